Source: an optimization exercise on an open RTL-to-GDS flow (aim: small area). Production flows keep margins and buffers that such runs may drop.
RTL that was checked went through simulation tests only; none was proved equivalent to the original.
The runs stand in the order in which they began. Some may have run side by side, so a run need not build on the results above it, and the first need not be the original design.
The series may have gaps, and a smaller design here may also do less where the tests do not look.
No functional check of the RTL was part of runs 2 to 4, 8, 13, 14 and 17.
No activity file was given, so power comes from the tool's default toggle rates.

<file path="flow/run.sh">
#!/bin/bash
# synth_recipe.tcl (not shown) runs the flow's synth.tcl, then flattens the netlist and writes it again
# the make line also repeats each setting of config.mk as NAME=value (left out here)
make -C /OpenROAD-flow-scripts/flow DESIGN_CONFIG=/design/flow/config.mk WORK_HOME=/design/flow/orfs CLKGATE_MAP_FILE= SYNTH_SCRIPT=/design/flow/synth_recipe.tcl finish
</file>
<file path="flow/config.mk">
export PLATFORM = sky130hd
export DESIGN_NAME = gba_drawer_merge
export DESIGN_NICKNAME = gba_drawer_merge
export VERILOG_FILES = /design/flow/design.v
export SDC_FILE = /design/flow/constraint.sdc
export NUM_CORES = 4
export LEC_CHECK = 0
export CAP_MARGIN = 20
export CORE_MARGIN = 2
export CORE_UTILIZATION = 40
export SLEW_MARGIN = 20
</file>
<file path="flow/constraint.sdc">
create_clock -name core_clock -period 10.0 [get_ports {clk100}]
set_input_delay 2.0000 -clock core_clock [delete_from_list [all_inputs] [get_ports {clk100}]]
set_output_delay 2.0000 -clock core_clock [all_outputs]
set_load 0.01 [all_outputs]
</file>
<file path="flow/design.v">
module gba_drawer_merge
(
   input             clk100,
   input             enable,
   input             hblank,
   input      [7:0]  xpos,
   input      [7:0]  ypos,
   input             in_WND0_on,
   input             in_WND1_on,
   input             in_WNDOBJ_on,
   input      [7:0]  in_WND0_X1,
   input      [7:0]  in_WND0_X2,
   input      [7:0]  in_WND0_Y1,
   input      [7:0]  in_WND0_Y2,
   input      [7:0]  in_WND1_X1,
   input      [7:0]  in_WND1_X2,
   input      [7:0]  in_WND1_Y1,
   input      [7:0]  in_WND1_Y2,
   input      [5:0]  in_enables_wnd0,
   input      [5:0]  in_enables_wnd1,
   input      [5:0]  in_enables_wndobj,
   input      [5:0]  in_enables_wndout,
   input      [1:0]  in_special_effect_in,
   input             in_effect_1st_bg0,
   input             in_effect_1st_bg1,
   input             in_effect_1st_bg2,
   input             in_effect_1st_bg3,
   input             in_effect_1st_obj,
   input             in_effect_1st_BD,
   input             in_effect_2nd_bg0,
   input             in_effect_2nd_bg1,
   input             in_effect_2nd_bg2,
   input             in_effect_2nd_bg3,
   input             in_effect_2nd_obj,
   input             in_effect_2nd_BD,
   input      [1:0]  in_Prio_BG0,
   input      [1:0]  in_Prio_BG1,
   input      [1:0]  in_Prio_BG2,
   input      [1:0]  in_Prio_BG3,
   input      [4:0]  in_EVA,
   input      [4:0]  in_EVB,
   input      [4:0]  in_BLDY,
   input             in_ena_bg0,
   input             in_ena_bg1,
   input             in_ena_bg2,
   input             in_ena_bg3,
   input             in_ena_obj,
   input      [15:0] pixeldata_bg0,
   input      [15:0] pixeldata_bg1,
   input      [15:0] pixeldata_bg2,
   input      [15:0] pixeldata_bg3,
   input      [18:0] pixeldata_obj,
   input      [15:0] pixeldata_back,
   input             objwindow_in,
   output reg [14:0] pixeldata_out,
   output reg [7:0]  pixel_x,
   output reg [7:0]  pixel_y,
   output reg        pixel_we
);
   localparam BG0 = 0;
   localparam BG1 = 1;
   localparam BG2 = 2;
   localparam BG3 = 3;
   localparam OBJ = 4;
   localparam BD  = 5;
   localparam TRANSPARENT = 15;
   localparam OBJALPHA    = 16;
   reg        WND0_on, WND1_on, WNDOBJ_on;
   reg [7:0]  WND0_X1, WND0_X2, WND0_Y1, WND0_Y2;
   reg [7:0]  WND1_X1, WND1_X2, WND1_Y1, WND1_Y2;
   reg [5:0]  enables_wnd0, enables_wnd1, enables_wndobj, enables_wndout;
   reg [1:0]  special_effect_in;
   reg [5:0]  first_target;     
   reg [5:0]  second_target;
   reg [1:0]  Prio_BG0, Prio_BG1, Prio_BG2, Prio_BG3;
   reg [4:0]  EVA, EVB, BLDY;
   reg        ena_bg0, ena_bg1, ena_bg2, ena_bg3, ena_obj;
   reg [4:0]  EVA_MAXED, EVB_MAXED, BLDY_MAXED;
   reg        anywindow;
   reg        inwin_0y, inwin_1y;
   reg        enable_cycle1;
   reg [7:0]  xpos_cycle1, ypos_cycle1;
   reg [15:0] pixeldata_bg0_cycle1, pixeldata_bg1_cycle1, pixeldata_bg2_cycle1, pixeldata_bg3_cycle1;
   reg [18:0] pixeldata_obj_cycle1;
   reg [5:0]  enables_cycle1;
   reg        special_enable_cycle1;
   reg        enable_cycle2;
   reg [7:0]  xpos_cycle2, ypos_cycle2;
   reg [15:0] pixeldata_bg0_cycle2, pixeldata_bg1_cycle2, pixeldata_bg2_cycle2, pixeldata_bg3_cycle2;
   reg [18:0] pixeldata_obj_cycle2;
   reg [5:0]  enables_cycle2;
   reg        special_enable_cycle2;
   reg [5:0]  topprio_cycle2;
   reg        enable_cycle3;
   reg [7:0]  xpos_cycle3, ypos_cycle3;
   reg [15:0] pixeldata_bg0_cycle3, pixeldata_bg1_cycle3, pixeldata_bg2_cycle3, pixeldata_bg3_cycle3;
   reg [18:0] pixeldata_obj_cycle3;
   reg [5:0]  topprio_cycle3;
   reg        special_enable_cycle3;
   reg [5:0]  firstprio_cycle3;
   reg [5:0]  secondprio_cycle3;
   reg [14:0] firstpixel_cycle3;
   reg        enable_cycle4;
   reg [7:0]  xpos_cycle4, ypos_cycle4;
   reg [15:0] pixeldata_bg0_cycle4, pixeldata_bg1_cycle4, pixeldata_bg2_cycle4, pixeldata_bg3_cycle4;
   reg [18:0] pixeldata_obj_cycle4;
   reg [5:0]  topprio_cycle4;
   reg [1:0]  special_effect_cycle4;
   reg        special_out_cycle4;
   reg [8:0]  alpha_red, alpha_green, alpha_blue;
   reg [8:0]  whiter_red, whiter_green, whiter_blue;
   reg [8:0]  blacker_red, blacker_green, blacker_blue;
   function [5:0] resolve_prio;
      input [5:0] en;
      input [1:0] objprio;
      input [1:0] p0, p1, p2, p3;
      reg   [5:0] v;
      begin
         v = en;
         if (v[BG0] && v[OBJ] && objprio > p0) v[OBJ] = 1'b0;
         if (v[BG1] && v[OBJ] && objprio > p1) v[OBJ] = 1'b0;
         if (v[BG2] && v[OBJ] && objprio > p2) v[OBJ] = 1'b0;
         if (v[BG3] && v[OBJ] && objprio > p3) v[OBJ] = 1'b0;
         if (v[BG0] && v[BG1] && p0 > p1) v[BG0] = 1'b0;
         if (v[BG0] && v[BG2] && p0 > p2) v[BG0] = 1'b0;
         if (v[BG0] && v[BG3] && p0 > p3) v[BG0] = 1'b0;
         if (v[BG1] && v[BG2] && p1 > p2) v[BG1] = 1'b0;
         if (v[BG1] && v[BG3] && p1 > p3) v[BG1] = 1'b0;
         if (v[BG2] && v[BG3] && p2 > p3) v[BG2] = 1'b0;
         if      (v[OBJ]) resolve_prio = 6'b010000;
         else if (v[BG0]) resolve_prio = 6'b000001;
         else if (v[BG1]) resolve_prio = 6'b000010;
         else if (v[BG2]) resolve_prio = 6'b000100;
         else if (v[BG3]) resolve_prio = 6'b001000;
         else             resolve_prio = 6'b100000;
      end
   endfunction
   function in_range;
      input [7:0] pos, lo, hi;
      begin
         in_range = (lo <= hi && pos >= lo && pos < hi) ||
                    (lo >  hi && (pos >= lo || pos < hi));
      end
   endfunction
   function [8:0] blend_alpha;
      input [4:0] a, b, eva, evb;
      reg  [10:0] t;
      begin
         t = a * eva + b * evb;
         blend_alpha = {2'b00, t[10:4]};
      end
   endfunction
   function [8:0] blend_whiter;
      input [4:0] a, y;
      reg   [9:0] t;
      begin
         t = (5'd31 - a) * y;
         blend_whiter = {4'd0, a} + {3'd0, t[9:4]};
      end
   endfunction
   function [8:0] blend_blacker;
      input [4:0] a, y;
      reg   [9:0] t;
      begin
         t = a * y;
         blend_blacker = {4'd0, a} - {3'd0, t[9:4]};
      end
   endfunction
   always @(posedge clk100) begin
      if (hblank) begin
         WND0_on           <= in_WND0_on;
         WND1_on           <= in_WND1_on;
         WNDOBJ_on         <= in_WNDOBJ_on;
         WND0_X1           <= in_WND0_X1;
         WND0_X2           <= in_WND0_X2;
         WND0_Y1           <= in_WND0_Y1;
         WND0_Y2           <= in_WND0_Y2;
         WND1_X1           <= in_WND1_X1;
         WND1_X2           <= in_WND1_X2;
         WND1_Y1           <= in_WND1_Y1;
         WND1_Y2           <= in_WND1_Y2;
         enables_wnd0      <= in_enables_wnd0;
         enables_wnd1      <= in_enables_wnd1;
         enables_wndobj    <= in_enables_wndobj;
         enables_wndout    <= in_enables_wndout;
         special_effect_in <= in_special_effect_in;
         first_target      <= {in_effect_1st_BD, in_effect_1st_obj, in_effect_1st_bg3,
                               in_effect_1st_bg2, in_effect_1st_bg1, in_effect_1st_bg0};
         second_target     <= {in_effect_2nd_BD, in_effect_2nd_obj, in_effect_2nd_bg3,
                               in_effect_2nd_bg2, in_effect_2nd_bg1, in_effect_2nd_bg0};
         Prio_BG0          <= in_Prio_BG0;
         Prio_BG1          <= in_Prio_BG1;
         Prio_BG2          <= in_Prio_BG2;
         Prio_BG3          <= in_Prio_BG3;
         EVA               <= in_EVA;
         EVB               <= in_EVB;
         BLDY              <= in_BLDY;
         ena_bg0           <= in_ena_bg0;
         ena_bg1           <= in_ena_bg1;
         ena_bg2           <= in_ena_bg2;
         ena_bg3           <= in_ena_bg3;
         ena_obj           <= in_ena_obj;
      end
   end
   always @(posedge clk100) begin
      EVA_MAXED  <= (EVA  < 5'd16) ? EVA  : 5'd16;
      EVB_MAXED  <= (EVB  < 5'd16) ? EVB  : 5'd16;
      BLDY_MAXED <= (BLDY < 5'd16) ? BLDY : 5'd16;
      anywindow <= WND0_on | WND1_on | WNDOBJ_on;
      inwin_0y  <= WND0_on && in_range(ypos, WND0_Y1, WND0_Y2);
      inwin_1y  <= WND1_on && in_range(ypos, WND1_Y1, WND1_Y2);
   end
   reg [4:0] enables_var;
   always @(posedge clk100) begin
      enable_cycle1        <= enable;
      xpos_cycle1          <= xpos;
      ypos_cycle1          <= ypos;
      pixeldata_bg0_cycle1 <= pixeldata_bg0;
      pixeldata_bg1_cycle1 <= pixeldata_bg1;
      pixeldata_bg2_cycle1 <= pixeldata_bg2;
      pixeldata_bg3_cycle1 <= pixeldata_bg3;
      pixeldata_obj_cycle1 <= pixeldata_obj;
      enables_var = {~pixeldata_obj[TRANSPARENT],
                     ~pixeldata_bg3[TRANSPARENT], ~pixeldata_bg2[TRANSPARENT],
                     ~pixeldata_bg1[TRANSPARENT], ~pixeldata_bg0[TRANSPARENT]};
      special_enable_cycle1 <= 1'b1;
      if (anywindow) begin
         if (inwin_0y && in_range(xpos, WND0_X1, WND0_X2)) begin
            special_enable_cycle1 <= enables_wnd0[5];
            enables_var           = enables_var & enables_wnd0[4:0];
         end else if (inwin_1y && in_range(xpos, WND1_X1, WND1_X2)) begin
            special_enable_cycle1 <= enables_wnd1[5];
            enables_var           = enables_var & enables_wnd1[4:0];
         end else if (objwindow_in) begin
            special_enable_cycle1 <= enables_wndobj[5];
            enables_var           = enables_var & enables_wndobj[4:0];
         end else begin
            special_enable_cycle1 <= enables_wndout[5];
            enables_var           = enables_var & enables_wndout[4:0];
         end
      end
      enables_cycle1 <= {1'b1, enables_var & {ena_obj, ena_bg3, ena_bg2, ena_bg1, ena_bg0}};
   end
   always @(posedge clk100) begin
      enable_cycle2         <= enable_cycle1;
      xpos_cycle2           <= xpos_cycle1;
      ypos_cycle2           <= ypos_cycle1;
      pixeldata_bg0_cycle2  <= pixeldata_bg0_cycle1;
      pixeldata_bg1_cycle2  <= pixeldata_bg1_cycle1;
      pixeldata_bg2_cycle2  <= pixeldata_bg2_cycle1;
      pixeldata_bg3_cycle2  <= pixeldata_bg3_cycle1;
      pixeldata_obj_cycle2  <= pixeldata_obj_cycle1;
      enables_cycle2        <= enables_cycle1;
      special_enable_cycle2 <= special_enable_cycle1;
      topprio_cycle2 <= resolve_prio(enables_cycle1, pixeldata_obj_cycle1[18:17],
                                     Prio_BG0, Prio_BG1, Prio_BG2, Prio_BG3);
   end
   reg [5:0] firstprio_var;
   reg [5:0] secondprio_var;
   always @(posedge clk100) begin
      enable_cycle3         <= enable_cycle2;
      xpos_cycle3           <= xpos_cycle2;
      ypos_cycle3           <= ypos_cycle2;
      pixeldata_bg0_cycle3  <= pixeldata_bg0_cycle2;
      pixeldata_bg1_cycle3  <= pixeldata_bg1_cycle2;
      pixeldata_bg2_cycle3  <= pixeldata_bg2_cycle2;
      pixeldata_bg3_cycle3  <= pixeldata_bg3_cycle2;
      pixeldata_obj_cycle3  <= pixeldata_obj_cycle2;
      topprio_cycle3        <= topprio_cycle2;
      special_enable_cycle3 <= special_enable_cycle2;
      firstprio_var = enables_cycle2 & first_target;
      if (pixeldata_obj_cycle2[OBJALPHA]) firstprio_var[OBJ] = 1'b1;
      firstprio_var = firstprio_var & topprio_cycle2;
      firstprio_cycle3 <= firstprio_var;
      secondprio_var = resolve_prio(enables_cycle2 & ~firstprio_var, pixeldata_obj_cycle2[18:17],
                                    Prio_BG0, Prio_BG1, Prio_BG2, Prio_BG3);
      secondprio_cycle3 <= secondprio_var & second_target;
      if      (firstprio_var[OBJ]) firstpixel_cycle3 <= pixeldata_obj_cycle2[14:0];
      else if (firstprio_var[BG0]) firstpixel_cycle3 <= pixeldata_bg0_cycle2[14:0];
      else if (firstprio_var[BG1]) firstpixel_cycle3 <= pixeldata_bg1_cycle2[14:0];
      else if (firstprio_var[BG2]) firstpixel_cycle3 <= pixeldata_bg2_cycle2[14:0];
      else if (firstprio_var[BG3]) firstpixel_cycle3 <= pixeldata_bg3_cycle2[14:0];
      else                         firstpixel_cycle3 <= pixeldata_back[14:0];
   end
   reg [1:0]  special_effect_var;
   reg [14:0] secondpixel;
   always @(posedge clk100) begin
      enable_cycle4        <= enable_cycle3;
      xpos_cycle4          <= xpos_cycle3;
      ypos_cycle4          <= ypos_cycle3;
      pixeldata_bg0_cycle4 <= pixeldata_bg0_cycle3;
      pixeldata_bg1_cycle4 <= pixeldata_bg1_cycle3;
      pixeldata_bg2_cycle4 <= pixeldata_bg2_cycle3;
      pixeldata_bg3_cycle4 <= pixeldata_bg3_cycle3;
      pixeldata_obj_cycle4 <= pixeldata_obj_cycle3;
      topprio_cycle4       <= topprio_cycle3;
      special_effect_var = special_effect_in;
      special_out_cycle4 <= 1'b0;
      if (special_enable_cycle3 && special_effect_in != 2'd0) begin
         if (firstprio_cycle3 != 6'd0) begin
            if (special_effect_in == 2'd1) begin
               if (secondprio_cycle3 != 6'd0)
                  special_out_cycle4 <= 1'b1;
            end else begin
               special_out_cycle4 <= 1'b1;
            end
         end
      end
      if (pixeldata_obj_cycle3[OBJALPHA] && firstprio_cycle3[4:0] == 5'b10000 && secondprio_cycle3 != 6'd0) begin
         special_effect_var = 2'd1;
         special_out_cycle4 <= 1'b1;
      end
      special_effect_cycle4 <= special_effect_var;
      if      (secondprio_cycle3[OBJ]) secondpixel = pixeldata_obj_cycle3[14:0];
      else if (secondprio_cycle3[BG0]) secondpixel = pixeldata_bg0_cycle3[14:0];
      else if (secondprio_cycle3[BG1]) secondpixel = pixeldata_bg1_cycle3[14:0];
      else if (secondprio_cycle3[BG2]) secondpixel = pixeldata_bg2_cycle3[14:0];
      else if (secondprio_cycle3[BG3]) secondpixel = pixeldata_bg3_cycle3[14:0];
      else                             secondpixel = pixeldata_back[14:0];
      alpha_blue    <= blend_alpha(firstpixel_cycle3[14:10], secondpixel[14:10], EVA_MAXED, EVB_MAXED);
      alpha_green   <= blend_alpha(firstpixel_cycle3[ 9: 5], secondpixel[ 9: 5], EVA_MAXED, EVB_MAXED);
      alpha_red     <= blend_alpha(firstpixel_cycle3[ 4: 0], secondpixel[ 4: 0], EVA_MAXED, EVB_MAXED);
      whiter_blue   <= blend_whiter(firstpixel_cycle3[14:10], BLDY_MAXED);
      whiter_green  <= blend_whiter(firstpixel_cycle3[ 9: 5], BLDY_MAXED);
      whiter_red    <= blend_whiter(firstpixel_cycle3[ 4: 0], BLDY_MAXED);
      blacker_blue  <= blend_blacker(firstpixel_cycle3[14:10], BLDY_MAXED);
      blacker_green <= blend_blacker(firstpixel_cycle3[ 9: 5], BLDY_MAXED);
      blacker_red   <= blend_blacker(firstpixel_cycle3[ 4: 0], BLDY_MAXED);
   end
   always @(posedge clk100) begin
      pixel_we <= 1'b0;
      if (enable_cycle4) begin
         if (special_out_cycle4) begin
            case (special_effect_cycle4)
               2'd1: begin  
                  pixeldata_out[14:10] <= (alpha_blue  < 9'd31) ? alpha_blue[4:0]  : 5'd31;
                  pixeldata_out[ 9: 5] <= (alpha_green < 9'd31) ? alpha_green[4:0] : 5'd31;
                  pixeldata_out[ 4: 0] <= (alpha_red   < 9'd31) ? alpha_red[4:0]   : 5'd31;
               end
               2'd2: begin  
                  pixeldata_out[14:10] <= (whiter_blue  < 9'd31) ? whiter_blue[4:0]  : 5'd31;
                  pixeldata_out[ 9: 5] <= (whiter_green < 9'd31) ? whiter_green[4:0] : 5'd31;
                  pixeldata_out[ 4: 0] <= (whiter_red   < 9'd31) ? whiter_red[4:0]   : 5'd31;
               end
               2'd3: begin  
                  pixeldata_out[14:10] <= blacker_blue[4:0];
                  pixeldata_out[ 9: 5] <= blacker_green[4:0];
                  pixeldata_out[ 4: 0] <= blacker_red[4:0];
               end
               default: ;
            endcase
         end else if (topprio_cycle4[OBJ]) begin
            pixeldata_out <= pixeldata_obj_cycle4[14:0];
         end else if (topprio_cycle4[BG0]) begin
            pixeldata_out <= pixeldata_bg0_cycle4[14:0];
         end else if (topprio_cycle4[BG1]) begin
            pixeldata_out <= pixeldata_bg1_cycle4[14:0];
         end else if (topprio_cycle4[BG2]) begin
            pixeldata_out <= pixeldata_bg2_cycle4[14:0];
         end else if (topprio_cycle4[BG3]) begin
            pixeldata_out <= pixeldata_bg3_cycle4[14:0];
         end else begin
            pixeldata_out <= pixeldata_back[14:0];
         end
         pixel_x  <= xpos_cycle4;
         pixel_y  <= ypos_cycle4;
         pixel_we <= 1'b1;
      end
   end
endmodule
</file>
==> results of run 1 <==
-- routing by layer --
layer	vias to the layer above	global-route usage, %	share of wire [%]
li1	9915	-	-
met1	9658	21.4	41
met2	436	32.6	49
met3	132	4.34	5.9
met4	10	8.21	3.8
met5	-	0	0.087
-- cells in the mapped netlist (all sizes together) (20+ instances only) --
cell type    n
fa         141
ha         332
clkbuf      75
dfxtp      510
nor3        20
inv        285
o21ai      143
nor2b       70
mux2i       70
o21a        32
a21o        34
xnor2       54
edfxtp     164
a21oi      120
nand4       26
and2       139
nand2      209
nand2b      60
nor2       107
-- report_power, final --
group / internal, mW / leakage (nW) / switching [mW]
logic: 1.02 / 9.51 / 1.16
registers: 3.11 / 5.90 / 0.149
clock network: 1.56 / 1.19 / 1.09
total: 5.69 / 16.6 / 2.40
-- worst min path at each step --
stage,startpoint,to,slack (ps)
detailed placement,xpos_cycle1[3],xpos_cycle2[3],310
global placement,xpos_cycle2[7],xpos_cycle3[7],310
CTS,ypos_cycle2[6],ypos_cycle3[6],320
floorplan,enable_cycle1,enable_cycle2,310
global route,ypos_cycle2[5],ypos_cycle3[5],330
finish,ypos_cycle2[6],ypos_cycle3[6],320
-- registers in the layout, indices dropped and copies added, names as in the netlist, 15 cells and up --
| signal | flops |
|---|---|
| firstpixel_cycle3 | 15 |
| pixeldata_bg0_cycle1 | 15 |
| pixeldata_bg0_cycle2 | 15 |
| pixeldata_bg0_cycle3 | 15 |
| pixeldata_bg0_cycle4 | 15 |
| pixeldata_bg1_cycle1 | 15 |
| pixeldata_bg1_cycle2 | 15 |
| pixeldata_bg1_cycle3 | 15 |
| pixeldata_bg1_cycle4 | 15 |
| pixeldata_bg2_cycle1 | 15 |
| pixeldata_bg2_cycle2 | 15 |
| pixeldata_bg2_cycle3 | 15 |
| pixeldata_bg2_cycle4 | 15 |
| pixeldata_bg3_cycle1 | 15 |
| pixeldata_bg3_cycle2 | 15 |
| pixeldata_bg3_cycle3 | 15 |
| pixeldata_bg3_cycle4 | 15 |
| pixeldata_obj_cycle1 | 18 |
| pixeldata_obj_cycle2 | 18 |
| pixeldata_obj_cycle3 | 16 |
| pixeldata_obj_cycle4 | 15 |
| pixeldata_out | 15 |
-- worst reg2reg max path, stage by stage, from the launching register on --
cell and delay, ps:
dfxtp_1 300, buf_4 330, mux2i_1 140, o21ai_0 160, mux2i_1 90, nor2_1 100
a21oi_1 50, o21ai_0 630, nand2_1 150, fa_1 490, fa_1 550, inv_1 60
fa_1 540, inv_1 60, fa_1 510, fa_1 550, inv_1 40, ha_1 330
a21oi_1 200, nor2b_1 100, o31a_1 320, or2_4 250, a21oi_2 150, xnor2_1 130
-- cell type report --
class / count / share of cell area (%)
antenna: 5 / 0.0334
clock buffer: 94 / 5.44
clock inverter: 35 / 0.937
inverter: 285 / 2.85
multi-input combinational: 1737 / 38.8
sequential: 674 / 40.4
tap: 1040 / 3.47
timing repair buffer: 314 / 8.17
-- cell families after synthesis --
logic type | count (synthesis) | share of synthesized area, %
and+or+nand+nor | 687 | 11.2
AOI/OAI and AO/OA | 421 | 8.29
xor gates and xnor gates | 72 | 2.03
adders and majority gates | 474 | 22.5
DFF | 674 | 48.7
muxes | 83 | 2.75
buffers and inverters | 377 | 4.62
-- cells in the final DEF, fill, tap and decap left out, drive strengths merged, types with 18 or more instances in the layout --
cell type | synthesis | final
nand3 | 19 | 19
nor3 | 20 | 20
ha | 332 | 332
a21o | 34 | 34
buf | 17 | 33
a21oi | 120 | 120
o21a | 32 | 32
o21ai | 143 | 143
nand4 | 26 | 26
xnor2 | 54 | 54
xor2 | 18 | 18
clkinv | 0 | 19
and2 | 139 | 139
nand2 | 209 | 209
nand2b | 60 | 60
edfxtp | 164 | 164
clkbuf | 75 | 94
dfxtp | 510 | 510
fa | 141 | 141
nor2b | 70 | 70
mux2i | 70 | 70
a211oi | 18 | 18
clkdlybuf4s50 | 0 | 281
nor2 | 107 | 107
inv | 285 | 295
==> impl_metrics.py, run 1 <==
metrics = {
    "run_status": {
        "outcome": "no timing/DRC/antenna violations",
    },
    "layout": {
        "multi_input_area_um2": 14500,
        "areaGrowthSynthToFinish_pct": 20.6,
        "drive_gt1_share_pct": 6.12,
        "seq_area_um2": 15100,
        "fill_cells": 6925,
        "layout.cells.non_filler": 4184,
        "post-route-util_pct": 48.6,
        "nets": 3809,
        "design_area_um2": 37500,
    },
    "logic_synthesis": {
        "yosysTopAreaCell": "dfxtp_1",
        "synth_edf_count": 164,
        "synth.cell_area_um2": 31100,
        "synthCells": 2788,
        "ys_types": 64,
        "synth.avg_cell_area_um2": 11.2,
        "synth-async-reset-ratio_pct": 0,
        "yosysWarnings": 1,
        "yosysSeqAreaShare_pct": 48.7,
        "synth-seq-cells": 674,
        "ys.flop_type": "dfxtp_1",
        "yosys.area.top_type_share_pct": 32.8,
        "synthesis.nets": 3513,
        "synth_area_leaders": "dfxtp_1 33%, edfxtp_1 16%, ha_1 13%",
    },
    "floorplanning": {
        "die_h_um": 283,
        "core-area_um2": 77200,
        "row_count": 102,
        "die_area_um2": 80000,
        "die_w_um": 283,
        "start_util_pct": 40.3,
        "ios": 284,
    },
    "drt": {
        "wirelength_um": 72200,
        "drc": 0,
        "first_pass_iters": 5,
        "via_per_inst": 4.82,
        "wl_per_cell_um": 17.2,
        "vias": 20151,
        "drt_iter0_drc": 742,
        "ant_nets": 0,
    },
    "cts": {
        "cts_buffer_depth": 3,
        "cts_setup_buffers": 0,
        "path_clk_slew_ps": 60,
        "clock_latency_ps": 620,
        "cts-resized-gates": 0,
        "cts_hold_buffers": 0,
        "cts-buffers-inserted": 72,
        "cts_root_buf": "clkbuf_16",
        "cts_tree": "built",
        "cts.sinks": 674,
        "htreeDepth": 3,
    },
    "setup_path": {
        "critPathRequiredTime_ps": 10540,
        "path_class": "in -> reg",
        "worst_r2r_endpoint": "alpha_blue[4]",
        "cp-endpoint": "alpha_blue[4]",
        "cp-startpoint": "pixeldata_back[12]",
        "crit_path_end_kind": "flop",
        "r2r_cells": 23,
        "worst-path-stages": 23,
        "cpLargestDelayFamily": "adder cells",
        "cp_num_buf_inv": 4,
        "crit_slowest_cell": "o21ai_0",
        "crit_arrival_ps": 8040,
        "rrSetupSlack_ps": 3710,
        "cpPeakStageDelay_ps": 630,
        "start_kind": "input port",
        "cp_cell_sequence": "clkdlybuf4s50_1 > mux2i_1 > o21ai_0 > mux2i_1 > nor2_1 > a21oi_1 > o21ai_0 > nand2_1 > fa_1 > fa_1 > inv_1 > fa_1 > inv_1 > fa_1 > fa_1 > inv_1 > ha_1 > a21oi_1 > nor2b_1 > o31a_1 > or2_4 > a21oi_2 > xnor2_1",
        "crit_top_cell": "fa_1",
        "cp_max_fo": 5,
        "reg2reg_from": "secondprio_cycle3[3]",
    },
    "pwr": {
        "powerDensity_nw_per_um2": 216,
        "fin_total_pwr_mw": 8.09,
        "power_leakage_nw": 16.6,
        "vdd_drop_max_v": 0.000152,
    },
    "sta": {
        "period_share_pct": 75.0,
        "holdWs_ps": 320,
        "fmax_mhz": 133,
        "hold_viol": 0,
        "fin_ws_ps": 2500,
        "slew_headroom_pct": 34.0,
        "period_needed_ps": 7500,
        "setup_viol": 0,
        "slew_viol_final": 0,
        "setup_tns_ps": 0,
        "rsz0062_at_grt": "no",
        "tightestPinTransition_ps": 987,
        "fin_skew_ps": 26.2,
    },
    "place": {
        "placed_cells": 4050,
        "gp_congestion": 0.863,
        "place_area_um2": 35100,
        "hpwl_um": 56800,
        "dp_slack_ps": 1810,
        "place.port_buffers": 282,
    },
    "grt": {
        "overflow": 0,
        "antenna_found_initial": 10,
        "grt.total_usage_pct": 18.5,
        "grt_pass1_wl_um": 114000,
        "grt_pass1_vias": 21413,
        "grt_start_max_net_pins": 70,
    },
    "hold_path": {
        "hold_class": "reg -> reg",
        "min_path_cells": 0,
    },
    "job": {
        "drv_cap": 0,
    },
}
==> run 2: changes to the inputs <==
==> flow/design.v (replaced) <==
module gba_drawer_merge
(
   input             clk100,
   input             enable,
   input             hblank,
   input      [7:0]  xpos,
   input      [7:0]  ypos,
   input             in_WND0_on,
   input             in_WND1_on,
   input             in_WNDOBJ_on,
   input      [7:0]  in_WND0_X1,
   input      [7:0]  in_WND0_X2,
   input      [7:0]  in_WND0_Y1,
   input      [7:0]  in_WND0_Y2,
   input      [7:0]  in_WND1_X1,
   input      [7:0]  in_WND1_X2,
   input      [7:0]  in_WND1_Y1,
   input      [7:0]  in_WND1_Y2,
   input      [5:0]  in_enables_wnd0,
   input      [5:0]  in_enables_wnd1,
   input      [5:0]  in_enables_wndobj,
   input      [5:0]  in_enables_wndout,
   input      [1:0]  in_special_effect_in,
   input             in_effect_1st_bg0,
   input             in_effect_1st_bg1,
   input             in_effect_1st_bg2,
   input             in_effect_1st_bg3,
   input             in_effect_1st_obj,
   input             in_effect_1st_BD,
   input             in_effect_2nd_bg0,
   input             in_effect_2nd_bg1,
   input             in_effect_2nd_bg2,
   input             in_effect_2nd_bg3,
   input             in_effect_2nd_obj,
   input             in_effect_2nd_BD,
   input      [1:0]  in_Prio_BG0,
   input      [1:0]  in_Prio_BG1,
   input      [1:0]  in_Prio_BG2,
   input      [1:0]  in_Prio_BG3,
   input      [4:0]  in_EVA,
   input      [4:0]  in_EVB,
   input      [4:0]  in_BLDY,
   input             in_ena_bg0,
   input             in_ena_bg1,
   input             in_ena_bg2,
   input             in_ena_bg3,
   input             in_ena_obj,
   input      [15:0] pixeldata_bg0,
   input      [15:0] pixeldata_bg1,
   input      [15:0] pixeldata_bg2,
   input      [15:0] pixeldata_bg3,
   input      [18:0] pixeldata_obj,
   input      [15:0] pixeldata_back,
   input             objwindow_in,
   output     [14:0] pixeldata_out,
   output     [7:0]  pixel_x,
   output     [7:0]  pixel_y,
   output            pixel_we
);
   localparam OBJ = 4;
   localparam BD  = 5;
   function in_range;
      input [7:0] pos, lo, hi;
      begin
         in_range = (lo <= hi) ? (pos >= lo && pos < hi) : (pos >= lo || pos < hi);
      end
   endfunction
   function [4:0] sat16;
      input [4:0] v;
      begin
         sat16 = v[4] ? 5'd16 : v;
      end
   endfunction
   function [9:0] mul16;
      input [4:0] a, k;
      begin
         mul16 = ({1'b0, a & {5{k[4]}}, 4'd0} | {5'd0, a & {5{k[0]}}}) +
                 {4'd0, a & {5{k[1]}}, 1'b0} +
                 {3'd0, a & {5{k[2]}}, 2'b0} +
                 {2'd0, a & {5{k[3]}}, 3'b0};
      end
   endfunction
   reg  [7:0] w0x1, w0x2, w1x1, w1x2;
   reg        w0y, w1y;               
   reg  [5:0] e_w0, e_w1, e_obj, e_out;   
   reg  [1:0] eff;
   reg  [5:0] ft, st;
   reg  [1:0] p0, p1, p2, p3;
   reg  [4:0] eva, evb, bldy;
   wire       anyw = in_WND0_on | in_WND1_on | in_WNDOBJ_on;
   wire [4:0] ena  = {in_ena_obj, in_ena_bg3, in_ena_bg2, in_ena_bg1, in_ena_bg0};
   always @(posedge clk100) begin
      if (hblank) begin
         w0x1  <= in_WND0_X1;
         w0x2  <= in_WND0_X2;
         w1x1  <= in_WND1_X1;
         w1x2  <= in_WND1_X2;
         w0y   <= in_WND0_on && in_range(ypos, in_WND0_Y1, in_WND0_Y2);
         w1y   <= in_WND1_on && in_range(ypos, in_WND1_Y1, in_WND1_Y2);
         e_w0  <= {in_enables_wnd0[5], in_enables_wnd0[4:0] & ena};
         e_w1  <= {in_enables_wnd1[5], in_enables_wnd1[4:0] & ena};
         e_obj <= anyw ? {in_enables_wndobj[5], in_enables_wndobj[4:0] & ena} : {1'b1, ena};
         e_out <= anyw ? {in_enables_wndout[5], in_enables_wndout[4:0] & ena} : {1'b1, ena};
         eff   <= in_special_effect_in;
         ft    <= {in_effect_1st_BD, in_effect_1st_obj, in_effect_1st_bg3,
                   in_effect_1st_bg2, in_effect_1st_bg1, in_effect_1st_bg0};
         st    <= {in_effect_2nd_BD, in_effect_2nd_obj, in_effect_2nd_bg3,
                   in_effect_2nd_bg2, in_effect_2nd_bg1, in_effect_2nd_bg0};
         p0    <= in_Prio_BG0;
         p1    <= in_Prio_BG1;
         p2    <= in_Prio_BG2;
         p3    <= in_Prio_BG3;
         eva   <= sat16(in_EVA);
         evb   <= sat16(in_EVB);
         bldy  <= sat16(in_BLDY);
      end
   end
   wire [1:0] op = pixeldata_obj[18:17];
   wire       obj_alpha = pixeldata_obj[16];
   wire       win0 = w0y && in_range(xpos, w0x1, w0x2);
   wire       win1 = w1y && in_range(xpos, w1x1, w1x2);
   wire [5:0] wen  = win0 ? e_w0 : win1 ? e_w1 : objwindow_in ? e_obj : e_out;
   wire [4:0] en = wen[4:0] & ~{pixeldata_obj[15], pixeldata_bg3[15], pixeldata_bg2[15],
                                pixeldata_bg1[15], pixeldata_bg0[15]};
   wire       spec = wen[5];
   wire [4:0] b [0:4];
   assign b[0] = {op > p0, p0 <= p3, p0 <= p2, p0 <= p1, 1'b0};
   assign b[1] = {op > p1, p1 <= p3, p1 <= p2, 1'b0,     p1 <  p0};
   assign b[2] = {op > p2, p2 <= p3, 1'b0,     p2 <  p1, p2 <  p0};
   assign b[3] = {op > p3, 1'b0,     p3 <  p2, p3 <  p1, p3 <  p0};
   assign b[4] = {1'b0,    op <= p3, op <= p2, op <= p1, op <= p0};
   wire [5:0] top, nxt;
   genvar l;
   generate
      for (l = 0; l < 5; l = l + 1) begin : g_prio
         wire [4:0] other = 5'b11111 & ~(5'b00001 << l);
         assign top[l] = en[l] & &(~en | b[l] | ~other);
         assign nxt[l] = en[l] & ~top[l] & &(~en | b[l] | top[4:0] | ~other);
      end
   endgenerate
   assign top[BD] = ~|en;
   assign nxt[BD] = ~|nxt[4:0];
   wire first_nz  = |(top & ft) | (top[OBJ] & obj_alpha);
   wire second_nz = |(nxt & st);
   wire force_a   = obj_alpha & top[OBJ] & second_nz;
   wire special   = force_a |
                    (spec && eff != 2'd0 && first_nz && (eff != 2'd1 || second_nz));
   wire m_alpha   = force_a | (eff == 2'd1);
   wire [14:0] cola = ({15{top[0]}}   & pixeldata_bg0[14:0]) |
                      ({15{top[1]}}   & pixeldata_bg1[14:0]) |
                      ({15{top[2]}}   & pixeldata_bg2[14:0]) |
                      ({15{top[3]}}   & pixeldata_bg3[14:0]) |
                      ({15{top[OBJ]}} & pixeldata_obj[14:0]) |
                      ({15{top[BD]}}  & pixeldata_back[14:0]);
   wire [14:0] colb = ({15{nxt[0]}}   & pixeldata_bg0[14:0]) |
                      ({15{nxt[1]}}   & pixeldata_bg1[14:0]) |
                      ({15{nxt[2]}}   & pixeldata_bg2[14:0]) |
                      ({15{nxt[3]}}   & pixeldata_bg3[14:0]) |
                      ({15{nxt[OBJ]}} & pixeldata_obj[14:0]) |
                      ({15{nxt[BD]}}  & pixeldata_back[14:0]);
   wire [4:0] ydown = 5'd16 - bldy;
   wire [4:0] k1 = !special ? 5'd16 : m_alpha ? eva : ydown;
   wire [4:0] k2 = !special ? 5'd0  : m_alpha ? evb : eff[0] ? 5'd1 : bldy;
   wire [4:0] bconst = {~eff[0], 4'b1111};
   genvar c;
   generate
      for (c = 0; c < 3; c = c + 1) begin : g_ch
         wire [4:0] a  = cola[5*c +: 5];
         wire [4:0] bo = m_alpha ? colb[5*c +: 5] : bconst;
         wire [9:0] s  = mul16(a, k1) + mul16(bo, k2);
         assign pixeldata_out[5*c +: 5] = s[9] ? 5'd31 : s[8:4];
      end
   endgenerate
   assign pixel_x  = xpos;
   assign pixel_y  = ypos;
   assign pixel_we = enable;
endmodule
==> impl_metrics.py, run 2 <==
metrics = {
    "run_status": {
        "outcome": "complete, but fails checks",
        "violations": "negative setup slack",
    },
    "sta": {
        "period_share_pct": 120,
        "rsz0062_at_grt": "yes",
        "slew_viol_final": 0,
        "fmax_mhz": 83.1,
        "tightestPinTransition_ps": 634,
        "holdWs_ps": 2170,
        "slew_headroom_pct": 57.8,
        "hold_viol": 0,
        "period_needed_ps": 12030,
        "fin_ws_ps": -2030,
        "setup_viol": 15,
    },
    "setup_path": {
        "start_kind": "input port",
        "crit_top_cell": "buf_4",
        "cp-startpoint": "xpos[0]",
        "cp_max_fo": 6,
        "cpPeakStageDelay_ps": 590,
        "path_class": "in -> out",
        "crit_slowest_cell": "fa_2",
        "critPathRequiredTime_ps": 8000,
        "cp_num_buf_inv": 7,
        "crit_path_end_kind": "output port",
        "cpLargestDelayFamily": "compound AO/OA/AOI/OAI gates",
        "crit_arrival_ps": 10030,
    },
    "cts": {
        "cts_root_buf": "clkbuf_16",
        "cts_hold_buffers": 0,
        "cts-buffers-inserted": 9,
        "path_clk_slew_ps": 80,
        "cts.sinks": 95,
        "htreeDepth": 3,
        "cts_buffer_depth": 2,
        "cts_tree": "built",
    },
    "drt": {
        "first_pass_iters": 6,
        "drc": 0,
        "via_per_inst": 5.35,
        "wirelength_um": 38400,
        "drt_iter0_drc": 797,
        "wl_per_cell_um": 18.4,
        "ant_nets": 0,
        "vias": 11143,
    },
    "grt": {
        "antenna_found_initial": 5,
        "grt_start_max_net_pins": 49,
        "grt_pass1_vias": 11883,
        "met1_usage_pct": 32.7,
        "met2_usage_pct": 43.7,
        "use_met3_pct": 5.48,
        "grt.total_usage_pct": 25.4,
        "grt_pass1_wl_um": 61400,
        "busiest_layer": "met2",
        "overflow": 0,
    },
    "logic_synthesis": {
        "synth_xor_area_share_pct": 1.58,
        "synth_area_leaders": "edfxtp_1 24%, fa_1 16%, ha_1 15%",
        "synth-seq-cells": 95,
        "yosysTopAreaCell": "edfxtp_1",
        "synthMuxAreaShare_pct": 1.01,
        "synth-simple-area-share_pct": 16.8,
        "synth.cell_area_um2": 11600,
        "synth_top_family_by_area": "adder cells",
        "synth_edf_count": 95,
        "synth.avg_cell_area_um2": 9.60,
        "ys_types": 73,
        "synthAdderAreaFrac_pct": 31.0,
        "yosys.area.top_type_share_pct": 24.5,
        "synthCells": 1213,
        "post-synth-top-count-cell": "ha_1",
        "synth_common_cells": "140 x ha_1, 132 x inv_1, 120 x nor2_1",
        "synth-compound-area-share_pct": 18.6,
        "synth-async-reset-ratio_pct": 0,
        "yosysWarnings": 1,
        "yosysSeqAreaShare_pct": 24.5,
        "ys.flop_type": "edfxtp_1",
        "synthesis.nets": 1698,
    },
    "floorplanning": {
        "core-area_um2": 28700,
        "die_h_um": 175,
        "die_area_um2": 30500,
        "die_w_um": 175,
        "ios": 284,
        "row_count": 62,
        "start_util_pct": 40.6,
    },
    "layout": {
        "fill_cells": 2489,
        "areaGrowthSynthToFinish_pct": 52.2,
        "nets": 2177,
        "layout_common_cells": "256 x clkdlybuf4s50_1, 213 x buf_4, 127 x ha_1",
        "design_area_um2": 17700,
        "final_common_cell": "clkdlybuf4s50_1",
        "drive_gt1_share_pct": 26.5,
    },
    "pwr": {
        "vdd_drop_max_v": 0.000104,
        "power_leakage_nw": 7.76,
        "powerDensity_nw_per_um2": 195,
    },
    "place": {
        "place.port_buffers": 280,
        "hpwl_um": 31400,
        "gp_congestion": 0.896,
        "place_area_um2": 16500,
    },
    "hold_path": {
        "hold_class": "in -> reg",
        "hold_path.startpoint": "hblank",
    },
    "job": {
        "drv_cap": 0,
    },
}
run 2: cell count changes in the layout (fill, tap and decap cells not counted), moves of 48 or more:
cell	previous run	this run
o21ai_0	141	35
inv_1	285	125
dfxtp_1	507	0
edfxtp_1	164	95
a21oi_1	117	45
a222oi_1	0	48
mux2i_1	70	5
fa_1	141	78
and2_1	138	15
buf_4	32	213
nand2_1	209	65
ha_1	332	127
clkbuf_16	76	10
run 2: stage by stage:
step	worst slack, ps	power, mW	std cells	utilization [%]	TNS, ps
after floorplan	-1260	1.88	1213	-	-18410
after global placement	-3070	2.98	2023	57.4	-45330
after detailed placement	-3120	2.99	2023	57.4	-46080
after CTS	-1970	3.40	2073	61.1	-28460
after global routing	-2310	3.76	2082	61.8	-34050
final	-2030	3.45	2083	61.8	-29600
run 2: power by group:
part           internal, mW  switching, mW  total (mW)
logic                  1.29           1.33        2.62
registers             0.475         0.0196       0.494
clock network         0.176          0.163       0.339
total                  1.94           1.52        3.45
run 2: cell families after synthesis:
group           after synthesis
compound gates              290
xor+xnor                     21
fa+ha+maj                   233
buf+inv                     181
flops                        95
mux                          11
simple gates                382
run 2: final timing paths:
kind,end,slack [ps],cells after the start
worst min-delay path,w0x1[7],2170,1
worst max-delay path,pixeldata_out[11],-2030,34
run 2: repair_timing:
| item | 4_1_cts | 5_1_grt |
|---|---|---|
| setup endpoints to repair | 15 | 15 |
| pin swaps | 86 | 50 |
| cloned | 2 | 0 |
| gates resized for setup | 200 | 38 |
| buffers inserted | 34 | 11 |
run 2: cell type report:
class                           count  area (um2)  area share [%]
Sequential cell                    95        2850            16.1
Multi-Input combinational cell    937        8950            50.5
Clock buffer                        9         225            1.27
Clock inverter                      7        73.8           0.416
Timing Repair Buffer              517        4630            26.1
Inverter                          132         508            2.86
Tap cell                          384         480            2.71
Antenna cell                        2        5.00          0.0282
run 2: metal layers:
layer	vias to the layer above	routed length, um
met5	-	40
met3	57	2610
met4	6	741
met1	5343	16600
met2	410	18400
li1	5327	-
==> run 3: changes to the inputs <==
--- a/flow/design.v
+++ b/flow/design.v
@@ -54,6 +54,6 @@
    input             objwindow_in,
-   output     [14:0] pixeldata_out,
-   output     [7:0]  pixel_x,
+   output reg [14:0] pixeldata_out,
+   output reg [7:0]  pixel_x,
    output     [7:0]  pixel_y,
-   output            pixel_we
+   output reg        pixel_we
 );
@@ -170,8 +170,11 @@
          wire [9:0] s  = mul16(a, k1) + mul16(bo, k2);
-         assign pixeldata_out[5*c +: 5] = s[9] ? 5'd31 : s[8:4];
+         always @(posedge clk100)
+            pixeldata_out[5*c +: 5] <= s[9] ? 5'd31 : s[8:4];
       end
    endgenerate
-   assign pixel_x  = xpos;
-   assign pixel_y  = ypos;
-   assign pixel_we = enable;
+   always @(posedge clk100) begin
+      pixel_x  <= xpos;
+      pixel_we <= enable;
+   end
+   assign pixel_y = ypos;
 endmodule
==> impl_metrics.py, run 3 <==
metrics = {
    "job": {
        "drv_cap": 0,
    },
    "place": {
        "hpwl_um": 34300,
        "place.port_buffers": 282,
        "placed_cells": 2119,
        "gp_congestion": 0.934,
    },
    "layout": {
        "post-route-util_pct": 60.1,
        "layout_common_cells": "274 x clkdlybuf4s50_1, 221 x buf_4, 172 x inv_1",
        "areaGrowthSynthToFinish_pct": 47.6,
        "layout.cells.non_filler": 2170,
        "fill_cells": 2654,
        "regMostFlops": "pixeldata_out",
        "largest_register_ffs": 15,
        "nets": 2243,
        "drive_gt1_share_pct": 22.3,
        "final_common_cell": "clkdlybuf4s50_1",
    },
    "grt": {
        "overflow": 0,
        "grt_pass1_wl_um": 65100,
        "grt_start_max_net_pins": 51,
        "grt.total_usage_pct": 25.7,
        "antenna_found_initial": 6,
        "grt_pass1_vias": 12224,
    },
    "logic_synthesis": {
        "synth.avg_cell_area_um2": 9.76,
        "synthCells": 1280,
        "ys_types": 80,
        "post-synth-top-count-cell": "inv_1",
        "yosys.area.top_type_share_pct": 22.8,
        "yosysTopAreaCell": "edfxtp_1",
        "synth_common_cells": "172 x inv_1, 140 x ha_1, 95 x edfxtp_1",
        "ys.flop_type": "edfxtp_1",
        "synth.cell_area_um2": 12500,
        "synth_edf_count": 95,
        "synthesis.nets": 1765,
        "yosysSeqAreaShare_pct": 26.7,
        "synth-async-reset-ratio_pct": 0,
        "synth-seq-cells": 119,
        "synth_area_leaders": "edfxtp_1 23%, fa_1 15%, ha_1 14%",
        "yosysWarnings": 1,
    },
    "cts": {
        "htreeDepth": 4,
        "cts-buffers-inserted": 17,
        "clock_latency_ps": 440,
        "cts_root_buf": "clkbuf_16",
        "cts.sinks": 119,
        "cts_buffer_depth": 2,
        "cts_hold_buffers": 0,
        "path_clk_slew_ps": 60,
        "cts_tree": "built",
    },
    "drt": {
        "via_per_inst": 5.44,
        "drc": 0,
        "vias": 11802,
        "first_pass_iters": 7,
        "ant_nets": 0,
        "drt_iter0_drc": 914,
        "wirelength_um": 41900,
        "wl_per_cell_um": 19.3,
    },
    "hold_path": {
        "hold_class": "reg -> reg",
    },
    "sta": {
        "hold_viol": 0,
        "fmax_mhz": 102,
        "slew_headroom_pct": 57.6,
        "setup_tns_ps": 0,
        "setup_viol": 0,
        "slew_viol_final": 0,
        "period_needed_ps": 9760,
        "tightestPinTransition_ps": 636,
        "fin_skew_ps": 6.29,
        "period_share_pct": 97.6,
    },
    "run_status": {
        "outcome": "no timing/DRC/antenna violations",
    },
    "floorplanning": {
        "die_h_um": 181,
        "row_count": 64,
        "die_w_um": 181,
        "ios": 284,
        "start_util_pct": 40.8,
        "core-area_um2": 30700,
        "die_area_um2": 32700,
    },
    "setup_path": {
        "cpLargestDelayFamily": "adder cells",
        "crit_path_end_kind": "flop",
        "crit_slowest_cell": "a2111oi_2",
        "rrSetupSlack_ps": 1590,
        "critPathRequiredTime_ps": 10320,
        "cp_max_fo": 6,
        "cp_num_buf_inv": 8,
        "path_class": "in -> reg",
        "start_kind": "input port",
        "cpPeakStageDelay_ps": 550,
        "crit_arrival_ps": 10080,
    },
    "pwr": {
        "powerDensity_nw_per_um2": 210,
        "power_leakage_nw": 8.17,
        "fin_total_pwr_mw": 3.86,
        "vdd_drop_max_v": 0.000151,
    },
}
==> run 3: per-layer routing <==
layer  share of wire (%)  vias to the layer above  global-route usage, %
li1                    -                     5603                      -
met1                  42                     5612                   32.2
met2                  46                      502                   42.7
met3                 9.0                       79                   6.95
met4                 2.7                        6                   8.65
met5               0.069                        -                      0
==> run 3: kinds of logic after synthesis <==
| family | after synthesis | synth area share (%) |
|---|---|---|
| adder cells (fa/ha/maj) | 233 | 28.9 |
| AND/OR/NAND/NOR | 377 | 16.5 |
| buffers and inverters | 228 | 7.49 |
| multiplexers | 14 | 1.19 |
| AO/OA/AOI/OAI | 288 | 17.8 |
| XOR/XNOR | 21 | 1.47 |
| flip-flops | 119 | 26.7 |
==> run 3: timing repair <==
action                                 CTS  global route
gates resized for setup                 28            82
setup endpoints to repair               15            15
endpoints found under the hold margin    0             0
gates cloned                             0             1
pin swaps                                6            30
setup buffers                            4            11
==> run 3: power breakdown <==
group | total [mW] | leakage, nW | switching [mW] | internal, mW
Clock | 0.597 | 0.276 | 0.253 | 0.344
Combinational | 2.62 | 6.76 | 1.33 | 1.29
Sequential | 0.646 | 1.13 | 0.0263 | 0.620
Total | 3.86 | 8.17 | 1.61 | 2.25
==> run 3: metrics by stage <==
| step | setup WS (ps) | hold slack [ps] | cell area, um2 |
|---|---|---|---|
| CTS | 3.57 | 1280 | 18000 |
| global placement | -1010 | 1260 | 17300 |
| floorplan | 477 | 1270 | 12500 |
| global route | -30.0 | 1330 | 18400 |
| detailed placement | -1010 | 1280 | 17300 |
| finish | 244 | 1280 | 18400 |
==> run 3: worst paths after layout <==
kind | from | endpoint | cells past startpoint
min reg2reg | evb[1] | pixeldata_out[10] | 6
max | xpos[0] | pixeldata_out[2] | 34
min | evb[1] | pixeldata_out[10] | 6
max reg2reg | w1x1[3] | pixeldata_out[2] | 32
==> run 3: final cells by class <==
type,count,area [um2],share of cell area (%)
Multi-Input combinational cell,933,8720,47.3
Inverter,172,646,3.50
Clock inverter,13,108,0.583
Sequential cell,119,3330,18.1
Clock buffer,19,464,2.52
Antenna cell,3,7.51,0.0407
Tap cell,396,495,2.69
Timing Repair Buffer,515,4670,25.3
==> run 3: worst reg2reg max path: cells and delay by family, from the launching register on <==
kind | cells | cell delay, ps
AO/OA/AOI/OAI | 13 | 3080
XOR/XNOR | 1 | 180
adder cells (fa/ha/maj) | 6 | 2680
buffers and inverters | 6 | 860
flip-flops | 1 | 430
multiplexers | 1 | 180
AND/OR/NAND/NOR | 5 | 870
==> run 4: changes to the inputs <==
--- a/flow/design.v
+++ b/flow/design.v
@@ -61,6 +61,21 @@
    localparam BD  = 5;
+   function ge8;
+      input [7:0] a, b;
+      integer i;
+      reg c;
+      begin
+         c = 1'b1;
+         for (i = 0; i < 8; i = i + 1)
+            c = (a[i] & ~b[i]) | (a[i] & c) | (~b[i] & c);
+         ge8 = c;
+      end
+   endfunction
    function in_range;
       input [7:0] pos, lo, hi;
+      reg ge, lt, wrap;
       begin
-         in_range = (lo <= hi) ? (pos >= lo && pos < hi) : (pos >= lo || pos < hi);
+         ge   = ge8(pos, lo);
+         lt   = ~ge8(pos, hi);
+         wrap = ~ge8(hi, lo);
+         in_range = (ge & lt) | (ge & wrap) | (lt & wrap);
       end
@@ -71,11 +86,2 @@
          sat16 = v[4] ? 5'd16 : v;
-      end
-   endfunction
-   function [9:0] mul16;
-      input [4:0] a, k;
-      begin
-         mul16 = ({1'b0, a & {5{k[4]}}, 4'd0} | {5'd0, a & {5{k[0]}}}) +
-                 {4'd0, a & {5{k[1]}}, 1'b0} +
-                 {3'd0, a & {5{k[2]}}, 2'b0} +
-                 {2'd0, a & {5{k[3]}}, 3'b0};
       end
@@ -169,3 +175,4 @@
          wire [4:0] bo = m_alpha ? colb[5*c +: 5] : bconst;
-         wire [9:0] s  = mul16(a, k1) + mul16(bo, k2);
+         wire [9:0] s;
+         gba_drawer_merge_madd u_madd (.a(a), .b(bo), .k1(k1), .k2(k2), .s(s));
          always @(posedge clk100)
@@ -180 +187,142 @@
 endmodule
+module gba_drawer_merge_madd
+(
+   input  [4:0] a, b, k1, k2,
+   output [9:0] s
+);
+   wire pa00 = a[0] & k1[0];
+   wire pa01 = a[0] & k1[1];
+   wire pa02 = a[0] & k1[2];
+   wire pa03 = a[0] & k1[3];
+   wire pa10 = a[1] & k1[0];
+   wire pa11 = a[1] & k1[1];
+   wire pa12 = a[1] & k1[2];
+   wire pa13 = a[1] & k1[3];
+   wire pa20 = a[2] & k1[0];
+   wire pa21 = a[2] & k1[1];
+   wire pa22 = a[2] & k1[2];
+   wire pa23 = a[2] & k1[3];
+   wire pa30 = a[3] & k1[0];
+   wire pa31 = a[3] & k1[1];
+   wire pa32 = a[3] & k1[2];
+   wire pa33 = a[3] & k1[3];
+   wire pa40 = (a[4] & k1[0]) | (a[0] & k1[4]);
+   wire pa41 = a[4] & k1[1];
+   wire pa42 = a[4] & k1[2];
+   wire pa43 = a[4] & k1[3];
+   wire pa14 = a[1] & k1[4];
+   wire pa24 = a[2] & k1[4];
+   wire pa34 = a[3] & k1[4];
+   wire pa44 = a[4] & k1[4];
+   wire pb00 = b[0] & k2[0];
+   wire pb01 = b[0] & k2[1];
+   wire pb02 = b[0] & k2[2];
+   wire pb03 = b[0] & k2[3];
+   wire pb10 = b[1] & k2[0];
+   wire pb11 = b[1] & k2[1];
+   wire pb12 = b[1] & k2[2];
+   wire pb13 = b[1] & k2[3];
+   wire pb20 = b[2] & k2[0];
+   wire pb21 = b[2] & k2[1];
+   wire pb22 = b[2] & k2[2];
+   wire pb23 = b[2] & k2[3];
+   wire pb30 = b[3] & k2[0];
+   wire pb31 = b[3] & k2[1];
+   wire pb32 = b[3] & k2[2];
+   wire pb33 = b[3] & k2[3];
+   wire pb40 = (b[4] & k2[0]) | (b[0] & k2[4]);
+   wire pb41 = b[4] & k2[1];
+   wire pb42 = b[4] & k2[2];
+   wire pb43 = b[4] & k2[3];
+   wire pb14 = b[1] & k2[4];
+   wire pb24 = b[2] & k2[4];
+   wire pb34 = b[3] & k2[4];
+   wire pb44 = b[4] & k2[4];
+   wire t1 = pa03 ^ pa12 ^ pa21;
+   wire t2 = (pa03 & pa12) | (pa03 & pa21) | (pa12 & pa21);
+   wire t3 = pa13 ^ pa22 ^ pa31;
+   wire t4 = (pa13 & pa22) | (pa13 & pa31) | (pa22 & pa31);
+   wire t5 = pa40 ^ pb13;
+   wire t6 = pa40 & pb13;
+   wire t7 = pa23 ^ pa32 ^ pa41;
+   wire t8 = (pa23 & pa32) | (pa23 & pa41) | (pa32 & pa41);
+   wire t9 = pa14 ^ pb23 ^ pb32;
+   wire t10 = (pa14 & pb23) | (pa14 & pb32) | (pb23 & pb32);
+   wire t11 = pa33 ^ pa42 ^ pa24;
+   wire t12 = (pa33 & pa42) | (pa33 & pa24) | (pa42 & pa24);
+   wire t13 = pa02 ^ pa11 ^ pa20;
+   wire t14 = (pa02 & pa11) | (pa02 & pa20) | (pa11 & pa20);
+   wire t15 = pa30 ^ pb03 ^ pb12;
+   wire t16 = (pa30 & pb03) | (pa30 & pb12) | (pb03 & pb12);
+   wire t17 = pb21 ^ pb30;
+   wire t18 = pb21 & pb30;
+   wire t19 = pb22 ^ pb31 ^ pb40;
+   wire t20 = (pb22 & pb31) | (pb22 & pb40) | (pb31 & pb40);
+   wire t21 = t3 ^ t5 ^ t2;
+   wire t22 = (t3 & t5) | (t3 & t2) | (t5 & t2);
+   wire t23 = pb41 ^ pb14 ^ t7;
+   wire t24 = (pb41 & pb14) | (pb41 & t7) | (pb14 & t7);
+   wire t25 = t9 ^ t4 ^ t6;
+   wire t26 = (t9 & t4) | (t9 & t6) | (t4 & t6);
+   wire t27 = pb33 ^ pb42 ^ pb24;
+   wire t28 = (pb33 & pb42) | (pb33 & pb24) | (pb42 & pb24);
+   wire t29 = t11 ^ t8 ^ t10;
+   wire t30 = (t11 & t8) | (t11 & t10) | (t8 & t10);
+   wire t31 = pa43 ^ pa34 ^ pb43;
+   wire t32 = (pa43 & pa34) | (pa43 & pb43) | (pa34 & pb43);
+   wire t33 = pb34 ^ t12;
+   wire t34 = pb34 & t12;
+   wire t35 = pa01 ^ pa10;
+   wire t36 = pa01 & pa10;
+   wire t37 = pb02 ^ pb11 ^ pb20;
+   wire t38 = (pb02 & pb11) | (pb02 & pb20) | (pb11 & pb20);
+   wire t39 = t1 ^ t15 ^ t17;
+   wire t40 = (t1 & t15) | (t1 & t17) | (t15 & t17);
+   wire t41 = t19 ^ t21 ^ t16;
+   wire t42 = (t19 & t21) | (t19 & t16) | (t21 & t16);
+   wire t43 = t23 ^ t25 ^ t20;
+   wire t44 = (t23 & t25) | (t23 & t20) | (t25 & t20);
+   wire t45 = t27 ^ t29 ^ t24;
+   wire t46 = (t27 & t29) | (t27 & t24) | (t29 & t24);
+   wire t47 = t31 ^ t33 ^ t28;
+   wire t48 = (t31 & t33) | (t31 & t28) | (t33 & t28);
+   wire t49 = pa44 ^ pb44 ^ t32;
+   wire t50 = (pa44 & pb44) | (pa44 & t32) | (pb44 & t32);
+   wire t51 = pb01 ^ pb10;
+   wire t52 = pb01 & pb10;
+   wire t53 = t13 ^ t37 ^ t36;
+   wire t54 = (t13 & t37) | (t13 & t36) | (t37 & t36);
+   wire t55 = t14 ^ t39 ^ t38;
+   wire t56 = (t14 & t39) | (t14 & t38) | (t39 & t38);
+   wire t57 = t18 ^ t41 ^ t40;
+   wire t58 = (t18 & t41) | (t18 & t40) | (t41 & t40);
+   wire t59 = t22 ^ t43 ^ t42;
+   wire t60 = (t22 & t43) | (t22 & t42) | (t43 & t42);
+   wire t61 = t26 ^ t45 ^ t44;
+   wire t62 = (t26 & t45) | (t26 & t44) | (t45 & t44);
+   wire t63 = t30 ^ t47 ^ t46;
+   wire t64 = (t30 & t47) | (t30 & t46) | (t47 & t46);
+   wire t65 = t34 ^ t49 ^ t48;
+   wire t66 = (t34 & t49) | (t34 & t48) | (t49 & t48);
+   wire rs1 = pa00 ^ pb00;
+   wire rc1 = pa00 & pb00;
+   wire rs2 = t35 ^ t51 ^ rc1;
+   wire rc2 = (t35 & t51) | (t35 & rc1) | (t51 & rc1);
+   wire rs3 = t53 ^ t52 ^ rc2;
+   wire rc3 = (t53 & t52) | (t53 & rc2) | (t52 & rc2);
+   wire rs4 = t55 ^ t54 ^ rc3;
+   wire rc4 = (t55 & t54) | (t55 & rc3) | (t54 & rc3);
+   wire rs5 = t57 ^ t56 ^ rc4;
+   wire rc5 = (t57 & t56) | (t57 & rc4) | (t56 & rc4);
+   wire rs6 = t59 ^ t58 ^ rc5;
+   wire rc6 = (t59 & t58) | (t59 & rc5) | (t58 & rc5);
+   wire rs7 = t61 ^ t60 ^ rc6;
+   wire rc7 = (t61 & t60) | (t61 & rc6) | (t60 & rc6);
+   wire rs8 = t63 ^ t62 ^ rc7;
+   wire rc8 = (t63 & t62) | (t63 & rc7) | (t62 & rc7);
+   wire rs9 = t65 ^ t64 ^ rc8;
+   wire rc9 = (t65 & t64) | (t65 & rc8) | (t64 & rc8);
+   wire rs10 = t50 ^ t66 ^ rc9;
+   wire rc10 = (t50 & t66) | (t50 & rc9) | (t66 & rc9);
+   assign s = {rs10, rs9, rs8, rs7, rs6, rs5, rs4, rs3, rs2, rs1};
+endmodule
==> impl_metrics.py, run 4 <==
metrics = {
    "run_status": {
        "outcome": "complete, but fails checks",
        "violations": "negative setup slack",
    },
    "cts": {
        "clock_latency_ps": 430,
        "htreeDepth": 4,
        "cts_hold_buffers": 0,
        "cts.sinks": 119,
        "cts_root_buf": "clkbuf_16",
        "path_clk_slew_ps": 70,
        "cts_buffer_depth": 2,
        "cts_tree": "built",
        "cts-buffers-inserted": 17,
    },
    "logic_synthesis": {
        "ys_types": 87,
        "synth-seq-cells": 119,
        "synth.avg_cell_area_um2": 9.96,
        "synthCells": 1130,
        "yosysSeqAreaShare_pct": 29.6,
        "synth_area_leaders": "edfxtp_1 25%, fa_1 18%, a222oi_1 4.4%",
        "synth.cell_area_um2": 11300,
        "yosysTopAreaCell": "edfxtp_1",
        "synth_common_cells": "120 x inv_1, 118 x nor2_1, 99 x fa_1",
        "yosys.area.top_type_share_pct": 25.3,
        "yosysWarnings": 1,
        "ys.flop_type": "edfxtp_1",
        "synth-async-reset-ratio_pct": 0,
        "synth_edf_count": 95,
        "post-synth-top-count-cell": "inv_1",
        "synthesis.nets": 1517,
    },
    "setup_path": {
        "start_kind": "input port",
        "critPathRequiredTime_ps": 10310,
        "cpPeakStageDelay_ps": 570,
        "crit_arrival_ps": 11340,
        "path_class": "in -> reg",
        "crit_top_cell": "fa_2",
        "crit_slowest_cell": "or4_4",
        "cp_max_fo": 13,
        "crit_path_end_kind": "flop",
    },
    "sta": {
        "slew_headroom_pct": 59.5,
        "fin_ws_ps": -1030,
        "setup_tns_ps": -14250,
        "period_needed_ps": 11030,
        "fin_skew_ps": 15.6,
        "slew_viol_final": 0,
        "setup_viol": 15,
        "period_share_pct": 110,
        "tightestPinTransition_ps": 592,
        "fmax_mhz": 90.6,
        "hold_viol": 0,
        "rsz0062_at_grt": "yes",
    },
    "grt": {
        "grt.total_usage_pct": 25.6,
        "overflow": 0,
        "grt_pass1_vias": 11079,
        "grt_pass1_wl_um": 58000,
        "grt_start_max_net_pins": 50,
        "antenna_found_initial": 5,
    },
    "place": {
        "place_area_um2": 15600,
        "hpwl_um": 29800,
        "gp_congestion": 0.909,
        "place.port_buffers": 282,
        "placed_cells": 1903,
    },
    "floorplanning": {
        "die_h_um": 172,
        "row_count": 61,
        "die_w_um": 172,
        "ios": 284,
        "core-area_um2": 27800,
        "start_util_pct": 40.5,
        "die_area_um2": 29500,
    },
    "layout": {
        "design_area_um2": 16800,
        "post-route-util_pct": 60.4,
        "final_common_cell": "clkdlybuf4s50_1",
        "nets": 1964,
        "regMostFlops": "pixeldata_out",
        "layout_common_cells": "273 x clkdlybuf4s50_1, 182 x buf_4, 115 x inv_1",
        "largest_register_ffs": 15,
        "fill_cells": 2365,
        "areaGrowthSynthToFinish_pct": 49.2,
        "layout.cells.non_filler": 1970,
        "drive_gt1_share_pct": 23.0,
    },
    "job": {
        "drv_cap": 0,
    },
    "drt": {
        "wirelength_um": 37300,
        "drt_iter0_drc": 803,
        "drc": 0,
        "wl_per_cell_um": 19.0,
        "first_pass_iters": 7,
        "vias": 10508,
        "ant_nets": 0,
        "via_per_inst": 5.33,
    },
    "pwr": {
        "powerDensity_nw_per_um2": 190,
        "power_leakage_nw": 6.49,
        "vdd_drop_max_v": 0.000110,
        "fin_total_pwr_mw": 3.20,
    },
    "hold_path": {
        "hold_class": "reg -> reg",
    },
}
==> run 4: cell count changes after synthesis, moves of 16 or more <==
cell / change
ha_1: -104
nor2_1: +71
nor3_1: -60
inv_1: -52
maj3_1: +27
nand3_1: -23
or2_1: +22
nand2_1: +20
a222oi_1: +18
a21oi_1: -17
a21o_1: -16
==> run 4: logic make-up (layout without fill, tap and decap cells) <==
logic type / count (synthesis) / count (layout) / synth area share [%]
AO/OA/AOI/OAI: 278 / 278 / 20.4
multiplexers: 11 / 12 / 1.23
adder cells (fa/ha/maj): 163 / 163 / 24.1
XOR/XNOR: 9 / 9 / 0.700
flip-flops: 119 / 119 / 29.6
buffers and inverters: 169 / 628 / 6.55
AND/OR/NAND/NOR: 381 / 381 / 17.4
other: 0 / 2 / 0
==> run 4: critical path, delay by kind of cell <==
| family | cells | cell delay (ps) |
|---|---|---|
| fa+ha+maj | 9 | 3710 |
| simple gates | 11 | 2790 |
| compound gates | 9 | 1830 |
| buf+inv | 6 | 630 |
| xor+xnor | 2 | 350 |
==> run 4: path summary, 6_finish.rpt <==
path | startpoint | end | slack [ps] | depth (start not counted)
max | xpos[0] | pixeldata_out[4] | -1030 | 37
min | evb[1] | pixeldata_out[0] | 1450 | 9
max reg2reg | w1x2[7] | pixeldata_out[4] | 160 | 39
min reg2reg | evb[1] | pixeldata_out[0] | 1450 | 9
==> run 4: layout make-up <==
class | instances | area, um2 | area share, %
timing repair buffer | 475 | 4330 | 25.8
tap | 378 | 473 | 2.82
antenna | 2 | 5.00 | 0.0298
multi-input combinational | 843 | 7600 | 45.3
clock inverter | 14 | 168 | 0.998
inverter | 121 | 454 | 2.70
clock buffer | 18 | 429 | 2.56
sequential | 119 | 3330 | 19.8
==> run 4: power by group <==
part	total, mW	switching [mW]	internal [mW]
Sequential	0.647	0.0311	0.616
Clock	0.643	0.268	0.376
Combinational	1.91	0.976	0.930
Total	3.20	1.27	1.92
==> run 4: per-stage QoR <==
step	worst slack [ps]	hold slack, ps
2_1_floorplan	-1070	1010
3_3_place_gp	-1820	1420
3_5_place_dp	-2060	1430
4_1_cts	-960	1410
5_1_grt	-1340	1540
6_report	-1030	1450
==> run 4: routing by layer <==
| layer | share of wire, % | GRT usage, % |
|---|---|---|
| met1 | 43 | 33.0 |
| met4 | 2.1 | 8.29 |
| met3 | 7.0 | 5.68 |
| met5 | 0.088 | 0 |
| met2 | 48 | 42.9 |
==> run 4: what timing repair did <==
item / CTS / global route
cloned: 1 / 0
buffers inserted: 22 / 11
gates resized for setup: 76 / 45
endpoints found under the setup margin: 15 / 15
pin swaps: 33 / 48
==> run 5: changes to the inputs <==
--- a/flow/design.v
+++ b/flow/design.v
@@ -54,3 +54,3 @@
    input             objwindow_in,
-   output reg [14:0] pixeldata_out,
+   output     [14:0] pixeldata_out,
    output reg [7:0]  pixel_x,
@@ -166,5 +166,16 @@
                       ({15{nxt[BD]}}  & pixeldata_back[14:0]);
+   reg [14:0] cola_r, colb_r;
+   reg        special_r, m_alpha_r;
+   always @(posedge clk100) begin
+      cola_r    <= cola;
+      colb_r    <= colb;
+      special_r <= special;
+      m_alpha_r <= m_alpha;
+      pixel_x   <= xpos;
+      pixel_we  <= enable;
+   end
+   assign pixel_y = ypos;
    wire [4:0] ydown = 5'd16 - bldy;
-   wire [4:0] k1 = !special ? 5'd16 : m_alpha ? eva : ydown;
-   wire [4:0] k2 = !special ? 5'd0  : m_alpha ? evb : eff[0] ? 5'd1 : bldy;
+   wire [4:0] k1 = !special_r ? 5'd16 : m_alpha_r ? eva : ydown;
+   wire [4:0] k2 = !special_r ? 5'd0  : m_alpha_r ? evb : eff[0] ? 5'd1 : bldy;
    wire [4:0] bconst = {~eff[0], 4'b1111};
@@ -173,15 +184,9 @@
       for (c = 0; c < 3; c = c + 1) begin : g_ch
-         wire [4:0] a  = cola[5*c +: 5];
-         wire [4:0] bo = m_alpha ? colb[5*c +: 5] : bconst;
+         wire [4:0] a  = cola_r[5*c +: 5];
+         wire [4:0] bo = m_alpha_r ? colb_r[5*c +: 5] : bconst;
          wire [9:0] s;
          gba_drawer_merge_madd u_madd (.a(a), .b(bo), .k1(k1), .k2(k2), .s(s));
-         always @(posedge clk100)
-            pixeldata_out[5*c +: 5] <= s[9] ? 5'd31 : s[8:4];
+         assign pixeldata_out[5*c +: 5] = s[9] ? 5'd31 : s[8:4];
       end
    endgenerate
-   always @(posedge clk100) begin
-      pixel_x  <= xpos;
-      pixel_we <= enable;
-   end
-   assign pixel_y = ypos;
 endmodule
==> flow/flow/run.sh (new file) <==
#!/bin/bash
# The standard layout (standard.sh), with the smallest buffer on the ports.
export BUFFER_PORTS_ARGS="-buffer_cell sky130_fd_sc_hd__buf_1"
bash standard.sh > standard.log 2>&1
==> flow/standard.sh (new file) <==
#!/bin/bash
# synth_recipe.tcl (not shown) runs the flow's synth.tcl, then flattens the netlist and writes it again
# the make line also repeats each setting of config.mk as NAME=value (left out here)
make -C /OpenROAD-flow-scripts/flow DESIGN_CONFIG=/design/flow/config.mk WORK_HOME=/design/flow/orfs CLKGATE_MAP_FILE= SYNTH_SCRIPT=/design/flow/synth_recipe.tcl "${@:-finish}"
removed: flow/run.sh
==> impl_metrics.py, run 5 <==
metrics = {
    "cts": {
        "path_clk_slew_ps": 70,
        "htreeDepth": 4,
        "cts_buffer_depth": 2,
        "clock_latency_ps": 420,
        "cts_hold_buffers": 0,
        "cts-buffers-inserted": 17,
        "cts-resized-gates": 0,
        "cts_root_buf": "clkbuf_16",
        "cts_tree": "built",
        "cts.sinks": 136,
        "cts_setup_buffers": 0,
    },
    "grt": {
        "busiest_layer": "met2",
        "antenna_found_initial": 9,
        "met2_usage_pct": 38.0,
        "grt_pass1_vias": 10026,
        "met1_usage_pct": 27.9,
        "use_met3_pct": 5.81,
        "grt_start_max_net_pins": 68,
        "overflow": 0,
        "grt_pass1_wl_um": 53200,
        "grt.total_usage_pct": 22.5,
    },
    "setup_path": {
        "crit_path_end_kind": "output port",
        "crit_slowest_cell": "edfxtp_1",
        "cpLargestDelayFamily": "adder cells",
        "cp_num_buf_inv": 5,
        "crit_arrival_ps": 6980,
        "cpPeakStageDelay_ps": 550,
        "start_kind": "flop",
        "cp_cell_sequence": "nor2_1 > a22o_1 > nand2_1 > buf_4 > nor2_1 > ha_1 > inv_1 > fa_1 > fa_1 > inv_1 > fa_1 > fa_1 > fa_1 > fa_1 > fa_1 > inv_1 > fa_1 > xor2_1 > xnor2_1 > nand2b_1 > buf_1",
        "cp_max_fo": 8,
        "critPathRequiredTime_ps": 8000,
        "crit_top_cell": "fa_1",
        "path_class": "reg -> out",
    },
    "pwr": {
        "seq_power_share_pct": 27.8,
        "netSwitchingFraction_pct": 39.7,
        "vdd_drop_max_v": 0.000112,
        "pwr-share-comb_pct": 47.5,
        "p_int_mw": 1.66,
        "fin_total_pwr_mw": 2.76,
        "powerDensity_nw_per_um2": 202,
        "power_leakage_nw": 5.56,
        "power_switching_mw": 1.09,
        "clockPowerShare_pct": 24.6,
    },
    "drt": {
        "ant_nets": 0,
        "via_per_inst": 5.40,
        "wirelength_um": 33700,
        "drt_iter0_drc": 966,
        "vias": 9944,
        "drc": 0,
        "wl_per_cell_um": 18.3,
        "first_pass_iters": 10,
    },
    "sta": {
        "setup_tns_ps": 0,
        "fmax_mhz": 111,
        "slew_headroom_pct": 34.8,
        "setup_viol": 0,
        "tightestPinTransition_ps": 978,
        "fin_skew_ps": 14.9,
        "hold_viol": 0,
        "period_needed_ps": 8980,
        "slew_viol_final": 0,
        "period_share_pct": 89.8,
        "rsz0062_at_grt": "no",
    },
    "hold_path": {
        "hold_class": "reg -> reg",
    },
    "run_status": {
        "outcome": "no timing/DRC/antenna violations",
    },
    "logic_synthesis": {
        "yosysWarnings": 1,
        "yosysTopAreaCell": "edfxtp_1",
        "synth_area_leaders": "edfxtp_1 25%, fa_1 17%, dfxtp_1 7.1%",
        "ys.flop_type": "edfxtp_1",
        "synth.cell_area_um2": 11500,
        "synth_common_cells": "171 x inv_1, 99 x fa_1, 95 x edfxtp_1",
        "synth-seq-cells": 136,
        "yosysSeqAreaShare_pct": 31.9,
        "synth_edf_count": 95,
        "synth-async-reset-ratio_pct": 0,
        "yosys.area.top_type_share_pct": 24.8,
        "synth.avg_cell_area_um2": 9.84,
        "synthCells": 1169,
        "ys_types": 76,
        "post-synth-top-count-cell": "inv_1",
        "synthesis.nets": 1556,
    },
    "layout": {
        "drive_gt1_share_pct": 6.82,
        "nets": 1827,
        "final_common_cell": "buf_1",
        "reg.largest.list": "cola_r: 15 flops, colb_r: 15 flops",
        "layout_common_cells": "281 x buf_1, 171 x inv_1, 99 x fa_1",
        "areaGrowthSynthToFinish_pct": 18.4,
    },
    "floorplanning": {
        "die_area_um2": 30100,
        "die_h_um": 174,
        "core-area_um2": 28500,
        "ios": 284,
        "start_util_pct": 40.3,
        "die_w_um": 174,
        "row_count": 62,
    },
    "place": {
        "hpwl_um": 26700,
        "place.port_buffers": 282,
        "gp_congestion": 0.886,
    },
    "job": {
        "drv_cap": 0,
    },
}
[run 5: stage by stage]
step | utilization, % | cells | worst slack [ps] | hold WS, ps | cell area, um2
finish | 47.7 | 1840 | 1020 | 608 | 13600
global route | 47.7 | 1840 | 520 | 650 | 13600
CTS | 47.7 | 1835 | 892 | 613 | 13600
detailed placement | 45.5 | 1805 | 1340 | 588 | 13000
global placement | 45.5 | 1805 | 1250 | 580 | 13000
floorplan | - | 1169 | 2050 | 533 | 11500
[run 5: layout make-up]
cell class / instances / area (um2)
clock inverter: 13 / 203
tap: 384 / 480
clock buffer: 17 / 425
antenna: 5 / 12.5
fill: 2816 / 14900
sequential: 136 / 3670
timing repair buffer: 298 / 1180
inverter: 173 / 649
multi-input combinational: 814 / 7000
[run 5: logic make-up (layout without fill, tap and decap cells)]
family          Yosys count  count (layout)  share of synthesized area, %
xor+xnor                  9               9                         0.685
flops                   136             136                          31.9
mux                      20              20                          1.90
simple gates            375             375                          17.1
buf+inv                 219             501                          7.49
compound gates          239             239                          16.6
other cells               0               5                             0
fa+ha+maj               171             171                          24.3
[run 5: worst paths after layout]
path | from | end | slack (ps) | cells past startpoint
hold / removal | eff[1] | m_alpha_r | 610 | 3
hold reg to reg | eff[1] | m_alpha_r | 610 | 3
setup / recovery | eff[0] | pixeldata_out[0] | 1020 | 21
setup reg to reg | w1x2[4] | colb_r[14] | 4080 | 14
[run 5: metal layers]
layer	part of all wire, %	vias up
li1	-	4657
met1	41	4730
met2	48	474
met3	8.6	75
met4	2.9	8
met5	0.16	-
[run 5: power by group through the flow]
stage                     Clock, mW  Combinational [mW]  Sequential, mW
after floorplan                   0               0.919           0.745
after global placement            0                1.30           0.776
after detailed placement          0                1.32           0.778
after CTS                     0.691                1.32           0.767
after global routing          0.710                1.49           0.779
final                         0.679                1.31           0.767
[run 5: worst min-delay path: cells and delay by family, from the launching register on]
kind / cells / cell delay, ps
DFF: 1 / 350
and+or+nand+nor: 2 / 160
AOI/OAI and AO/OA: 1 / 50
==> run 6: changes to the inputs <==
==> flow/run.sh (new file) <==
#!/bin/bash
# synth_recipe.tcl (not shown) runs the flow's synth.tcl, then flattens the netlist and writes it again
# the make line also repeats each setting of config.mk as NAME=value (left out here)
make -C /OpenROAD-flow-scripts/flow DESIGN_CONFIG=/design/flow/config.mk WORK_HOME=/design/flow/orfs CLKGATE_MAP_FILE= SYNTH_SCRIPT=/design/flow/synth_recipe.tcl finish
removed: flow/flow/run.sh
removed: flow/standard.sh
==> impl_metrics.py, run 6 <==
metrics = {
    "drt": {
        "wirelength_um": 35500,
        "vias": 9980,
        "drc": 0,
        "ant_nets": 0,
        "first_pass_iters": 7,
        "wl_per_cell_um": 19.3,
        "drt_iter0_drc": 822,
        "via_per_inst": 5.42,
    },
    "layout": {
        "design_area_um2": 15300,
        "layout_common_cells": "281 x clkdlybuf4s50_1, 171 x inv_1, 99 x fa_1",
        "seq_area_um2": 3670,
        "reg.largest.list": "cola_r: 15 flops, colb_r: 15 flops",
        "nets": 1830,
        "multi_input_area_um2": 6990,
        "areaGrowthSynthToFinish_pct": 33.3,
        "post-route-util_pct": 53.7,
        "final_common_cell": "clkdlybuf4s50_1",
        "fill_cells": 2635,
        "drive_gt1_share_pct": 7.08,
    },
    "setup_path": {
        "path_class": "reg -> out",
        "r2r_cells": 13,
        "crit_path_end_kind": "output port",
        "worst_r2r_endpoint": "colb_r[14]",
        "critPathRequiredTime_ps": 8000,
        "cp-startpoint": "m_alpha_r",
        "start_kind": "flop",
        "cp_max_fo": 18,
        "cp-endpoint": "pixeldata_out[9]",
        "crit_arrival_ps": 7310,
        "rrSetupSlack_ps": 4080,
        "reg2reg_from": "w0x2[3]",
    },
    "logic_synthesis": {
        "synth_edf_count": 95,
        "synthesis.nets": 1556,
        "synth.cell_area_um2": 11500,
        "yosysSeqAreaShare_pct": 31.9,
        "synthCells": 1169,
        "yosysWarnings": 1,
        "ys_types": 76,
        "synth_area_leaders": "edfxtp_1 25%, fa_1 17%, dfxtp_1 7.1%",
        "ys.flop_type": "edfxtp_1",
        "synth-seq-cells": 136,
        "synth-async-reset-ratio_pct": 0,
        "yosys.area.top_type_share_pct": 24.8,
        "post-synth-top-count-cell": "inv_1",
        "yosysTopAreaCell": "edfxtp_1",
        "synth_common_cells": "171 x inv_1, 99 x fa_1, 95 x edfxtp_1",
        "synth.avg_cell_area_um2": 9.84,
    },
    "floorplanning": {
        "core-area_um2": 28500,
        "die_h_um": 174,
        "row_count": 62,
        "start_util_pct": 40.3,
        "die_area_um2": 30100,
        "die_w_um": 174,
        "ios": 284,
    },
    "place": {
        "place_area_um2": 14800,
        "gp_congestion": 0.964,
        "dp_slack_ps": 973,
        "hpwl_um": 28700,
        "place.port_buffers": 282,
    },
    "grt": {
        "grt_pass1_vias": 10497,
        "grt_start_max_net_pins": 80,
        "use_met3_pct": 5.77,
        "busiest_layer": "met2",
        "overflow": 0,
        "grt_pass1_wl_um": 55600,
        "met2_usage_pct": 39.9,
        "grt.total_usage_pct": 23.6,
        "antenna_found_initial": 4,
        "met1_usage_pct": 29.5,
    },
    "cts": {
        "cts_buffer_depth": 2,
        "cts_tree": "built",
        "cts.sinks": 136,
        "clock_latency_ps": 420,
        "cts-resized-gates": 0,
        "cts-buffers-inserted": 17,
        "path_clk_slew_ps": 60,
        "cts_setup_buffers": 0,
        "htreeDepth": 4,
        "cts_root_buf": "clkbuf_16",
        "cts_hold_buffers": 0,
    },
    "sta": {
        "rsz0062_at_grt": "no",
        "period_share_pct": 93.1,
        "setup_viol": 0,
        "period_needed_ps": 9310,
        "setup_tns_ps": 0,
        "fin_skew_ps": 11.6,
        "slew_headroom_pct": 34.0,
        "fin_ws_ps": 691,
        "hold_viol": 0,
        "fmax_mhz": 107,
        "tightestPinTransition_ps": 991,
        "slew_viol_final": 0,
    },
    "job": {
        "drv_cap": 0,
    },
    "hold_path": {
        "min_path_cells": 3,
        "hold_path.startpoint": "eff[1]",
        "hold_class": "reg -> reg",
    },
    "pwr": {
        "powerDensity_nw_per_um2": 190,
        "vdd_drop_max_v": 0.000121,
        "power_leakage_nw": 6.31,
    },
    "run_status": {
        "outcome": "no timing/DRC/antenna violations",
    },
}
-- run 6: cell count changes in the layout (fill, tap and decap cells not counted), moves of 2 or more --
cell | before | now
o21ai_1 | 1 | 3
clkinv_4 | 1 | 3
buf_4 | 16 | 19
bufinv_16 | 5 | 2
clkinvlp_4 | 2 | 4
buf_1 | 281 | 0
clkinv_1 | 4 | 1
clkdlybuf4s50_1 | 0 | 281
-- run 6: metal layers --
layer,share of wire (%),up-vias,wire (um)
met5,0,-,0
met3,8.9,67,3150
li1,-,4671,-
met2,48,486,16900
met4,2.9,0,1040
met1,41,4756,14500
-- run 6: cell type report --
cell class              instances  share of cell area, %
multi-input cells             814                   45.6
clock buffers                  18                   2.80
clock inverters                13                  0.962
flip-flops and latches        136                   23.9
inverters                     173                   4.23
well taps                     384                   3.13
diodes                          4                 0.0653
repair buffers                301                   19.3
-- run 6: report_power, final --
group	switching (mW)	internal [mW]
registers	0.0753	0.698
logic	0.790	0.731
clock network	0.253	0.368
total	1.12	1.80
-- run 6: per-stage QoR --
stage	power [mW]	hold WS [ps]	std cells
2_1_floorplan	1.66	533	1169
3_3_place_gp	2.29	580	1807
3_5_place_dp	2.32	591	1808
4_1_cts	2.95	600	1839
5_1_grt	3.15	650	1841
6_report	2.92	602	1843
-- run 6: worst min-delay path by stage --
stage and to:
3_5_place_dp m_alpha_r, 6_report m_alpha_r, 4_1_cts m_alpha_r, 3_3_place_gp m_alpha_r, 5_1_grt m_alpha_r, 2_1_floorplan m_alpha_r
-- run 6: critical path, stage by stage (launching register included) --
cell and delay (ps):
dfxtp_1 720, nor2_1 310, a22o_1 270, nand2_1 300, buf_4 250, nor2_1 60
ha_1 300, inv_1 70, fa_1 440, fa_1 510, inv_1 50, fa_1 470
fa_1 420, fa_1 470, fa_1 470, fa_1 430, inv_1 90, fa_1 180
xor2_1 70, xnor2_1 370, nand2_1 110, clkdlybuf4s50_1 510
-- run 6: cells by family after synthesis --
group	Yosys count	synth area share (%)
adder cells (fa/ha/maj)	171	24.3
AO/OA/AOI/OAI	239	16.6
multiplexers	20	1.90
AND/OR/NAND/NOR	375	17.1
XOR/XNOR	9	0.685
flip-flops	136	31.9
buffers and inverters	219	7.49
==> run 7: changes to the inputs <==
==> flow/flow/run.sh (new file) <==
#!/bin/bash
# The standard layout (standard.sh) with the smallest buffer on the ports and
# a clock tree of small buffers without dummy loads.
export BUFFER_PORTS_ARGS="-buffer_cell sky130_fd_sc_hd__buf_1"
export CTS_ARGS="-sink_clustering_enable -repair_clock_nets -dont_use_dummy_load -buf_list {sky130_fd_sc_hd__clkbuf_4 sky130_fd_sc_hd__clkbuf_8}"
bash standard.sh > standard.log 2>&1
==> flow/standard.sh (new file) <==
#!/bin/bash
# synth_recipe.tcl (not shown) runs the flow's synth.tcl, then flattens the netlist and writes it again
# the make line also repeats each setting of config.mk as NAME=value (left out here)
make -C /OpenROAD-flow-scripts/flow DESIGN_CONFIG=/design/flow/config.mk WORK_HOME=/design/flow/orfs CLKGATE_MAP_FILE= SYNTH_SCRIPT=/design/flow/synth_recipe.tcl "${@:-finish}"
removed: flow/run.sh
==> impl_metrics.py, run 7 <==
metrics = {
    "drt": {
        "drt_iter0_drc": 1065,
        "ant_nets": 0,
        "first_pass_iters": 8,
        "wirelength_um": 33500,
        "via_per_inst": 5.39,
        "drc": 0,
        "wl_per_cell_um": 18.3,
        "vias": 9839,
    },
    "cts": {
        "cts_root_buf": "clkbuf_8",
        "cts_tree": "built",
        "path_clk_slew_ps": 80,
        "cts-buffers-inserted": 17,
        "htreeDepth": 4,
        "cts.sinks": 136,
        "clock_latency_ps": 450,
        "cts_hold_buffers": 0,
        "cts_buffer_depth": 2,
        "cts-resized-gates": 0,
        "cts_setup_buffers": 0,
    },
    "place": {
        "gp_congestion": 0.886,
        "place_area_um2": 13000,
        "place.port_buffers": 282,
        "hpwl_um": 26700,
    },
    "setup_path": {
        "cp_num_buf_inv": 5,
        "crit_path_end_kind": "output port",
        "cpLargestDelayFamily": "adder cells",
        "cp_cell_sequence": "nor2_1 > a22o_1 > nand2_1 > buf_4 > nor2_1 > ha_1 > inv_1 > fa_1 > fa_1 > inv_1 > fa_1 > fa_1 > fa_1 > fa_1 > fa_1 > inv_1 > fa_1 > xor2_1 > xnor2_1 > nand2b_1 > buf_1",
        "crit_slowest_cell": "edfxtp_1",
        "crit_top_cell": "fa_1",
        "path_class": "reg -> out",
        "cp_max_fo": 8,
        "cpPeakStageDelay_ps": 550,
        "critPathRequiredTime_ps": 8000,
        "start_kind": "flop",
        "crit_arrival_ps": 7020,
    },
    "logic_synthesis": {
        "yosysTopAreaCell": "edfxtp_1",
        "ys.flop_type": "edfxtp_1",
        "yosysSeqAreaShare_pct": 31.9,
        "synthCells": 1169,
        "synth.avg_cell_area_um2": 9.84,
        "synth-seq-cells": 136,
        "synth-async-reset-ratio_pct": 0,
        "synth.cell_area_um2": 11500,
        "synth_area_leaders": "edfxtp_1 25%, fa_1 17%, dfxtp_1 7.1%",
        "ys_types": 76,
        "yosysWarnings": 1,
        "yosys.area.top_type_share_pct": 24.8,
        "synth_common_cells": "171 x inv_1, 99 x fa_1, 95 x edfxtp_1",
        "synth_edf_count": 95,
        "synthesis.nets": 1556,
        "post-synth-top-count-cell": "inv_1",
    },
    "grt": {
        "grt_pass1_vias": 9944,
        "grt_pass1_wl_um": 52900,
        "antenna_found_initial": 8,
        "grt.total_usage_pct": 22.4,
        "grt_start_max_net_pins": 68,
        "overflow": 0,
    },
    "hold_path": {
        "hold_class": "reg -> reg",
    },
    "sta": {
        "tightestPinTransition_ps": 948,
        "setup_viol": 0,
        "period_needed_ps": 9020,
        "fmax_mhz": 111,
        "fin_skew_ps": 26.5,
        "hold_viol": 0,
        "slew_headroom_pct": 36.8,
        "setup_tns_ps": 0,
        "slew_viol_final": 0,
        "period_share_pct": 90.2,
        "rsz0062_at_grt": "no",
    },
    "layout": {
        "layout_common_cells": "281 x buf_1, 171 x inv_1, 99 x fa_1",
        "nets": 1827,
        "areaGrowthSynthToFinish_pct": 15.0,
        "design_area_um2": 13200,
        "reg.largest.list": "cola_r: 15 flops, colb_r: 15 flops",
        "drive_gt1_share_pct": 6.19,
        "final_common_cell": "buf_1",
    },
    "floorplanning": {
        "core-area_um2": 28500,
        "start_util_pct": 40.3,
        "row_count": 62,
        "die_h_um": 174,
        "ios": 284,
        "die_area_um2": 30100,
        "die_w_um": 174,
    },
    "job": {
        "drv_cap": 0,
    },
    "pwr": {
        "powerDensity_nw_per_um2": 182,
        "fin_total_pwr_mw": 2.41,
        "power_leakage_nw": 5.38,
        "vdd_drop_max_v": 0.0000775,
    },
    "run_status": {
        "outcome": "no timing/DRC/antenna violations",
    },
}
## run 7: area by class of cell
class	instances	area [um2]
Sequential cell	136	3670
Clock buffer	17	234
Timing Repair Buffer	298	1180
Tap cell	384	480
Antenna cell	4	10.0
Fill cell	2852	15300
Inverter	173	649
Multi-Input combinational cell	814	7000
## run 7: tightest hold or removal path: stages (launching register included)
cell and delay (ps):
edfxtp_1 320, a222oi_1 80, a31oi_1 180
## run 7: final timing paths
kind,startpoint,to,slack [ps],cells past startpoint
worst max-delay path,eff[0],pixeldata_out[0],980,21
worst min register to register,st[3],special_r,610,2
worst max register to register,w1x2[4],colb_r[14],4100,14
worst min-delay path,st[3],special_r,610,2
## run 7: logic make-up after synthesis
kind of cell,after synthesis,synth area share [%]
flip-flops,136,31.9
buffers and inverters,219,7.49
multiplexers,20,1.90
adder cells (fa/ha/maj),171,24.3
AND/OR/NAND/NOR,375,17.1
AO/OA/AOI/OAI,239,16.6
XOR/XNOR,9,0.685
## run 7: routing by layer
| layer | global-route usage (%) | wire length (um) | vias to the layer above |
|---|---|---|---|
| met3 | 5.53 | 2600 | 64 |
| met4 | 7.60 | 877 | 8 |
| li1 | - | - | 4642 |
| met5 | 0 | 54 | - |
| met1 | 28.0 | 13900 | 4683 |
| met2 | 37.9 | 16100 | 442 |
## run 7: where the power goes
| group | internal, mW | switching (mW) | leakage [nW] |
|---|---|---|---|
| Sequential | 0.698 | 0.0684 | 1.27 |
| Combinational | 0.524 | 0.783 | 3.99 |
| Clock | 0.150 | 0.183 | 0.122 |
## run 7: through the flow
| stage | util, % | hold WS (ps) | instances | setup slack, ps |
|---|---|---|---|---|
| 6_report | 46.3 | 614 | 1826 | 978 |
| 5_1_grt | 46.3 | 647 | 1826 | 479 |
| 4_1_cts | 46.3 | 618 | 1822 | 859 |
| 3_5_place_dp | 45.5 | 588 | 1805 | 1340 |
| 3_3_place_gp | 45.5 | 580 | 1805 | 1250 |
| 2_1_floorplan | - | 533 | 1169 | 2050 |
==> run 8: changes to the inputs <==
--- a/flow/design.v
+++ b/flow/design.v
@@ -245,89 +245,106 @@
    wire pb44 = b[4] & k2[4];
-   wire t1 = pa03 ^ pa12 ^ pa21;
-   wire t2 = (pa03 & pa12) | (pa03 & pa21) | (pa12 & pa21);
-   wire t3 = pa13 ^ pa22 ^ pa31;
-   wire t4 = (pa13 & pa22) | (pa13 & pa31) | (pa22 & pa31);
-   wire t5 = pa40 ^ pb13;
-   wire t6 = pa40 & pb13;
-   wire t7 = pa23 ^ pa32 ^ pa41;
-   wire t8 = (pa23 & pa32) | (pa23 & pa41) | (pa32 & pa41);
-   wire t9 = pa14 ^ pb23 ^ pb32;
-   wire t10 = (pa14 & pb23) | (pa14 & pb32) | (pb23 & pb32);
-   wire t11 = pa33 ^ pa42 ^ pa24;
-   wire t12 = (pa33 & pa42) | (pa33 & pa24) | (pa42 & pa24);
-   wire t13 = pa02 ^ pa11 ^ pa20;
-   wire t14 = (pa02 & pa11) | (pa02 & pa20) | (pa11 & pa20);
-   wire t15 = pa30 ^ pb03 ^ pb12;
-   wire t16 = (pa30 & pb03) | (pa30 & pb12) | (pb03 & pb12);
-   wire t17 = pb21 ^ pb30;
-   wire t18 = pb21 & pb30;
-   wire t19 = pb22 ^ pb31 ^ pb40;
-   wire t20 = (pb22 & pb31) | (pb22 & pb40) | (pb31 & pb40);
-   wire t21 = t3 ^ t5 ^ t2;
-   wire t22 = (t3 & t5) | (t3 & t2) | (t5 & t2);
-   wire t23 = pb41 ^ pb14 ^ t7;
-   wire t24 = (pb41 & pb14) | (pb41 & t7) | (pb14 & t7);
-   wire t25 = t9 ^ t4 ^ t6;
-   wire t26 = (t9 & t4) | (t9 & t6) | (t4 & t6);
-   wire t27 = pb33 ^ pb42 ^ pb24;
-   wire t28 = (pb33 & pb42) | (pb33 & pb24) | (pb42 & pb24);
-   wire t29 = t11 ^ t8 ^ t10;
-   wire t30 = (t11 & t8) | (t11 & t10) | (t8 & t10);
-   wire t31 = pa43 ^ pa34 ^ pb43;
-   wire t32 = (pa43 & pa34) | (pa43 & pb43) | (pa34 & pb43);
-   wire t33 = pb34 ^ t12;
-   wire t34 = pb34 & t12;
-   wire t35 = pa01 ^ pa10;
-   wire t36 = pa01 & pa10;
-   wire t37 = pb02 ^ pb11 ^ pb20;
-   wire t38 = (pb02 & pb11) | (pb02 & pb20) | (pb11 & pb20);
-   wire t39 = t1 ^ t15 ^ t17;
-   wire t40 = (t1 & t15) | (t1 & t17) | (t15 & t17);
-   wire t41 = t19 ^ t21 ^ t16;
-   wire t42 = (t19 & t21) | (t19 & t16) | (t21 & t16);
-   wire t43 = t23 ^ t25 ^ t20;
-   wire t44 = (t23 & t25) | (t23 & t20) | (t25 & t20);
-   wire t45 = t27 ^ t29 ^ t24;
-   wire t46 = (t27 & t29) | (t27 & t24) | (t29 & t24);
-   wire t47 = t31 ^ t33 ^ t28;
-   wire t48 = (t31 & t33) | (t31 & t28) | (t33 & t28);
-   wire t49 = pa44 ^ pb44 ^ t32;
-   wire t50 = (pa44 & pb44) | (pa44 & t32) | (pb44 & t32);
-   wire t51 = pb01 ^ pb10;
-   wire t52 = pb01 & pb10;
-   wire t53 = t13 ^ t37 ^ t36;
-   wire t54 = (t13 & t37) | (t13 & t36) | (t37 & t36);
-   wire t55 = t14 ^ t39 ^ t38;
-   wire t56 = (t14 & t39) | (t14 & t38) | (t39 & t38);
-   wire t57 = t18 ^ t41 ^ t40;
-   wire t58 = (t18 & t41) | (t18 & t40) | (t41 & t40);
-   wire t59 = t22 ^ t43 ^ t42;
-   wire t60 = (t22 & t43) | (t22 & t42) | (t43 & t42);
-   wire t61 = t26 ^ t45 ^ t44;
-   wire t62 = (t26 & t45) | (t26 & t44) | (t45 & t44);
-   wire t63 = t30 ^ t47 ^ t46;
-   wire t64 = (t30 & t47) | (t30 & t46) | (t47 & t46);
-   wire t65 = t34 ^ t49 ^ t48;
-   wire t66 = (t34 & t49) | (t34 & t48) | (t49 & t48);
-   wire rs1 = pa00 ^ pb00;
-   wire rc1 = pa00 & pb00;
-   wire rs2 = t35 ^ t51 ^ rc1;
-   wire rc2 = (t35 & t51) | (t35 & rc1) | (t51 & rc1);
-   wire rs3 = t53 ^ t52 ^ rc2;
-   wire rc3 = (t53 & t52) | (t53 & rc2) | (t52 & rc2);
-   wire rs4 = t55 ^ t54 ^ rc3;
-   wire rc4 = (t55 & t54) | (t55 & rc3) | (t54 & rc3);
-   wire rs5 = t57 ^ t56 ^ rc4;
-   wire rc5 = (t57 & t56) | (t57 & rc4) | (t56 & rc4);
-   wire rs6 = t59 ^ t58 ^ rc5;
-   wire rc6 = (t59 & t58) | (t59 & rc5) | (t58 & rc5);
-   wire rs7 = t61 ^ t60 ^ rc6;
-   wire rc7 = (t61 & t60) | (t61 & rc6) | (t60 & rc6);
-   wire rs8 = t63 ^ t62 ^ rc7;
-   wire rc8 = (t63 & t62) | (t63 & rc7) | (t62 & rc7);
-   wire rs9 = t65 ^ t64 ^ rc8;
-   wire rc9 = (t65 & t64) | (t65 & rc8) | (t64 & rc8);
-   wire rs10 = t50 ^ t66 ^ rc9;
-   wire rc10 = (t50 & t66) | (t50 & rc9) | (t66 & rc9);
+   wire t1, t2;
+   gba_drawer_merge_fa u_t1 (pa03, pa12, pa21, t1, t2);
+   wire t3, t4;
+   gba_drawer_merge_fa u_t3 (pa13, pa22, pa31, t3, t4);
+   wire t5, t6;
+   gba_drawer_merge_ha u_t5 (pa40, pb13, t5, t6);
+   wire t7, t8;
+   gba_drawer_merge_fa u_t7 (pa23, pa32, pa41, t7, t8);
+   wire t9, t10;
+   gba_drawer_merge_fa u_t9 (pa14, pb23, pb32, t9, t10);
+   wire t11, t12;
+   gba_drawer_merge_fa u_t11 (pa33, pa42, pa24, t11, t12);
+   wire t13, t14;
+   gba_drawer_merge_fa u_t13 (pa02, pa11, pa20, t13, t14);
+   wire t15, t16;
+   gba_drawer_merge_fa u_t15 (pa30, pb03, pb12, t15, t16);
+   wire t17, t18;
+   gba_drawer_merge_ha u_t17 (pb21, pb30, t17, t18);
+   wire t19, t20;
+   gba_drawer_merge_fa u_t19 (pb22, pb31, pb40, t19, t20);
+   wire t21, t22;
+   gba_drawer_merge_fa u_t21 (t3, t5, t2, t21, t22);
+   wire t23, t24;
+   gba_drawer_merge_fa u_t23 (pb41, pb14, t7, t23, t24);
+   wire t25, t26;
+   gba_drawer_merge_fa u_t25 (t9, t4, t6, t25, t26);
+   wire t27, t28;
+   gba_drawer_merge_fa u_t27 (pb33, pb42, pb24, t27, t28);
+   wire t29, t30;
+   gba_drawer_merge_fa u_t29 (t11, t8, t10, t29, t30);
+   wire t31, t32;
+   gba_drawer_merge_fa u_t31 (pa43, pa34, pb43, t31, t32);
+   wire t33, t34;
+   gba_drawer_merge_ha u_t33 (pb34, t12, t33, t34);
+   wire t35, t36;
+   gba_drawer_merge_ha u_t35 (pa01, pa10, t35, t36);
+   wire t37, t38;
+   gba_drawer_merge_fa u_t37 (pb02, pb11, pb20, t37, t38);
+   wire t39, t40;
+   gba_drawer_merge_fa u_t39 (t1, t15, t17, t39, t40);
+   wire t41, t42;
+   gba_drawer_merge_fa u_t41 (t19, t21, t16, t41, t42);
+   wire t43, t44;
+   gba_drawer_merge_fa u_t43 (t23, t25, t20, t43, t44);
+   wire t45, t46;
+   gba_drawer_merge_fa u_t45 (t27, t29, t24, t45, t46);
+   wire t47, t48;
+   gba_drawer_merge_fa u_t47 (t31, t33, t28, t47, t48);
+   wire t49, t50;
+   gba_drawer_merge_fa u_t49 (pa44, pb44, t32, t49, t50);
+   wire t51, t52;
+   gba_drawer_merge_ha u_t51 (pb01, pb10, t51, t52);
+   wire t53, t54;
+   gba_drawer_merge_fa u_t53 (t13, t37, t36, t53, t54);
+   wire t55, t56;
+   gba_drawer_merge_fa u_t55 (t14, t39, t38, t55, t56);
+   wire t57, t58;
+   gba_drawer_merge_fa u_t57 (t18, t41, t40, t57, t58);
+   wire t59, t60;
+   gba_drawer_merge_fa u_t59 (t22, t43, t42, t59, t60);
+   wire t61, t62;
+   gba_drawer_merge_fa u_t61 (t26, t45, t44, t61, t62);
+   wire t63, t64;
+   gba_drawer_merge_fa u_t63 (t30, t47, t46, t63, t64);
+   wire t65, t66;
+   gba_drawer_merge_fa u_t65 (t34, t49, t48, t65, t66);
+   wire rs1, rc1;
+   gba_drawer_merge_ha u_rs1 (pa00, pb00, rs1, rc1);
+   wire rs2, rc2;
+   gba_drawer_merge_fa u_rs2 (t35, t51, rc1, rs2, rc2);
+   wire rs3, rc3;
+   gba_drawer_merge_fa u_rs3 (t53, t52, rc2, rs3, rc3);
+   wire rs4, rc4;
+   gba_drawer_merge_fa u_rs4 (t55, t54, rc3, rs4, rc4);
+   wire rs5, rc5;
+   gba_drawer_merge_fa u_rs5 (t57, t56, rc4, rs5, rc5);
+   wire rs6, rc6;
+   gba_drawer_merge_fa u_rs6 (t59, t58, rc5, rs6, rc6);
+   wire rs7, rc7;
+   gba_drawer_merge_fa u_rs7 (t61, t60, rc6, rs7, rc7);
+   wire rs8, rc8;
+   gba_drawer_merge_fa u_rs8 (t63, t62, rc7, rs8, rc8);
+   wire rs9, rc9;
+   gba_drawer_merge_fa u_rs9 (t65, t64, rc8, rs9, rc9);
+   wire rs10, rc10;
+   gba_drawer_merge_fa u_rs10 (t50, t66, rc9, rs10, rc10);
    assign s = {rs10, rs9, rs8, rs7, rs6, rs5, rs4, rs3, rs2, rs1};
 endmodule
+module gba_drawer_merge_fa
+(
+   input  a, b, c,
+   output s, co
+);
+   wire x = a ^ b;
+   assign s  = x ^ c;
+   assign co = (a & b) | (c & x);
+endmodule
+module gba_drawer_merge_ha
+(
+   input  a, b,
+   output s, co
+);
+   assign s  = a ^ b;
+   assign co = a & b;
+endmodule
--- a/flow/config.mk
+++ b/flow/config.mk
@@ -11 +11,3 @@
 export SLEW_MARGIN = 20
+export SYNTH_HIERARCHICAL = 1
+export SYNTH_MINIMUM_KEEP_SIZE = 0
==> impl_metrics.py, run 8 <==
metrics = {
    "run_status": {
        "outcome": "no timing/DRC/antenna violations",
    },
    "sta": {
        "rsz0062_at_grt": "no",
        "setup_tns_ps": 0,
        "fin_skew_ps": 34.1,
        "setup_viol": 0,
        "hold_viol": 0,
        "period_needed_ps": 9480,
        "period_share_pct": 94.8,
        "slew_headroom_pct": 35.4,
        "tightestPinTransition_ps": 968,
        "fmax_mhz": 105,
        "slew_viol_final": 0,
    },
    "logic_synthesis": {
        "synth.cell_area_um2": 11600,
        "synthCells": 1079,
        "synthesis.nets": 1481,
        "yosysWarnings": 7,
        "synth.avg_cell_area_um2": 10.8,
    },
    "layout": {
        "final_common_cell": "buf_1",
        "fill_cells": 2794,
        "reg.largest.list": "cola_r: 15 flops, colb_r: 15 flops",
        "drive_gt1_share_pct": 7.93,
        "areaGrowthSynthToFinish_pct": 14.5,
        "layout_common_cells": "281 x buf_1, 132 x and2_1, 111 x fa_1",
        "layout.cells.non_filler": 1734,
        "nets": 1753,
    },
    "drt": {
        "wl_per_cell_um": 18.8,
        "vias": 9514,
        "drt_iter0_drc": 983,
        "wirelength_um": 32600,
        "ant_nets": 0,
        "via_per_inst": 5.49,
        "drc": 0,
        "first_pass_iters": 10,
    },
    "cts": {
        "cts.sinks": 136,
        "cts_buffer_depth": 2,
        "cts_root_buf": "clkbuf_8",
        "cts_hold_buffers": 0,
        "path_clk_slew_ps": 90,
        "cts-buffers-inserted": 17,
        "cts-resized-gates": 0,
        "htreeDepth": 4,
        "cts_setup_buffers": 0,
        "clock_latency_ps": 440,
        "cts_tree": "built",
    },
    "grt": {
        "grt.total_usage_pct": 21.6,
        "overflow": 0,
        "grt_pass1_vias": 9882,
        "antenna_found_initial": 1,
        "grt_start_max_net_pins": 77,
        "grt_pass1_wl_um": 51400,
    },
    "place": {
        "gp_congestion": 0.870,
        "place.port_buffers": 282,
        "hpwl_um": 25500,
        "placed_cells": 1716,
    },
    "setup_path": {
        "crit_path_end_kind": "output port",
        "cpPeakStageDelay_ps": 760,
        "crit_slowest_cell": "dfxtp_1",
        "crit_top_cell": "fa_1",
        "crit_arrival_ps": 7480,
        "cpLargestDelayFamily": "adder cells",
        "cp_num_buf_inv": 2,
        "cp_cell_sequence": "buf_4 > nand2_1 > o21ai_0 > and2_1 > and2_1 > fa_1 > fa_1 > fa_1 > fa_1 > fa_1 > fa_1 > fa_1 > fa_1 > fa_1 > fa_1 > or2_2 > buf_1",
        "start_kind": "flop",
        "path_class": "reg -> out",
        "cp_max_fo": 16,
        "critPathRequiredTime_ps": 8000,
    },
    "pwr": {
        "powerDensity_nw_per_um2": 211,
        "power_leakage_nw": 5.53,
        "vdd_drop_max_v": 0.0000876,
    },
    "floorplanning": {
        "die_area_um2": 30400,
        "start_util_pct": 40.6,
        "row_count": 62,
        "ios": 284,
        "core-area_um2": 28600,
        "die_w_um": 174,
        "die_h_um": 174,
    },
    "hold_path": {
        "hold_class": "reg -> reg",
    },
    "job": {
        "drv_cap": 0,
    },
}
[run 8: routing by layer]
layer / routed length [um] / up-vias / global-route usage, %
met3: 2320 / 39 / 4.42
met1: 13700 / 4613 / 28.2
met2: 16000 / 404 / 36.5
met4: 553 / 0 / 5.53
met5: 0 / - / 0
li1: - / 4458 / -
[run 8: path summary, 6_finish.rpt]
path | slack (ps) | depth (start not counted) | endpoint | startpoint
max reg2reg | 4770 | 14 | special_r | w1x1[0]
max | 520 | 17 | pixeldata_out[8] | m_alpha_r
min | 540 | 1 | special_r | st[5]
min reg2reg | 540 | 1 | special_r | st[5]
[run 8: cell type report]
| class | count | area, um2 | area share [%] |
|---|---|---|---|
| clock buffers | 17 | 234 | 1.76 |
| repair buffers | 301 | 1200 | 9.06 |
| diodes | 1 | 2.50 | 0.0188 |
| well taps | 384 | 480 | 3.61 |
| flip-flops and latches | 136 | 3670 | 27.6 |
| multi-input cells | 838 | 7500 | 56.3 |
| inverters | 57 | 214 | 1.61 |
[run 8: where the power goes]
group	leakage [nW]	internal, mW	switching (mW)
clock network	0.122	0.150	0.182
registers	1.27	0.704	0.0757
logic	4.14	0.746	0.951
[run 8: per-stage QoR]
| step | utilization, % | hold slack, ps | setup slack, ps | power, mW | instance area, um2 |
|---|---|---|---|---|---|
| after floorplan | - | 487 | 1730 | 2.15 | 11600 |
| after global placement | 45.6 | 537 | 1030 | 2.49 | 13100 |
| after detailed placement | 45.6 | 532 | 971 | 2.52 | 13100 |
| after global routing | 46.5 | 586 | 231 | 3.09 | 13300 |
| after CTS | 46.4 | 546 | 493 | 2.86 | 13300 |
| final | 46.5 | 535 | 519 | 2.81 | 13300 |
==> run 9: changes to the inputs <==
==> flow/design.v (replaced) <==
module gba_drawer_merge
(
   input             clk100,
   input             enable,
   input             hblank,
   input      [7:0]  xpos,
   input      [7:0]  ypos,
   input             in_WND0_on,
   input             in_WND1_on,
   input             in_WNDOBJ_on,
   input      [7:0]  in_WND0_X1,
   input      [7:0]  in_WND0_X2,
   input      [7:0]  in_WND0_Y1,
   input      [7:0]  in_WND0_Y2,
   input      [7:0]  in_WND1_X1,
   input      [7:0]  in_WND1_X2,
   input      [7:0]  in_WND1_Y1,
   input      [7:0]  in_WND1_Y2,
   input      [5:0]  in_enables_wnd0,
   input      [5:0]  in_enables_wnd1,
   input      [5:0]  in_enables_wndobj,
   input      [5:0]  in_enables_wndout,
   input      [1:0]  in_special_effect_in,
   input             in_effect_1st_bg0,
   input             in_effect_1st_bg1,
   input             in_effect_1st_bg2,
   input             in_effect_1st_bg3,
   input             in_effect_1st_obj,
   input             in_effect_1st_BD,
   input             in_effect_2nd_bg0,
   input             in_effect_2nd_bg1,
   input             in_effect_2nd_bg2,
   input             in_effect_2nd_bg3,
   input             in_effect_2nd_obj,
   input             in_effect_2nd_BD,
   input      [1:0]  in_Prio_BG0,
   input      [1:0]  in_Prio_BG1,
   input      [1:0]  in_Prio_BG2,
   input      [1:0]  in_Prio_BG3,
   input      [4:0]  in_EVA,
   input      [4:0]  in_EVB,
   input      [4:0]  in_BLDY,
   input             in_ena_bg0,
   input             in_ena_bg1,
   input             in_ena_bg2,
   input             in_ena_bg3,
   input             in_ena_obj,
   input      [15:0] pixeldata_bg0,
   input      [15:0] pixeldata_bg1,
   input      [15:0] pixeldata_bg2,
   input      [15:0] pixeldata_bg3,
   input      [18:0] pixeldata_obj,
   input      [15:0] pixeldata_back,
   input             objwindow_in,
   output     [14:0] pixeldata_out,
   output reg [7:0]  pixel_x,
   output     [7:0]  pixel_y,
   output reg        pixel_we
);
   localparam OBJ = 4;
   localparam BD  = 5;
   function in_range;
      input lt_lo, lt_hi, wrap;
      begin
         in_range = (~lt_lo & lt_hi) | (~lt_lo & wrap) | (lt_hi & wrap);
      end
   endfunction
   function gt2;
      input [1:0] a, b;
      begin
         gt2 = (a[1] & ~b[1]) | (~(a[1] ^ b[1]) & a[0] & ~b[0]);
      end
   endfunction
   function [4:0] sat16;
      input [4:0] v;
      begin
         sat16 = v[4] ? 5'd16 : v;
      end
   endfunction
   reg  [7:0] w0x1, w0x2, w1x1, w1x2;
   reg        w0y, w1y;               
   reg  [5:0] e_w0, e_w1, e_obj, e_out;   
   reg  [1:0] eff;
   reg  [5:0] ft, st;
   reg  [1:0] p0, p1, p2, p3;
   reg  [4:0] eva, evb, bldy;
   wire       anyw = in_WND0_on | in_WND1_on | in_WNDOBJ_on;
   wire [4:0] ena  = {in_ena_obj, in_ena_bg3, in_ena_bg2, in_ena_bg1, in_ena_bg0};
   wire [7:0] nypos = ~ypos;
   wire       y0_lt_lo, y0_lt_hi, y0_wrap, y1_lt_lo, y1_lt_hi, y1_wrap;
   gba_drawer_merge_lt8 u_y0lo (.na(nypos),       .b(in_WND0_Y1), .lt(y0_lt_lo));
   gba_drawer_merge_lt8 u_y0hi (.na(nypos),       .b(in_WND0_Y2), .lt(y0_lt_hi));
   gba_drawer_merge_lt8 u_y0wr (.na(~in_WND0_Y2), .b(in_WND0_Y1), .lt(y0_wrap));
   gba_drawer_merge_lt8 u_y1lo (.na(nypos),       .b(in_WND1_Y1), .lt(y1_lt_lo));
   gba_drawer_merge_lt8 u_y1hi (.na(nypos),       .b(in_WND1_Y2), .lt(y1_lt_hi));
   gba_drawer_merge_lt8 u_y1wr (.na(~in_WND1_Y2), .b(in_WND1_Y1), .lt(y1_wrap));
   always @(posedge clk100) begin
      if (hblank) begin
         w0x1  <= in_WND0_X1;
         w0x2  <= in_WND0_X2;
         w1x1  <= in_WND1_X1;
         w1x2  <= in_WND1_X2;
         w0y   <= in_WND0_on && in_range(y0_lt_lo, y0_lt_hi, y0_wrap);
         w1y   <= in_WND1_on && in_range(y1_lt_lo, y1_lt_hi, y1_wrap);
         e_w0  <= {in_enables_wnd0[5], in_enables_wnd0[4:0] & ena};
         e_w1  <= {in_enables_wnd1[5], in_enables_wnd1[4:0] & ena};
         e_obj <= anyw ? {in_enables_wndobj[5], in_enables_wndobj[4:0] & ena} : {1'b1, ena};
         e_out <= anyw ? {in_enables_wndout[5], in_enables_wndout[4:0] & ena} : {1'b1, ena};
         eff   <= in_special_effect_in;
         ft    <= {in_effect_1st_BD, in_effect_1st_obj, in_effect_1st_bg3,
                   in_effect_1st_bg2, in_effect_1st_bg1, in_effect_1st_bg0};
         st    <= {in_effect_2nd_BD, in_effect_2nd_obj, in_effect_2nd_bg3,
                   in_effect_2nd_bg2, in_effect_2nd_bg1, in_effect_2nd_bg0};
         p0    <= in_Prio_BG0;
         p1    <= in_Prio_BG1;
         p2    <= in_Prio_BG2;
         p3    <= in_Prio_BG3;
         eva   <= sat16(in_EVA);
         evb   <= sat16(in_EVB);
         bldy  <= sat16(in_BLDY);
      end
   end
   wire [1:0] op = pixeldata_obj[18:17];
   wire       obj_alpha = pixeldata_obj[16];
   wire [7:0] nxpos = ~xpos;
   wire       x0_lt_lo, x0_lt_hi, x0_wrap, x1_lt_lo, x1_lt_hi, x1_wrap;
   gba_drawer_merge_lt8 u_x0lo (.na(nxpos), .b(w0x1), .lt(x0_lt_lo));
   gba_drawer_merge_lt8 u_x0hi (.na(nxpos), .b(w0x2), .lt(x0_lt_hi));
   gba_drawer_merge_lt8 u_x0wr (.na(~w0x2), .b(w0x1), .lt(x0_wrap));
   gba_drawer_merge_lt8 u_x1lo (.na(nxpos), .b(w1x1), .lt(x1_lt_lo));
   gba_drawer_merge_lt8 u_x1hi (.na(nxpos), .b(w1x2), .lt(x1_lt_hi));
   gba_drawer_merge_lt8 u_x1wr (.na(~w1x2), .b(w1x1), .lt(x1_wrap));
   wire       win0 = w0y && in_range(x0_lt_lo, x0_lt_hi, x0_wrap);
   wire       win1 = w1y && in_range(x1_lt_lo, x1_lt_hi, x1_wrap);
   wire [5:0] wen  = win0 ? e_w0 : win1 ? e_w1 : objwindow_in ? e_obj : e_out;
   wire [4:0] en = wen[4:0] & ~{pixeldata_obj[15], pixeldata_bg3[15], pixeldata_bg2[15],
                                pixeldata_bg1[15], pixeldata_bg0[15]};
   wire       spec = wen[5];
   wire [4:0] b [0:4];
   assign b[0] = { gt2(op, p0), ~gt2(p0, p3), ~gt2(p0, p2), ~gt2(p0, p1), 1'b0};
   assign b[1] = { gt2(op, p1), ~gt2(p1, p3), ~gt2(p1, p2), 1'b0,          gt2(p0, p1)};
   assign b[2] = { gt2(op, p2), ~gt2(p2, p3), 1'b0,          gt2(p1, p2),  gt2(p0, p2)};
   assign b[3] = { gt2(op, p3), 1'b0,          gt2(p2, p3),  gt2(p1, p3),  gt2(p0, p3)};
   assign b[4] = {1'b0,        ~gt2(op, p3), ~gt2(op, p2), ~gt2(op, p1), ~gt2(op, p0)};
   wire [5:0] top, nxt;
   genvar l;
   generate
      for (l = 0; l < 5; l = l + 1) begin : g_prio
         wire [4:0] other = 5'b11111 & ~(5'b00001 << l);
         assign top[l] = en[l] & &(~en | b[l] | ~other);
         assign nxt[l] = en[l] & ~top[l] & &(~en | b[l] | top[4:0] | ~other);
      end
   endgenerate
   assign top[BD] = ~|en;
   assign nxt[BD] = ~|nxt[4:0];
   wire first_nz  = |(top & ft) | (top[OBJ] & obj_alpha);
   wire second_nz = |(nxt & st);
   wire force_a   = obj_alpha & top[OBJ] & second_nz;
   wire special   = force_a |
                    (spec && eff != 2'd0 && first_nz && (eff != 2'd1 || second_nz));
   wire m_alpha   = force_a | (eff == 2'd1);
   wire [14:0] cola = ({15{top[0]}}   & pixeldata_bg0[14:0]) |
                      ({15{top[1]}}   & pixeldata_bg1[14:0]) |
                      ({15{top[2]}}   & pixeldata_bg2[14:0]) |
                      ({15{top[3]}}   & pixeldata_bg3[14:0]) |
                      ({15{top[OBJ]}} & pixeldata_obj[14:0]) |
                      ({15{top[BD]}}  & pixeldata_back[14:0]);
   wire [14:0] colb = ({15{nxt[0]}}   & pixeldata_bg0[14:0]) |
                      ({15{nxt[1]}}   & pixeldata_bg1[14:0]) |
                      ({15{nxt[2]}}   & pixeldata_bg2[14:0]) |
                      ({15{nxt[3]}}   & pixeldata_bg3[14:0]) |
                      ({15{nxt[OBJ]}} & pixeldata_obj[14:0]) |
                      ({15{nxt[BD]}}  & pixeldata_back[14:0]);
   reg [14:0] cola_r, colb_r;
   reg        special_r, m_alpha_r;
   always @(posedge clk100) begin
      cola_r    <= cola;
      colb_r    <= colb;
      special_r <= special;
      m_alpha_r <= m_alpha;
      pixel_x   <= xpos;
      pixel_we  <= enable;
   end
   assign pixel_y = ypos;
   wire [4:0] ydown = {~|bldy, bldy[3] ^ |bldy[2:0], bldy[2] ^ |bldy[1:0], bldy[1] ^ bldy[0], bldy[0]};
   wire [4:0] k1 = !special_r ? 5'd16 : m_alpha_r ? eva : ydown;
   wire [4:0] k2 = !special_r ? 5'd0  : m_alpha_r ? evb : eff[0] ? 5'd1 : bldy;
   wire [4:0] bconst = {~eff[0], 4'b1111};
   genvar c;
   generate
      for (c = 0; c < 3; c = c + 1) begin : g_ch
         wire [4:0] a  = cola_r[5*c +: 5];
         wire [4:0] bo = m_alpha_r ? colb_r[5*c +: 5] : bconst;
         wire [9:4] ns;
         gba_drawer_merge_madd u_madd (.a(a), .b(bo), .k1(k1), .k2(k2), .ns(ns));
         assign pixeldata_out[5*c +: 5] = ~(ns[8:4] & {5{ns[9]}});
      end
   endgenerate
endmodule
module gba_drawer_merge_madd
(
   input  [4:0] a, b, k1, k2,
   output [9:4] ns
);
   wire na00 = ~(a[0] & k1[0]);
   wire na01 = ~(a[0] & k1[1]);
   wire na02 = ~(a[0] & k1[2]);
   wire na03 = ~(a[0] & k1[3]);
   wire na10 = ~(a[1] & k1[0]);
   wire na11 = ~(a[1] & k1[1]);
   wire na12 = ~(a[1] & k1[2]);
   wire na13 = ~(a[1] & k1[3]);
   wire na20 = ~(a[2] & k1[0]);
   wire na21 = ~(a[2] & k1[1]);
   wire na22 = ~(a[2] & k1[2]);
   wire na23 = ~(a[2] & k1[3]);
   wire na30 = ~(a[3] & k1[0]);
   wire na31 = ~(a[3] & k1[1]);
   wire na32 = ~(a[3] & k1[2]);
   wire na33 = ~(a[3] & k1[3]);
   wire na40 = ~((a[4] & k1[0]) | (a[0] & k1[4]));
   wire na41 = ~(a[4] & k1[1]);
   wire na42 = ~(a[4] & k1[2]);
   wire na43 = ~(a[4] & k1[3]);
   wire na14 = ~(a[1] & k1[4]);
   wire na24 = ~(a[2] & k1[4]);
   wire na34 = ~(a[3] & k1[4]);
   wire na44 = ~(a[4] & k1[4]);
   wire nb00 = ~(b[0] & k2[0]);
   wire nb01 = ~(b[0] & k2[1]);
   wire nb02 = ~(b[0] & k2[2]);
   wire nb03 = ~(b[0] & k2[3]);
   wire nb10 = ~(b[1] & k2[0]);
   wire nb11 = ~(b[1] & k2[1]);
   wire nb12 = ~(b[1] & k2[2]);
   wire nb13 = ~(b[1] & k2[3]);
   wire nb20 = ~(b[2] & k2[0]);
   wire nb21 = ~(b[2] & k2[1]);
   wire nb22 = ~(b[2] & k2[2]);
   wire nb23 = ~(b[2] & k2[3]);
   wire nb30 = ~(b[3] & k2[0]);
   wire nb31 = ~(b[3] & k2[1]);
   wire nb32 = ~(b[3] & k2[2]);
   wire nb33 = ~(b[3] & k2[3]);
   wire nb40 = ~((b[4] & k2[0]) | (b[0] & k2[4]));
   wire nb41 = ~(b[4] & k2[1]);
   wire nb42 = ~(b[4] & k2[2]);
   wire nb43 = ~(b[4] & k2[3]);
   wire nb14 = ~(b[1] & k2[4]);
   wire nb24 = ~(b[2] & k2[4]);
   wire nb34 = ~(b[3] & k2[4]);
   wire nb44 = ~(b[4] & k2[4]);
   wire s1, c2;
   gba_drawer_merge_fa u_s1 (na03, na12, na21, s1, c2);
   wire s3, c4;
   gba_drawer_merge_fa u_s3 (na13, na22, na31, s3, c4);
   wire s5;
   wire c6 = na40 | nb13;
   gba_drawer_merge_xnor u_s5 (na40, nb13, s5);
   wire s7, c8;
   gba_drawer_merge_fa u_s7 (na23, na32, na41, s7, c8);
   wire s9, c10;
   gba_drawer_merge_fa u_s9 (na14, nb23, nb32, s9, c10);
   wire s11, c12;
   gba_drawer_merge_fa u_s11 (na33, na42, na24, s11, c12);
   wire s13, c14;
   gba_drawer_merge_fa u_s13 (na02, na11, na20, s13, c14);
   wire s15, c16;
   gba_drawer_merge_fa u_s15 (na30, nb03, nb12, s15, c16);
   wire s17;
   wire c18 = nb21 | nb30;
   gba_drawer_merge_xnor u_s17 (nb21, nb30, s17);
   wire s19, c20;
   gba_drawer_merge_fa u_s19 (nb22, nb31, nb40, s19, c20);
   wire s21, c22;
   gba_drawer_merge_fa u_s21 (s3, s5, c2, s21, c22);
   wire s23, c24;
   gba_drawer_merge_fa u_s23 (nb41, nb14, s7, s23, c24);
   wire s25, c26;
   gba_drawer_merge_fa u_s25 (s9, c4, c6, s25, c26);
   wire s27, c28;
   gba_drawer_merge_fa u_s27 (nb33, nb42, nb24, s27, c28);
   wire s29, c30;
   gba_drawer_merge_fa u_s29 (s11, c8, c10, s29, c30);
   wire s31, c32;
   gba_drawer_merge_fa u_s31 (na43, na34, nb43, s31, c32);
   wire s33;
   wire c34 = nb34 | c12;
   gba_drawer_merge_xnor u_s33 (nb34, c12, s33);
   wire s35;
   wire c36 = na01 | na10;
   gba_drawer_merge_xnor u_s35 (na01, na10, s35);
   wire s37, c38;
   gba_drawer_merge_fa u_s37 (nb02, nb11, nb20, s37, c38);
   wire s39, c40;
   gba_drawer_merge_fa u_s39 (s1, s15, s17, s39, c40);
   wire s41, c42;
   gba_drawer_merge_fa u_s41 (s19, s21, c16, s41, c42);
   wire s43, c44;
   gba_drawer_merge_fa u_s43 (s23, s25, c20, s43, c44);
   wire s45, c46;
   gba_drawer_merge_fa u_s45 (s27, s29, c24, s45, c46);
   wire s47, c48;
   gba_drawer_merge_fa u_s47 (s31, s33, c28, s47, c48);
   wire s49, c50;
   gba_drawer_merge_fa u_s49 (na44, nb44, c32, s49, c50);
   wire s51;
   wire c52 = nb01 | nb10;
   gba_drawer_merge_xnor u_s51 (nb01, nb10, s51);
   wire s53, c54;
   gba_drawer_merge_fa u_s53 (s13, s37, c36, s53, c54);
   wire s55, c56;
   gba_drawer_merge_fa u_s55 (c14, s39, c38, s55, c56);
   wire s57, c58;
   gba_drawer_merge_fa u_s57 (c18, s41, c40, s57, c58);
   wire s59, c60;
   gba_drawer_merge_fa u_s59 (c22, s43, c42, s59, c60);
   wire s61, c62;
   gba_drawer_merge_fa u_s61 (c26, s45, c44, s61, c62);
   wire s63, c64;
   gba_drawer_merge_fa u_s63 (c30, s47, c46, s63, c64);
   wire s65, c66;
   gba_drawer_merge_fa u_s65 (c34, s49, c48, s65, c66);
   wire r67 = na00 | nb00;
   wire r68;
   gba_drawer_merge_maj u_r68 (s35, s51, r67, r68);
   wire r69;
   gba_drawer_merge_maj u_r69 (s53, c52, r68, r69);
   wire r70;
   gba_drawer_merge_maj u_r70 (s55, c54, r69, r70);
   wire s71, c72;
   gba_drawer_merge_fa u_s71 (s57, c56, r70, s71, c72);
   wire s73, c74;
   gba_drawer_merge_fa u_s73 (s59, c58, c72, s73, c74);
   wire s75, c76;
   gba_drawer_merge_fa u_s75 (s61, c60, c74, s75, c76);
   wire s77, c78;
   gba_drawer_merge_fa u_s77 (s63, c62, c76, s77, c78);
   wire s79, c80;
   gba_drawer_merge_fa u_s79 (s65, c64, c78, s79, c80);
   wire s81, c82;
   gba_drawer_merge_fa u_s81 (c50, c66, c80, s81, c82);
   assign ns = {s81, s79, s77, s75, s73, s71};
endmodule
module gba_drawer_merge_lt8
(
   input  [7:0] na, b,
   output       lt
);
   wire [7:0] c;
   assign c[0] = na[0] & b[0];
   genvar i;
   generate
      for (i = 1; i < 8; i = i + 1) begin : g_bit
         gba_drawer_merge_maj u_maj (.a(na[i]), .b(b[i]), .c(c[i-1]), .y(c[i]));
      end
   endgenerate
   assign lt = c[7];
endmodule
module gba_drawer_merge_maj
(
   input  a, b, c,
   output y
);
   assign y = (a & b) | (c & (a | b));
endmodule
module gba_drawer_merge_fa
(
   input  a, b, c,
   output s, co
);
   wire x = a ^ b;
   assign s  = x ^ c;
   assign co = (a & b) | (c & x);
endmodule
module gba_drawer_merge_xnor
(
   input  a, b,
   output y
);
   assign y = ~(a ^ b);
endmodule
==> impl_metrics.py, run 9 <==
metrics = {
    "cts": {
        "clock_latency_ps": 450,
        "cts_tree": "built",
        "cts-resized-gates": 0,
        "cts-buffers-inserted": 17,
        "path_clk_slew_ps": 80,
        "htreeDepth": 4,
        "cts_buffer_depth": 2,
        "cts_hold_buffers": 0,
        "cts.sinks": 136,
        "cts_setup_buffers": 0,
        "cts_root_buf": "clkbuf_8",
    },
    "layout": {
        "reg.largest.list": "cola_r: 15 flops, colb_r: 15 flops",
        "nets": 1638,
        "design_area_um2": 12300,
        "layout.cells.non_filler": 1605,
        "layout_common_cells": "281 x buf_1, 184 x nand2_1, 102 x fa_1",
        "final_common_cell": "buf_1",
        "areaGrowthSynthToFinish_pct": 15.2,
        "antenna_cells": 0,
        "drive_gt1_share_pct": 12.4,
        "post-route-util_pct": 47.2,
    },
    "sta": {
        "rsz0062_at_grt": "no",
        "fin_ws_ps": 792,
        "slew_viol_final": 0,
        "holdWs_ps": 530,
        "tightestPinTransition_ps": 1140,
        "fin_skew_ps": 38.8,
        "period_needed_ps": 9210,
        "hold_viol": 0,
        "setup_tns_ps": 0,
        "setup_viol": 0,
        "fmax_mhz": 109,
        "period_share_pct": 92.1,
        "slew_headroom_pct": 22.8,
    },
    "drt": {
        "via_per_inst": 5.44,
        "wl_per_cell_um": 18.7,
        "first_pass_iters": 6,
        "drt_iter0_drc": 557,
        "ant_nets": 0,
        "drc": 0,
        "wirelength_um": 30000,
        "vias": 8727,
    },
    "logic_synthesis": {
        "synth.avg_cell_area_um2": 10.7,
        "synth_area_leaders": "edfxtp_1 27%, fa_1 19%, maj3_2 9.8%",
        "yosys.area.top_type_share_pct": 26.7,
        "ys.flop_type": "edfxtp_1",
        "ys_types": 55,
        "yosysWarnings": 7,
        "synth_common_cells": "184 x nand2_1, 102 x fa_1, 95 x edfxtp_1",
        "yosysSeqAreaShare_pct": 34.3,
        "post-synth-top-count-cell": "nand2_1",
        "synth-async-reset-ratio_pct": 0,
        "synth.cell_area_um2": 10700,
        "yosysTopAreaCell": "edfxtp_1",
        "synthesis.nets": 1364,
        "synthCells": 998,
        "synth_edf_count": 95,
        "synth-seq-cells": 136,
    },
    "place": {
        "place_area_um2": 12100,
        "gp_congestion": 0.853,
        "placed_cells": 1587,
        "hpwl_um": 23500,
        "dp_slack_ps": 1060,
        "place.port_buffers": 282,
    },
    "floorplanning": {
        "die_w_um": 168,
        "ios": 284,
        "core-area_um2": 26100,
        "start_util_pct": 41.0,
        "die_area_um2": 28100,
        "die_h_um": 168,
        "row_count": 59,
    },
    "grt": {
        "overflow": 0,
        "grt_pass1_wl_um": 46500,
        "grt_pass1_vias": 9041,
        "grt.total_usage_pct": 21.4,
        "antenna_found_initial": 1,
        "grt_start_max_net_pins": 73,
    },
    "pwr": {
        "power_leakage_nw": 3.99,
        "powerDensity_nw_per_um2": 200,
        "vdd_drop_max_v": 0.0000968,
        "fin_total_pwr_mw": 2.46,
    },
    "setup_path": {
        "cp_max_fo": 15,
        "crit_arrival_ps": 7210,
        "path_class": "reg -> out",
        "start_kind": "flop",
        "critPathRequiredTime_ps": 8000,
        "crit_path_end_kind": "output port",
    },
    "run_status": {
        "outcome": "no timing/DRC/antenna violations",
    },
    "job": {
        "drv_cap": 0,
    },
    "hold_path": {
        "hold_class": "reg -> reg",
    },
}
[run 9: modules after synthesis (local to each module, per instance)]
module                 cell area (um2)  times used  flip-flops and latches  cells inside
gba_drawer_merge                  6600           1                     136           602
gba_drawer_merge_fa               20.0         102                       0             1
gba_drawer_merge_lt8              6.26          12                       0             1
gba_drawer_merge_madd              268           3                       0            58
gba_drawer_merge_maj              11.3          93                       0             1
gba_drawer_merge_xnor             8.76          15                       0             1
[run 9: metal layers]
layer | up-vias | wire length, um | global-route usage (%)
met3 | 45 | 2730 | 6.07
li1 | 4109 | - | -
met1 | 4176 | 11600 | 25.2
met5 | - | 0 | 0
met4 | 0 | 883 | 8.20
met2 | 397 | 14700 | 37.1
[run 9: worst paths after layout]
kind / to / startpoint / depth (start not counted) / slack, ps
worst max-delay path: pixeldata_out[1] / bldy[0] / 19 / 790
worst min-delay path: m_alpha_r / eff[1] / 1 / 530
worst max register to register: colb_r[10] / w0x1[0] / 20 / 3810
worst min register to register: m_alpha_r / eff[1] / 1 / 530
[run 9: area by class of cell]
class	instances	area (um2)
Clock buffer	17	234
Inverter	70	263
Tap cell	335	419
Fill cell	2560	13800
Multi-Input combinational cell	742	6510
Sequential cell	136	3670
Timing Repair Buffer	305	1230
[run 9: cells by family (layout without fill, tap and decap cells)]
kind of cell	after synthesis	count (layout)	share of synthesized area [%]
muxes	9	9	0.842
xor gates and xnor gates	16	16	1.31
AOI/OAI and AO/OA	152	152	11.8
and+or+nand+nor	356	356	16.2
buffers and inverters	120	392	5.13
adders and majority gates	209	209	30.5
DFF	136	136	34.3
[run 9: power breakdown]
part	total, mW	leakage, nW	internal, mW	switching (mW)
combinational	1.35	2.60	0.555	0.800
sequential	0.766	1.27	0.696	0.0695
clock	0.344	0.122	0.150	0.194
[run 9: critical path: stages, from the launching register on]
cell	delay, ps
edfxtp_1	350
inv_1	70
ha_1	220
ha_1	190
xor2_1	140
o21ai_0	120
and2_1	600
nand2_1	180
fa_1	540
fa_1	590
fa_1	450
fa_1	500
fa_1	440
fa_1	380
fa_1	390
fa_1	390
fa_1	390
fa_1	620
nand2_1	80
buf_1	130
==> run 10: changes to the inputs <==
--- a/flow/config.mk
+++ b/flow/config.mk
@@ -7,6 +7,7 @@
 export LEC_CHECK = 0
-export CAP_MARGIN = 20
+export CAP_MARGIN = 0
 export CORE_MARGIN = 2
 export CORE_UTILIZATION = 40
-export SLEW_MARGIN = 20
+export GPL_TIMING_DRIVEN = 0
+export SLEW_MARGIN = 0
 export SYNTH_HIERARCHICAL = 1
==> impl_metrics.py, run 10 <==
metrics = {
    "place": {
        "gp_congestion": 0.905,
        "place.port_buffers": 281,
        "hpwl_um": 23900,
        "place_area_um2": 12300,
    },
    "grt": {
        "grt_pass1_vias": 9094,
        "antenna_found_initial": 5,
        "grt_pass1_wl_um": 47000,
        "grt_start_max_net_pins": 43,
        "grt.total_usage_pct": 21.7,
        "overflow": 0,
    },
    "sta": {
        "slew_viol_final": 0,
        "setup_tns_ps": 0,
        "setup_viol": 0,
        "period_share_pct": 95.5,
        "hold_viol": 0,
        "slew_headroom_pct": 12.8,
        "rsz0062_at_grt": "no",
        "fin_skew_ps": 36.1,
        "tightestPinTransition_ps": 1310,
        "fmax_mhz": 105,
        "period_needed_ps": 9550,
    },
    "cts": {
        "clock_latency_ps": 460,
        "cts-buffers-inserted": 17,
        "cts_tree": "built",
        "path_clk_slew_ps": 80,
        "cts_root_buf": "clkbuf_8",
        "cts.sinks": 136,
        "cts_buffer_depth": 2,
        "htreeDepth": 4,
    },
    "logic_synthesis": {
        "synthesis.nets": 1364,
        "synth_edf_count": 95,
        "synthCells": 998,
        "yosys.area.top_type_share_pct": 26.7,
        "yosysTopAreaCell": "edfxtp_1",
        "post-synth-top-count-cell": "nand2_1",
        "ys_types": 55,
        "yosysSeqAreaShare_pct": 34.3,
        "synth_common_cells": "184 x nand2_1, 102 x fa_1, 95 x edfxtp_1",
        "synth.cell_area_um2": 10700,
        "synth-async-reset-ratio_pct": 0,
        "ys.flop_type": "edfxtp_1",
        "synth-seq-cells": 136,
        "yosysWarnings": 7,
        "synth_area_leaders": "edfxtp_1 27%, fa_1 19%, maj3_2 9.8%",
        "synth.avg_cell_area_um2": 10.7,
    },
    "hold_path": {
        "hold_path.startpoint": "eff[1]",
        "min_path_cells": 1,
        "hold_end": "m_alpha_r",
        "hold_class": "reg -> reg",
    },
    "layout": {
        "design_area_um2": 12500,
        "layout_common_cells": "281 x buf_1, 184 x nand2_1, 102 x fa_1",
        "reg.largest.list": "cola_r: 15 flops, colb_r: 15 flops",
        "fill_cells": 2535,
        "nets": 1669,
        "post-route-util_pct": 47.9,
        "final_common_cell": "buf_1",
        "drive_gt1_share_pct": 12.9,
        "areaGrowthSynthToFinish_pct": 17.0,
    },
    "setup_path": {
        "path_class": "reg -> out",
        "crit_path_end_kind": "output port",
        "cp_max_fo": 15,
        "cp-startpoint": "bldy[0]",
        "crit_arrival_ps": 7550,
        "critPathRequiredTime_ps": 8000,
        "reg2reg_from": "w0x1[0]",
        "worst_r2r_endpoint": "colb_r[13]",
        "start_kind": "flop",
        "rrSetupSlack_ps": 3220,
        "r2r_cells": 18,
    },
    "floorplanning": {
        "ios": 284,
        "core-area_um2": 26100,
        "die_w_um": 168,
        "row_count": 59,
        "start_util_pct": 41.0,
        "die_h_um": 168,
        "die_area_um2": 28100,
    },
    "pwr": {
        "pwr-share-comb_pct": 57.4,
        "power_leakage_nw": 4.06,
        "seq_power_share_pct": 29.4,
        "vdd_drop_max_v": 0.0000960,
        "p_int_mw": 1.52,
        "fin_total_pwr_mw": 2.61,
        "netSwitchingFraction_pct": 41.9,
        "clockPowerShare_pct": 13.2,
        "power_switching_mw": 1.09,
        "powerDensity_nw_per_um2": 208,
    },
    "job": {
        "drv_cap": 0,
    },
    "drt": {
        "via_per_inst": 5.35,
        "ant_nets": 0,
        "drc": 0,
        "first_pass_iters": 7,
        "vias": 8771,
        "wl_per_cell_um": 18.3,
        "wirelength_um": 30100,
        "drt_iter0_drc": 598,
    },
    "run_status": {
        "outcome": "no timing/DRC/antenna violations",
    },
}
==> run 10: cell counts after synthesis <==
No cell type changed its count.
==> run 10: worst max-delay path by stage <==
stage	endpoint	slack (ps)	cells past startpoint
global placement	pixeldata_out[13]	570	18
finish	pixeldata_out[11]	450	19
floorplan	pixeldata_out[11]	1670	16
detailed placement	pixeldata_out[11]	510	18
global route	pixeldata_out[5]	40	19
CTS	pixeldata_out[11]	30	18
==> run 10: per-stage QoR <==
step	cells	worst slack, ps	hold slack (ps)
floorplan	998	1670	465
global placement	1614	568	513
detailed placement	1618	513	514
CTS	1635	31.7	525
global route	1636	43.2	535
finish	1640	446	523
==> run 10: metal layers <==
layer / wire (um) / track usage (%) / vias up / share of wire (%)
met3: 3070 / 7.75 / 37 / 10
met2: 14700 / 37.2 / 394 / 49
met5: 13 / 0 / - / 0.043
li1: - / - / 4183 / -
met4: 570 / 6.09 / 2 / 1.9
met1: 11800 / 25.8 / 4155 / 39
==> run 10: Yosys stat by module (local to each module, per instance) <==
module / cells inside / copies in the design
gba_drawer_merge_lt8: 1 / 12
gba_drawer_merge_madd: 58 / 3
gba_drawer_merge_fa: 1 / 102
gba_drawer_merge_maj: 1 / 93
gba_drawer_merge: 602 / 1
gba_drawer_merge_xnor: 1 / 15
==> run 10: repair_timing <==
item | in CTS | in global routing
resized for setup | 0 | 3
setup buffers | 0 | 0
hold buffers | 0 | 0
setup endpoints to repair | 0 | 15
==> run 10: cells by family (layout without fill, tap and decap cells) <==
logic type	after synthesis	count (layout)	synth area share, %
other cells	0	4	0
fa+ha+maj	209	209	30.5
flops	136	136	34.3
compound gates	152	152	11.8
buf+inv	120	423	5.13
xor+xnor	16	16	1.31
simple gates	356	356	16.2
mux	9	9	0.842
==> run 10: power by group through the flow <==
stage / logic [mW] / registers [mW] / clock network [mW]
after floorplan: 1.10 / 0.751 / 0
after global placement: 1.49 / 0.781 / 0
after detailed placement: 1.52 / 0.778 / 0
after CTS: 1.52 / 0.768 / 0.358
after global routing: 1.69 / 0.779 / 0.378
final: 1.50 / 0.768 / 0.344
==> run 10: final cells by class <==
class,count,area (um2),share of cell area (%)
multi-input cells,742,6500,51.9
well taps,335,419,3.35
clock buffers,17,234,1.87
inverters,70,263,2.10
plain buffers,50,288,2.30
diodes,4,10.0,0.0800
repair buffers,286,1130,9.02
flip-flops and latches,136,3670,29.3
==> run 10: critical path: stages, from the launching register on <==
cell      delay, ps
edfxtp_1        360
inv_1            80
ha_1            210
ha_1            270
mux2i_1          70
nor2b_1         990
nand2_1         180
fa_1            540
fa_1            580
fa_1            450
fa_1            500
fa_1            450
fa_1            390
fa_1            380
fa_1            380
fa_1            390
fa_1            460
buf_4           160
nand2_1          90
buf_1           170
==> run 11: changes to the inputs <==
--- a/flow/design.v
+++ b/flow/design.v
@@ -211,3 +211,3 @@
    wire na12 = ~(a[1] & k1[2]);
-   wire na13 = ~(a[1] & k1[3]);
+   wire na13 = ~((a[1] & k1[3]) | (a[0] & k1[4]));
    wire na20 = ~(a[2] & k1[0]);
@@ -215,3 +215,3 @@
    wire na22 = ~(a[2] & k1[2]);
-   wire na23 = ~(a[2] & k1[3]);
+   wire na23 = ~((a[2] & k1[3]) | (a[1] & k1[4]));
    wire na30 = ~(a[3] & k1[0]);
@@ -219,10 +219,7 @@
    wire na32 = ~(a[3] & k1[2]);
-   wire na33 = ~(a[3] & k1[3]);
-   wire na40 = ~((a[4] & k1[0]) | (a[0] & k1[4]));
+   wire na33 = ~((a[3] & k1[3]) | (a[2] & k1[4]));
+   wire na40 = ~(a[4] & k1[0]);
    wire na41 = ~(a[4] & k1[1]);
    wire na42 = ~(a[4] & k1[2]);
-   wire na43 = ~(a[4] & k1[3]);
-   wire na14 = ~(a[1] & k1[4]);
-   wire na24 = ~(a[2] & k1[4]);
-   wire na34 = ~(a[3] & k1[4]);
+   wire na43 = ~((a[4] & k1[3]) | (a[3] & k1[4]));
    wire na44 = ~(a[4] & k1[4]);
@@ -235,3 +232,3 @@
    wire nb12 = ~(b[1] & k2[2]);
-   wire nb13 = ~(b[1] & k2[3]);
+   wire nb13 = ~((b[1] & k2[3]) | (b[0] & k2[4]));
    wire nb20 = ~(b[2] & k2[0]);
@@ -239,3 +236,3 @@
    wire nb22 = ~(b[2] & k2[2]);
-   wire nb23 = ~(b[2] & k2[3]);
+   wire nb23 = ~((b[2] & k2[3]) | (b[1] & k2[4]));
    wire nb30 = ~(b[3] & k2[0]);
@@ -243,10 +240,7 @@
    wire nb32 = ~(b[3] & k2[2]);
-   wire nb33 = ~(b[3] & k2[3]);
-   wire nb40 = ~((b[4] & k2[0]) | (b[0] & k2[4]));
+   wire nb33 = ~((b[3] & k2[3]) | (b[2] & k2[4]));
+   wire nb40 = ~(b[4] & k2[0]);
    wire nb41 = ~(b[4] & k2[1]);
    wire nb42 = ~(b[4] & k2[2]);
-   wire nb43 = ~(b[4] & k2[3]);
-   wire nb14 = ~(b[1] & k2[4]);
-   wire nb24 = ~(b[2] & k2[4]);
-   wire nb34 = ~(b[3] & k2[4]);
+   wire nb43 = ~((b[4] & k2[3]) | (b[3] & k2[4]));
    wire nb44 = ~(b[4] & k2[4]);
@@ -262,83 +256,74 @@
    wire s9, c10;
-   gba_drawer_merge_fa u_s9 (na14, nb23, nb32, s9, c10);
+   gba_drawer_merge_fa u_s9 (na02, na11, na20, s9, c10);
    wire s11, c12;
-   gba_drawer_merge_fa u_s11 (na33, na42, na24, s11, c12);
-   wire s13, c14;
-   gba_drawer_merge_fa u_s13 (na02, na11, na20, s13, c14);
+   gba_drawer_merge_fa u_s11 (na30, nb03, nb12, s11, c12);
+   wire s13;
+   wire c14 = nb21 | nb30;
+   gba_drawer_merge_xnor u_s13 (nb21, nb30, s13);
    wire s15, c16;
-   gba_drawer_merge_fa u_s15 (na30, nb03, nb12, s15, c16);
-   wire s17;
-   wire c18 = nb21 | nb30;
-   gba_drawer_merge_xnor u_s17 (nb21, nb30, s17);
+   gba_drawer_merge_fa u_s15 (nb22, nb31, nb40, s15, c16);
+   wire s17, c18;
+   gba_drawer_merge_fa u_s17 (s3, s5, c2, s17, c18);
    wire s19, c20;
-   gba_drawer_merge_fa u_s19 (nb22, nb31, nb40, s19, c20);
+   gba_drawer_merge_fa u_s19 (nb23, nb32, nb41, s19, c20);
    wire s21, c22;
-   gba_drawer_merge_fa u_s21 (s3, s5, c2, s21, c22);
+   gba_drawer_merge_fa u_s21 (s7, c4, c6, s21, c22);
    wire s23, c24;
-   gba_drawer_merge_fa u_s23 (nb41, nb14, s7, s23, c24);
-   wire s25, c26;
-   gba_drawer_merge_fa u_s25 (s9, c4, c6, s25, c26);
-   wire s27, c28;
-   gba_drawer_merge_fa u_s27 (nb33, nb42, nb24, s27, c28);
+   gba_drawer_merge_fa u_s23 (na33, na42, nb33, s23, c24);
+   wire s25;
+   wire c26 = nb42 | c8;
+   gba_drawer_merge_xnor u_s25 (nb42, c8, s25);
+   wire s27;
+   wire c28 = na01 | na10;
+   gba_drawer_merge_xnor u_s27 (na01, na10, s27);
    wire s29, c30;
-   gba_drawer_merge_fa u_s29 (s11, c8, c10, s29, c30);
+   gba_drawer_merge_fa u_s29 (nb02, nb11, nb20, s29, c30);
    wire s31, c32;
-   gba_drawer_merge_fa u_s31 (na43, na34, nb43, s31, c32);
-   wire s33;
-   wire c34 = nb34 | c12;
-   gba_drawer_merge_xnor u_s33 (nb34, c12, s33);
-   wire s35;
-   wire c36 = na01 | na10;
-   gba_drawer_merge_xnor u_s35 (na01, na10, s35);
+   gba_drawer_merge_fa u_s31 (s1, s11, s13, s31, c32);
+   wire s33, c34;
+   gba_drawer_merge_fa u_s33 (s15, s17, c12, s33, c34);
+   wire s35, c36;
+   gba_drawer_merge_fa u_s35 (s19, s21, c16, s35, c36);
    wire s37, c38;
-   gba_drawer_merge_fa u_s37 (nb02, nb11, nb20, s37, c38);
+   gba_drawer_merge_fa u_s37 (s23, s25, c20, s37, c38);
    wire s39, c40;
-   gba_drawer_merge_fa u_s39 (s1, s15, s17, s39, c40);
-   wire s41, c42;
-   gba_drawer_merge_fa u_s41 (s19, s21, c16, s41, c42);
+   gba_drawer_merge_fa u_s39 (na43, nb43, c24, s39, c40);
+   wire s41;
+   wire c42 = nb01 | nb10;
+   gba_drawer_merge_xnor u_s41 (nb01, nb10, s41);
    wire s43, c44;
-   gba_drawer_merge_fa u_s43 (s23, s25, c20, s43, c44);
+   gba_drawer_merge_fa u_s43 (s9, s29, c28, s43, c44);
    wire s45, c46;
-   gba_drawer_merge_fa u_s45 (s27, s29, c24, s45, c46);
+   gba_drawer_merge_fa u_s45 (c10, s31, c30, s45, c46);
    wire s47, c48;
-   gba_drawer_merge_fa u_s47 (s31, s33, c28, s47, c48);
+   gba_drawer_merge_fa u_s47 (c14, s33, c32, s47, c48);
    wire s49, c50;
-   gba_drawer_merge_fa u_s49 (na44, nb44, c32, s49, c50);
-   wire s51;
-   wire c52 = nb01 | nb10;
-   gba_drawer_merge_xnor u_s51 (nb01, nb10, s51);
+   gba_drawer_merge_fa u_s49 (c18, s35, c34, s49, c50);
+   wire s51, c52;
+   gba_drawer_merge_fa u_s51 (c22, s37, c36, s51, c52);
    wire s53, c54;
-   gba_drawer_merge_fa u_s53 (s13, s37, c36, s53, c54);
+   gba_drawer_merge_fa u_s53 (c26, s39, c38, s53, c54);
    wire s55, c56;
-   gba_drawer_merge_fa u_s55 (c14, s39, c38, s55, c56);
-   wire s57, c58;
-   gba_drawer_merge_fa u_s57 (c18, s41, c40, s57, c58);
-   wire s59, c60;
-   gba_drawer_merge_fa u_s59 (c22, s43, c42, s59, c60);
+   gba_drawer_merge_fa u_s55 (na44, nb44, c40, s55, c56);
+   wire r57 = na00 | nb00;
+   wire r58;
+   gba_drawer_merge_maj u_r58 (s27, s41, r57, r58);
+   wire r59;
+   gba_drawer_merge_maj u_r59 (s43, c42, r58, r59);
+   wire r60;
+   gba_drawer_merge_maj u_r60 (s45, c44, r59, r60);
    wire s61, c62;
-   gba_drawer_merge_fa u_s61 (c26, s45, c44, s61, c62);
+   gba_drawer_merge_fa u_s61 (s47, c46, r60, s61, c62);
    wire s63, c64;
-   gba_drawer_merge_fa u_s63 (c30, s47, c46, s63, c64);
+   gba_drawer_merge_fa u_s63 (s49, c48, c62, s63, c64);
    wire s65, c66;
-   gba_drawer_merge_fa u_s65 (c34, s49, c48, s65, c66);
-   wire r67 = na00 | nb00;
-   wire r68;
-   gba_drawer_merge_maj u_r68 (s35, s51, r67, r68);
-   wire r69;
-   gba_drawer_merge_maj u_r69 (s53, c52, r68, r69);
-   wire r70;
-   gba_drawer_merge_maj u_r70 (s55, c54, r69, r70);
-   wire s71, c72;
-   gba_drawer_merge_fa u_s71 (s57, c56, r70, s71, c72);
-   wire s73, c74;
-   gba_drawer_merge_fa u_s73 (s59, c58, c72, s73, c74);
-   wire s75, c76;
-   gba_drawer_merge_fa u_s75 (s61, c60, c74, s75, c76);
-   wire s77, c78;
-   gba_drawer_merge_fa u_s77 (s63, c62, c76, s77, c78);
-   wire s79, c80;
-   gba_drawer_merge_fa u_s79 (s65, c64, c78, s79, c80);
-   wire s81, c82;
-   gba_drawer_merge_fa u_s81 (c50, c66, c80, s81, c82);
-   assign ns = {s81, s79, s77, s75, s73, s71};
+   gba_drawer_merge_fa u_s65 (s51, c50, c64, s65, c66);
+   wire s67, c68;
+   gba_drawer_merge_fa u_s67 (s53, c52, c66, s67, c68);
+   wire s69, c70;
+   gba_drawer_merge_fa u_s69 (s55, c54, c68, s69, c70);
+   wire s71;
+   wire c72 = c56 | c70;
+   gba_drawer_merge_xnor u_s71 (c56, c70, s71);
+   assign ns = {s71, s69, s67, s65, s63, s61};
 endmodule
==> flow/flow/run.sh (replaced) <==
#!/bin/bash
# The standard layout (standard.sh) with the smallest buffer on the ports and
# a clock tree of fewer, larger sink clusters without dummy loads.
export BUFFER_PORTS_ARGS="-buffer_cell sky130_fd_sc_hd__buf_1"
export CTS_ARGS="-sink_clustering_enable -repair_clock_nets -dont_use_dummy_load -sink_clustering_size 35 -sink_clustering_max_diameter 200 -buf_list {sky130_fd_sc_hd__clkbuf_4 sky130_fd_sc_hd__clkbuf_8}"
bash standard.sh > standard.log 2>&1
--- a/flow/config.mk
+++ b/flow/config.mk
@@ -7,7 +7,6 @@
 export LEC_CHECK = 0
-export CAP_MARGIN = 0
+export CAP_MARGIN = 20
 export CORE_MARGIN = 2
 export CORE_UTILIZATION = 40
-export GPL_TIMING_DRIVEN = 0
-export SLEW_MARGIN = 0
+export SLEW_MARGIN = 20
 export SYNTH_HIERARCHICAL = 1
==> impl_metrics.py, run 11 <==
metrics = {
    "cts": {
        "cts.sinks": 136,
        "cts_root_buf": "clkbuf_8",
        "path_clk_slew_ps": 70,
        "htreeDepth": 4,
        "cts_setup_buffers": 0,
        "cts_hold_buffers": 0,
        "cts-resized-gates": 0,
        "cts-buffers-inserted": 17,
        "cts_buffer_depth": 2,
        "cts_tree": "built",
        "clock_latency_ps": 460,
    },
    "sta": {
        "fmax_mhz": 107,
        "setup_viol": 0,
        "slew_viol_final": 0,
        "rsz0062_at_grt": "no",
        "hold_viol": 0,
        "slew_headroom_pct": 24.0,
        "fin_skew_ps": 50.6,
        "period_share_pct": 93.7,
        "period_needed_ps": 9370,
        "tightestPinTransition_ps": 1130,
        "holdWs_ps": 540,
        "setup_tns_ps": 0,
    },
    "drt": {
        "via_per_inst": 5.43,
        "wl_per_cell_um": 18.4,
        "vias": 8518,
        "drt_iter0_drc": 592,
        "drc": 0,
        "first_pass_iters": 7,
        "ant_nets": 0,
        "wirelength_um": 29000,
    },
    "layout": {
        "drive_gt1_share_pct": 12.9,
        "design_area_um2": 12000,
        "layout.cells.non_filler": 1570,
        "nets": 1589,
        "fill_cells": 2372,
        "layout_common_cells": "281 x buf_1, 148 x nand2_1, 95 x edfxtp_1",
        "reg.largest.list": "cola_r: 15 flops, colb_r: 15 flops",
        "areaGrowthSynthToFinish_pct": 15.9,
        "final_common_cell": "buf_1",
    },
    "setup_path": {
        "cp_num_buf_inv": 2,
        "cpLargestDelayFamily": "adder cells",
        "critPathRequiredTime_ps": 8000,
        "crit_arrival_ps": 7370,
        "cp_cell_sequence": "inv_1 > ha_1 > or4b_2 > o211ai_1 > a22oi_1 > fa_1 > fa_1 > fa_1 > fa_1 > fa_1 > fa_1 > fa_1 > fa_1 > fa_1 > xnor2_1 > nand2_1 > buf_1",
        "worst_r2r_endpoint": "colb_r[1]",
        "cpPeakStageDelay_ps": 690,
        "start_kind": "flop",
        "reg2reg_from": "w0x1[0]",
        "crit_top_cell": "fa_1",
        "rrSetupSlack_ps": 3580,
        "crit_path_end_kind": "output port",
        "crit_slowest_cell": "o211ai_1",
        "path_class": "reg -> out",
        "r2r_cells": 20,
        "cp_max_fo": 8,
    },
    "floorplanning": {
        "die_h_um": 165,
        "die_area_um2": 27200,
        "core-area_um2": 25300,
        "row_count": 58,
        "ios": 284,
        "start_util_pct": 40.9,
        "die_w_um": 165,
    },
    "logic_synthesis": {
        "ys.flop_type": "edfxtp_1",
        "yosysWarnings": 7,
        "synth_area_leaders": "edfxtp_1 28%, fa_1 16%, maj3_2 10%",
        "yosys.area.top_type_share_pct": 27.5,
        "yosysSeqAreaShare_pct": 35.4,
        "synth-seq-cells": 136,
        "synth_edf_count": 95,
        "synth_common_cells": "148 x nand2_1, 95 x edfxtp_1, 93 x maj3_2",
        "synthCells": 965,
        "ys_types": 55,
        "post-synth-top-count-cell": "nand2_1",
        "synth-async-reset-ratio_pct": 0,
        "synth.cell_area_um2": 10400,
        "synthesis.nets": 1313,
        "synth.avg_cell_area_um2": 10.7,
        "yosysTopAreaCell": "edfxtp_1",
    },
    "hold_path": {
        "hold_path.startpoint": "eff[1]",
        "hold_end": "m_alpha_r",
        "min_path_cells": 1,
        "hold_class": "reg -> reg",
    },
    "grt": {
        "grt_pass1_vias": 8564,
        "grt.total_usage_pct": 21.6,
        "antenna_found_initial": 2,
        "overflow": 0,
        "grt_pass1_wl_um": 44100,
        "grt_start_max_net_pins": 69,
    },
    "place": {
        "place.port_buffers": 282,
        "hpwl_um": 22900,
        "placed_cells": 1552,
        "place_area_um2": 11800,
        "gp_congestion": 0.834,
    },
    "pwr": {
        "powerDensity_nw_per_um2": 200,
        "vdd_drop_max_v": 0.000112,
        "power_leakage_nw": 3.95,
        "fin_total_pwr_mw": 2.40,
    },
    "job": {
        "drv_cap": 0,
    },
    "run_status": {
        "outcome": "no timing/DRC/antenna violations",
    },
}
-- run 11: cell types whose count changed in the layout (fill, tap and decap cells not counted), sizes merged --
cell,previous run,this run
clkbuf,39,18
buf,314,306
diode,4,1
nand2,184,148
fa,102,84
xnor2,15,18
a22oi,39,57
-- run 11: area by class of cell --
| type | instances | area [um2] | share of cell area (%) |
|---|---|---|---|
| repair buffers | 307 | 1250 | 10.4 |
| flip-flops and latches | 136 | 3670 | 30.6 |
| well taps | 330 | 413 | 3.44 |
| clock buffers | 17 | 234 | 1.95 |
| inverters | 70 | 263 | 2.19 |
| multi-input cells | 709 | 6180 | 51.4 |
| diodes | 1 | 2.50 | 0.0208 |
-- run 11: power by group --
part	internal, mW	leakage [nW]	switching (mW)	total [mW]
Sequential	0.696	1.27	0.0737	0.770
Combinational	0.534	2.56	0.753	1.29
Clock	0.150	0.122	0.194	0.344
-- run 11: kinds of logic (layout without fill, tap and decap cells) --
family | Yosys count | after routing | synth area share, %
flip-flops | 136 | 136 | 35.4
multiplexers | 9 | 9 | 0.869
AO/OA/AOI/OAI | 170 | 170 | 13.5
other | 0 | 1 | 0
AND/OR/NAND/NOR | 320 | 320 | 15.4
buffers and inverters | 120 | 394 | 5.30
adder cells (fa/ha/maj) | 191 | 191 | 28.0
XOR/XNOR | 19 | 19 | 1.61
-- run 11: how the worst max path moves through the flow --
stage                                   end  startpoint  slack (ps)  cells after the start
after floorplan           pixeldata_out[11]     bldy[0]        1640                     17
after global routing       pixeldata_out[7]     bldy[0]         200                     17
final                      pixeldata_out[6]     bldy[0]         630                     17
after CTS                  pixeldata_out[7]     bldy[0]         540                     17
after detailed placement   pixeldata_out[7]     bldy[0]        1040                     17
after global placement     pixeldata_out[6]     bldy[0]        1100                     17
-- run 11: modules after synthesis, one instance, submodules excluded --
module / cell area [um2] / flops+latches / cells
gba_drawer_merge: 6600 / 136 / 602
gba_drawer_merge_fa: 20.0 / 0 / 1
gba_drawer_merge_lt8: 6.26 / 0 / 1
gba_drawer_merge_madd: 268 / 0 / 52
gba_drawer_merge_maj: 11.3 / 0 / 1
gba_drawer_merge_xnor: 8.76 / 0 / 1
-- run 11: per-layer routing --
layer / track usage, % / vias to the layer above / share of wire (%)
li1: - / 4051 / -
met1: 25.8 / 4030 / 40
met2: 36.4 / 386 / 48
met3: 6.71 / 49 / 9.1
met4: 8.14 / 2 / 2.8
met5: 0 / - / 0.038
-- run 11: through the flow --
step | utilization [%] | worst slack [ps]
global placement | 46.4 | 1100
CTS | 47.4 | 537
finish | 47.4 | 633
floorplan | - | 1640
global route | 47.4 | 197
detailed placement | 46.4 | 1040
-- run 11: worst register-to-register path: cells and delay by family (launching register included) --
kind / cells / cell delay [ps]
compound gates: 5 / 920
fa+ha+maj: 7 / 2170
buf+inv: 2 / 580
flops: 1 / 390
simple gates: 6 / 2240
==> run 12: changes to the inputs <==
==> flow/flow/run.sh (replaced) <==
#!/bin/bash
# The standard layout (standard.sh) with the smallest buffer on the ports and
# a clock tree of small buffers without dummy loads.
export BUFFER_PORTS_ARGS="-buffer_cell sky130_fd_sc_hd__buf_1"
export CTS_ARGS="-sink_clustering_enable -repair_clock_nets -dont_use_dummy_load -buf_list {sky130_fd_sc_hd__clkbuf_4 sky130_fd_sc_hd__clkbuf_8}"
bash standard.sh > standard.log 2>&1
==> impl_metrics.py, run 12 <==
metrics = {
    "layout": {
        "final_common_cell": "buf_1",
        "design_area_um2": 12000,
        "layout_common_cells": "281 x buf_1, 148 x nand2_1, 95 x edfxtp_1",
        "drive_gt1_share_pct": 12.9,
        "areaGrowthSynthToFinish_pct": 15.9,
        "fill_cells": 2372,
        "multi_input_area_um2": 6180,
        "seq_area_um2": 3670,
        "nets": 1589,
        "reg.largest.list": "cola_r: 15 flops, colb_r: 15 flops",
    },
    "place": {
        "place_area_um2": 11800,
        "hpwl_um": 22900,
        "place.port_buffers": 282,
        "gp_congestion": 0.834,
    },
    "sta": {
        "hold_viol": 0,
        "fin_skew_ps": 50.6,
        "setup_viol": 0,
        "slew_headroom_pct": 24.0,
        "setup_tns_ps": 0,
        "fmax_mhz": 107,
        "rsz0062_at_grt": "no",
        "period_needed_ps": 9370,
        "period_share_pct": 93.7,
        "slew_viol_final": 0,
        "tightestPinTransition_ps": 1130,
    },
    "pwr": {
        "fin_total_pwr_mw": 2.40,
        "netSwitchingFraction_pct": 42.5,
        "power_leakage_nw": 3.95,
        "seq_power_share_pct": 32.1,
        "power_switching_mw": 1.02,
        "p_int_mw": 1.38,
        "powerDensity_nw_per_um2": 200,
        "clockPowerShare_pct": 14.3,
        "vdd_drop_max_v": 0.000112,
        "pwr-share-comb_pct": 53.6,
    },
    "floorplanning": {
        "core-area_um2": 25300,
        "start_util_pct": 40.9,
        "die_w_um": 165,
        "die_area_um2": 27200,
        "die_h_um": 165,
        "row_count": 58,
        "ios": 284,
    },
    "drt": {
        "drt_iter0_drc": 592,
        "wirelength_um": 29000,
        "first_pass_iters": 7,
        "vias": 8518,
        "via_per_inst": 5.43,
        "ant_nets": 0,
        "wl_per_cell_um": 18.4,
        "drc": 0,
    },
    "setup_path": {
        "cp_cell_sequence": "inv_1 > ha_1 > or4b_2 > o211ai_1 > a22oi_1 > fa_1 > fa_1 > fa_1 > fa_1 > fa_1 > fa_1 > fa_1 > fa_1 > fa_1 > xnor2_1 > nand2_1 > buf_1",
        "reg2reg_from": "w0x1[0]",
        "rrSetupSlack_ps": 3580,
        "critPathRequiredTime_ps": 8000,
        "path_class": "reg -> out",
        "cp_max_fo": 8,
        "r2r_cells": 20,
        "crit_top_cell": "fa_1",
        "crit_slowest_cell": "o211ai_1",
        "cpLargestDelayFamily": "adder cells",
        "crit_arrival_ps": 7370,
        "start_kind": "flop",
        "worst_r2r_endpoint": "colb_r[1]",
        "cp_num_buf_inv": 2,
        "cpPeakStageDelay_ps": 690,
        "crit_path_end_kind": "output port",
    },
    "cts": {
        "cts_hold_buffers": 0,
        "cts-buffers-inserted": 17,
        "path_clk_slew_ps": 70,
        "cts_setup_buffers": 0,
        "cts-resized-gates": 0,
        "cts_tree": "built",
        "cts_buffer_depth": 2,
        "clock_latency_ps": 460,
        "cts_root_buf": "clkbuf_8",
        "cts.sinks": 136,
        "htreeDepth": 4,
    },
    "job": {
        "drv_cap": 0,
    },
    "hold_path": {
        "hold_class": "reg -> reg",
        "hold_path.startpoint": "eff[1]",
        "min_path_cells": 1,
        "hold_end": "m_alpha_r",
    },
    "grt": {
        "antenna_found_initial": 2,
        "grt_pass1_wl_um": 44100,
        "grt_pass1_vias": 8564,
        "grt.total_usage_pct": 21.6,
        "overflow": 0,
        "grt_start_max_net_pins": 69,
    },
    "logic_synthesis": {
        "synthCells": 965,
        "synth_area_leaders": "edfxtp_1 28%, fa_1 16%, maj3_2 10%",
        "yosysSeqAreaShare_pct": 35.4,
        "yosysTopAreaCell": "edfxtp_1",
        "synth-seq-cells": 136,
        "synth.cell_area_um2": 10400,
        "synth.avg_cell_area_um2": 10.7,
        "yosys.area.top_type_share_pct": 27.5,
        "yosysWarnings": 7,
        "synth-async-reset-ratio_pct": 0,
        "synth_common_cells": "148 x nand2_1, 95 x edfxtp_1, 93 x maj3_2",
        "ys_types": 55,
        "ys.flop_type": "edfxtp_1",
        "synthesis.nets": 1313,
        "post-synth-top-count-cell": "nand2_1",
        "synth_edf_count": 95,
    },
    "run_status": {
        "outcome": "no timing/DRC/antenna violations",
    },
}
## run 12: cell counts after synthesis
Identical to the previous run, type by type.
## run 12: power by group through the flow
| stage | Sequential [mW] | Clock [mW] | Combinational [mW] |
|---|---|---|---|
| 2_1_floorplan | 0.750 | 0 | 1.05 |
| 3_3_place_gp | 0.780 | 0 | 1.30 |
| 3_5_place_dp | 0.779 | 0 | 1.31 |
| 4_1_cts | 0.770 | 0.356 | 1.32 |
| 5_1_grt | 0.780 | 0.377 | 1.46 |
| 6_report | 0.770 | 0.344 | 1.29 |
## run 12: through the flow
step | hold slack [ps] | worst slack, ps | std cells | util (%)
3_5_place_dp | 520 | 1040 | 1552 | 46.4
3_3_place_gp | 516 | 1100 | 1552 | 46.4
4_1_cts | 531 | 537 | 1569 | 47.4
2_1_floorplan | 465 | 1640 | 965 | -
6_report | 540 | 633 | 1570 | 47.4
5_1_grt | 553 | 197 | 1569 | 47.4
## run 12: cell type report
class	count	share of cell area (%)
Clock buffer	17	1.95
Inverter	70	2.19
Multi-Input combinational cell	709	51.4
Tap cell	330	3.44
Sequential cell	136	30.6
Timing Repair Buffer	307	10.4
Antenna cell	1	0.0208
## run 12: how the worst max path moves through the flow
stage | startpoint | end | slack [ps] | depth (start not counted)
after floorplan | bldy[0] | pixeldata_out[11] | 1640 | 17
after global placement | bldy[0] | pixeldata_out[6] | 1100 | 17
after detailed placement | bldy[0] | pixeldata_out[7] | 1040 | 17
after CTS | bldy[0] | pixeldata_out[7] | 540 | 17
after global routing | bldy[0] | pixeldata_out[7] | 200 | 17
final | bldy[0] | pixeldata_out[6] | 630 | 17
## run 12: cells by family after synthesis
kind of cell / synth area share [%]
AND/OR/NAND/NOR: 15.4
adder cells (fa/ha/maj): 28.0
buffers and inverters: 5.30
XOR/XNOR: 1.61
AO/OA/AOI/OAI: 13.5
flip-flops: 35.4
multiplexers: 0.869
## run 12: metal layers
metal / up-vias / wire [um] / global-route usage, %
met5: - / 11 / 0
met1: 4030 / 11500 / 25.8
li1: 4051 / - / -
met2: 386 / 14000 / 36.4
met3: 49 / 2640 / 6.71
met4: 2 / 815 / 8.14
## run 12: Yosys stat by module (local to each module, per instance)
| module | cells inside | times used | area, um2 | flip-flops and latches |
|---|---|---|---|---|
| gba_drawer_merge_lt8 | 1 | 12 | 6.26 | 0 |
| gba_drawer_merge_fa | 1 | 84 | 20.0 | 0 |
| gba_drawer_merge | 602 | 1 | 6600 | 136 |
| gba_drawer_merge_maj | 1 | 93 | 11.3 | 0 |
| gba_drawer_merge_xnor | 1 | 18 | 8.76 | 0 |
| gba_drawer_merge_madd | 52 | 3 | 268 | 0 |
==> run 13: changes to the inputs <==
--- a/flow/design.v
+++ b/flow/design.v
@@ -161,14 +161,19 @@
    wire m_alpha   = force_a | (eff == 2'd1);
-   wire [14:0] cola = ({15{top[0]}}   & pixeldata_bg0[14:0]) |
-                      ({15{top[1]}}   & pixeldata_bg1[14:0]) |
-                      ({15{top[2]}}   & pixeldata_bg2[14:0]) |
-                      ({15{top[3]}}   & pixeldata_bg3[14:0]) |
-                      ({15{top[OBJ]}} & pixeldata_obj[14:0]) |
-                      ({15{top[BD]}}  & pixeldata_back[14:0]);
-   wire [14:0] colb = ({15{nxt[0]}}   & pixeldata_bg0[14:0]) |
-                      ({15{nxt[1]}}   & pixeldata_bg1[14:0]) |
-                      ({15{nxt[2]}}   & pixeldata_bg2[14:0]) |
-                      ({15{nxt[3]}}   & pixeldata_bg3[14:0]) |
-                      ({15{nxt[OBJ]}} & pixeldata_obj[14:0]) |
-                      ({15{nxt[BD]}}  & pixeldata_back[14:0]);
+   wire [14:0] cola, colb;
+   wire [14:0] cola_n0, cola_n1, colb_n0, colb_n1;
+   genvar i;
+   generate
+      for (i = 0; i < 15; i = i + 1) begin : g_col
+         gba_drawer_merge_aoi222 u_a0 (top[0], pixeldata_bg0[i], top[1], pixeldata_bg1[i],
+                                       top[2], pixeldata_bg2[i], cola_n0[i]);
+         gba_drawer_merge_aoi222 u_a1 (top[3], pixeldata_bg3[i], top[OBJ], pixeldata_obj[i],
+                                       top[BD], pixeldata_back[i], cola_n1[i]);
+         gba_drawer_merge_aoi222 u_b0 (nxt[0], pixeldata_bg0[i], nxt[1], pixeldata_bg1[i],
+                                       nxt[2], pixeldata_bg2[i], colb_n0[i]);
+         gba_drawer_merge_aoi222 u_b1 (nxt[3], pixeldata_bg3[i], nxt[OBJ], pixeldata_obj[i],
+                                       nxt[BD], pixeldata_back[i], colb_n1[i]);
+      end
+   endgenerate
+   assign cola = ~(cola_n0 & cola_n1);
+   assign colb = ~(colb_n0 & colb_n1);
    reg [14:0] cola_r, colb_r;
@@ -360,2 +365,9 @@
 endmodule
+module gba_drawer_merge_aoi222
+(
+   input  a1, a2, b1, b2, c1, c2,
+   output y
+);
+   assign y = ~((a1 & a2) | (b1 & b2) | (c1 & c2));
+endmodule
 module gba_drawer_merge_xnor
==> impl_metrics.py, run 13 <==
metrics = {
    "cts": {
        "cts_root_buf": "clkbuf_8",
        "cts-resized-gates": 0,
        "htreeDepth": 4,
        "cts_hold_buffers": 0,
        "cts.sinks": 136,
        "path_clk_slew_ps": 70,
        "cts-buffers-inserted": 17,
        "cts_buffer_depth": 2,
        "cts_setup_buffers": 0,
        "clock_latency_ps": 450,
        "cts_tree": "built",
    },
    "logic_synthesis": {
        "yosysWarnings": 7,
        "synth_common_cells": "147 x nand2_1, 95 x edfxtp_1, 93 x maj3_2",
        "synthesis.nets": 1265,
        "synth.avg_cell_area_um2": 11.3,
        "synth_area_leaders": "edfxtp_1 27%, fa_1 16%, maj3_2 10%",
        "synthCells": 917,
        "synth-seq-cells": 136,
        "yosysTopAreaCell": "edfxtp_1",
        "yosys.area.top_type_share_pct": 27.4,
        "post-synth-top-count-cell": "nand2_1",
        "ys.flop_type": "edfxtp_1",
        "synth_edf_count": 95,
        "yosysSeqAreaShare_pct": 35.3,
        "ys_types": 62,
        "synth.cell_area_um2": 10400,
        "synth-async-reset-ratio_pct": 0,
    },
    "drt": {
        "drt_iter0_drc": 607,
        "ant_nets": 0,
        "vias": 8270,
        "first_pass_iters": 6,
        "wl_per_cell_um": 18.1,
        "drc": 0,
        "via_per_inst": 5.36,
        "wirelength_um": 27800,
    },
    "floorplanning": {
        "die_h_um": 165,
        "row_count": 59,
        "core-area_um2": 25800,
        "start_util_pct": 40.4,
        "die_w_um": 165,
        "die_area_um2": 27300,
        "ios": 284,
    },
    "job": {
        "drv_cap": 0,
    },
    "pwr": {
        "clockPowerShare_pct": 15.2,
        "p_int_mw": 1.30,
        "seq_power_share_pct": 34.8,
        "power_leakage_nw": 3.93,
        "vdd_drop_max_v": 0.0000961,
        "pwr-share-comb_pct": 50.0,
        "fin_total_pwr_mw": 2.19,
        "powerDensity_nw_per_um2": 182,
        "power_switching_mw": 0.891,
        "netSwitchingFraction_pct": 40.6,
    },
    "sta": {
        "holdWs_ps": 515,
        "slew_viol_final": 0,
        "period_share_pct": 90.1,
        "hold_viol": 0,
        "slew_headroom_pct": 36.4,
        "tightestPinTransition_ps": 951,
        "fin_skew_ps": 46.1,
        "setup_viol": 0,
        "period_needed_ps": 9010,
        "fmax_mhz": 111,
        "rsz0062_at_grt": "no",
        "setup_tns_ps": 0,
    },
    "place": {
        "hpwl_um": 21800,
        "placed_cells": 1525,
        "place.port_buffers": 282,
        "gp_congestion": 0.916,
    },
    "setup_path": {
        "path_class": "reg -> out",
        "start_kind": "flop",
        "critPathRequiredTime_ps": 8000,
        "rrSetupSlack_ps": 4080,
        "crit_path_end_kind": "output port",
        "cp_max_fo": 15,
        "crit_arrival_ps": 7010,
    },
    "layout": {
        "layout_common_cells": "281 x buf_1, 147 x nand2_1, 95 x edfxtp_1",
        "final_common_cell": "buf_1",
        "areaGrowthSynthToFinish_pct": 16.2,
        "nets": 1557,
        "reg.largest.list": "cola_r: 15 flops, colb_r: 15 flops",
        "antenna_cells": 0,
        "multi_input_area_um2": 6270,
        "fill_cells": 2489,
        "drive_gt1_share_pct": 15.2,
        "post-route-util_pct": 46.9,
        "layout.cells.non_filler": 1542,
        "seq_area_um2": 3670,
    },
    "grt": {
        "grt_pass1_wl_um": 42600,
        "overflow": 0,
        "grt_pass1_vias": 8318,
        "antenna_found_initial": 3,
        "grt_start_max_net_pins": 51,
        "grt.total_usage_pct": 20.5,
    },
    "run_status": {
        "outcome": "no timing/DRC/antenna violations",
    },
    "hold_path": {
        "hold_class": "reg -> reg",
    },
}
run 13: cell count changes in the layout (fill, tap and decap cells not counted), sizes merged, moves of 3 or more:
cell | before | now
nor4b | 6 | 10
o41a | 3 | 0
buf | 306 | 303
a31oi | 10 | 6
and3 | 5 | 1
and2 | 31 | 28
o31ai | 13 | 16
a222oi | 31 | 60
nand4 | 16 | 13
a31o | 1 | 4
nand3 | 33 | 4
a22oi | 57 | 27
nor2 | 10 | 14
run 13: cell families (layout without fill, tap and decap cells):
family	count (synthesis)	in the layout	synth area share (%)
mux	9	9	0.866
buf+inv	100	390	4.62
flops	136	136	35.3
fa+ha+maj	191	191	27.9
xor+xnor	19	19	1.60
simple gates	294	294	15.9
compound gates	168	168	13.8
run 13: Yosys stat by module (local to each module, per instance):
| module | cells | copies in the design | cell area, um2 |
|---|---|---|---|
| gba_drawer_merge | 494 | 1 | 6030 |
| gba_drawer_merge_aoi222 | 1 | 60 | 10.0 |
| gba_drawer_merge_fa | 1 | 84 | 20.0 |
| gba_drawer_merge_lt8 | 1 | 12 | 6.26 |
| gba_drawer_merge_madd | 52 | 3 | 268 |
| gba_drawer_merge_maj | 1 | 93 | 11.3 |
| gba_drawer_merge_xnor | 1 | 18 | 8.76 |
run 13: worst paths after layout:
path,start,end,cells past startpoint
setup / recovery,bldy[0],pixeldata_out[3],18
setup reg to reg,w0x1[0],special_r,20
hold / removal,eff[1],m_alpha_r,1
hold reg to reg,eff[1],m_alpha_r,1
run 13: metal layers:
layer	up-vias	global-route usage [%]	wire (um)
met5	-	0	33
met4	4	4.74	273
met3	22	5.84	2300
met2	337	37.1	14200
met1	3916	24.0	11000
li1	3991	-	-
run 13: cell type report:
type | instances | share of cell area (%)
Clock buffer | 17 | 1.94
Sequential cell | 136 | 30.4
Tap cell | 335 | 3.47
Timing Repair Buffer | 304 | 10.2
Inverter | 69 | 2.14
Multi-Input combinational cell | 681 | 51.9
run 13: per-stage QoR:
stage	area, um2	setup slack [ps]
global placement	11800	1430
finish	12100	987
floorplan	10400	1640
CTS	12100	885
detailed placement	11800	1380
global route	12100	554
run 13: worst max-delay path, cell delays in order, from the launching register on:
cell and delay (ps):
edfxtp_1 400, inv_1 110, ha_1 180, or4b_2 580
o211ai_1 170, buf_4 260, a22oi_1 130, fa_1 520
fa_1 590, fa_1 450, fa_1 500, fa_1 450
fa_1 390, fa_1 400, fa_1 390, fa_1 380
xnor2_1 410, nand2_1 120, buf_1 150
run 13: power by group through the flow:
stage	clock [mW]	sequential (mW)	combinational (mW)
after floorplan	0	0.749	0.877
after global routing	0.368	0.777	1.24
after detailed placement	0	0.774	1.12
after CTS	0.350	0.763	1.12
final	0.333	0.764	1.10
after global placement	0	0.774	1.10
==> run 14: changes to the inputs <==
--- a/flow/design.v
+++ b/flow/design.v
@@ -70,3 +70,3 @@
       begin
-         gt2 = (a[1] & ~b[1]) | (~(a[1] ^ b[1]) & a[0] & ~b[0]);
+         gt2 = (a[1] & ~b[1]) | ((a[1] | ~b[1]) & a[0] & ~b[0]);
       end
@@ -161,19 +161,14 @@
    wire m_alpha   = force_a | (eff == 2'd1);
-   wire [14:0] cola, colb;
-   wire [14:0] cola_n0, cola_n1, colb_n0, colb_n1;
-   genvar i;
-   generate
-      for (i = 0; i < 15; i = i + 1) begin : g_col
-         gba_drawer_merge_aoi222 u_a0 (top[0], pixeldata_bg0[i], top[1], pixeldata_bg1[i],
-                                       top[2], pixeldata_bg2[i], cola_n0[i]);
-         gba_drawer_merge_aoi222 u_a1 (top[3], pixeldata_bg3[i], top[OBJ], pixeldata_obj[i],
-                                       top[BD], pixeldata_back[i], cola_n1[i]);
-         gba_drawer_merge_aoi222 u_b0 (nxt[0], pixeldata_bg0[i], nxt[1], pixeldata_bg1[i],
-                                       nxt[2], pixeldata_bg2[i], colb_n0[i]);
-         gba_drawer_merge_aoi222 u_b1 (nxt[3], pixeldata_bg3[i], nxt[OBJ], pixeldata_obj[i],
-                                       nxt[BD], pixeldata_back[i], colb_n1[i]);
-      end
-   endgenerate
-   assign cola = ~(cola_n0 & cola_n1);
-   assign colb = ~(colb_n0 & colb_n1);
+   wire [14:0] cola = ({15{top[0]}}   & pixeldata_bg0[14:0]) |
+                      ({15{top[1]}}   & pixeldata_bg1[14:0]) |
+                      ({15{top[2]}}   & pixeldata_bg2[14:0]) |
+                      ({15{top[3]}}   & pixeldata_bg3[14:0]) |
+                      ({15{top[OBJ]}} & pixeldata_obj[14:0]) |
+                      ({15{top[BD]}}  & pixeldata_back[14:0]);
+   wire [14:0] colb = ({15{nxt[0]}}   & pixeldata_bg0[14:0]) |
+                      ({15{nxt[1]}}   & pixeldata_bg1[14:0]) |
+                      ({15{nxt[2]}}   & pixeldata_bg2[14:0]) |
+                      ({15{nxt[3]}}   & pixeldata_bg3[14:0]) |
+                      ({15{nxt[OBJ]}} & pixeldata_obj[14:0]) |
+                      ({15{nxt[BD]}}  & pixeldata_back[14:0]);
    reg [14:0] cola_r, colb_r;
@@ -365,9 +360,2 @@
 endmodule
-module gba_drawer_merge_aoi222
-(
-   input  a1, a2, b1, b2, c1, c2,
-   output y
-);
-   assign y = ~((a1 & a2) | (b1 & b2) | (c1 & c2));
-endmodule
 module gba_drawer_merge_xnor
==> impl_metrics.py, run 14 <==
metrics = {
    "run_status": {
        "outcome": "no timing/DRC/antenna violations",
    },
    "cts": {
        "cts_root_buf": "clkbuf_8",
        "cts_setup_buffers": 0,
        "cts_tree": "built",
        "cts_buffer_depth": 2,
        "cts_hold_buffers": 0,
        "htreeDepth": 4,
        "cts.sinks": 136,
        "cts-resized-gates": 0,
        "path_clk_slew_ps": 80,
        "cts-buffers-inserted": 17,
        "clock_latency_ps": 450,
    },
    "setup_path": {
        "crit_slowest_cell": "o211ai_1",
        "cp_num_buf_inv": 2,
        "cpPeakStageDelay_ps": 680,
        "path_class": "reg -> out",
        "cp_cell_sequence": "inv_1 > ha_1 > or4b_2 > o211ai_1 > a22oi_1 > fa_1 > fa_1 > fa_1 > fa_1 > fa_1 > fa_1 > fa_1 > fa_1 > fa_1 > xnor2_1 > nand2_1 > buf_1",
        "crit_path_end_kind": "output port",
        "crit_arrival_ps": 7330,
        "cpLargestDelayFamily": "adder cells",
        "cp_max_fo": 8,
        "critPathRequiredTime_ps": 8000,
        "crit_top_cell": "fa_1",
        "start_kind": "flop",
    },
    "logic_synthesis": {
        "synth_top_family_by_area": "adder cells",
        "synth-async-reset-ratio_pct": 0,
        "synth_common_cells": "159 x nand2_1, 95 x edfxtp_1, 93 x maj3_2",
        "ys.flop_type": "edfxtp_1",
        "synth_edf_count": 95,
        "yosysSeqAreaShare_pct": 34.6,
        "synthesis.nets": 1301,
        "ys_types": 65,
        "synth-seq-cells": 136,
        "yosysWarnings": 7,
        "synthCells": 963,
        "yosysTopAreaCell": "edfxtp_1",
        "synth.cell_area_um2": 10600,
        "synth-compound-area-share_pct": 16.2,
        "yosys.area.top_type_share_pct": 26.9,
        "synthMuxAreaShare_pct": 1.08,
        "synth_area_leaders": "edfxtp_1 27%, fa_1 16%, maj3_2 9.9%",
        "synthAdderAreaFrac_pct": 26.2,
        "post-synth-top-count-cell": "nand2_1",
        "synth-simple-area-share_pct": 14.7,
        "synth.avg_cell_area_um2": 11.0,
        "synth_xor_area_share_pct": 1.57,
    },
    "grt": {
        "antenna_found_initial": 0,
        "grt.total_usage_pct": 20.5,
        "grt_pass1_vias": 8562,
        "grt_pass1_wl_um": 44500,
        "overflow": 0,
        "grt_start_max_net_pins": 86,
    },
    "drt": {
        "vias": 8488,
        "drc": 0,
        "via_per_inst": 5.42,
        "first_pass_iters": 7,
        "wirelength_um": 28500,
        "ant_nets": 0,
        "drt_iter0_drc": 544,
        "wl_per_cell_um": 18.2,
    },
    "layout": {
        "multi_input_area_um2": 6340,
        "final_common_cell": "buf_1",
        "layout_common_cells": "281 x buf_1, 159 x nand2_1, 95 x edfxtp_1",
        "seq_area_um2": 3670,
        "nets": 1572,
        "drive_gt1_share_pct": 16.1,
        "areaGrowthSynthToFinish_pct": 14.4,
        "reg.largest.list": "cola_r: 15 flops, colb_r: 15 flops",
        "fill_cells": 2494,
        "antenna_cells": 0,
    },
    "pwr": {
        "power_leakage_nw": 3.96,
        "pwr-share-comb_pct": 53.1,
        "p_int_mw": 1.37,
        "vdd_drop_max_v": 0.000158,
        "power_switching_mw": 0.992,
        "clockPowerShare_pct": 14.4,
        "powerDensity_nw_per_um2": 195,
        "seq_power_share_pct": 32.5,
        "netSwitchingFraction_pct": 42.0,
    },
    "floorplanning": {
        "ios": 284,
        "die_w_um": 167,
        "start_util_pct": 40.7,
        "row_count": 59,
        "core-area_um2": 26100,
        "die_area_um2": 27800,
        "die_h_um": 167,
    },
    "sta": {
        "period_share_pct": 93.3,
        "hold_viol": 0,
        "fmax_mhz": 107,
        "fin_ws_ps": 668,
        "rsz0062_at_grt": "no",
        "setup_tns_ps": 0,
        "tightestPinTransition_ps": 1120,
        "slew_viol_final": 0,
        "fin_skew_ps": 34.0,
        "period_needed_ps": 9330,
        "slew_headroom_pct": 25.3,
        "setup_viol": 0,
    },
    "job": {
        "drv_cap": 0,
    },
    "place": {
        "hpwl_um": 22100,
        "place.port_buffers": 282,
        "dp_slack_ps": 997,
        "gp_congestion": 0.885,
    },
    "hold_path": {
        "hold_class": "reg -> reg",
    },
}
run 14: cell types whose count changed in the layout (fill, tap and decap cells not counted), moves of 9 or more:
cell and change:
a221o_1 +14, a222oi_1 -29, o31ai_1 -16, nor4_2 -9
o211ai_1 -9, nand2_1 +12, a22oi_1 +26, a22oi_2 +10
a31oi_1 +11, ha_1 -10
run 14: cell type report:
| type | count | share of cell area [%] |
|---|---|---|
| sequential | 136 | 30.3 |
| tap | 335 | 3.45 |
| inverter | 70 | 2.16 |
| multi-input combinational | 708 | 52.3 |
| clock buffer | 17 | 1.93 |
| timing repair buffer | 301 | 9.93 |
run 14: modules after synthesis, one instance, submodules excluded:
module                 cell area [um2]  times used  cells inside  flops+latches
gba_drawer_merge                  6850           1           600            136
gba_drawer_merge_fa               20.0          84             1              0
gba_drawer_merge_lt8              6.26          12             1              0
gba_drawer_merge_madd              268           3            52              0
gba_drawer_merge_maj              11.3          93             1              0
gba_drawer_merge_xnor             8.76          18             1              0
run 14: worst paths after layout:
path	startpoint	end	slack, ps	cells after the start
worst min register to register	eff[1]	m_alpha_r	480	1
worst max-delay path	bldy[0]	pixeldata_out[13]	670	17
worst max register to register	w0x2[0]	colb_r[14]	3930	17
worst min-delay path	eff[1]	m_alpha_r	480	1
run 14: cells by family (layout without fill, tap and decap cells):
family	after synthesis	in the layout
simple gates	299	299
compound gates	199	199
fa+ha+maj	182	182
xor+xnor	19	19
mux	9	9
buf+inv	119	388
flops	136	136
run 14: metrics by stage:
step	total power, mW	util (%)	area [um2]	std cells	hold WS [ps]
after floorplan	1.79	-	10600	963	422
after global placement	2.04	45.7	11900	1550	443
after detailed placement	2.05	45.7	11900	1550	448
after CTS	2.40	46.6	12100	1567	484
after global routing	2.57	46.6	12100	1567	497
final	2.36	46.6	12100	1567	481
run 14: power groups by stage:
stage,Sequential (mW),Combinational (mW),Clock (mW)
floorplan,0.749,1.04,0
global route,0.780,1.41,0.376
CTS,0.766,1.28,0.355
global placement,0.777,1.27,0
detailed placement,0.776,1.28,0
finish,0.767,1.25,0.340
run 14: metal layers:
layer / GRT usage (%) / wire [um] / vias up
li1: - / - / 4034
met1: 24.5 / 11500 / 4078
met2: 36.9 / 14700 / 345
met3: 4.75 / 1970 / 31
met4: 5.62 / 448 / 0
met5: 0 / 0 / -
run 14: worst reg2reg max path, delay by kind of cell, from the launching register on:
kind	cells	cell delay [ps]
flip-flops	1	380
AND/OR/NAND/NOR	5	2340
AO/OA/AOI/OAI	5	1060
adder cells (fa/ha/maj)	7	2210
==> run 15: changes to the inputs <==
--- a/flow/design.v
+++ b/flow/design.v
@@ -70,3 +70,3 @@
       begin
-         gt2 = (a[1] & ~b[1]) | ((a[1] | ~b[1]) & a[0] & ~b[0]);
+         gt2 = (a[1] & ~b[1]) | (~(a[1] ^ b[1]) & a[0] & ~b[0]);
       end
@@ -334,11 +334,27 @@
 );
-   wire [7:0] c;
-   assign c[0] = na[0] & b[0];
+   wire [3:0] c;
+   gba_drawer_merge_lt2 u_lt2 (.na(na[1:0]), .b(b[1:0]), .bo(c[0]));
    genvar i;
    generate
-      for (i = 1; i < 8; i = i + 1) begin : g_bit
-         gba_drawer_merge_maj u_maj (.a(na[i]), .b(b[i]), .c(c[i-1]), .y(c[i]));
+      for (i = 1; i < 4; i = i + 1) begin : g_bit
+         gba_drawer_merge_bor2 u_bor2 (.na(na[2*i+1:2*i]), .b(b[2*i+1:2*i]), .bi(c[i-1]), .bo(c[i]));
       end
    endgenerate
-   assign lt = c[7];
+   assign lt = c[3];
+endmodule
+module gba_drawer_merge_lt2
+(
+   input  [1:0] na, b,
+   output       bo
+);
+   assign bo = (na[1] & b[1]) | (na[0] & b[0] & (na[1] | b[1]));
+endmodule
+module gba_drawer_merge_bor2
+(
+   input  [1:0] na, b,
+   input        bi,
+   output       bo
+);
+   wire b0 = (na[0] & b[0]) | (bi & (na[0] | b[0]));
+   assign bo = (na[1] & b[1]) | (b0 & (na[1] | b[1]));
 endmodule
==> impl_metrics.py, run 15 <==
metrics = {
    "cts": {
        "cts_hold_buffers": 0,
        "cts_buffer_depth": 2,
        "cts_setup_buffers": 0,
        "cts-resized-gates": 0,
        "cts_root_buf": "clkbuf_8",
        "cts.sinks": 136,
        "path_clk_slew_ps": 70,
        "htreeDepth": 4,
        "clock_latency_ps": 460,
        "cts_tree": "built",
        "cts-buffers-inserted": 17,
    },
    "layout": {
        "fill_cells": 2432,
        "reg.largest.list": "cola_r: 15 flops, colb_r: 15 flops",
        "post-route-util_pct": 47.2,
        "nets": 1673,
        "areaGrowthSynthToFinish_pct": 15.9,
        "layout.cells.non_filler": 1655,
        "drive_gt1_share_pct": 5.52,
        "final_common_cell": "buf_1",
        "layout_common_cells": "281 x buf_1, 184 x nand2_1, 95 x edfxtp_1",
    },
    "sta": {
        "fin_skew_ps": 44.3,
        "fin_ws_ps": 599,
        "setup_viol": 0,
        "slew_viol_final": 0,
        "holdWs_ps": 522,
        "period_needed_ps": 9400,
        "period_share_pct": 94.0,
        "setup_tns_ps": 0,
        "tightestPinTransition_ps": 1170,
        "hold_viol": 0,
        "slew_headroom_pct": 21.1,
        "rsz0062_at_grt": "no",
        "fmax_mhz": 106,
    },
    "logic_synthesis": {
        "synth_area_leaders": "edfxtp_1 28%, fa_1 16%, dfxtp_1 8.0%",
        "yosysWarnings": 7,
        "ys_types": 55,
        "synthCells": 1049,
        "yosysSeqAreaShare_pct": 35.8,
        "yosys.area.top_type_share_pct": 27.8,
        "synth.cell_area_um2": 10200,
        "synth_common_cells": "184 x nand2_1, 95 x edfxtp_1, 84 x fa_1",
        "synth-async-reset-ratio_pct": 0,
        "synth-seq-cells": 136,
        "post-synth-top-count-cell": "nand2_1",
        "synth.avg_cell_area_um2": 9.77,
        "yosysTopAreaCell": "edfxtp_1",
        "synth_edf_count": 95,
        "ys.flop_type": "edfxtp_1",
        "synthesis.nets": 1397,
    },
    "place": {
        "hpwl_um": 24000,
        "dp_slack_ps": 1080,
        "placed_cells": 1636,
        "place.port_buffers": 282,
        "gp_congestion": 0.861,
    },
    "hold_path": {
        "hold_class": "reg -> reg",
    },
    "pwr": {
        "vdd_drop_max_v": 0.000187,
        "powerDensity_nw_per_um2": 207,
        "power_leakage_nw": 3.93,
    },
    "floorplanning": {
        "die_area_um2": 26900,
        "start_util_pct": 40.7,
        "row_count": 58,
        "die_w_um": 164,
        "ios": 284,
        "die_h_um": 164,
        "core-area_um2": 25200,
    },
    "drt": {
        "wirelength_um": 30900,
        "wl_per_cell_um": 18.7,
        "via_per_inst": 5.64,
        "vias": 9328,
        "drt_iter0_drc": 645,
        "drc": 0,
        "first_pass_iters": 5,
        "ant_nets": 0,
    },
    "grt": {
        "grt_pass1_wl_um": 46400,
        "grt_start_max_net_pins": 70,
        "antenna_found_initial": 4,
        "grt.total_usage_pct": 22.7,
        "overflow": 0,
        "grt_pass1_vias": 8938,
    },
    "setup_path": {
        "critPathRequiredTime_ps": 8000,
        "path_class": "reg -> out",
        "start_kind": "flop",
        "cp_max_fo": 10,
        "crit_arrival_ps": 7400,
        "crit_path_end_kind": "output port",
    },
    "run_status": {
        "outcome": "no timing/DRC/antenna violations",
    },
    "job": {
        "drv_cap": 0,
    },
}
==> run 15: metrics by stage <==
step	power [mW]	cell area [um2]
after floorplan	1.84	10200
after global placement	2.13	11600
after detailed placement	2.14	11600
after CTS	2.48	11900
after global routing	2.66	11900
final	2.45	11900
==> run 15: layer usage <==
layer	GRT usage [%]	vias up	share of wire, %
met3	4.97	53	6.9
met5	0	-	0.10
met1	27.2	4448	40
met4	7.58	4	2.2
met2	40.4	424	51
li1	-	4399	-
==> run 15: worst paths after layout <==
kind | from | to | slack (ps) | cells past startpoint
max | bldy[0] | pixeldata_out[13] | 600 | 18
min | eff[1] | m_alpha_r | 520 | 1
max reg2reg | w1x2[0] | colb_r[10] | 5120 | 21
min reg2reg | eff[1] | m_alpha_r | 520 | 1
==> run 15: cell type report <==
| type | instances | area (um2) | area share, % |
|---|---|---|---|
| multi-input cells | 793 | 6040 | 50.8 |
| flip-flops and latches | 136 | 3670 | 30.9 |
| repair buffers | 307 | 1250 | 10.5 |
| well taps | 330 | 413 | 3.48 |
| inverters | 70 | 263 | 2.21 |
| clock buffers | 17 | 234 | 1.97 |
| diodes | 2 | 5.00 | 0.0421 |
==> run 15: logic make-up (layout without fill, tap and decap cells) <==
kind of cell	after synthesis	count (layout)	synth area share (%)
buffers and inverters	120	394	5.36
XOR/XNOR	19	19	1.62
multiplexers	9	9	0.879
adder cells (fa/ha/maj)	107	107	19.1
other	0	2	0
AND/OR/NAND/NOR	356	356	16.6
AO/OA/AOI/OAI	302	302	20.6
flip-flops	136	136	35.8
==> run 15: where the power goes <==
group	total, mW	internal, mW	switching, mW
Combinational	1.34	0.540	0.801
Clock	0.341	0.150	0.192
Sequential	0.773	0.699	0.0738
==> run 15: Yosys stat by module (local to each module, per instance), a selection <==
module / cells inside / times used / area (um2)
gba_drawer_merge_maj: 1 / 9 / 11.3
gba_drawer_merge_xnor: 1 / 18 / 8.76
gba_drawer_merge_bor2: 4 / 36 / 20.0
gba_drawer_merge: 602 / 1 / 6600
gba_drawer_merge_madd: 52 / 3 / 268
gba_drawer_merge_fa: 1 / 84 / 20.0
==> run 15: worst max-delay path, cell delays in order (launching register included) <==
cell and delay, ps:
edfxtp_1 400, inv_1 110, ha_1 180, or4b_2 590, o211ai_1 520, buf_4 290, a22oi_1 110, fa_1 540
fa_1 590, fa_1 450, fa_1 490, fa_1 450, fa_1 380, fa_1 380, fa_1 380, fa_1 380
xnor2_1 460, nand2_1 120, buf_1 160
==> run 16: changes to the inputs <==
--- a/flow/config.mk
+++ b/flow/config.mk
@@ -7,6 +7,6 @@
 export LEC_CHECK = 0
-export CAP_MARGIN = 20
+export CAP_MARGIN = 0
 export CORE_MARGIN = 2
 export CORE_UTILIZATION = 40
-export SLEW_MARGIN = 20
+export SLEW_MARGIN = 0
 export SYNTH_HIERARCHICAL = 1
==> impl_metrics.py, run 16 <==
metrics = {
    "sta": {
        "fin_ws_ps": 599,
        "rsz0062_at_grt": "no",
        "slew_headroom_pct": 21.1,
        "setup_tns_ps": 0,
        "period_needed_ps": 9400,
        "slew_viol_final": 0,
        "tightestPinTransition_ps": 1170,
        "fin_skew_ps": 44.3,
        "fmax_mhz": 106,
        "hold_viol": 0,
        "period_share_pct": 94.0,
        "setup_viol": 0,
    },
    "drt": {
        "drc": 0,
        "ant_nets": 0,
        "drt_iter0_drc": 645,
        "vias": 9328,
        "first_pass_iters": 5,
        "wirelength_um": 30900,
        "wl_per_cell_um": 18.7,
        "via_per_inst": 5.64,
    },
    "grt": {
        "grt_pass1_vias": 8938,
        "grt_pass1_wl_um": 46400,
        "grt_start_max_net_pins": 70,
        "overflow": 0,
        "grt.total_usage_pct": 22.7,
        "antenna_found_initial": 4,
    },
    "layout": {
        "drive_gt1_share_pct": 5.52,
        "nets": 1673,
        "final_common_cell": "buf_1",
        "layout_common_cells": "281 x buf_1, 184 x nand2_1, 95 x edfxtp_1",
        "reg.largest.list": "cola_r: 15 flops, colb_r: 15 flops",
        "areaGrowthSynthToFinish_pct": 15.9,
        "fill_cells": 2432,
    },
    "logic_synthesis": {
        "synth_edf_count": 95,
        "synth.avg_cell_area_um2": 9.77,
        "post-synth-top-count-cell": "nand2_1",
        "synthCells": 1049,
        "yosysTopAreaCell": "edfxtp_1",
        "yosysWarnings": 7,
        "synth-seq-cells": 136,
        "synthesis.nets": 1397,
        "synth_area_leaders": "edfxtp_1 28%, fa_1 16%, dfxtp_1 8.0%",
        "ys.flop_type": "edfxtp_1",
        "yosysSeqAreaShare_pct": 35.8,
        "synth_common_cells": "184 x nand2_1, 95 x edfxtp_1, 84 x fa_1",
        "yosys.area.top_type_share_pct": 27.8,
        "synth-async-reset-ratio_pct": 0,
        "synth.cell_area_um2": 10200,
        "ys_types": 55,
    },
    "cts": {
        "cts_tree": "built",
        "cts-resized-gates": 0,
        "cts_hold_buffers": 0,
        "cts.sinks": 136,
        "cts_setup_buffers": 0,
        "path_clk_slew_ps": 70,
        "cts-buffers-inserted": 17,
        "clock_latency_ps": 460,
        "cts_root_buf": "clkbuf_8",
        "cts_buffer_depth": 2,
        "htreeDepth": 4,
    },
    "floorplanning": {
        "die_w_um": 164,
        "ios": 284,
        "start_util_pct": 40.7,
        "die_h_um": 164,
        "die_area_um2": 26900,
        "row_count": 58,
        "core-area_um2": 25200,
    },
    "pwr": {
        "power_leakage_nw": 3.93,
        "vdd_drop_max_v": 0.000187,
        "power_switching_mw": 1.07,
        "clockPowerShare_pct": 13.9,
        "pwr-share-comb_pct": 54.6,
        "p_int_mw": 1.39,
        "netSwitchingFraction_pct": 43.4,
        "seq_power_share_pct": 31.5,
        "powerDensity_nw_per_um2": 207,
    },
    "setup_path": {
        "cp_max_fo": 10,
        "crit_top_cell": "fa_1",
        "crit_slowest_cell": "or4b_2",
        "cp_num_buf_inv": 3,
        "critPathRequiredTime_ps": 8000,
        "path_class": "reg -> out",
        "worst_r2r_endpoint": "colb_r[10]",
        "cpPeakStageDelay_ps": 590,
        "crit_path_end_kind": "output port",
        "start_kind": "flop",
        "cpLargestDelayFamily": "adder cells",
        "rrSetupSlack_ps": 5120,
        "r2r_cells": 21,
        "crit_arrival_ps": 7400,
        "reg2reg_from": "w1x2[0]",
        "cp_cell_sequence": "inv_1 > ha_1 > or4b_2 > o211ai_1 > buf_4 > a22oi_1 > fa_1 > fa_1 > fa_1 > fa_1 > fa_1 > fa_1 > fa_1 > fa_1 > fa_1 > xnor2_1 > nand2_1 > buf_1",
    },
    "hold_path": {
        "hold_class": "reg -> reg",
        "min_path_cells": 1,
        "hold_path.startpoint": "eff[1]",
        "hold_end": "m_alpha_r",
    },
    "place": {
        "place.port_buffers": 282,
        "hpwl_um": 24000,
        "dp_slack_ps": 1080,
        "gp_congestion": 0.861,
    },
    "job": {
        "drv_cap": 0,
    },
    "run_status": {
        "outcome": "no timing/DRC/antenna violations",
    },
}
run 16: cell counts after synthesis:
No cell type changed its count.
run 16: worst max path at each step:
| stage | start | endpoint | depth (start not counted) |
|---|---|---|---|
| CTS | bldy[0] | pixeldata_out[4] | 18 |
| detailed placement | bldy[0] | pixeldata_out[4] | 18 |
| floorplan | bldy[0] | pixeldata_out[11] | 17 |
| finish | bldy[0] | pixeldata_out[13] | 18 |
| global placement | bldy[0] | pixeldata_out[4] | 18 |
| global route | bldy[0] | pixeldata_out[13] | 18 |
run 16: logic make-up after synthesis:
| group | after synthesis | synth area share, % |
|---|---|---|
| adders and majority gates | 107 | 19.1 |
| buffers and inverters | 120 | 5.36 |
| xor gates and xnor gates | 19 | 1.62 |
| AOI/OAI and AO/OA | 302 | 20.6 |
| DFF | 136 | 35.8 |
| muxes | 9 | 0.879 |
| and+or+nand+nor | 356 | 16.6 |
run 16: layout make-up:
type / count / area, um2 / area share [%]
tap: 330 / 413 / 3.48
antenna: 2 / 5.00 / 0.0421
timing repair buffer: 307 / 1250 / 10.5
sequential: 136 / 3670 / 30.9
clock buffer: 17 / 234 / 1.97
multi-input combinational: 793 / 6040 / 50.8
inverter: 70 / 263 / 2.21
run 16: modules after synthesis (local to each module, per instance), excerpt:
module                 area [um2]  times used  cells  flip-flops and latches
gba_drawer_merge             6600           1    602                     136
gba_drawer_merge_lt2         15.0          12      3                       0
gba_drawer_merge_bor2        20.0          36      4                       0
gba_drawer_merge_madd         268           3     52                       0
gba_drawer_merge_maj         11.3           9      1                       0
gba_drawer_merge_fa          20.0          84      1                       0
gba_drawer_merge_xnor        8.76          18      1                       0
run 16: worst register-to-register path, stage by stage (launching register included):
cell,delay (ps)
edfxtp_1,430
inv_1,90
a21oi_1,70
nor2_1,110
a21oi_1,50
o21ai_1,150
a21oi_1,60
o21ai_1,180
a21oi_1,60
o21ai_1,290
nand3_1,260
o211ai_1,180
a21oi_2,120
nor4b_1,850
or3_1,280
a221o_1,200
a2111oi_4,50
buf_4,260
nor4_4,550
buf_4,340
nand2_1,90
nand3_1,90
run 16: power groups by stage:
stage	logic (mW)	clock network (mW)	registers, mW
after floorplan	1.09	0	0.756
after global placement	1.34	0	0.786
after detailed placement	1.36	0	0.783
after CTS	1.36	0.352	0.773
after global routing	1.50	0.373	0.786
final	1.34	0.341	0.773
run 16: metal layers:
layer | track usage, % | vias to the layer above | wire length [um]
li1 | - | 4399 | -
met1 | 27.2 | 4448 | 12300
met2 | 40.4 | 424 | 15700
met3 | 4.97 | 53 | 2120
met4 | 7.58 | 4 | 689
met5 | 0 | - | 31
run 16: metrics by stage:
stage	std cells	total power, mW	cell area, um2	utilization (%)	hold slack [ps]
finish	1655	2.45	11900	47.2	522
global route	1653	2.66	11900	47.1	550
CTS	1653	2.48	11900	47.1	522
detailed placement	1636	2.14	11600	46.2	506
global placement	1636	2.13	11600	46.2	514
floorplan	1049	1.84	10200	-	465
==> run 17: changes to the inputs <==
--- a/flow/design.v
+++ b/flow/design.v
@@ -96,28 +96,25 @@
    gba_drawer_merge_lt8 u_y1wr (.na(~in_WND1_Y2), .b(in_WND1_Y1), .lt(y1_wrap));
-   always @(posedge clk100) begin
-      if (hblank) begin
-         w0x1  <= in_WND0_X1;
-         w0x2  <= in_WND0_X2;
-         w1x1  <= in_WND1_X1;
-         w1x2  <= in_WND1_X2;
-         w0y   <= in_WND0_on && in_range(y0_lt_lo, y0_lt_hi, y0_wrap);
-         w1y   <= in_WND1_on && in_range(y1_lt_lo, y1_lt_hi, y1_wrap);
-         e_w0  <= {in_enables_wnd0[5], in_enables_wnd0[4:0] & ena};
-         e_w1  <= {in_enables_wnd1[5], in_enables_wnd1[4:0] & ena};
-         e_obj <= anyw ? {in_enables_wndobj[5], in_enables_wndobj[4:0] & ena} : {1'b1, ena};
-         e_out <= anyw ? {in_enables_wndout[5], in_enables_wndout[4:0] & ena} : {1'b1, ena};
-         eff   <= in_special_effect_in;
-         ft    <= {in_effect_1st_BD, in_effect_1st_obj, in_effect_1st_bg3,
-                   in_effect_1st_bg2, in_effect_1st_bg1, in_effect_1st_bg0};
-         st    <= {in_effect_2nd_BD, in_effect_2nd_obj, in_effect_2nd_bg3,
-                   in_effect_2nd_bg2, in_effect_2nd_bg1, in_effect_2nd_bg0};
-         p0    <= in_Prio_BG0;
-         p1    <= in_Prio_BG1;
-         p2    <= in_Prio_BG2;
-         p3    <= in_Prio_BG3;
-         eva   <= sat16(in_EVA);
-         evb   <= sat16(in_EVB);
-         bldy  <= sat16(in_BLDY);
-      end
-   end
+   localparam NCFG = 95;
+   wire [NCFG-1:0] cfg_new = {
+      in_WND0_X1, in_WND0_X2, in_WND1_X1, in_WND1_X2,
+      in_WND0_on && in_range(y0_lt_lo, y0_lt_hi, y0_wrap),
+      in_WND1_on && in_range(y1_lt_lo, y1_lt_hi, y1_wrap),
+      in_enables_wnd0[5], in_enables_wnd0[4:0] & ena,
+      in_enables_wnd1[5], in_enables_wnd1[4:0] & ena,
+      anyw ? {in_enables_wndobj[5], in_enables_wndobj[4:0] & ena} : {1'b1, ena},
+      anyw ? {in_enables_wndout[5], in_enables_wndout[4:0] & ena} : {1'b1, ena},
+      in_special_effect_in,
+      in_effect_1st_BD, in_effect_1st_obj, in_effect_1st_bg3,
+      in_effect_1st_bg2, in_effect_1st_bg1, in_effect_1st_bg0,
+      in_effect_2nd_BD, in_effect_2nd_obj, in_effect_2nd_bg3,
+      in_effect_2nd_bg2, in_effect_2nd_bg1, in_effect_2nd_bg0,
+      in_Prio_BG0, in_Prio_BG1, in_Prio_BG2, in_Prio_BG3,
+      sat16(in_EVA), sat16(in_EVB), sat16(in_BLDY)};
+   wire [NCFG-1:0] cfg_q = {w0x1, w0x2, w1x1, w1x2, w0y, w1y, e_w0, e_w1, e_obj, e_out,
+                            eff, ft, st, p0, p1, p2, p3, eva, evb, bldy};
+   wire [NCFG-1:0] cfg_d;
+   gba_drawer_merge_hold #(.W(NCFG)) u_hold (.h(hblank), .hn(~hblank), .d(cfg_new), .q(cfg_q), .y(cfg_d));
+   always @(posedge clk100)
+      {w0x1, w0x2, w1x1, w1x2, w0y, w1y, e_w0, e_w1, e_obj, e_out,
+       eff, ft, st, p0, p1, p2, p3, eva, evb, bldy} <= cfg_d;
    wire [1:0] op = pixeldata_obj[18:17];
@@ -376,2 +373,13 @@
 endmodule
+module gba_drawer_merge_hold
+#(
+   parameter W = 1
+)
+(
+   input          h, hn,
+   input  [W-1:0] d, q,
+   output [W-1:0] y
+);
+   assign y = ({W{h}} & d) | ({W{hn}} & q);
+endmodule
 module gba_drawer_merge_xnor
--- a/flow/config.mk
+++ b/flow/config.mk
@@ -7,6 +7,6 @@
 export LEC_CHECK = 0
-export CAP_MARGIN = 0
+export CAP_MARGIN = 20
 export CORE_MARGIN = 2
 export CORE_UTILIZATION = 40
-export SLEW_MARGIN = 0
+export SLEW_MARGIN = 20
 export SYNTH_HIERARCHICAL = 1
==> impl_metrics.py, run 17 <==
metrics = {
    "cts": {
        "cts_tree": "built",
        "clock_latency_ps": 460,
        "cts_buffer_depth": 2,
        "cts.sinks": 136,
        "cts_root_buf": "clkbuf_8",
        "cts-resized-gates": 0,
        "cts-buffers-inserted": 17,
        "cts_hold_buffers": 0,
        "cts_setup_buffers": 0,
        "htreeDepth": 4,
        "path_clk_slew_ps": 80,
    },
    "setup_path": {
        "crit_path_end_kind": "output port",
        "cp_cell_sequence": "inv_1 > ha_1 > or4b_2 > o211ai_1 > buf_4 > a22oi_1 > fa_1 > fa_1 > fa_1 > fa_1 > fa_1 > fa_1 > fa_1 > fa_1 > fa_1 > xnor2_1 > nand2_1 > buf_1",
        "cp_num_buf_inv": 3,
        "cp_max_fo": 9,
        "rrSetupSlack_ps": 5150,
        "reg2reg_from": "w1x2[0]",
        "worst_r2r_endpoint": "colb_r[4]",
        "cpPeakStageDelay_ps": 680,
        "critPathRequiredTime_ps": 8000,
        "crit_slowest_cell": "o211ai_1",
        "crit_top_cell": "fa_1",
        "r2r_cells": 19,
        "cpLargestDelayFamily": "adder cells",
        "path_class": "reg -> out",
        "start_kind": "flop",
        "crit_arrival_ps": 7370,
    },
    "sta": {
        "tightestPinTransition_ps": 1090,
        "slew_viol_final": 0,
        "setup_tns_ps": 0,
        "period_needed_ps": 9370,
        "hold_viol": 0,
        "fmax_mhz": 107,
        "holdWs_ps": 467,
        "fin_skew_ps": 43.3,
        "slew_headroom_pct": 27.3,
        "fin_ws_ps": 634,
        "rsz0062_at_grt": "no",
        "period_share_pct": 93.7,
        "setup_viol": 0,
    },
    "place": {
        "placed_cells": 1733,
        "place.port_buffers": 282,
        "hpwl_um": 24400,
        "gp_congestion": 0.871,
        "dp_slack_ps": 1050,
    },
    "layout": {
        "drive_gt1_share_pct": 6.78,
        "final_common_cell": "buf_1",
        "seq_area_um2": 2720,
        "reg.largest.list": "cola_r: 15 flops, colb_r: 15 flops",
        "nets": 1765,
        "fill_cells": 2620,
        "layout.cells.non_filler": 1755,
        "multi_input_area_um2": 7050,
        "areaGrowthSynthToFinish_pct": 13.5,
        "layout_common_cells": "281 x buf_1, 168 x nand2_1, 136 x dfxtp_1",
    },
    "grt": {
        "grt_start_max_net_pins": 65,
        "antenna_found_initial": 7,
        "overflow": 0,
        "grt_pass1_wl_um": 50700,
        "grt.total_usage_pct": 22.7,
        "grt_pass1_vias": 9785,
    },
    "logic_synthesis": {
        "synth-seq-cells": 136,
        "synthCells": 1164,
        "synth.cell_area_um2": 10500,
        "synth.avg_cell_area_um2": 9.01,
        "yosysWarnings": 7,
        "yosysTopAreaCell": "dfxtp_1",
        "yosysSeqAreaShare_pct": 26.0,
        "synthesis.nets": 1512,
        "synth_edf_count": 0,
        "synth-async-reset-ratio_pct": 0,
        "synth_area_leaders": "dfxtp_1 26%, fa_1 16%, a22o_1 8.0%",
        "yosys.area.top_type_share_pct": 26.0,
        "ys.flop_type": "dfxtp_1",
        "ys_types": 68,
        "synth_common_cells": "168 x nand2_1, 136 x dfxtp_1, 96 x a22o_1",
        "post-synth-top-count-cell": "nand2_1",
    },
    "drt": {
        "wl_per_cell_um": 18.3,
        "vias": 9983,
        "drc": 0,
        "wirelength_um": 32100,
        "via_per_inst": 5.69,
        "first_pass_iters": 8,
        "drt_iter0_drc": 702,
        "ant_nets": 0,
    },
    "hold_path": {
        "min_path_cells": 1,
        "hold_end": "eva[1]",
        "hold_class": "reg -> reg",
        "hold_path.startpoint": "eva[1]",
    },
    "pwr": {
        "fin_total_pwr_mw": 2.02,
        "vdd_drop_max_v": 0.000106,
        "powerDensity_nw_per_um2": 170,
        "power_leakage_nw": 4.06,
    },
    "floorplanning": {
        "core-area_um2": 25900,
        "die_area_um2": 27500,
        "row_count": 59,
        "die_w_um": 166,
        "ios": 284,
        "die_h_um": 166,
        "start_util_pct": 40.5,
    },
    "run_status": {
        "outcome": "no timing/DRC/antenna violations",
    },
    "job": {
        "drv_cap": 0,
    },
}
## run 17: cell types whose count changed after synthesis, sizes merged, moves of 7 or more
cell and change:
a222oi -15, a22o +94, a22oi +29, buf +22, dfxtp +95, edfxtp -95, nand2 -16, or4 +7
## run 17: cell type report
class	count	share of cell area (%)
sequential	136	22.9
multi-input combinational	891	59.2
antenna	5	0.105
clock buffer	17	1.96
inverter	70	2.21
tap	335	3.52
timing repair buffer	301	10.1
## run 17: where the power goes
group	switching, mW	internal [mW]	leakage (nW)
clock network	0.189	0.150	0.122
registers	0.0865	0.635	1.14
logic	0.571	0.393	2.80
total	0.847	1.18	4.06
## run 17: cells by family after synthesis
kind of cell | Yosys count | share of synthesized area, %
AND/OR/NAND/NOR | 345 | 16.9
buffers and inverters | 137 | 6.85
flip-flops | 136 | 26.0
adder cells (fa/ha/maj) | 107 | 18.6
multiplexers | 9 | 0.859
XOR/XNOR | 19 | 1.59
AO/OA/AOI/OAI | 411 | 29.2
## run 17: stage by stage
step / util, % / cell area, um2
after floorplan: - / 10500
after global placement: 45.0 / 11700
after detailed placement: 45.0 / 11700
after CTS: 45.9 / 11900
after global routing: 45.9 / 11900
final: 46.0 / 11900
## run 17: how the worst max path moves through the flow
stage                                    to  slack, ps  startpoint  cells past startpoint
after global placement     pixeldata_out[9]       1140     bldy[0]                     18
after floorplan           pixeldata_out[12]       1720     bldy[0]                     17
final                     pixeldata_out[12]        630     bldy[1]                     18
after CTS                  pixeldata_out[9]        550     bldy[1]                     18
after global routing       pixeldata_out[9]        200     bldy[1]                     18
after detailed placement   pixeldata_out[9]       1050     bldy[0]                     18
## run 17: Yosys stat by module (local to each module, per instance), excerpt
module	cells inside	area, um2
gba_drawer_merge_lt2	3	15.0
gba_drawer_merge_maj	1	11.3
gba_drawer_merge_xnor	1	8.76
gba_drawer_merge_bor2	4	20.0
gba_drawer_merge	600	5830
gba_drawer_merge_fa	1	20.0
gba_drawer_merge_madd	52	268
## run 17: per-layer routing
metal	share of wire, %	track usage (%)	up-vias
li1	-	-	4811
met1	42	29.2	4692
met2	47	37.1	430
met3	9.0	6.24	46
met4	2.0	7.60	4
met5	0.084	0	-
## run 17: worst register-to-register path, cell delays in order (launching register included)
cell and delay [ps]:
dfxtp_1 400, inv_1 80, a31oi_1 160, nor2_1 60
a21oi_1 110, o21ai_1 80, a21oi_1 110, o21ai_1 80
a21oi_1 120, o21ai_1 160, o21ba_1 260, o211ai_1 220
a21oi_2 140, nor4_1 870, nor3_1 160, o22ai_1 210
nor2_2 240, nor4_4 960, nand2_1 110, nand3_1 190
==> run 18: changes to the inputs <==
==> flow/design.v: back to that of run 15 <==
--- a/flow/config.mk
+++ b/flow/config.mk
@@ -9,3 +9,4 @@
 export CORE_MARGIN = 2
-export CORE_UTILIZATION = 40
+export CORE_UTILIZATION = 50
+export PLACE_DENSITY = 0.75
 export SLEW_MARGIN = 20
==> impl_metrics.py, run 18 <==
metrics = {
    "sta": {
        "period_share_pct": 90.9,
        "period_needed_ps": 9090,
        "hold_viol": 0,
        "fin_skew_ps": 49.3,
        "slew_viol_final": 0,
        "slew_headroom_pct": 27.7,
        "setup_tns_ps": 0,
        "fmax_mhz": 110,
        "rsz0062_at_grt": "no",
        "tightestPinTransition_ps": 1070,
        "fin_ws_ps": 911,
        "holdWs_ps": 535,
        "setup_viol": 0,
    },
    "place": {
        "gp_congestion": 0.920,
        "place.port_buffers": 282,
        "dp_slack_ps": 1360,
        "hpwl_um": 22300,
    },
    "cts": {
        "cts_tree": "built",
        "cts.sinks": 136,
        "cts_root_buf": "clkbuf_8",
        "clock_latency_ps": 460,
        "htreeDepth": 4,
        "cts-buffers-inserted": 17,
        "cts_buffer_depth": 2,
        "cts_setup_buffers": 0,
        "path_clk_slew_ps": 50,
        "cts-resized-gates": 0,
        "cts_hold_buffers": 0,
    },
    "floorplanning": {
        "ios": 284,
        "die_w_um": 147,
        "row_count": 52,
        "start_util_pct": 50.8,
        "die_area_um2": 21700,
        "core-area_um2": 20200,
        "die_h_um": 147,
    },
    "setup_path": {
        "crit_arrival_ps": 7090,
        "path_class": "reg -> out",
        "crit_top_cell": "fa_1",
        "crit_path_end_kind": "output port",
        "cpPeakStageDelay_ps": 580,
        "rrSetupSlack_ps": 4950,
        "crit_slowest_cell": "fa_1",
        "r2r_cells": 21,
        "cp_cell_sequence": "inv_1 > ha_1 > ha_1 > xor2_1 > o21ai_0 > and2_1 > a22oi_1 > fa_1 > fa_1 > fa_1 > fa_1 > fa_1 > fa_1 > fa_1 > fa_1 > fa_1 > xnor2_1 > nand2_1 > buf_1",
        "start_kind": "flop",
        "reg2reg_from": "w1x2[0]",
        "worst_r2r_endpoint": "colb_r[10]",
        "cp_num_buf_inv": 2,
        "cpLargestDelayFamily": "adder cells",
        "critPathRequiredTime_ps": 8000,
        "cp_max_fo": 15,
        "worst-path-stages": 19,
    },
    "drt": {
        "ant_nets": 0,
        "drt_iter0_drc": 714,
        "wl_per_cell_um": 18.3,
        "drc": 0,
        "wirelength_um": 29200,
        "vias": 9405,
        "via_per_inst": 5.91,
        "first_pass_iters": 10,
    },
    "grt": {
        "antenna_found_initial": 2,
        "grt.total_usage_pct": 26.8,
        "grt_pass1_vias": 9445,
        "grt_pass1_wl_um": 45700,
        "grt_start_max_net_pins": 87,
        "overflow": 0,
    },
    "layout": {
        "reg.largest.list": "cola_r: 15 flops, colb_r: 15 flops",
        "final_common_cell": "buf_1",
        "areaGrowthSynthToFinish_pct": 15.0,
        "post-route-util_pct": 58.4,
        "drive_gt1_share_pct": 5.38,
        "layout_common_cells": "281 x buf_1, 184 x nand2_1, 95 x edfxtp_1",
        "nets": 1669,
    },
    "hold_path": {
        "hold_path.startpoint": "eff[1]",
        "hold_class": "reg -> reg",
        "hold_end": "m_alpha_r",
        "min_path_cells": 1,
    },
    "logic_synthesis": {
        "ys_types": 55,
        "post-synth-top-count-cell": "nand2_1",
        "synth.cell_area_um2": 10200,
        "yosysSeqAreaShare_pct": 35.8,
        "yosysWarnings": 7,
        "yosys.area.top_type_share_pct": 27.8,
        "synth-seq-cells": 136,
        "ys.flop_type": "edfxtp_1",
        "synth_area_leaders": "edfxtp_1 28%, fa_1 16%, dfxtp_1 8.0%",
        "synth_common_cells": "184 x nand2_1, 95 x edfxtp_1, 84 x fa_1",
        "synth.avg_cell_area_um2": 9.77,
        "yosysTopAreaCell": "edfxtp_1",
        "synth-async-reset-ratio_pct": 0,
        "synthCells": 1049,
        "synthesis.nets": 1397,
        "synth_edf_count": 95,
    },
    "job": {
        "drv_cap": 0,
    },
    "run_status": {
        "outcome": "no timing/DRC/antenna violations",
    },
    "pwr": {
        "vdd_drop_max_v": 0.0000896,
        "powerDensity_nw_per_um2": 208,
        "power_leakage_nw": 3.92,
        "fin_total_pwr_mw": 2.45,
    },
}
-- run 18: cell types whose count changed after synthesis, sizes merged, moves of 6 or more --
cell    delta
or4        -7
nand2     +16
a22oi     -29
nor4       +6
a222oi    +15
buf       -22
dfxtp     -95
a22o      -94
edfxtp    +95
-- run 18: area by class of cell --
| type | count | area, um2 |
|---|---|---|
| antenna | 2 | 5.00 |
| clock buffer | 17 | 234 |
| fill | 1805 | 8380 |
| inverter | 70 | 263 |
| multi-input combinational | 793 | 6060 |
| sequential | 136 | 3670 |
| tap | 270 | 338 |
| timing repair buffer | 303 | 1220 |
-- run 18: layer usage --
metal	GRT usage, %	vias to the layer above	share of wire (%)
met5	0	-	0
met1	31.5	4461	39
met2	47.8	481	51
met4	10.0	0	2.2
met3	6.34	62	7.8
li1	-	4401	-
-- run 18: per-module statistics from Yosys, one instance, submodules excluded, a selection --
module / times used / flip-flops and latches / area (um2) / cells inside
gba_drawer_merge_maj: 9 / 0 / 11.3 / 1
gba_drawer_merge_lt2: 12 / 0 / 15.0 / 3
gba_drawer_merge_xnor: 18 / 0 / 8.76 / 1
gba_drawer_merge_fa: 84 / 0 / 20.0 / 1
gba_drawer_merge: 1 / 136 / 6600 / 602
gba_drawer_merge_bor2: 36 / 0 / 20.0 / 4
gba_drawer_merge_madd: 3 / 0 / 268 / 52
-- run 18: kinds of logic (layout without fill, tap and decap cells) --
kind of cell	Yosys count	count (layout)	share of synthesized area, %
AO/OA/AOI/OAI	302	302	20.6
AND/OR/NAND/NOR	356	356	16.6
buffers and inverters	120	390	5.36
flip-flops	136	136	35.8
XOR/XNOR	19	19	1.62
multiplexers	9	9	0.879
adder cells (fa/ha/maj)	107	107	19.1
other	0	2	0
-- run 18: worst reg2reg max path, cell delays in order, from the launching register on --
cell,delay (ps)
edfxtp_1,440
inv_1,100
a31oi_1,80
nor2_1,100
a21oi_1,50
o21ai_1,160
a21oi_1,60
o21ai_1,160
a21oi_1,60
o21ai_1,250
nand3_1,220
o211ai_1,160
a21oi_1,180
nor4b_1,940
or3_1,240
a221o_1,200
a2111oi_4,60
buf_4,270
nor4_4,760
buf_4,310
nand2_1,70
nand3_1,90
-- run 18: through the flow --
stage | area (um2) | std cells
after floorplan | 10200 | 1049
after global placement | 11500 | 1571
after detailed placement | 11500 | 1571
after CTS | 11800 | 1588
after global routing | 11800 | 1589
final | 11800 | 1591
-- run 18: report_power, final --
part | internal [mW] | total (mW) | leakage (nW) | switching, mW
Sequential | 0.700 | 0.777 | 1.27 | 0.0772
Clock | 0.149 | 0.332 | 0.122 | 0.182
Combinational | 0.537 | 1.34 | 2.52 | 0.804
-- run 18: how the worst max path moves through the flow --
| stage | start | endpoint | slack [ps] |
|---|---|---|---|
| after floorplan | bldy[0] | pixeldata_out[11] | 1640 |
| after global placement | bldy[0] | pixeldata_out[5] | 1500 |
| after detailed placement | bldy[0] | pixeldata_out[4] | 1360 |
| after CTS | bldy[0] | pixeldata_out[4] | 880 |
| after global routing | bldy[0] | pixeldata_out[4] | 510 |
| final | bldy[0] | pixeldata_out[13] | 910 |
==> run 19: changes to the inputs <==
--- a/flow/design.v
+++ b/flow/design.v
@@ -67,8 +67,2 @@
    endfunction
-   function gt2;
-      input [1:0] a, b;
-      begin
-         gt2 = (a[1] & ~b[1]) | (~(a[1] ^ b[1]) & a[0] & ~b[0]);
-      end
-   endfunction
    function [4:0] sat16;
@@ -139,7 +133,19 @@
    wire [4:0] b [0:4];
-   assign b[0] = { gt2(op, p0), ~gt2(p0, p3), ~gt2(p0, p2), ~gt2(p0, p1), 1'b0};
-   assign b[1] = { gt2(op, p1), ~gt2(p1, p3), ~gt2(p1, p2), 1'b0,          gt2(p0, p1)};
-   assign b[2] = { gt2(op, p2), ~gt2(p2, p3), 1'b0,          gt2(p1, p2),  gt2(p0, p2)};
-   assign b[3] = { gt2(op, p3), 1'b0,          gt2(p2, p3),  gt2(p1, p3),  gt2(p0, p3)};
-   assign b[4] = {1'b0,        ~gt2(op, p3), ~gt2(op, p2), ~gt2(op, p1), ~gt2(op, p0)};
+   wire [1:0] np0 = ~p0, np1 = ~p1, np2 = ~p2, np3 = ~p3;
+   wire g01, g02, g03, g12, g13, g23, go0, go1, go2, go3;
+   gba_drawer_merge_lt2 u_g01 (.na(np1), .b(p0), .bo(g01));
+   gba_drawer_merge_lt2 u_g02 (.na(np2), .b(p0), .bo(g02));
+   gba_drawer_merge_lt2 u_g03 (.na(np3), .b(p0), .bo(g03));
+   gba_drawer_merge_lt2 u_g12 (.na(np2), .b(p1), .bo(g12));
+   gba_drawer_merge_lt2 u_g13 (.na(np3), .b(p1), .bo(g13));
+   gba_drawer_merge_lt2 u_g23 (.na(np3), .b(p2), .bo(g23));
+   gba_drawer_merge_lt2 u_go0 (.na(np0), .b(op), .bo(go0));
+   gba_drawer_merge_lt2 u_go1 (.na(np1), .b(op), .bo(go1));
+   gba_drawer_merge_lt2 u_go2 (.na(np2), .b(op), .bo(go2));
+   gba_drawer_merge_lt2 u_go3 (.na(np3), .b(op), .bo(go3));
+   assign b[0] = { go0, ~g03, ~g02, ~g01, 1'b0};
+   assign b[1] = { go1, ~g13, ~g12, 1'b0,  g01};
+   assign b[2] = { go2, ~g23, 1'b0,  g12,  g02};
+   assign b[3] = { go3, 1'b0,  g23,  g13,  g03};
+   assign b[4] = {1'b0, ~go3, ~go2, ~go1, ~go0};
    wire [5:0] top, nxt;
--- a/flow/config.mk
+++ b/flow/config.mk
@@ -9,4 +9,3 @@
 export CORE_MARGIN = 2
-export CORE_UTILIZATION = 50
-export PLACE_DENSITY = 0.75
+export CORE_UTILIZATION = 40
 export SLEW_MARGIN = 20
==> impl_metrics.py, run 19 <==
metrics = {
    "sta": {
        "setup_tns_ps": 0,
        "slew_viol_final": 0,
        "period_needed_ps": 9040,
        "fmax_mhz": 111,
        "fin_ws_ps": 956,
        "rsz0062_at_grt": "no",
        "holdWs_ps": 663,
        "tightestPinTransition_ps": 985,
        "period_share_pct": 90.4,
        "slew_headroom_pct": 34.3,
        "hold_viol": 0,
        "fin_skew_ps": 48.6,
        "setup_viol": 0,
    },
    "floorplanning": {
        "start_util_pct": 40.6,
        "core-area_um2": 25200,
        "ios": 284,
        "die_h_um": 164,
        "die_area_um2": 26900,
        "die_w_um": 164,
        "row_count": 58,
    },
    "hold_path": {
        "hold_end": "special_r",
        "hold_path.startpoint": "st[2]",
        "hold_class": "reg -> reg",
        "min_path_cells": 3,
    },
    "pwr": {
        "fin_total_pwr_mw": 2.33,
        "power_leakage_nw": 3.83,
        "vdd_drop_max_v": 0.000212,
        "powerDensity_nw_per_um2": 199,
    },
    "logic_synthesis": {
        "synth.avg_cell_area_um2": 9.78,
        "synth_edf_count": 95,
        "yosys.area.top_type_share_pct": 27.9,
        "synthCells": 1046,
        "synth-seq-cells": 136,
        "yosysWarnings": 7,
        "synth_common_cells": "185 x nand2_1, 95 x edfxtp_1, 84 x fa_1",
        "ys_types": 69,
        "synth-async-reset-ratio_pct": 0,
        "synthesis.nets": 1384,
        "ys.flop_type": "edfxtp_1",
        "yosysSeqAreaShare_pct": 35.9,
        "yosysTopAreaCell": "edfxtp_1",
        "synth_area_leaders": "edfxtp_1 28%, fa_1 16%, dfxtp_1 8.0%",
        "synth.cell_area_um2": 10200,
        "post-synth-top-count-cell": "nand2_1",
    },
    "cts": {
        "cts_tree": "built",
        "cts.sinks": 136,
        "cts_root_buf": "clkbuf_8",
        "cts_setup_buffers": 0,
        "cts-resized-gates": 0,
        "cts_hold_buffers": 0,
        "htreeDepth": 4,
        "cts_buffer_depth": 2,
        "cts-buffers-inserted": 17,
        "path_clk_slew_ps": 70,
        "clock_latency_ps": 450,
    },
    "setup_path": {
        "start_kind": "flop",
        "cp_max_fo": 14,
        "cp_num_buf_inv": 3,
        "crit_slowest_cell": "or4b_2",
        "critPathRequiredTime_ps": 8000,
        "crit_path_end_kind": "output port",
        "worst_r2r_endpoint": "special_r",
        "r2r_cells": 19,
        "cpPeakStageDelay_ps": 590,
        "crit_top_cell": "fa_1",
        "cp_cell_sequence": "inv_1 > ha_1 > or4b_2 > o211ai_1 > buf_4 > a22oi_1 > fa_1 > fa_1 > fa_1 > fa_1 > fa_1 > fa_1 > fa_1 > fa_1 > fa_1 > xnor2_1 > nand2_1 > buf_1",
        "crit_arrival_ps": 7040,
        "reg2reg_from": "w1x2[0]",
        "rrSetupSlack_ps": 4730,
        "worst-path-stages": 18,
        "path_class": "reg -> out",
        "cpLargestDelayFamily": "adder cells",
    },
    "layout": {
        "final_common_cell": "buf_1",
        "fill_cells": 2452,
        "areaGrowthSynthToFinish_pct": 14.7,
        "multi_input_area_um2": 5970,
        "design_area_um2": 11700,
        "seq_area_um2": 3670,
        "layout_common_cells": "281 x buf_1, 185 x nand2_1, 95 x edfxtp_1",
        "drive_gt1_share_pct": 4.66,
        "reg.largest.list": "cola_r: 15 flops, colb_r: 15 flops",
        "nets": 1648,
    },
    "drt": {
        "drt_iter0_drc": 866,
        "ant_nets": 0,
        "via_per_inst": 5.62,
        "wl_per_cell_um": 18.2,
        "drc": 0,
        "first_pass_iters": 6,
        "wirelength_um": 29800,
        "vias": 9206,
    },
    "grt": {
        "grt.total_usage_pct": 22.2,
        "grt_start_max_net_pins": 60,
        "overflow": 0,
        "grt_pass1_vias": 9009,
        "antenna_found_initial": 1,
        "grt_pass1_wl_um": 45800,
    },
    "place": {
        "gp_congestion": 0.902,
        "place_area_um2": 11500,
        "dp_slack_ps": 1380,
        "hpwl_um": 22800,
        "place.port_buffers": 282,
    },
    "job": {
        "drv_cap": 0,
    },
    "run_status": {
        "outcome": "no timing/DRC/antenna violations",
    },
}
==> run 19: changes by cell type in the layout (fill, tap and decap cells not counted), sizes merged, moves of 9 or more <==
cell	previous run	this run
a222oi	31	48
nor4	15	4
nor2	22	33
a22oi	57	44
o31ai	13	0
a21oi	59	68
ha	12	2
==> run 19: where the power goes <==
group	internal, mW	switching [mW]	leakage (nW)	total [mW]
sequential	0.699	0.0729	1.27	0.772
combinational	0.491	0.737	2.43	1.23
clock	0.150	0.183	0.122	0.333
total	1.34	0.994	3.83	2.33
==> run 19: tightest hold or removal path, delay by kind of cell, from the launching register on <==
family	cells	cell delay [ps]
compound gates	2	210
flops	1	310
simple gates	1	100
==> run 19: area by class of cell <==
class	instances	area share (%)
clock buffer	17	1.99
tap	330	3.52
timing repair buffer	298	10.1
sequential	136	31.3
multi-input combinational	788	50.9
antenna	1	0.0213
inverter	69	2.21
==> run 19: Yosys stat by module (local to each module, per instance), excerpt <==
module | flip-flops and latches | cells inside | cell area, um2
gba_drawer_merge_madd | 0 | 52 | 268
gba_drawer_merge_xnor | 0 | 1 | 8.76
gba_drawer_merge_fa | 0 | 1 | 20.0
gba_drawer_merge_maj | 0 | 1 | 11.3
gba_drawer_merge | 136 | 569 | 6440
gba_drawer_merge_bor2 | 0 | 4 | 20.0
gba_drawer_merge_lt2 | 0 | 3 | 15.0
==> run 19: cells by family (layout without fill, tap and decap cells) <==
| family | after synthesis | count (layout) | share of synthesized area (%) |
|---|---|---|---|
| AND/OR/NAND/NOR | 351 | 351 | 16.1 |
| AO/OA/AOI/OAI | 312 | 312 | 21.8 |
| flip-flops | 136 | 136 | 35.9 |
| buffers and inverters | 122 | 384 | 5.81 |
| adder cells (fa/ha/maj) | 97 | 97 | 17.9 |
| XOR/XNOR | 19 | 19 | 1.63 |
| multiplexers | 9 | 9 | 0.880 |
| other | 0 | 1 | 0 |
==> run 19: how the worst max path moves through the flow <==
| stage | start | to | slack [ps] |
|---|---|---|---|
| after floorplan | bldy[0] | pixeldata_out[11] | 1640 |
| after global placement | bldy[0] | pixeldata_out[5] | 1430 |
| after detailed placement | bldy[0] | pixeldata_out[4] | 1380 |
| after CTS | bldy[0] | pixeldata_out[3] | 900 |
| after global routing | bldy[0] | pixeldata_out[1] | 620 |
| final | bldy[0] | pixeldata_out[12] | 960 |
==> run 19: metrics by stage <==
step                utilization [%]  instances
floorplan                         -       1046
global placement               45.6       1621
detailed placement             45.6       1621
CTS                            46.6       1638
global route                   46.6       1638
finish                         46.6       1639
==> run 19: routing by layer <==
metal	share of wire [%]	wire length (um)	vias up	GRT usage, %
li1	-	-	4381	-
met1	39	11700	4321	26.4
met2	49	14600	449	38.8
met3	8.9	2650	55	5.53
met4	3.0	891	0	7.93
met5	0	0	-	0

==> static timing again, ports no longer ideal <==
In the flow no input, the clock included, has a driving cell. The finished layouts below were timed again as built, in two steps. Step 1, drivers: a clkbuf_16 drives clk100 and a buf_2 each remaining input, both assumed. Step 2, shift: input delay + t, output delay - t, t = (earliest + latest rising clock arrival at the registers) / 2. This alone moves slack from input paths to output paths. a / b / c = ideal ports / drivers / drivers and shift; a / b = the first two.
run	t (ns)	setup WS [ns]	hold WS [ns]	worst data-port slew with drivers (ns)
run 1	0.663	2.497 / 2.474 / 1.811	0.320 / 0.320 / 0.320	0.10
run 2	0.394	-2.034 / -2.079 / -2.079	2.167 / 2.146 / 2.540	0.10
run 3	0.485	0.244 / 0.264 / -0.221	1.284 / 1.284 / 1.284	0.09
run 4	0.469	-1.033 / -1.019 / -1.488	1.452 / 1.452 / 1.452	0.08
run 5	0.466	1.015 / 0.967 / 1.432	0.608 / 0.608 / 0.608	0.08
run 6	0.467	0.691 / 0.640 / 1.107	0.602 / 0.602 / 0.602	0.09
run 7	0.477	0.978 / 0.934 / 1.410	0.614 / 0.614 / 0.614	0.08
run 8	0.470	0.519 / 0.474 / 0.944	0.535 / 0.535 / 0.535	0.07
run 9	0.470	0.792 / 0.749 / 1.219	0.530 / 0.530 / 0.530	0.07
run 10	0.480	0.446 / 0.405 / 0.885	0.523 / 0.523 / 0.523	0.08
run 11	0.479	0.633 / 0.591 / 1.070	0.540 / 0.540 / 0.540	0.08
run 12	0.479	0.633 / 0.591 / 1.070	0.540 / 0.540 / 0.540	0.08
run 13	0.468	0.987 / 0.945 / 1.413	0.515 / 0.515 / 0.515	0.07
run 14	0.471	0.668 / 0.628 / 1.099	0.481 / 0.481 / 0.481	0.07
run 15	0.488	0.599 / 0.552 / 1.040	0.522 / 0.522 / 0.522	0.09
run 16	0.488	0.599 / 0.552 / 1.040	0.522 / 0.522 / 0.522	0.09
run 17	0.473	0.634 / 0.593 / 1.066	0.467 / 0.467 / 0.467	0.08
run 18	0.481	0.911 / 0.868 / 1.349	0.535 / 0.535 / 0.535	0.09
run 19	0.466	0.956 / 0.916 / 1.382	0.663 / 0.663 / 0.663	0.08
With both steps, setup timing fails in run 3, where it was met with ideal ports. For run 1, which loses most, drivers alone change the setup slack by -0.023 ns; drivers and shift together by -0.686 ns.
